This design comes from an exercise in tuning for small area on the open sky130 flow, not from production work.
Only simulation tests tie the RTL to the original design; equivalence was not proved.
Order is by start time. A run may have started before the one above it ended, and the first run may already hold edits.
Not every run is shown, and edits may drop behaviour that the tests do not exercise.
The clock port is modelled as an ideal driver; clocking choices that lean on that would not hold on a real chip.
Power and IR drop assume default switching activity.

--- design.v ---
module ex5_start_rom
(
	input [10:0] address_a,
	input clock0,
	output [255:0] q_a
);
	assign q_a = 256'd0;
endmodule
module ex5_over_rom
(
	input [10:0] addra,
	input clka,
	output [255:0] douta
);
	assign douta = 256'd0;
endmodule
module Key_check_module 
(	
	input Clk_50mhz, 
	input Rst_n, 
	input Left, 
	input Right, 
	input Up, 
	input Down, 
	output reg Key_left, 
	output reg Key_right, 
	output reg Key_up, 
	output reg Key_down 
);
	reg [31:0] Count1; 
	reg Key_left2; 
	reg Key_right2; 
	reg Key_up2; 
	reg Key_down2; 
	always @ (posedge Clk_50mhz or negedge Rst_n)
	begin
		if(!Rst_n)
		begin
			Count1 <= 32'd0;
			Key_left <= 1'd0;
			Key_right <= 1'd0;
			Key_up <= 1'd0;
			Key_down <= 1'd0;
			Key_left2 <= 1'd0;
			Key_right2 <= 1'd0;
			Key_up2 <= 1'd0;
			Key_down2 <= 1'd0;						
		end
		else 
		begin
			if(Count1 == 32'd5)
			begin 
				Count1 <= 0; 
				Key_left2 <= Left; 
				Key_right2 <= Right;
				Key_up2 <= Up;
				Key_down2 <= Down;
				if((Key_left2 == 1'd1) && (Left == 1'd0))
					Key_left <= 1'd1;
				if((Key_right2 == 1'd1) && (Right == 1'd0))
					Key_right <= 1'd1;
				if((Key_up2 == 1'd1) && (Up == 1'd0))
					Key_up <= 1'd1;
				if((Key_down2 == 1'd1) && (Down == 1'd0))
					Key_down <= 1'd1;	
			end
			else
			begin
				Count1 <= Count1 + 32'd1;
				Key_left <= 1'd0;
				Key_right <= 1'd0;
				Key_up <= 1'd0;
				Key_down <= 1'd0;
			end
		end	
	end				
endmodule
module Game_ctrl_module 
(
	input Clk_50mhz, 
	input Rst_n, 
	input Key_left, 
	input Key_right, 
	input Key_up, 
	input Key_down, 
	output reg  [2:0] Game_status, 
	input Hit_wall_sig, 
	input Hit_body_sig, 
	output reg Flash_sig 
);
	parameter START = 3'b001;
	parameter  PLAY = 3'b010;
	parameter   END = 3'b100;
	always @ (posedge Clk_50mhz or negedge Rst_n)
	begin
		if(!Rst_n)
		begin
			Game_status <= START;; 
			Flash_sig <= 1'd1;
		end
		else
		begin
			Game_status <= START;
			case(Game_status) 
				START: 
							begin	
								if(Key_left | Key_right | Key_up | Key_down)
								begin		
									Game_status <= PLAY;
								end
								else
									Game_status <= START; 
							end
				PLAY: 
						begin
							if(Hit_wall_sig | Hit_body_sig)
							begin		
								Game_status <= END;
							end
							else
								Game_status <= PLAY;
						end
				END: 
					begin
						if(Key_left | Key_right | Key_up | Key_down)
						begin
							Game_status <= START;
							Flash_sig <= 1'd1; 
						end
						else
						begin
							Game_status <= END;
							Flash_sig <= 1'd1; 
						end		
					end
			endcase
		end
	end
	endmodule
module Apple_generate_module 
(
	input Clk_50mhz, 
	input Rst_n, 
	input [5:0] Head_x, 
	input [5:0] Head_y, 
	output reg [5:0] Apple_x, 
	output reg [4:0] Apple_y, 
	output reg Apple_type,
	output reg Body_add_sig 
);
	reg [31:0] Count1; 
	reg [10:0] Random_num; 
	always@(posedge Clk_50mhz or negedge Rst_n)
	begin
		if(!Rst_n)
			Random_num <= 11'd0;
		else
		Random_num <= Random_num + 11'd921;   
	end												  
	always@(posedge Clk_50mhz or negedge Rst_n)
	begin
		if(!Rst_n)
		begin
			Count1 <= 32'd0; 
			Apple_type<=0;
			Apple_x <= 6'd28; 
			Apple_y <= 5'd13; 
			Body_add_sig <= 1'd0; 
		end
		else	if(Count1 == 32'd25)
				begin
					Count1 <= 32'd0;
					if((Apple_x == Head_x) && (Apple_y == Head_y)) 
					begin 
						Body_add_sig <= 1'd1;
						Apple_x <= (Random_num[10:5]> 6'd38)?		(Random_num[10:5] - 6'd25)		:		((Random_num[10:5] == 6'd0)?		6'd1		:		Random_num[10:5]);
						Apple_y <= (Random_num[4:0] > 5'd28)?		(Random_num[4:0] - 5'd3)		:		((Random_num[4:0] == 5'd0)?		5'd1		:		Random_num[4:0]);
					end   
					else
						Body_add_sig <= 1'd0;
				end
		else begin
			Count1 <= Count1 + 32'd1;
		end
	end
endmodule
module Snake_ctrl_module 
(
	input Clk_50mhz, 
	input Rst_n, 
	input Key_left, 
	input Key_right, 
	input Key_up, 
	input Key_down, 
	output reg [1:0] Object, 
	input [9:0] Pixel_x, 
	input [9:0] Pixel_y, 
	output [5:0] Head_x,	 
	output [5:0] Head_y, 
	input Body_add_sig, 
	input [2:0] Game_status, 
	output reg Hit_body_sig, 
	output reg Hit_wall_sig, 
	input Flash_sig 
);
	localparam Up = 2'b00;
	localparam Down = 2'b01;
	localparam Left = 2'b10;
	localparam Right = 2'b11;
	localparam NONE = 2'b00;
	localparam HEAD = 2'b01;
	localparam BODY = 2'b10;
	localparam WALL = 2'b11;
	parameter   _END = 3'b100;
	reg [6:0] Body_num; 
	reg [31:0] Count; 
	wire [1:0] Direct;
	reg [1:0] Direct_r; 
	reg [1:0] Direct_next; 
	assign Direct = Direct_r;
	reg Direct_left; 
	reg Direct_right; 
	reg Direct_up; 
	reg Direct_down; 
	reg [5:0] Body_x [15:0]; 
	reg [5:0] Body_y [15:0]; 
	reg [15:0] Snake_light_sig; 
	reg [2:0] color; 
	assign Head_x = Body_x[0]; 
	assign Head_y = Body_y[0];
	always @ (posedge Clk_50mhz or negedge Rst_n)
	begin
		if(!Rst_n)
			Direct_r <= Right; 
		else
			Direct_r <= Direct_next;
	end
	always @ (posedge Clk_50mhz or negedge Rst_n)
	begin
		if(!Rst_n)
		begin
			Count <= 32'd0;
			Body_x[0] <= 6'd10; 
			Body_y[0] <= 6'd5; 
			Body_x[1] <= 6'd9; 
			Body_y[1] <= 6'd5; 
			Body_x[2] <= 6'd8; 
			Body_y[2] <= 6'd5; 
			Body_x[3] <= 6'd9;
			Body_y[3] <= 6'd5;
			Body_x[4] <= 6'd10;
			Body_y[4] <= 6'd5;
			Body_x[5] <= 6'd0;
			Body_y[5] <= 6'd0;
			Body_x[6] <= 6'd0;
			Body_y[6] <= 6'd0;
			Body_x[7] <= 6'd0;
			Body_y[7] <= 6'd0;
			Body_x[8] <= 6'd0;
			Body_y[8] <= 6'd0;
			Body_x[9] <= 6'd0;
			Body_y[9] <= 6'd0;
			Body_x[10] <= 6'd0;
			Body_y[10] <= 6'd0;
			Body_x[11] <= 6'd0;
			Body_y[11] <= 6'd0;
			Body_x[12] <= 6'd0;
			Body_y[12] <= 6'd0;
			Body_x[13] <= 6'd0;
			Body_y[13] <= 6'd0;
			Body_x[14] <= 6'd0;
			Body_y[14] <= 6'd0;
			Body_x[15] <= 6'd0;
			Body_y[15] <= 6'd0;
			Hit_wall_sig <= 1'd0;
			Hit_body_sig <= 1'd0;
		end
		else	if(Count == 32'd1_250)
				begin
					Count <= 32'd0;
					if(Game_status == _END)
					begin
						Body_x[0] <= 6'd10; 
						Body_y[0] <= 6'd5; 
						Body_x[1] <= 6'd9; 
						Body_y[1] <= 6'd5; 
						Body_x[2] <= 6'd8; 
						Body_y[2] <= 6'd5; 
						Body_x[3] <= 6'd0;
						Body_y[3] <= 6'd0;
						Body_x[4] <= 6'd0;
						Body_y[4] <= 6'd0;
						Body_x[5] <= 6'd0;
						Body_y[5] <= 6'd0;
						Body_x[6] <= 6'd0;
						Body_y[6] <= 6'd0;
						Body_x[7] <= 6'd0;
						Body_y[7] <= 6'd0;
						Body_x[8] <= 6'd0;
						Body_y[8] <= 6'd0;
						Body_x[9] <= 6'd0;
						Body_y[9] <= 6'd0;
						Body_x[10] <= 6'd0;
						Body_y[10] <= 6'd0;
						Body_x[11] <= 6'd0;
						Body_y[11] <= 6'd0;
						Body_x[12] <= 6'd0;
						Body_y[12] <= 6'd0;
						Body_x[13] <= 6'd0;
						Body_y[13] <= 6'd0;
						Body_x[14] <= 6'd0;
						Body_y[14] <= 6'd0;
						Body_x[15] <= 6'd0;
						Body_y[15] <= 6'd0;
						Hit_wall_sig <= 1'd0;
						Hit_body_sig <= 1'd0;
					end
					else
					begin 
						if(((Direct == Up) && (Body_y[0] == 6'd1)) | 
							((Direct == Down) && (Body_y[0] == 6'd28)) | 
							((Direct == Left) && (Body_x[0] == 6'd1)) | 
							((Direct == Right) && (Body_x[0] == 6'd38)))
							Hit_wall_sig <= 1'd1;
						else if(((Body_y[0] == Body_y[1]) && (Body_x[0] == Body_x[1]) && (Snake_light_sig[1] == 1'd1)) | 
								((Body_y[0] == Body_y[2]) && (Body_x[0] == Body_x[2]) && (Snake_light_sig[2] == 1'd1)) | 
								((Body_y[0] == Body_y[3]) && (Body_x[0] == Body_x[3]) && (Snake_light_sig[3] == 1'd1)) | 
								((Body_y[0] == Body_y[4]) && (Body_x[0] == Body_x[4]) && (Snake_light_sig[4] == 1'd1)) | 
								((Body_y[0] == Body_y[5]) && (Body_x[0] == Body_x[5]) && (Snake_light_sig[5] == 1'd1)) | 
								((Body_y[0] == Body_y[6]) && (Body_x[0] == Body_x[6]) && (Snake_light_sig[6] == 1'd1)) | 
								((Body_y[0] == Body_y[7]) && (Body_x[0] == Body_x[7]) && (Snake_light_sig[7] == 1'd1)) | 
								((Body_y[0] == Body_y[8]) && (Body_x[0] == Body_x[8]) && (Snake_light_sig[8] == 1'd1)) | 
								((Body_y[0] == Body_y[9]) && (Body_x[0] == Body_x[9]) && (Snake_light_sig[9] == 1'd1)) | 
								((Body_y[0] == Body_y[10]) && (Body_x[0] == Body_x[10]) && (Snake_light_sig[10] == 1'd1)) | 
								((Body_y[0] == Body_y[11]) && (Body_x[0] == Body_x[11]) && (Snake_light_sig[11] == 1'd1)) | 
								((Body_y[0] == Body_y[12]) && (Body_x[0] == Body_x[12]) && (Snake_light_sig[12] == 1'd1)) | 
								((Body_y[0] == Body_y[13]) && (Body_x[0] == Body_x[13]) && (Snake_light_sig[13] == 1'd1)) | 
								((Body_y[0] == Body_y[14]) && (Body_x[0] == Body_x[14]) && (Snake_light_sig[14] == 1'd1)) | 
								((Body_y[0] == Body_y[15]) && (Body_x[0] == Body_x[15]) && (Snake_light_sig[15] == 1'd1)))
								Hit_body_sig <= 1'd1; 
						else
						begin 
							Body_x[1] <= Body_x[0];
							Body_y[1] <= Body_y[0];
							Body_x[2] <= Body_x[1];
							Body_y[2] <= Body_y[1];
							Body_x[3] <= Body_x[2];
							Body_y[3] <= Body_y[2];
							Body_x[4] <= Body_x[3];
							Body_y[4] <= Body_y[3];
							Body_x[5] <= Body_x[4];
							Body_y[5] <= Body_y[4];
							Body_x[6] <= Body_x[5];
							Body_y[6] <= Body_y[5];
							Body_x[7] <= Body_x[6];
							Body_y[7] <= Body_y[6];
							Body_x[8] <= Body_x[7];
							Body_y[8] <= Body_y[7];
							Body_x[9] <= Body_x[8];
							Body_y[9] <= Body_y[8];
							Body_x[10] <= Body_x[9];
							Body_y[10] <= Body_y[9];
							Body_x[11] <= Body_x[10];
							Body_y[11] <= Body_y[10];
							Body_x[12] <= Body_x[11];
							Body_y[12] <= Body_y[11];
							Body_x[13] <= Body_x[12];
							Body_y[13] <= Body_y[12];
							Body_x[14] <= Body_x[13];
							Body_y[14] <= Body_y[13];
							Body_x[15] <= Body_x[14];
							Body_y[15] <= Body_y[14];
							case(Direct) 
								Up:
									begin
									if(Body_y[0] == 6'd1) 
											Hit_wall_sig <= 1'd1;
										else
											Body_y[0] <= Body_y[0] - 6'd1; 
									end
								Down:
									begin
										if(Body_y[0] == 6'd28)
											Hit_wall_sig <= 1'd1;
										else
											Body_y[0] <= Body_y[0] + 6'd1;
									end
								Left:
									begin
										if(Body_x[0] == 6'd1)
											Hit_wall_sig <= 1'd1;
										else
											Body_x[0] <= Body_x[0] - 6'd1; 
									end
								Right:
									begin
										if(Body_x[0] == 6'd38)
											Hit_wall_sig <= 1'd1;
										else
											Body_x[0] <= Body_x[0] + 6'd1;
									end
							endcase																	
						end					
					end
			end 
		else
			Count <= Count + 32'd1; 
	end
	always @ (posedge Clk_50mhz) 
	begin
		if(Key_left == 1'd1)
				Direct_left <= 1'd1; 
		else if(Key_right == 1'd1)
				Direct_right <= 1'd1;
		else if(Key_up == 1'd1)
				Direct_up <= 1'd1;
		else if(Key_down == 1'd1)
				Direct_down <= 1'd1;			
		else 
		begin
			Direct_left <= 1'd0;
			Direct_right <= 1'd0;
			Direct_up <= 1'd0;
			Direct_down <= 1'd0;
		end
	end
	always @ (*) 
	begin    
		Direct_next = Right; 
		case(Direct)
			Up: 
				begin
					if(Direct_left)
						Direct_next = Left;
					else if(Direct_right)
						Direct_next = Right;
					else
						Direct_next = Up;
				end
			Down:
				begin
					if(Direct_left)
						Direct_next = Left;
					else if(Direct_right)
						Direct_next = Right;
					else
						Direct_next = Down;
				end		
			Left:
				begin
					if(Direct_up)
						Direct_next = Up;
					else if(Direct_down)
						Direct_next = Down;
					else
						Direct_next = Left;
				end
			Right:
				begin
					if(Direct_up)
						Direct_next = Up;
					else if(Direct_down)
						Direct_next = Down;
					else
						Direct_next = Right;
				end		
		endcase
	end
	reg Eaten_sig; 
	always @ (posedge Clk_50mhz or negedge Rst_n) 
	begin
		if(!Rst_n)
		begin
			Snake_light_sig <= 16'd7; 
			Body_num <= 7'd3;
			Eaten_sig <= 1'd0; 
		end		
		else if(Game_status == _END)
				begin
					Body_num <= 7'd3;
					Eaten_sig <= 1'd0;
					Snake_light_sig <= 16'd7;
				end 
		else				
		begin 
			case(Eaten_sig)
				1'd0	:
					begin
						if(Body_add_sig)
						begin
							Body_num <= Body_num + 7'd1;
							Snake_light_sig[Body_num] <= 1'b1;
							Eaten_sig <= 1'd1; 
						end
						else
							Snake_light_sig[Body_num] <= Snake_light_sig[Body_num];
					end
				1'd1	:
					begin
						if(!Body_add_sig) 
							Eaten_sig <= 0;
						else
							Eaten_sig <= Eaten_sig;
					end
			endcase
		end
	end
	always @ (Pixel_x or Pixel_y or Snake_light_sig or Flash_sig) 
	begin
		if((Pixel_x >= 10'd0) && (Pixel_x < 10'd640) && (Pixel_y >= 10'd0) && (Pixel_y < 10'd480)) 
		begin
			if(Pixel_x[9:4] == 6'd0 |
				Pixel_y[9:4] == 6'd0 | 
				Pixel_x[9:4] == 6'd39 | 
				Pixel_y[9:4] == 6'd29)
				Object = WALL; 
			else if(Pixel_x[9:4] == Body_x[0] && Pixel_y[9:4] == Body_y[0] && Snake_light_sig[0] == 1'd1) 
					Object = (Flash_sig == 1'd1)?		HEAD		:		NONE; 
			else if(((Pixel_x[9:4] == Body_x[1]) && (Pixel_y[9:4] == Body_y[1]) && (Snake_light_sig[1] == 1'd1)) | 
					 ((Pixel_x[9:4] == Body_x[2]) && (Pixel_y[9:4] == Body_y[2]) && (Snake_light_sig[2] == 1'd1)) | 
					 ((Pixel_x[9:4] == Body_x[3]) && (Pixel_y[9:4] == Body_y[3]) && (Snake_light_sig[3] == 1'd1)) | 
					 ((Pixel_x[9:4] == Body_x[4]) && (Pixel_y[9:4] == Body_y[4]) && (Snake_light_sig[4] == 1'd1)) | 
					 ((Pixel_x[9:4] == Body_x[5]) && (Pixel_y[9:4] == Body_y[5]) && (Snake_light_sig[5] == 1'd1)) | 
					 ((Pixel_x[9:4] == Body_x[6]) && (Pixel_y[9:4] == Body_y[6]) && (Snake_light_sig[6] == 1'd1)) | 
					 ((Pixel_x[9:4] == Body_x[7]) && (Pixel_y[9:4] == Body_y[7]) && (Snake_light_sig[8] == 1'd1)) | 
					 ((Pixel_x[9:4] == Body_x[8]) && (Pixel_y[9:4] == Body_y[8]) && (Snake_light_sig[8] == 1'd1)) | 
					 ((Pixel_x[9:4] == Body_x[9]) && (Pixel_y[9:4] == Body_y[9]) && (Snake_light_sig[9] == 1'd1)) | 
					 ((Pixel_x[9:4] == Body_x[10]) && (Pixel_y[9:4] == Body_y[10]) && (Snake_light_sig[10] == 1'd1)) | 
					 ((Pixel_x[9:4] == Body_x[11]) && (Pixel_y[9:4] == Body_y[11]) && (Snake_light_sig[11] == 1'd1)) | 
					 ((Pixel_x[9:4] == Body_x[12]) && (Pixel_y[9:4] == Body_y[12]) && (Snake_light_sig[12] == 1'd1)) | 
					 ((Pixel_x[9:4] == Body_x[13]) && (Pixel_y[9:4] == Body_y[13]) && (Snake_light_sig[13] == 1'd1)) | 
					 ((Pixel_x[9:4] == Body_x[14]) && (Pixel_y[9:4] == Body_y[14]) && (Snake_light_sig[14] == 1'd1)) | 
					 ((Pixel_x[9:4] == Body_x[15]) && (Pixel_y[9:4] == Body_y[15]) && (Snake_light_sig[15] == 1'd1)))
					Object = (Flash_sig == 1)?		BODY		:		NONE; 
			else 
					Object = NONE;
		end
		else
			Object = NONE;
	end
endmodule
module Vga_ctrl_module 
(
	input Clk_25mhz, 
	input Rst_n, 
	input [1:0] Object, 
	input [5:0] Apple_x, 
	input [4:0] Apple_y, 
	input Apple_type,
	output reg [9:0] Pixel_x,
	output reg [9:0] Pixel_y,
	output reg Hsync_sig, 
	output reg Vsync_sig, 
	output  play_VGA_red,
	output  play_VGA_green,
	output  play_VGA_blue
);
	reg [2:0] Vga_rgb; 
	assign play_VGA_red = Vga_rgb[0];
	assign play_VGA_green = Vga_rgb[1];
	assign play_VGA_blue = Vga_rgb[2];
	reg [9:0] Column_count; 
	reg [9:0] Row_count; 
	localparam NONE = 2'b00;
	localparam HEAD = 2'b01;
	localparam BODY = 2'b10;
	localparam WALL = 2'b11;
	localparam HEAD_COLOR = 3'b011;
	localparam BODY_COLOR = 3'b010;
	reg [3:0] lox;
	reg [3:0] loy;
	always @ (posedge Clk_25mhz or negedge Rst_n)
	begin	
		if(!Rst_n)
		begin
			Row_count <= 10'd0;
			Column_count <= 10'd0;
			Hsync_sig <= 1'd1;
			Vsync_sig <= 1'd1;
			Pixel_x <= 10'd0;
			Pixel_y <= 10'd0;
			Vga_rgb = 3'b000;
		end
		else 
		begin
			Pixel_x <= Row_count - 10'd144; 
			Pixel_y <= Column_count - 10'd33; 
			if(Row_count == 10'd0) 
			begin
				Hsync_sig <= 1'd0;
				Row_count <= Row_count + 10'd1;
			end
			else if(Row_count == 10'd96) 
					begin
						Hsync_sig <= 1'd1;
						Row_count <= Row_count + 10'd1;
					end
			else if(Row_count == 10'd799) 
					begin
						Row_count <= 10'd0;
						Column_count <= Column_count + 10'd1; 
					end
			else 
					Row_count <= Row_count + 10'd1;
			if(Column_count == 10'd0) 
					Vsync_sig <= 1'd0;							
			else if(Column_count == 10'd2) 
						Vsync_sig <= 1'd1;
			else if(Column_count == 10'd521)
					begin
						Column_count <= 10'd0;
						Vsync_sig <= 1'd0;
					end
			if((Pixel_x >= 10'd0) && (Pixel_x < 10'd640) && (Pixel_y >= 10'd0) && (Pixel_y < 10'd480))
			begin
				lox = Pixel_x[3:0];
				loy = Pixel_y[3:0];
				if((Pixel_x[9:4] == Apple_x) && (Pixel_y[9:4] == Apple_y))begin
					if(Apple_type==1)begin
						Vga_rgb=3'b011;
					end else begin
						Vga_rgb=3'b001;
					end
				end 
				else if(Object == NONE)
						Vga_rgb = 3'b000;
				else if(Object == WALL)		
						Vga_rgb = 3'b100;
				else if((Object == HEAD) | (Object == BODY)) 
						begin
							case({lox,loy})
								8'b0000_0000:
													Vga_rgb = 3'b000; 
								8'b0000_1111:
													Vga_rgb = 3'b000; 
								8'b1111_1111:
													Vga_rgb = 3'b000; 
								8'b1111_0000:
													Vga_rgb = 3'b000; 
								default:
													Vga_rgb = (Object == HEAD)?	HEAD_COLOR		:		BODY_COLOR;
							endcase
						end
			end
			else
				Vga_rgb = 3'b000; 
		end
	end
endmodule
	module Smg_display_module 
(
	input Clk_50mhz, 
	input Rst_n, 
	input Body_add_sig, 
	input [2:0] Game_status, 
	input Apple_type,
	output reg [7:0] Smg_duan, 
	output reg [3:0] Smg_we 
);
	reg [15:0] Points; 
	reg [31:0] Count1; 
	reg apple_type;
	parameter   _END = 3'b100;
	always@(posedge Clk_50mhz)begin
		if(Apple_type==1)
			apple_type<=1;
		else
			apple_type<=0;
	end
	always@(posedge Clk_50mhz or negedge Rst_n)
	begin
		if(!Rst_n)
		begin
			Smg_duan <= 8'd0;
			Count1 <= 32'd0;
			Smg_we <= 4'b0000;	
		end
		else
		begin
			if(Count1 == 32'd5)
			begin
				Smg_we <= 4'b1110; 
				Count1 <= Count1 + 32'd1; 
				case(Points[3:0]) 
					4'b0000:
								Smg_duan <= 8'b1100_0000;
					4'b0001:
								Smg_duan <= 8'b1111_1001;
					4'b0010:
								Smg_duan <= 8'b1010_0100;
					4'b0011:
								Smg_duan <= 8'b1011_0000;
					4'b0100:
								Smg_duan <= 8'b1001_1001;
					4'b0101:
								Smg_duan <= 8'b1001_0010;
					4'b0110:
								Smg_duan <= 8'b1000_0010;
					4'b0111:
								Smg_duan <= 8'b1111_1000;
					4'b1000:
								Smg_duan <= 8'b1000_0000;
					4'b1001:
								Smg_duan <= 8'b1001_0000;
				endcase
			end
			else if(Count1 == 32'd10)
					begin
						Smg_we <= 4'b1101; 
						Count1 <= Count1 + 32'd1; 
						case(Points[7:4]) 
							4'b0000:
											Smg_duan <= 8'b1100_0000;
							4'b0001:
											Smg_duan <= 8'b1111_1001;
							4'b0010:
											Smg_duan <= 8'b1010_0100;
							4'b0011:
											Smg_duan <= 8'b1011_0000;
							4'b0100:
											Smg_duan <= 8'b1001_1001;
							4'b0101:
											Smg_duan <= 8'b1001_0010;
							4'b0110:
											Smg_duan <= 8'b1000_0010;
							4'b0111:
											Smg_duan <= 8'b1111_1000;
							4'b1000:
											Smg_duan <= 8'b1000_0000;
							4'b1001:
											Smg_duan <= 8'b1001_0000;							
						endcase
					end
			else if(Count1 == 32'd15)
					begin
						Smg_we <= 4'b1011;
						Count1 <= Count1 + 32'd1; 
						case(Points[11:8]) 
							4'b0000:
										Smg_duan <= 8'b1100_0000;
							4'b0001:
										Smg_duan <= 8'b1111_1001;
							4'b0010:
										Smg_duan <= 8'b1010_0100;
							4'b0011:
										Smg_duan <= 8'b1011_0000;
							4'b0100:
										Smg_duan <= 8'b1001_1001;
							4'b0101:
										Smg_duan <= 8'b1001_0010;
							4'b0110:
										Smg_duan <= 8'b1000_0010;
							4'b0111:
										Smg_duan <= 8'b1111_1000;
							4'b1000:
										Smg_duan <= 8'b1000_0000;
							4'b1001:
										Smg_duan <= 8'b1001_0000;				
						endcase
					end
			else if(Count1 == 32'd20)
					begin
						Count1 <= 32'd0; 
						Smg_we <= 4'b0111;
						case(Points[15:12]) 
							4'b0000:
										Smg_duan <= 8'b1100_0000;
							4'b0001:
										Smg_duan <= 8'b1111_1001;
							4'b0010:
										Smg_duan <= 8'b1010_0100;
							4'b0011:
										Smg_duan <= 8'b1011_0000;
							4'b0100:
										Smg_duan <= 8'b1001_1001;
							4'b0101:
										Smg_duan <= 8'b1001_0010;
							4'b0110:
										Smg_duan <= 8'b1000_0010;
							4'b0111:
										Smg_duan <= 8'b1111_1000;
							4'b1000:
										Smg_duan <= 8'b1000_0000;
							4'b1001:
										Smg_duan <= 8'b1001_0000;					
						endcase
					end				
			else
				Count1 <= Count1 + 32'd1;
		end	
	end
	reg Eaten_sig; 
	always @ (posedge Clk_50mhz or negedge Rst_n)
	begin
		if(!Rst_n)
		begin
			Points <= 16'd0;
			Eaten_sig <= 1'd0;
		end
		else if(Game_status == _END)
				Points <= 16'd0;
		else 
		begin
			case(Eaten_sig)
				1'd0		:
				begin
					if(Body_add_sig) 
					begin
						if(apple_type==0)begin
							if(Points[3:0] < 4'd9) 
								Points[3:0] <= Points[3:0] + 4'd1;
							else begin
								Points[3:0] <= 4'd0; 
								if(Points[7:4] < 4'd9)
									Points[7:4] <= Points[7:4] + 4'd1;
								else begin
									Points[7:4] <= 4'd0; 
									if(Points[11:8] < 4'd9)
										Points[11:8] <= Points[11:8] + 4'd1;
									else begin
										Points[11:8] <= 4'd0; 
										Points[15:12] <= Points[15:12] + 4'd1;
									end
								end
							end								
						end else begin
							if(Points[3:0]<4'd8)begin
								Points[3:0]<=Points[3:0]+4'd2;
							end else begin
								if(Points[3:0]==4'd8)begin
									Points[3:0]<=4'd0;
									if(Points[7:4]==4'd9)begin
										if(Points[11:8]==4'd9)begin
											Points[11:8]<=0;
											Points[7:4]<=0;
											Points[15:12]<=Points[15:12]+1;
										end else begin
											Points[11:8]<=Points[11:8]+1;
										end
									end else begin
										Points[7:4]<=Points[7:4]+1;
									end
								end else if(Points[3:0]==4'd9)begin
									Points[3:0]<=4'd1;
									if(Points[7:4]==4'd9)begin
										if(Points[11:8]==4'd9)begin
											Points[11:8]<=0;
											Points[7:4]<=0;
											Points[15:12]<=Points[15:12]+1;
										end else begin
											Points[11:8]<=Points[11:8]+1;
										end
									end else begin
										Points[7:4]<=Points[7:4]+1;
									end
								end
							end
						end
						Eaten_sig <= 1'd1;
					end
				end
				1'd1		:
					if(!Body_add_sig) 
						Eaten_sig <= 1'd0;	
			endcase
		end							
	end	
endmodule
module start_Vga_sync		 
(
	input CLK_40M,
	input RSTn,
	output start_Hsync_sig,		 
	output start_Vsync_sig,		 
	output start_Ready_sig,		 
	output [10:0] Row_add,	 
	output [10:0] Column_add	 
);
	reg [10:0] Count_hsync;		 
	always @ (posedge CLK_40M or negedge RSTn)
	begin
		if(!RSTn)
			Count_hsync <= 11'd 0;
		else 
			 if(Count_hsync == 11'd 800)
				Count_hsync <= 11'd 0;
			 else	
				Count_hsync <= Count_hsync + 1'd 1;	
	end
	reg [10:0] Count_vsync;		 
	always @ (posedge CLK_40M or negedge RSTn)
	begin
		if(!RSTn)
			Count_vsync <= 11'd 0;
		else 
			if(Count_vsync == 11'd 525)
				Count_vsync <= 11'd 0;
			else	if(Count_hsync == 11'd 800) 		 
						Count_vsync <= Count_vsync + 1'd 1;					
	end
	reg rReady_sig;		 
	always @ (posedge CLK_40M or negedge RSTn)
	begin
		if(!RSTn)
			rReady_sig <= 1'd 0;
		else	if((Count_hsync > (11'd 144 + 11'd200)) && (Count_hsync < (11'd 784 - 11'd184))		 
					 && (Count_vsync > (11'd 35 + 11'd93)) && (Count_vsync < (11'd 515 - 11'd133)))
					rReady_sig <= 1'd 1;
				else
					rReady_sig <= 1'd 0;		
	end
	assign start_Ready_sig = rReady_sig;		 
	reg [10:0] rRow_add;		 
	reg [10:0] rColumn_add;		 
	always @ (posedge CLK_40M or negedge RSTn)
	begin
		if(!RSTn)
			begin
				rRow_add <= 11'd 0;
				rColumn_add <= 11'd 0;
			end
		else	
			begin
				rColumn_add <= (rReady_sig)?		Count_hsync - 11'd 144   :	 11'd 0;		 
				rRow_add <= (rReady_sig)?	 Count_vsync - 11'd 27	 :	 11'd 0; 		 
			end
	end
	assign Row_add = rRow_add;
	assign Column_add = rColumn_add;
	reg rHsync_sig;		 
	reg rVsync_sig;		 
	always @ ( posedge CLK_40M or negedge RSTn )
	begin
		if(!RSTn)
			begin
				rHsync_sig <= 1'd 0;
				rVsync_sig <= 1'd 0;
			end
		else
			begin
				rVsync_sig <= (Count_vsync <= 11'd 2)?		1'd 0	:	1'd 1;		 
				rHsync_sig <= (Count_hsync <= 11'd 96)? 	1'd 0 	:	1'd 1; 		 
			end
	end
	assign start_Hsync_sig = rHsync_sig;
	assign start_Vsync_sig = rVsync_sig;
endmodule 
module start_Vga_control		 
(
	input CLK_40M,
	input RSTn,
	input start_Ready_sig,
	input [10:0] Row_add,
	input [10:0] Column_add,
	input [255:0] Rom_data,
	output [10:0] Rom_add,
	output start_Vga_red,
	output start_Vga_green,
	output start_Vga_blue
);
	reg [10:0] m;
	reg [10:0] n;
	always @ (posedge CLK_40M or negedge RSTn)
	begin
		if(!RSTn)
			begin
				m <= 11'd 0;
				n <= 11'd 0;
			end
		else
			begin 
				n <= (start_Ready_sig && ((11'd0 + 11'd200) < Column_add ) && (Column_add < (11'd 256 + 11'd200)))?		(Column_add [10:0] - 11'd200	)	:	11'd 0;
				m <= (start_Ready_sig && ((11'd0 + 11'd100) < Row_add ) && (Row_add < (11'd 256 + 11'd100)))?				(Row_add [10:0] - 11'd100		)	:	11'd 0;		
			end	
	end
	assign Rom_add = m;
	assign start_Vga_red = (start_Ready_sig)?			(		(Rom_data [11'd 255 - n])?		1'b0	:		1'b1		)				:	1'd 0;
	assign start_Vga_green = (start_Ready_sig)?		(		(Rom_data [11'd 255 - n])?		1'b0	:		1'b1		)				:	1'd 0;
	assign start_Vga_blue = (start_Ready_sig)?	(	(Rom_data [11'd 255 - n])?		1'b1		:		1'b1		):	1'b0;
endmodule 
module start_top		
(								
	input CLK_40M,				
	input RSTn,					
	output start_Vga_green,			
	output start_Vga_blue,			
	output start_Vga_red,
	output start_Hsync_sig,
	output start_Vsync_sig
);
	wire [10:0] Row_add;
	wire [10:0] Rom_add; 	
	wire [255:0] Rom_data;	
	wire [10:0] Column_add;
	wire start_Ready_sig;	
	start_Vga_sync	U2
	(
		.CLK_40M(CLK_40M),
		.RSTn(RSTn),
		.start_Hsync_sig(start_Hsync_sig),
		.start_Vsync_sig(start_Vsync_sig),
		.start_Ready_sig(start_Ready_sig),
		.Row_add(Row_add),
		.Column_add(Column_add)
	);
	start_Vga_control	U3
	(
		.CLK_40M(CLK_40M),
		.RSTn(RSTn),
		.start_Ready_sig(start_Ready_sig),
		.Row_add(Row_add),
		.Column_add(Column_add),
		.start_Vga_red(start_Vga_red),
		.start_Vga_green(start_Vga_green),
		.Rom_add(Rom_add),
		.Rom_data(Rom_data),
		.start_Vga_blue(start_Vga_blue)
	);
	ex5_start_rom	U4 
	(
		.address_a(Rom_add),
		.clock0(CLK_40M),
		.q_a(Rom_data)
	);
endmodule 
module end_Vga_sync		 
(
	input CLK_40M,
	input RSTn,
	output end_Hsync_sig,		 
	output end_Vsync_sig,		 
	output end_Ready_sig,		 
	output [10:0] Row_add,	 
	output [10:0] Column_add	 
);
	reg [10:0] Count_hsync;		 
	always @ (posedge CLK_40M or negedge RSTn)
	begin
		if(!RSTn)
			Count_hsync <= 11'd 0;
		else 
			 if(Count_hsync == 11'd 800)
				Count_hsync <= 11'd 0;
			 else	
				Count_hsync <= Count_hsync + 1'd 1;	
	end
	reg [10:0] Count_vsync;		 
	always @ (posedge CLK_40M or negedge RSTn)
	begin
		if(!RSTn)
			Count_vsync <= 11'd 0;
		else 
			if(Count_vsync == 11'd 525)
				Count_vsync <= 11'd 0;
			else	if(Count_hsync == 11'd 800) 		 
						Count_vsync <= Count_vsync + 1'd 1;					
	end
	reg r_Ready_sig;		 
	always @ (posedge CLK_40M or negedge RSTn)
	begin
		if(!RSTn)
			r_Ready_sig <= 1'd 0;
		else	if((Count_hsync > (11'd 144 + 11'd200)) && (Count_hsync < (11'd 784 - 11'd184))		 
					 && (Count_vsync > (11'd 35 + 11'd93)) && (Count_vsync < (11'd 515 - 11'd133)))
					r_Ready_sig <= 1'd 1;
				else
					r_Ready_sig <= 1'd 0;		
	end
	assign end_Ready_sig = r_Ready_sig;		 
	reg [10:0] rRow_add;		 
	reg [10:0] rColumn_add;		 
	always @ (posedge CLK_40M or negedge RSTn)
	begin
		if(!RSTn)
			begin
				rRow_add <= 11'd 0;
				rColumn_add <= 11'd 0;
			end
		else	
			begin
				rColumn_add <= (r_Ready_sig)?		Count_hsync - 11'd 144   :	 11'd 0;		 
				rRow_add <= (r_Ready_sig)?	 Count_vsync - 11'd 27	 :	 11'd 0; 		 
			end
	end
	assign Row_add = rRow_add;
	assign Column_add = rColumn_add;
	reg r_Hsync_sig;		 
	reg r_Vsync_sig;		 
	always @ ( posedge CLK_40M or negedge RSTn )
	begin
		if(!RSTn)
			begin
				r_Hsync_sig <= 1'd 0;
				r_Vsync_sig <= 1'd 0;
			end
		else
			begin
				r_Vsync_sig <= (Count_vsync <= 11'd 2)?		1'd 0	:	1'd 1;		 
				r_Hsync_sig <= (Count_hsync <= 11'd 96)? 	1'd 0 	:	1'd 1; 		 
			end
	end
	assign end_Hsync_sig = r_Hsync_sig;
	assign end_Vsync_sig = r_Vsync_sig;
endmodule 
module end_Vga_control		 
(
	input CLK_40M,            
	input RSTn,               
	input end_Ready_sig,      
	input [10:0] Row_add,     
	input [10:0] Column_add,  
	input [255:0] Rom_data,   
	output [10:0] Rom_add,    
	output end_Vga_red,       
	output end_Vga_green,     
	output end_Vga_blue       
);
	reg [10:0] m;   
	reg [10:0] n;   
	always @ (posedge CLK_40M or negedge RSTn)
	begin
		if (!RSTn)   
			begin
				m <= 11'd 0;   
				n <= 11'd 0;   
			end
		else
			begin
				n <= (end_Ready_sig && ((11'd0 + 11'd200) < Column_add ) && (Column_add < (11'd 256 + 11'd200)))?
				    (Column_add[10:0] - 11'd200) : 11'd 0;
				m <= (end_Ready_sig && ((11'd0 + 11'd100) < Row_add ) && (Row_add < (11'd 256 + 11'd100)))?
				    (Row_add[10:0] - 11'd100) : 11'd 0;		
			end	
	end
	assign Rom_add = m;
	assign end_Vga_red = (end_Ready_sig) ? ( (Rom_data[11'd 255 - n]) ? 1'b0 : 1'b0 ) : 1'd 0;
	assign end_Vga_green = (end_Ready_sig) ? ( (Rom_data[11'd 255 - n]) ? 1'b0 : 1'b0 ) : 1'd 0;
	assign end_Vga_blue = (end_Ready_sig) ? ( (Rom_data[11'd 255 - n]) ? 1'b1 : 1'b0 ) : 1'b0;
endmodule 
module end_top		 
(								
	input CLK_40M,					
	input RSTn,					
	output end_Vga_green,			
	output end_Vga_blue,			
	output end_Vga_red,
	output end_Hsync_sig,
	output end_Vsync_sig
);
	wire [10:0] Row_add;
	wire [255:0] Rom_data;
	wire [10:0] Rom_add; 	
	wire [10:0] Column_add;
	wire end_Ready_sig;	
	end_Vga_sync	U2
	(
		.CLK_40M(CLK_40M),
		.RSTn(RSTn),
		.end_Hsync_sig(end_Hsync_sig),
		.end_Vsync_sig(end_Vsync_sig),
		.end_Ready_sig(end_Ready_sig),
		.Row_add(Row_add),
		.Column_add(Column_add)
	);
	end_Vga_control	U3
	(
		.CLK_40M(CLK_40M),
		.RSTn(RSTn),
		.end_Ready_sig(end_Ready_sig),
		.Row_add(Row_add),
		.Column_add(Column_add),
		.end_Vga_red(end_Vga_red),
		.end_Vga_green(end_Vga_green),
		.Rom_add(Rom_add),
		.Rom_data(Rom_data),
		.end_Vga_blue(end_Vga_blue)
	);
	ex5_over_rom	U4 
	(
		.addra(Rom_add),
		.clka(CLK_40M),
		.douta(Rom_data)
	);
endmodule 
module vga_select_module 
(	
	input play_VSYNC_Sig,
	input play_HSYNC_Sig,
	input play_VGA_red,
	input play_VGA_green,
	input play_VGA_blue,
	input end_VSYNC_Sig,
	input end_HSYNC_Sig,
	input end_VGA_red,
	input end_VGA_green,
	input end_VGA_blue,
	input start_VSYNC_Sig,
	input start_HSYNC_Sig,
	input start_VGA_red,
	input start_VGA_green,
	input start_VGA_blue,
	input [2:0] Game_status, 
	input Flash_over_sig,
	output VSYNC_Sig_out,
	output HSYNC_Sig_out,
	output VGA_red_out,
	output VGA_green_out,
	output VGA_blue_out
);
	localparam START = 3'b001;
	localparam PLAY = 3'b010;
	localparam _END = 3'b100;
	reg VSYNC_Sig;
	reg HSYNC_Sig;
	reg VGA_red;
	reg VGA_green;
	reg VGA_blue;	
	always @ (*)	
		begin
			case(Game_status)			
				START:
					begin
						VSYNC_Sig = start_VSYNC_Sig; 
						HSYNC_Sig = start_HSYNC_Sig;
						VGA_red 	 = start_VGA_red;
						VGA_green = start_VGA_green;
						VGA_blue  = start_VGA_blue; 									
					end							
				PLAY:
					begin
						VSYNC_Sig = play_VSYNC_Sig; 
						HSYNC_Sig = play_HSYNC_Sig;
						VGA_red   = play_VGA_red;
						VGA_green = play_VGA_green;
						VGA_blue  = play_VGA_blue; 
					end	
				_END:
					begin
						VSYNC_Sig = end_VSYNC_Sig; 
						HSYNC_Sig = end_HSYNC_Sig;
						VGA_red   = end_VGA_red;
						VGA_green = end_VGA_green;
						VGA_blue  = end_VGA_blue; 
					end
				default:
					begin
						VSYNC_Sig = start_VSYNC_Sig; 
						HSYNC_Sig = start_HSYNC_Sig;
						VGA_red   = start_VGA_red;
						VGA_green = start_VGA_green;
						VGA_blue  = start_VGA_blue; 						
					end
			endcase
		end
	assign	VSYNC_Sig_out = VSYNC_Sig; 
	assign   HSYNC_Sig_out = HSYNC_Sig;
	assign	VGA_red_out   = VGA_red;
	assign	VGA_green_out = VGA_green;
	assign	VGA_blue_out  = VGA_blue; 		
endmodule					
module start_and_end_top
(
	input CLK_40M,
	input RSTn,
	input [2:0] Game_status, 
	input play_VGA_red,
	input play_VGA_green,
	input play_VGA_blue,
	input play_HSYNC_sig,
	input play_VSYNC_sig,
	output VSYNC_Sig_out,
	output HSYNC_Sig_out,
	output VGA_red_out,
	output VGA_green_out,
	output VGA_blue_out
);
	wire start_Vga_red;
	wire start_Hsync_sig;
	wire start_Vsync_sig;
	wire start_Vga_green;
	wire start_Vga_blue;
	wire end_Vsync_sig;
	wire end_Hsync_sig;
	wire end_Vga_red;
	wire end_Vga_blue;
	wire end_Vga_green;
	start_top	start_top		 
(								
	.CLK_40M(CLK_40M),					
	.RSTn(RSTn),				
	.start_Vga_green(start_Vga_green),			
	.start_Vga_blue(start_Vga_blue),			
	.start_Vga_red(start_Vga_red),
	.start_Hsync_sig(start_Hsync_sig),
	.start_Vsync_sig(start_Vsync_sig)
);
	end_top		end_top	 
(								
	.CLK_40M(CLK_40M),				
	.RSTn(RSTn),					
	.end_Vga_green(end_Vga_green),			
	.end_Vga_blue(end_Vga_blue),			
	.end_Vga_red(end_Vga_red),
	.end_Hsync_sig(end_Hsync_sig),
	.end_Vsync_sig(end_Vsync_sig)
);
	vga_select_module 	vga_select_module
(
	.play_VSYNC_Sig(play_VSYNC_sig),
	.play_HSYNC_Sig(play_HSYNC_sig),
	.play_VGA_red(play_VGA_red),
	.play_VGA_green(play_VGA_green),
	.play_VGA_blue(play_VGA_blue),
	.end_VSYNC_Sig(end_Vsync_sig),
	.end_HSYNC_Sig(end_Hsync_sig),
	.end_VGA_red(end_Vga_red),
	.end_VGA_green(end_Vga_green),
	.end_VGA_blue(end_Vga_blue),
	.start_VGA_green(start_Vga_green),			 
	.start_VGA_blue(start_Vga_blue),			 
	.start_VGA_red(start_Vga_red),
	.start_HSYNC_Sig(start_Hsync_sig),
	.start_VSYNC_Sig(start_Vsync_sig),
	.Game_status(Game_status),
	.VSYNC_Sig_out(VSYNC_Sig_out),
	.HSYNC_Sig_out(HSYNC_Sig_out),
	.VGA_red_out(VGA_red_out),
	.VGA_green_out(VGA_green_out),
	.VGA_blue_out(VGA_blue_out)
);
endmodule
module Greedy_snake 
(
	input Clk, 
	input Rst_n, 
	input Left, 
	input Right, 
	input Up, 
	input Down, 
	output VSYNC_Sig_out,
	output HSYNC_Sig_out,
	output [4:0] VGA_red_o,
	output [5:0] VGA_green_o,
	output [4:0] VGA_blue_o,
	output vga_blank,
	output vga_sync,
	output [7:0] Smg_duan, 
	output [3:0] Smg_we 
);
	assign VGA_red_o = {5{VGA_red_out}};
	assign VGA_green_o = {6{VGA_green_out}};
	assign VGA_blue_o = {5{VGA_blue_out}};
	wire VGA_red_out;
	wire VGA_green_out;
	wire VGA_blue_out; 
	assign vga_blank = VSYNC_Sig_out & HSYNC_Sig_out;
	assign vga_sync = 1'b0;
	wire Clk_50mhz;
	wire Clk_25mhz;	
	assign Clk_50mhz=Clk;
	assign Clk_25mhz=Clk;
	wire Key_left; 
	wire Key_right; 
	wire Key_up; 
	wire Key_down; 
	wire [2:0] Game_status; 
	wire Hit_wall_sig; 
	wire Hit_body_sig; 
	wire Flash_sig; 
	wire Restart_sig; 
	wire play_VGA_red;
	wire play_VGA_green;
	wire play_VGA_blue;
	wire play_HSYNC_sig;
	wire play_VSYNC_sig;	
	Game_ctrl_module	 U2 
	(
		.Clk_50mhz(Clk_50mhz),
		.Rst_n(Rst_n),
		.Key_left(Key_left),
		.Key_right(Key_right),
		.Key_up(Key_up),
		.Key_down(Key_down),
		.Game_status(Game_status),
		.Hit_wall_sig(Hit_wall_sig),
		.Hit_body_sig(Hit_body_sig),
		.Flash_sig(Flash_sig)
	);
	wire [5:0] Apple_x; 
	wire [4:0] Apple_y; 
	wire [5:0] Head_x; 
	wire [5:0] Head_y; 
	wire Body_add_sig; 
	wire Apple_type;
		Apple_generate_module	 U3 
	(
		.Clk_50mhz(Clk_50mhz),
		.Rst_n(Rst_n),
		.Apple_x(Apple_x),
		.Apple_y(Apple_y),
		.Head_x(Head_x),
		.Head_y(Head_y),
		.Body_add_sig(Body_add_sig),
		.Apple_type(Apple_type)
	);
	wire [1:0] Object; 
	wire [9:0] Pixel_x; 
	wire [9:0] Pixel_y; 
	wire [6:0] Body_num; 
	Snake_ctrl_module		U4 
	(
		.Clk_50mhz(Clk_50mhz),
		.Rst_n(Rst_n),
		.Key_left(Key_left),
		.Key_right(Key_right),
		.Key_up(Key_up),
		.Key_down(Key_down),
		.Object(Object),
		.Pixel_x(Pixel_x),
		.Pixel_y(Pixel_y),
		.Head_x(Head_x),
		.Head_y(Head_y),
		.Body_add_sig(Body_add_sig),
		.Game_status(Game_status),
		.Hit_body_sig(Hit_body_sig),
		.Hit_wall_sig(Hit_wall_sig),
		.Flash_sig(Flash_sig)
	);
	Vga_ctrl_module	 U5 
	(
		.Clk_25mhz(Clk_25mhz),
		.Rst_n(Rst_n),
		.Hsync_sig(play_HSYNC_sig),
		.Vsync_sig(play_VSYNC_sig),
		.Object(Object),
		.Apple_type(Apple_type),
		.play_VGA_red(play_VGA_red),
		.play_VGA_green(play_VGA_green),
		.play_VGA_blue(play_VGA_blue),
		.Pixel_x(Pixel_x),
		.Pixel_y(Pixel_y),
		.Apple_x(Apple_x),
		.Apple_y(Apple_y)
	);
	Key_check_module	 U6 
	(
		.Clk_50mhz(Clk_50mhz),
		.Rst_n(Rst_n),
		.Left(Left),
		.Right(Right),
		.Up(Up),
		.Down(Down),
		.Key_left(Key_left),
		.Key_right(Key_right),
		.Key_up(Key_up),
		.Key_down(Key_down)		
	);
	Smg_display_module	 U7 
	(
		.Clk_50mhz(Clk_50mhz),
		.Rst_n(Rst_n),	
		.Apple_type(Apple_type),
		.Body_add_sig(Body_add_sig),
		.Game_status(Game_status),
		.Smg_duan(Smg_duan),
		.Smg_we(Smg_we)
	);
	start_and_end_top		U8
(
	.CLK_40M(Clk_25mhz),
	.RSTn(Rst_n),
	.Game_status(Game_status),
	.play_VGA_red(play_VGA_red),
	.play_VGA_green(play_VGA_green),
	.play_VGA_blue(play_VGA_blue),
	.play_HSYNC_sig(play_HSYNC_sig),
	.play_VSYNC_sig(play_VSYNC_sig),
	.VSYNC_Sig_out(VSYNC_Sig_out),
	.HSYNC_Sig_out(HSYNC_Sig_out),
	.VGA_red_out(VGA_red_out),
	.VGA_green_out(VGA_green_out),
	.VGA_blue_out(VGA_blue_out)
);
endmodule
--- run.sh ---
#!/bin/bash
# synth_recipe.tcl (not shown) runs the flow's synth.tcl, then flattens the netlist and writes it again
# the make line also repeats each setting of config.mk as NAME=value (left out here)
make -C /OpenROAD-flow-scripts/flow DESIGN_CONFIG=/design/flow/config.mk WORK_HOME=/design/flow/orfs CLKGATE_MAP_FILE= SYNTH_SCRIPT=/design/flow/synth_recipe.tcl finish
--- config.mk ---
export PLATFORM = sky130hd
export DESIGN_NAME = Greedy_snake
export DESIGN_NICKNAME = Greedy_snake
export VERILOG_FILES = /design/flow/design.v
export SDC_FILE = /design/flow/constraint.sdc
export NUM_CORES = 4
export LEC_CHECK = 0
export CAP_MARGIN = 20
export CORE_MARGIN = 2
export CORE_UTILIZATION = 40
export PLACE_DENSITY = 0.6
export SLEW_MARGIN = 20
--- constraint.sdc ---
create_clock -name core_clock -period 10.0 [get_ports {Clk}]
set_input_delay 2.0000 -clock core_clock [delete_from_list [all_inputs] [get_ports {Clk}]]
set_output_delay 2.0000 -clock core_clock [all_outputs]
set_load 0.01 [all_outputs]
==> results_dict.tcl, run 1 <==
set metrics [dict create \
    routed_wirelength_microns 68700 \
    drtIter0Drc 1684 \
    end_kind "flip-flop" \
    cts_made_buffers 55 \
    yosysWarnings 13 \
    fin_tns_setup_ns 0 \
    ys.flop_type "dfrtp_1" \
    placed_cell_area_sq_um 29200 \
    crit_start "U4.Body_x[0][3]" \
    hold_depth 1 \
    finalMaxSlewViolations 0 \
    p_leak_nw 13.1 \
    fillCellCount 6517 \
    nNetsFinal 2810 \
    maxCapViolCount 0 \
    rsz0062_at_grt "no" \
    crit_fanout 102 \
    dp_hpwl_microns 44500 \
    utilization 0.447 \
    yosys.area.top_type "dfrtp_1" \
    period_minus_slack_ns 4.80 \
    cp_cell_sequence "xnor2_1 > nand4_1 > nor4_1 > nor4_2 > nand4_2 > nor2_4 > buf_4 > buf_4 > a22o_1" \
    setup_viol 0 \
    intPower_mw 3.59 \
    async_flop_share 0.992 \
    fmax_mhz 208 \
    cp-start-kind "flip-flop" \
    seqPwrFrac 0.458 \
    synth_top_area_frac 0.415 \
    drc 0 \
    max_stage_delay_ns 1.07 \
    port_buffers 36 \
    synth_area_per_cell_sq_um 10.2 \
    fp-row-count 97 \
    grt_pass1_vias 20361 \
    drive_above_1_share 0.0823 \
    path_delay_family "buffers and inverters" \
    synth-edff-count 3 \
    reg2reg_to "U4.Body_x[8][3]" \
    ys_seq_area_frac 0.452 \
    regArea_sq_um 12800 \
    clk_pin_slew_ns 0.07 \
    postSynthCellCount 2770 \
    area_delta_synth_final_pct 10.6 \
    crit_arrival_ns 5.33 \
    ys_ff_latch 509 \
    clockBufferDepth 3 \
    grt_pass1_wl_microns 111000 \
    synthTopCellsByArea "dfrtp_1, xnor2_1, a22o_1" \
    cts_sinks 509 \
    grtUsageTotal 0.186 \
    synth_nets 2844 \
    antennaDiodeCount 0 \
    finClkSkew_ns 0.0171 \
    cpMostUsedCell "buf_4" \
    path_buf_inv 2 \
    p_comb_frac 0.024 \
    status "timing/DRC/antenna clean" \
    die_h_microns 270 \
    cts_root_buffer "clkbuf_16" \
    design_area_sq_um 31300 \
    first_pass_iters 5 \
    criticalPathCategory "flip-flop to flip-flop" \
    regToRegStartpoint "U4.Body_x[0][3]" \
    gr-total-overflow 0 \
    finalHoldViolations 0 \
    r2r_slack_ns 5.20 \
    antenna_found_initial 0 \
    wire_per_inst_microns 18.5 \
    h-tree-depth 2 \
    start_util 0.404 \
    postCtsSetupRepairBufs 0 \
    p_per_area_nw_per_um2 145 \
    clock_latency_ns 0.61 \
    min_to "U4.Direct_r[0]" \
    tightest_slew_ns 1.14 \
    dieWidth_microns 270 \
    cp_slowest_cell "dfstp_2" \
    reg2reg_depth 9 \
    slew-limit-headroom 0.240 \
    synth_area_sq_um 28300 \
    ir_drop_uv 121 \
    grt_max_degree 164 \
    p_clk_frac 0.518 \
    crit_required_ns 10.53 \
    p_switching_mw 0.957 \
    period_share 0.480 \
    ant_nets 0 \
    core_sq_um 70000 \
    post_cts_resized 0 \
    boundaryPins 38 \
    viasPerCell 5.50 \
    hold_buffers 0 \
    via_count 20456 \
    worstHoldStart "U4.Direct_up" \
    cts_tree "built" \
    min_path_type "flip-flop to flip-flop" \
    multi_input_area_sq_um 14300 \
    globalplace.congestion 0.907 \
    synth_cell_types 84 \
    swShare 0.210 \
    dieArea_sq_um 72900 \
]
final cells by class:
class                      count  area share
multi-input combinational   2023       0.456
sequential                   509       0.408
clock buffer                  66      0.0485
tap                          940      0.0376
timing repair buffer          72      0.0207
clock inverter                36      0.0196
inverter                      75     0.00899
placed cells by master (no fill, tap or decap), types with 49 or more instances in the layout:
cell,n
a21oi_1,80
and3_1,49
ha_1,68
nor3_1,57
clkbuf_16,55
nand2_1,174
o21ai_0,54
nor2_1,208
nand3_1,107
a22o_1,173
nand4_1,106
xnor2_1,439
nor4_1,82
inv_1,75
dfrtp_1,470
xor2_1,160
power by group through the flow:
stage | clock, mW | sequential, mW | combinational, mW
5_1_grt | 2.50 | 2.08 | 0.124
3_3_place_gp | 0 | 2.12 | 0.106
3_5_place_dp | 0 | 2.12 | 0.109
2_1_floorplan | 0 | 2.11 | 0.0506
6_report | 2.36 | 2.08 | 0.108
4_1_cts | 2.41 | 2.08 | 0.110
worst reg2reg max path: stages, from the launching register on:
cell	delay, ns
dfstp_2	1.07
xnor2_1	0.18
nand4_1	0.13
nor4_1	0.07
nor4_2	0.52
nand4_2	0.52
nor2_4	0.26
buf_4	0.66
buf_4	0.93
a22o_1	0.39
cells in the mapped netlist (9+ instances only):
cell type and number:
dfrtp_1 470, xnor2_1 439, nor2_1 208, nand2_1 174, a22o_1 173, xor2_1 160
nand3_1 107, nand4_1 106, nor4_1 82, a21oi_1 80, inv_1 75, ha_1 68
nor3_1 57, o21ai_0 54, buf_2 50, and3_1 49, clkbuf_1 48, buf_4 37
dfstp_2 35, nand2b_1 21, or3_1 21, buf_6 20, nor2b_1 18, mux2_2 14
mux2i_1 12, and2_1 10, and4_1 10, a22oi_1 9, nor4b_1 9, o22ai_1 9
cell families after synthesis:
logic type | after synthesis | share of synthesized area
AO/OA/AOI/OAI | 394 | 0.103
buffers and inverters | 238 | 0.0440
multiplexers | 36 | 0.0158
adder cells (fa/ha/maj) | 68 | 0.0301
XOR/XNOR | 599 | 0.185
other | 1 | 0.000132
flip-flops | 509 | 0.452
AND/OR/NAND/NOR | 925 | 0.170
state kept, by name, indices dropped and copies added, names as in the netlist, 5 cells and up:
signal,flops
U7.Smg_duan,8
U3.Apple_x,6
U7.Points,16
U5.Pixel_x,10
U4.Snake_light_sig,16
U8.end_top.U2.Count_vsync,11
U8.end_top.U2.Count_hsync,11
U5.Pixel_y,10
U4.Body_y,96
U5.Column_count,10
U3.Apple_y,5
U6.Count1,32
U3.Count1,32
U8.start_top.U2.Count_hsync,11
U4.Body_x,96
U5.Row_count,10
U8.start_top.U2.Count_vsync,11
U4.Count,32
U7.Count1,32
U4.Body_num,7
U3.Random_num,11
metal layers:
metal | up-vias | GRT usage | wire, microns
li1 | 9604 | - | -
met1 | 10093 | 0.255 | 30900
met2 | 596 | 0.296 | 31500
met3 | 163 | 0.0277 | 3910
met4 | 0 | 0.0718 | 2470
met5 | - | 0 | 0
worst max path at each step:
stage / end / slack [ns] / cells after the start
4_1_cts: VGA_green_o[1] / 5.24 / 4
3_3_place_gp: U4.Body_x[15][5] / 5.47 / 9
2_1_floorplan: VGA_green_o[0] / 6.56 / 5
3_5_place_dp: U4.Body_x[11][3] / 5.32 / 9
5_1_grt: U4.Body_x[10][5] / 4.95 / 9
6_report: U4.Body_x[8][3] / 5.20 / 9
through the flow:
stage          hold slack, ns  instances  setup WS [ns]  total power [mW]
6_report                0.423       3721           5.20              4.55
3_3_place_gp            0.404       3619           5.47              2.23
5_1_grt                 0.441       3721           4.95              4.70
4_1_cts                 0.433       3721           5.24              4.60
2_1_floorplan           0.393       2770           6.56              2.16
3_5_place_dp            0.422       3619           5.32              2.23
==> run 2: changes to the inputs <==
==> design.v (replaced) <==
module Greedy_snake
(
	input Clk,
	input Rst_n,
	input Left,
	input Right,
	input Up,
	input Down,
	output VSYNC_Sig_out,
	output HSYNC_Sig_out,
	output [4:0] VGA_red_o,
	output [5:0] VGA_green_o,
	output [4:0] VGA_blue_o,
	output vga_blank,
	output vga_sync,
	output [7:0] Smg_duan,
	output [3:0] Smg_we
);
	reg [2:0] kc;
	reg [3:0] k2;
	reg       kany;
	reg [1:0] kidx;
	wire kc_s5 = kc[2] & ~kc[1];
	wire kc_s0 = ~kc[2] & ~kc[0];
	wire kc_s1 = ~kc[1] & kc[0];
	wire [3:0] kin = {Down, Up, Right, Left};
	wire [3:0] kfall = k2 & ~kin;
	always @(posedge Clk or negedge Rst_n)
		if (!Rst_n) begin
			kc <= 3'b000;
			k2 <= 4'd0;
			kany <= 1'b0;
			kidx <= 2'd0;
		end else begin
			kc <= {kc[1:0], ~kc[2]};
			if (kc_s5) begin
				k2 <= kin;
				kany <= |kfall;
				kidx <= kfall[0] ? 2'd0 : kfall[1] ? 2'd1 : kfall[2] ? 2'd2 : 2'd3;
			end
		end
	wire key_any = kany & kc_s0;
	reg [1:0] gs;
	wire st_play = gs[0];
	wire st_end = gs[1];
	reg hitw, hitb;
	always @(posedge Clk or negedge Rst_n)
		if (!Rst_n)
			gs <= 2'b00;
		else if (st_end) begin
			if (key_any) gs <= 2'b00;
		end else if (st_play) begin
			if (hitw | hitb) gs <= 2'b10;
		end else begin
			if (key_any) gs <= 2'b01;
		end
	reg [10:0] rnd;
	reg [4:0] ac;
	reg [5:0] ax;
	reg [4:0] ay;
	reg add;
	wire [5:0] hx;
	wire [4:0] hy;
	wire ac_end = ac[4] & ac[3] & ac[0];
	wire [5:0] rx = rnd[10:5];
	wire [4:0] ry = rnd[4:0];
	always @(posedge Clk or negedge Rst_n)
		if (!Rst_n)
			rnd <= 11'd0;
		else
			rnd <= rnd + 11'd921;
	always @(posedge Clk or negedge Rst_n)
		if (!Rst_n) begin
			ac <= 5'd0;
			ax <= 6'd28;
			ay <= 5'd13;
			add <= 1'b0;
		end else if (ac_end) begin
			ac <= 5'd0;
			if (ax == hx && ay == hy) begin
				add <= 1'b1;
				ax <= (rx > 6'd38) ? (rx - 6'd25) : ((rx == 6'd0) ? 6'd1 : rx);
				ay <= (ry > 5'd28) ? (ry - 5'd3) : ((ry == 5'd0) ? 5'd1 : ry);
			end else
				add <= 1'b0;
		end else
			ac <= ac + 5'd1;
	reg [10:0] sc;
	wire step = sc[10] & sc[7] & sc[6] & sc[5] & sc[1];    
	reg [1:0] dr;    
	reg [5:0] bx [0:15];
	reg [4:0] by [0:15];
	reg [3:0] lc;    
	reg eat_s;
	assign hx = bx[0];
	assign hy = by[0];
	wire [15:0] light;
	genvar gi;
	assign light[2:0] = 3'b111;
	generate
		for (gi = 3; gi < 16; gi = gi + 1) begin : g_light
			assign light[gi] = (lc >= gi - 2);
		end
	endgenerate
	always @(posedge Clk or negedge Rst_n)
		if (!Rst_n)
			sc <= 11'd0;
		else if (step)
			sc <= 11'd0;
		else
			sc <= sc + 11'd1;
	always @(posedge Clk or negedge Rst_n)
		if (!Rst_n)
			dr <= 2'b11;
		else if (kc_s1 & kany & (kidx[1] == dr[1]))
			dr <= {~kidx[1], kidx[0]};
	wire wallc = ((dr == 2'b00) && (hy == 5'd1)) |
	             ((dr == 2'b01) && (hy == 5'd28)) |
	             ((dr == 2'b10) && (hx == 6'd1)) |
	             ((dr == 2'b11) && (hx == 6'd38));
	reg bodyc;
	integer i;
	always @(*) begin
		bodyc = 1'b0;
		for (i = 1; i < 16; i = i + 1)
			if (bx[i] == hx && by[i] == hy && light[i]) bodyc = 1'b1;
	end
	always @(posedge Clk or negedge Rst_n)
		if (!Rst_n) begin
			bx[0] <= 6'd10; by[0] <= 5'd5;
			bx[1] <= 6'd9;  by[1] <= 5'd5;
			bx[2] <= 6'd8;  by[2] <= 5'd5;
			bx[3] <= 6'd9;  by[3] <= 5'd5;
			bx[4] <= 6'd10; by[4] <= 5'd5;
			for (i = 5; i < 16; i = i + 1) begin
				bx[i] <= 6'd0; by[i] <= 5'd0;
			end
			hitw <= 1'b0;
			hitb <= 1'b0;
		end else if (step) begin
			if (st_end) begin
				bx[0] <= 6'd10; by[0] <= 5'd5;
				bx[1] <= 6'd9;  by[1] <= 5'd5;
				bx[2] <= 6'd8;  by[2] <= 5'd5;
				for (i = 3; i < 16; i = i + 1) begin
					bx[i] <= 6'd0; by[i] <= 5'd0;
				end
				hitw <= 1'b0;
				hitb <= 1'b0;
			end else if (wallc)
				hitw <= 1'b1;
			else if (bodyc)
				hitb <= 1'b1;
			else begin
				for (i = 1; i < 16; i = i + 1) begin
					bx[i] <= bx[i-1]; by[i] <= by[i-1];
				end
				case (dr)
					2'b00: by[0] <= hy - 5'd1;
					2'b01: by[0] <= hy + 5'd1;
					2'b10: bx[0] <= hx - 6'd1;
					2'b11: bx[0] <= hx + 6'd1;
				endcase
			end
		end
	always @(posedge Clk or negedge Rst_n)
		if (!Rst_n) begin
			lc <= 4'd0;
			eat_s <= 1'b0;
		end else if (st_end) begin
			lc <= 4'd0;
			eat_s <= 1'b0;
		end else begin
			eat_s <= add;
			if (~eat_s & add & (lc != 4'd13))
				lc <= lc + 4'd1;
		end
	reg [9:0] px;
	reg [9:0] py;
	reg [2:0] rgb;
	wire px_end = (px == 10'd655);
	always @(posedge Clk or negedge Rst_n)
		if (!Rst_n) begin
			px <= 10'd655;
			py <= 10'd990;
		end else begin
			px <= px_end ? 10'd880 : px + 10'd1;
			if (py == 10'd488)
				py <= 10'd991;
			else if (px_end)
				py <= py + 10'd1;
		end
	wire p_hs = ~(px[9] & px[8] & ~(px[7] & px[6] & (px[5] | px[4])));
	wire p_vs = ~((py == 10'd991) | (py == 10'd992) | (py == 10'd488));
	wire inx = ~px[9] | (~px[8] & ~px[7]);
	wire iny = ~py[9] & ~(py[8] & py[7] & py[6] & py[5]);
	wire inr = inx & iny;
	wire [5:0] cx = px[9:4];
	wire [4:0] cy = py[8:4];
	wire [3:0] lox = px[3:0];
	wire [3:0] loy = py[3:0];
	wire wallp = (cx == 6'd0) | (cy == 5'd0) | (cx == 6'd39) | (cy == 5'd29);
	wire headp = (cx == hx) & (cy == hy);
	reg bodyp;
	always @(*) begin
		bodyp = 1'b0;
		for (i = 1; i < 16; i = i + 1)
			if (bx[i] == cx && by[i] == cy && light[(i == 7) ? 8 : i]) bodyp = 1'b1;
	end
	wire applep = (cx == ax) & (cy == ay);
	wire corner = ((lox == 4'd0) | (lox == 4'd15)) & ((loy == 4'd0) | (loy == 4'd15));
	reg [9:0] sh;
	reg [9:0] sv;
	wire first = sv[9] & sv[5];    
	wire sh_end = (sh == 10'd800);
	always @(posedge Clk or negedge Rst_n)
		if (!Rst_n) begin
			sh <= 10'd800;
			sv <= 10'd1023;
		end else begin
			sh <= sh_end ? 10'd0 : sh + 10'd1;
			if (sv == 10'd525)
				sv <= 10'd0;
			else if (sh_end)
				sv <= sv + 10'd1;
		end
	always @(posedge Clk or negedge Rst_n)
		if (!Rst_n)
			rgb <= 3'b000;
		else if (first)
			rgb <= 3'b100;
		else if (!inr)
			rgb <= 3'b000;
		else if (applep)
			rgb <= 3'b001;
		else if (wallp)
			rgb <= 3'b100;
		else if ((headp | bodyp) & ~corner)
			rgb <= headp ? 3'b011 : 3'b010;
		else
			rgb <= 3'b000;
	wire s_hs = ~first & (sh > 10'd96);
	wire s_vs = ~first & (sv > 10'd2);
	wire s_rdy = (sh > 10'd344) & (sh < 10'd600) & (sv > 10'd128) & (sv < 10'd382);
	assign HSYNC_Sig_out = st_play ? p_hs : s_hs;
	assign VSYNC_Sig_out = st_play ? p_vs : s_vs;
	wire r_o = st_play ? rgb[0] : (~st_end & s_rdy);
	wire g_o = st_play ? rgb[1] : (~st_end & s_rdy);
	wire b_o = st_play ? rgb[2] : (~st_end & s_rdy);
	assign VGA_red_o = {5{r_o}};
	assign VGA_green_o = {6{g_o}};
	assign VGA_blue_o = {5{b_o}};
	assign vga_blank = VSYNC_Sig_out & HSYNC_Sig_out;
	assign vga_sync = 1'b0;
	reg [4:0] sm;
	reg [15:0] pts;
	reg eat_m;
	reg [3:0] dig;
	wire started = ~(sm[4] & sm[3]);
	wire u0 = (sm == 5'd5) | (sm == 5'd31);
	wire u1 = (sm == 5'd10);
	wire u2 = (sm == 5'd15);
	wire u3 = (sm == 5'd20);
	always @(posedge Clk or negedge Rst_n)
		if (!Rst_n)
			sm <= 5'd26;
		else if (u3)
			sm <= 5'd0;
		else if (sm == 5'd31)
			sm <= 5'd6;
		else
			sm <= sm + 5'd1;
	always @(posedge Clk or negedge Rst_n)
		if (!Rst_n)
			dig <= 4'd0;
		else if (u0)
			dig <= pts[3:0];
		else if (u1)
			dig <= pts[7:4];
		else if (u2)
			dig <= pts[11:8];
		else if (u3 & (pts[15:12] <= 4'd9))
			dig <= pts[15:12];
	reg [7:0] seg;
	always @(*)
		case (dig)
			4'd0: seg = 8'b1100_0000;
			4'd1: seg = 8'b1111_1001;
			4'd2: seg = 8'b1010_0100;
			4'd3: seg = 8'b1011_0000;
			4'd4: seg = 8'b1001_1001;
			4'd5: seg = 8'b1001_0010;
			4'd6: seg = 8'b1000_0010;
			4'd7: seg = 8'b1111_1000;
			4'd8: seg = 8'b1000_0000;
			default: seg = 8'b1001_0000;
		endcase
	assign Smg_duan = started ? seg : 8'd0;
	reg [3:0] we;
	always @(*)
		if (!started) we = 4'b0000;
		else if (sm <= 5'd5) we = 4'b0111;
		else if (sm <= 5'd10) we = 4'b1110;
		else if (sm <= 5'd15) we = 4'b1101;
		else we = 4'b1011;
	assign Smg_we = we;
	always @(posedge Clk or negedge Rst_n)
		if (!Rst_n)
			eat_m <= 1'b0;
		else if (!st_end)
			eat_m <= add;
	always @(posedge Clk or negedge Rst_n)
		if (!Rst_n)
			pts <= 16'd0;
		else if (st_end)
			pts <= 16'd0;
		else if (~eat_m & add) begin
			if (pts[3:0] != 4'd9)
				pts[3:0] <= pts[3:0] + 4'd1;
			else begin
				pts[3:0] <= 4'd0;
				if (pts[7:4] != 4'd9)
					pts[7:4] <= pts[7:4] + 4'd1;
				else begin
					pts[7:4] <= 4'd0;
					if (pts[11:8] != 4'd9)
						pts[11:8] <= pts[11:8] + 4'd1;
					else begin
						pts[11:8] <= 4'd0;
						pts[15:12] <= pts[15:12] + 4'd1;
					end
				end
			end
		end
endmodule
==> run 2 against run 1 <==
Non-clock buffer count decreased by 10. Critical path depth decreased by 2. Synthesized area decreased by 36%. Count of clock-buffer cells in the layout decreased by 19. Largest cell class unchanged. Clock power decreased by about 40%. Register-to-register slack improved by 0.21 ns. Largest power group unchanged. Sequential cell count decreased by 204. Clock skew about the same. Die area decreased by 36%.
==> results_dict.tcl, run 2 <==
set metrics [dict create \
    status "timing/DRC/antenna clean" \
    synth_nets 1839 \
    grt_max_degree 103 \
    core_sq_um 44400 \
    finClkSkew_ns 0.0170 \
    layout_commonest_cell "dfrtp_1" \
    ys_seq_area_frac 0.426 \
    clk_pin_slew_ns 0.06 \
    regMostFlops "bx" \
    start_util 0.407 \
    grtUsageTotal 0.203 \
    ant_nets 0 \
    maxCapViolCount 0 \
    cts_root_buffer "clkbuf_16" \
    h-tree-depth 2 \
    cp_slowest_cell "or3b_2" \
    viasPerCell 5.63 \
    finalHoldViolations 0 \
    drtIter0Drc 1152 \
    yosysWarnings 3 \
    gr-total-overflow 0 \
    fmax_mhz 200 \
    postSynthCellCount 1784 \
    worst_slack_ns 5.00 \
    path_delay_family "simple AND/OR/NAND/NOR gates" \
    antenna_found_initial 0 \
    swShare 0.210 \
    netlist_top_cells_count "dfrtp_1, xnor2_1, xor2_1" \
    p_clk_frac 0.523 \
    wire_per_inst_microns 19.8 \
    crit_fanout 25 \
    dieArea_sq_um 46900 \
    synth_area_per_cell_sq_um 10.1 \
    p_leak_nw 8.92 \
    ys.flop_type "dfrtp_1" \
    setup_viol 0 \
    area_delta_synth_final_pct 10.2 \
    crit_required_ns 8.00 \
    p_switching_mw 0.572 \
    slew-limit-headroom 0.281 \
    postCtsSetupRepairBufs 0 \
    criticalPathCategory "flip-flop to primary output" \
    first_pass_iters 5 \
    p_per_area_nw_per_um2 136 \
    synth-edff-count 0 \
    globalplace.congestion 0.844 \
    ir_drop_uv 117 \
    max_stage_delay_ns 0.51 \
    synthTopCellsByArea "dfrtp_1, xnor2_1, xor2_1" \
    finalMaxSlewViolations 0 \
    fin_tns_setup_ns 0 \
    yosys.area.top_type "dfrtp_1" \
    p_comb_frac 0.018 \
    period_share 0.500 \
    synth_top_area_frac 0.343 \
    hold_buffers 0 \
    antennaDiodeCount 0 \
    final_cell_mix "dfrtp_1, xnor2_1, xor2_1" \
    drc 0 \
    fillCellCount 4041 \
    grt_pass1_vias 13224 \
    via_count 13331 \
    cts_made_buffers 36 \
    preCtsSetupSlack_ns 5.38 \
    tightest_slew_ns 1.08 \
    port_buffers 36 \
    drive_above_1_share 0.0878 \
    largest_reg_flops 96 \
    intPower_mw 2.15 \
    clock_latency_ns 0.53 \
    synth_cell_types 64 \
    synth_area_sq_um 18100 \
    dieWidth_microns 217 \
    routed_wirelength_microns 47000 \
    nNetsFinal 1805 \
    post_cts_resized 0 \
    cp_cell_sequence "buf_4 > or3b_2 > nor3b_1 > a21o_1 > a31oi_1 > and2_1 > clkdlybuf4s50_1" \
    min_path_type "flip-flop to flip-flop" \
    cts_tree "built" \
    synth_most_common_cell "dfrtp_1" \
    cts_sinks 305 \
    largest_registers "bx x96, by x80, pts x16" \
    ys_ff_latch 305 \
    clockBufferDepth 3 \
    rsz0062_at_grt "no" \
    boundaryPins 38 \
    dp_hpwl_microns 29500 \
    cp-start-kind "flip-flop" \
    async_flop_share 1.00 \
    seqPwrFrac 0.459 \
    fp-row-count 77 \
    period_minus_slack_ns 5.00 \
    grt_pass1_wl_microns 76300 \
    crit_arrival_ns 3.00 \
    path_buf_inv 2 \
    die_h_microns 217 \
    end_kind "primary output" \
]
[run 2: cell types whose count changed in the layout (fill, tap and decap cells not counted), sizes merged, moves of 19 or more]
cell	previous run	this run
nand3	107	46
nand4	108	63
nor3	64	43
nand2	174	84
nor2	209	85
xnor2	439	242
clkbuf	66	47
dfstp	35	57
a21oi	82	46
xor2	160	181
ha	68	49
and3	49	16
nor4	85	58
dfrtp	470	248
[run 2: kinds of logic (layout without fill, tap and decap cells)]
logic type / count (synthesis) / after routing / share of synthesized area
buf+inv: 192 / 184 / 0.0528
flops: 305 / 305 / 0.426
fa+ha+maj: 49 / 49 / 0.0339
mux: 28 / 28 / 0.0161
compound gates: 329 / 329 / 0.134
other cells: 1 / 1 / 0.000207
xor+xnor: 423 / 423 / 0.205
simple gates: 457 / 457 / 0.132
[run 2: power by group through the flow]
stage                     registers, mW  logic, mW  clock network [mW]
after floorplan                    1.26     0.0238                   0
after global placement             1.27     0.0502                   0
after detailed placement           1.27     0.0510                   0
after CTS                          1.25     0.0514                1.46
after global routing               1.25     0.0589                1.51
final                              1.25     0.0494                1.42
[run 2: area by class of cell]
class	instances	area, sq um	area share
timing repair buffer	62	573	0.0287
clock inverter	17	290	0.0146
inverter	58	218	0.0109
clock buffer	47	973	0.0488
sequential	305	7700	0.386
multi-input combinational	1287	9440	0.473
tap	592	741	0.0372
[run 2: worst register-to-register path: stages, from the launching register on]
cell       delay, ns
dfstp_2         1.08
inv_1           0.26
ha_1            0.25
or4b_4          0.21
a2111oi_4       0.07
nor3b_1         0.38
nor2b_1         0.23
nand4_1         0.61
nor3_4          0.36
buf_4           0.59
buf_12          0.34
a22o_1          0.18
[run 2: stage by stage]
step	total power, mW	instances	instance area (sq um)	hold slack [ns]	utilization
2_1_floorplan	1.29	1784	18100	0.358	-
3_3_place_gp	1.32	2303	18700	0.366	0.420
3_5_place_dp	1.32	2303	18700	0.370	0.420
4_1_cts	2.75	2367	19900	0.389	0.448
5_1_grt	2.81	2368	19900	0.415	0.449
6_report	2.72	2368	19900	0.392	0.449
[run 2: worst paths after layout]
path / startpoint / end / slack [ns] / cells after the start
min in group asynchronous: Rst_n / rnd[10] / 1.49 / 1
setup / recovery: py[5] / vga_blank / 5.00 / 7
setup reg to reg: bx[0][1] / by[12][1] / 5.41 / 11
max in group asynchronous: Rst_n / sh[0] / 7.01 / 2
hold / removal: kc[1] / kc[2] / 0.39 / 0
hold reg to reg: kc[1] / kc[2] / 0.39 / 0
[run 2: layer usage]
layer | vias up | track usage | wire [microns]
met1 | 6685 | 0.287 | 21900
met3 | 109 | 0.0345 | 2410
met2 | 355 | 0.312 | 21000
met5 | - | 0 | 0
li1 | 6182 | - | -
met4 | 0 | 0.0763 | 1610
==> run 3: changes to the inputs <==
--- a/design.v
+++ b/design.v
@@ -59,8 +59,8 @@
 	reg [5:0] ax;
 	reg [4:0] ay;
 	reg add;
-	wire [5:0] hx;
-	wire [4:0] hy;
+	reg [5:0] hx;    
+	reg [4:0] hy;
 	wire ac_end = ac[4] & ac[3] & ac[0];
 	wire [5:0] rx = rnd[10:5];
 	wire [4:0] ry = rnd[4:0];
@@ -88,20 +88,12 @@
 	reg [10:0] sc;
 	wire step = sc[10] & sc[7] & sc[6] & sc[5] & sc[1];    
 	reg [1:0] dr;    
-	reg [5:0] bx [0:15];
-	reg [4:0] by [0:15];
+	reg [1:0] mv [0:14];
+	reg [3:0] vc;    
 	reg [3:0] lc;    
 	reg eat_s;
-	assign hx = bx[0];
-	assign hy = by[0];
-	wire [15:0] light;
-	genvar gi;
-	assign light[2:0] = 3'b111;
-	generate
-		for (gi = 3; gi < 16; gi = gi + 1) begin : g_light
-			assign light[gi] = (lc >= gi - 2);
-		end
-	endgenerate
+	reg [3:0] hidx;  
+	integer i;
 	always @(posedge Clk or negedge Rst_n)
 		if (!Rst_n)
 			sc <= 11'd0;
@@ -118,50 +110,65 @@
 	             ((dr == 2'b01) && (hy == 5'd28)) |
 	             ((dr == 2'b10) && (hx == 6'd1)) |
 	             ((dr == 2'b11) && (hx == 6'd38));
-	reg bodyc;
-	integer i;
+	wire [4:0] lit_max = {1'b0, lc} + 5'd2;         
+	wire bodyc = (hidx != 4'd0) & ({1'b0, hidx} <= lit_max);
+	wire rstep = step & st_end;                       
+	wire mstep = step & ~st_end & ~wallc & ~bodyc;    
+	reg [5:0] hx_n;
+	reg [4:0] hy_n;
 	always @(*) begin
-		bodyc = 1'b0;
-		for (i = 1; i < 16; i = i + 1)
-			if (bx[i] == hx && by[i] == hy && light[i]) bodyc = 1'b1;
+		hx_n = hx;
+		hy_n = hy;
+		if (rstep) begin
+			hx_n = 6'd10;
+			hy_n = 5'd5;
+		end else if (mstep)
+			case (dr)
+				2'b00: hy_n = hy - 5'd1;
+				2'b01: hy_n = hy + 5'd1;
+				2'b10: hx_n = hx - 6'd1;
+				2'b11: hx_n = hx + 6'd1;
+			endcase
 	end
 	always @(posedge Clk or negedge Rst_n)
 		if (!Rst_n) begin
-			bx[0] <= 6'd10; by[0] <= 5'd5;
-			bx[1] <= 6'd9;  by[1] <= 5'd5;
-			bx[2] <= 6'd8;  by[2] <= 5'd5;
-			bx[3] <= 6'd9;  by[3] <= 5'd5;
-			bx[4] <= 6'd10; by[4] <= 5'd5;
-			for (i = 5; i < 16; i = i + 1) begin
-				bx[i] <= 6'd0; by[i] <= 5'd0;
-			end
+			hx <= 6'd10;
+			hy <= 5'd5;
+		end else begin
+			hx <= hx_n;
+			hy <= hy_n;
+		end
+	always @(posedge Clk or negedge Rst_n)
+		if (!Rst_n) begin
+			for (i = 0; i < 15; i = i + 1)
+				mv[i] <= 2'b11;
+		end else if (rstep) begin
+			mv[0] <= 2'b11;
+			mv[1] <= 2'b11;
+		end else if (mstep) begin
+			for (i = 1; i < 15; i = i + 1)
+				mv[i] <= mv[i-1];
+			mv[0] <= dr;
+		end
+	always @(posedge Clk or negedge Rst_n)
+		if (!Rst_n)
+			vc <= 4'd0;
+		else if (rstep)
+			vc <= 4'd0;
+		else if (mstep && vc != 4'd13)
+			vc <= vc + 4'd1;
+	always @(posedge Clk or negedge Rst_n)
+		if (!Rst_n) begin
 			hitw <= 1'b0;
 			hitb <= 1'b0;
 		end else if (step) begin
 			if (st_end) begin
-				bx[0] <= 6'd10; by[0] <= 5'd5;
-				bx[1] <= 6'd9;  by[1] <= 5'd5;
-				bx[2] <= 6'd8;  by[2] <= 5'd5;
-				for (i = 3; i < 16; i = i + 1) begin
-					bx[i] <= 6'd0; by[i] <= 5'd0;
-				end
 				hitw <= 1'b0;
 				hitb <= 1'b0;
 			end else if (wallc)
 				hitw <= 1'b1;
 			else if (bodyc)
 				hitb <= 1'b1;
-			else begin
-				for (i = 1; i < 16; i = i + 1) begin
-					bx[i] <= bx[i-1]; by[i] <= by[i-1];
-				end
-				case (dr)
-					2'b00: by[0] <= hy - 5'd1;
-					2'b01: by[0] <= hy + 5'd1;
-					2'b10: bx[0] <= hx - 6'd1;
-					2'b11: bx[0] <= hx + 6'd1;
-				endcase
-			end
 		end
 	always @(posedge Clk or negedge Rst_n)
 		if (!Rst_n) begin
@@ -201,12 +208,79 @@
 	wire [3:0] loy = py[3:0];
 	wire wallp = (cx == 6'd0) | (cy == 5'd0) | (cx == 6'd39) | (cy == 5'd29);
 	wire headp = (cx == hx) & (cy == hy);
-	reg bodyp;
-	always @(*) begin
-		bodyp = 1'b0;
-		for (i = 1; i < 16; i = i + 1)
-			if (bx[i] == cx && by[i] == cy && light[(i == 7) ? 8 : i]) bodyp = 1'b1;
-	end
+	wire [3:0] j = px[3:0];
+	wire j15 = &j;
+	wire dmode = (cx <= 6'd37);
+	wire [5:0] tx = dmode ? cx + 6'd1 : hx;
+	wire [4:0] ty = dmode ? cy : hy;
+	reg [5:0] wx;
+	reg [4:0] wy;
+	wire [1:0] mvj = mv[j];
+	wire cmpv = (wx == tx) & (wy == ty) & ({1'b0, j} <= {1'b0, vc} + 5'd2);
+	reg [3:0] nidx;    
+	reg n0;            
+	reg [3:0] midx;    
+	reg wclean;        
+	reg rb;            
+	wire [3:0] nshift = n0 ? 4'd1 : ((nidx != 4'd0) ? nidx + 4'd1 : 4'd0);
+	wire [3:0] nfin = (nidx != 4'd0) ? nidx : (cmpv ? 4'd15 : 4'd0);
+	always @(posedge Clk or negedge Rst_n)
+		if (!Rst_n) begin
+			wx <= 6'd0;
+			wy <= 5'd0;
+		end else if (j15) begin
+			wx <= hx_n;
+			wy <= hy_n;
+		end else if (!mstep)
+			case (mvj)
+				2'b00: wy <= wy + 5'd1;
+				2'b01: wy <= wy - 5'd1;
+				2'b10: wx <= wx + 6'd1;
+				2'b11: wx <= wx - 6'd1;
+			endcase
+	always @(posedge Clk or negedge Rst_n)
+		if (!Rst_n) begin
+			nidx <= 4'd0;
+			n0 <= 1'b0;
+		end else if (j15) begin
+			nidx <= 4'd0;
+			n0 <= 1'b0;
+		end else if (mstep) begin
+			nidx <= nshift;
+			n0 <= 1'b0;
+		end else if (j == 4'd0)
+			n0 <= cmpv;
+		else if (cmpv && nidx == 4'd0)
+			nidx <= j;
+	always @(posedge Clk or negedge Rst_n)
+		if (!Rst_n)
+			midx <= 4'd0;
+		else if (j15)
+			midx <= mstep ? nshift : nfin;
+		else if (mstep)
+			midx <= headp ? 4'd1 : ((midx != 4'd0 && midx != 4'd15) ? midx + 4'd1 : 4'd0);
+	always @(posedge Clk or negedge Rst_n)
+		if (!Rst_n)
+			hidx <= 4'd0;
+		else if (j15 & ~dmode & wclean & ~mstep & ~rstep)
+			hidx <= nfin;
+	always @(posedge Clk or negedge Rst_n)
+		if (!Rst_n) begin
+			wclean <= 1'b0;
+			rb <= 1'b1;
+		end else begin
+			if (j15)
+				wclean <= 1'b1;
+			else if (mstep | rstep)
+				wclean <= 1'b0;
+			if (rstep)
+				rb <= 1'b1;
+			else if (j15 & wclean & ~mstep)
+				rb <= 1'b0;
+		end
+	wire [4:0] lq = (midx == 4'd7) ? 5'd8 : {1'b0, midx};
+	wire bodyp = rb ? ((cy == 5'd5) & ((cx == 6'd8) | (cx == 6'd9)))
+	                : ((midx != 4'd0) & (lq <= lit_max));
 	wire applep = (cx == ax) & (cy == ay);
 	wire corner = ((lox == 4'd0) | (lox == 4'd15)) & ((loy == 4'd0) | (loy == 4'd15));
 	reg [9:0] sh;
==> run 3 against run 2 <==
Critical path depth did not move. Critical path type unchanged. Largest cell class unchanged. Still clean. First-iteration DRC count down 48%. Global-route usage down 3.4 points. Synthesized cell count decreased by 23%. Final cell count is 26% lower. Non-clock buffer count is 20 lower. Power fell by 41%. Worst hold slack barely moved. Setup slack lost 0.042 ns.
==> results_dict.tcl, run 3 <==
set metrics [dict create \
    fmax_mhz 198 \
    slew-limit-headroom 0.342 \
    clock_latency_ns 0.44 \
    crit_fanout 6 \
    dp.cells 1713 \
    final_cell_mix "nand2_1, dfrtp_1, nor2_1" \
    fillCellCount 2909 \
    end_kind "primary output" \
    maxCapViolCount 0 \
    path_buf_inv 1 \
    reg2reg_depth 17 \
    netlist_top_cells_count "nand2_1, dfrtp_1, nor2_1" \
    drive_above_1_share 0.106 \
    drc 0 \
    hold_buffers 0 \
    start_util 0.404 \
    tightest_slew_ns 0.987 \
    fin_tns_setup_ns 0 \
    synth_area_per_cell_sq_um 9.02 \
    cp_slowest_cell "or4_1" \
    cts_made_buffers 17 \
    ys_ff_latch 200 \
    crit_arrival_ns 3.04 \
    antennaDiodeCount 0 \
    cp-start-kind "flip-flop" \
    rsz0062_at_grt "no" \
    placed_cell_area_sq_um 12800 \
    port_buffers 36 \
    die_h_microns 179 \
    min_path_type "flip-flop to flip-flop" \
    post_cts_resized 0 \
    worstHoldStart "kc[1]" \
    cpMostUsedCell "or4_1" \
    synthTopCellsByArea "dfrtp_1, dfstp_2, ha_1" \
    core_sq_um 30400 \
    p_total_mw 1.60 \
    synth_nets 1450 \
    ys_seq_area_frac 0.414 \
    clockBufferDepth 2 \
    grt_pass1_wl_microns 44400 \
    dieWidth_microns 179 \
    period_minus_slack_ns 5.04 \
    ys.flop_type "dfrtp_1" \
    critical_path_depth 7 \
    synth_cell_types 79 \
    cts_sinks 200 \
    routed_wirelength_microns 26400 \
    synth-edff-count 0 \
    path_delay_family "simple AND/OR/NAND/NOR gates" \
    finalMaxSlewViolations 0 \
    preCtsSetupSlack_ns 5.42 \
    first_pass_iters 5 \
    grt_max_degree 78 \
    reg2reg_to "wx[5]" \
    p_leak_nw 5.97 \
    crit_required_ns 8.00 \
    largest_reg_flops 30 \
    synth_area_sq_um 12300 \
    setup_viol 0 \
    layout_commonest_cell "nand2_1" \
    postCtsSetupRepairBufs 0 \
    utilization 0.441 \
    grtUsageTotal 0.170 \
    boundaryPins 38 \
    crit_end "VGA_green_o[4]" \
    clk_pin_slew_ns 0.08 \
    viasPerCell 5.29 \
    r2r_slack_ns 5.91 \
    crit_start "sv[4]" \
    ant_nets 0 \
    area_delta_synth_final_pct 9.10 \
    whs_ns 0.392 \
    synth_top_area_frac 0.258 \
    nNetsFinal 1421 \
    drtIter0Drc 603 \
    postSynthCellCount 1365 \
    dp_hpwl_microns 18400 \
    yosysWarnings 2 \
    ir_drop_uv 119 \
    period_share 0.504 \
    synth_most_common_cell "nand2_1" \
    async_flop_share 1.00 \
    design_area_sq_um 13400 \
    largest_registers "mv x30, pts x16" \
    p_per_area_nw_per_um2 120 \
    h-tree-depth 4 \
    final_cells 1745 \
    finalHoldViolations 0 \
    finClkSkew_ns 0.0166 \
    regToRegStartpoint "px[0]" \
    wire_per_inst_microns 15.1 \
    worst_slack_ns 4.96 \
    max_stage_delay_ns 0.52 \
    cp_cell_sequence "or4_1 > or4_1 > or3_1 > a21oi_1 > a211oi_1 > a21o_1 > clkdlybuf4s50_1" \
    cts_root_buffer "clkbuf_16" \
    criticalPathCategory "flip-flop to primary output" \
    regMostFlops "mv" \
    gr-total-overflow 0 \
    yosys.area.top_type "dfrtp_1" \
    antenna_found_initial 0 \
    fp-row-count 64 \
    grt_pass1_vias 8730 \
    cts_tree "built" \
    via_count 9224 \
    status "timing/DRC/antenna clean" \
    dieArea_sq_um 32200 \
    globalplace.congestion 0.850 \
]
==> run 3: where the power goes <==
| part | switching, mW | internal (mW) |
|---|---|---|
| Clock | 0.354 | 0.385 |
| Sequential | 0.0117 | 0.815 |
| Combinational | 0.0256 | 0.0134 |
==> run 3: area by class of cell <==
cell class / instances / area (sq um) / share of cell area
Timing Repair Buffer: 42 / 409 / 0.0305
Multi-Input combinational cell: 1005 / 6530 / 0.487
Clock inverter: 15 / 204 / 0.0152
Sequential cell: 200 / 5100 / 0.380
Tap cell: 396 / 495 / 0.0369
Inverter: 70 / 263 / 0.0196
Clock buffer: 17 / 425 / 0.0317
==> run 3: layer usage <==
metal / global-route usage / wire [microns] / vias to the layer above
met1: 0.237 / 13100 / 4483
met3: 0.0257 / 800 / 20
met2: 0.274 / 12200 / 144
met4: 0.0467 / 331 / 0
li1: - / - / 4577
met5: 0 / 0 / -
==> run 3: worst min-delay path by stage <==
stage / cells after the start / endpoint / slack [ns]
final: 0 / kc[2] / 0.39
after global routing: 0 / kc[2] / 0.41
after floorplan: 0 / kc[2] / 0.36
after CTS: 0 / kc[2] / 0.39
after global placement: 0 / kc[2] / 0.37
after detailed placement: 0 / kc[2] / 0.37
==> run 3: cell families (layout without fill, tap and decap cells) <==
group                    Yosys count  count (layout)  synth area share
flip-flops                       200             200             0.414
buffers and inverters            160             144            0.0555
AO/OA/AOI/OAI                    237             237             0.120
AND/OR/NAND/NOR                  519             519             0.203
multiplexers                      34              34            0.0294
adder cells (fa/ha/maj)           79              79            0.0815
XOR/XNOR                         135             135            0.0961
other                              1               1          0.000305
==> run 4: changes to the inputs <==
--- a/config.mk
+++ b/config.mk
@@ -5,6 +5,7 @@
 export SDC_FILE = /design/flow/constraint.sdc
 export NUM_CORES = 4
 export LEC_CHECK = 0
+export ABC_AREA = 1
 export CAP_MARGIN = 20
 export CORE_MARGIN = 2
 export CORE_UTILIZATION = 40
==> run 4 against run 3 <==
Still clean. Utilization rose by 0.13 points. Sequential share of layout area decreased by 1.3 points. Global-route usage increased by 1.3 points. Synthesized cell count is 21% higher. Sequential cell count unchanged. Final cell count increased by 18%. Die area grew 3.0%. Final area rose by 3.5%. Sequential power fell by 1%. Critical path depth up 1. Via count is 14% higher. Critical path type unchanged. Largest cell class unchanged. Highest routed layer unchanged.
==> results_dict.tcl, run 4 <==
set metrics [dict create \
    synth-edff-count 0 \
    synth_fa_ha_area_frac 0.0791 \
    dieWidth_microns 182 \
    tightest_slew_ns 0.940 \
    multi_input_area_sq_um 6330 \
    netlist_top_cells_count "nand2_1, inv_1, nor2_1" \
    cts_sinks 200 \
    clock_latency_ns 0.44 \
    area_delta_synth_final_pct 9.49 \
    dieArea_sq_um 33200 \
    synth_area_sq_um 12700 \
    fillCellCount 3085 \
    die_h_microns 182 \
    dp_hpwl_microns 21500 \
    fp-row-count 65 \
    finClkSkew_ns 0.0159 \
    clk_pin_slew_ns 0.08 \
    wire_per_inst_microns 14.3 \
    hold_buffers 0 \
    synth_cell_types 60 \
    muxShareOfSynthArea 0 \
    end_kind "primary output" \
    ys.flop_type "dfrtp_1" \
    first_pass_iters 7 \
    crit_required_ns 8.00 \
    drive_above_1_share 0.0836 \
    period_share 0.456 \
    layout_commonest_cell "nand2_1" \
    crit_start "py[7]" \
    drtIter0Drc 750 \
    viasPerCell 5.11 \
    grt_pass1_vias 10011 \
    routed_wirelength_microns 29500 \
    maxCapViolCount 0 \
    fin_tns_setup_ns 0 \
    synth_top_family_by_area "simple AND/OR/NAND/NOR gates" \
    cts_root_buffer "clkbuf_16" \
    regMostFlops "mv" \
    p_per_area_nw_per_um2 112 \
    gr-total-overflow 0 \
    grt_max_degree 129 \
    boundaryPins 38 \
    h-tree-depth 4 \
    ant_nets 0 \
    start_util 0.404 \
    period_minus_slack_ns 4.56 \
    ys_ff_latch 200 \
    finalMaxSlewViolations 0 \
    synth_nets 1730 \
    reg2reg_to "wx[5]" \
    final_cells 2064 \
    placed_cell_area_sq_um 13300 \
    largest_reg_flops 30 \
    via_count 10545 \
    criticalPathCategory "flip-flop to primary output" \
    reg2reg_depth 19 \
    async_flop_share 1.00 \
    setup_viol 0 \
    r2r_slack_ns 6.21 \
    post_cts_resized 0 \
    slew-limit-headroom 0.369 \
    crit_end "vga_blank" \
    fmax_mhz 219 \
    yosysWarnings 2 \
    p_total_mw 1.56 \
    finalHoldViolations 0 \
    cts_tree "built" \
    globalplace.congestion 0.910 \
    synthTopCellsByArea "dfrtp_1, dfstp_2, nand2_1" \
    drc 0 \
    core_sq_um 31400 \
    cp-start-kind "flip-flop" \
    regArea_sq_um 5100 \
    ir_drop_uv 114 \
    clockBufferDepth 2 \
    dp.cells 2031 \
    status "timing/DRC/antenna clean" \
    postSynthCellCount 1645 \
    cts_made_buffers 17 \
    synth_area_per_cell_sq_um 7.71 \
    final_cell_mix "nand2_1, inv_1, nor2_1" \
    crit_fanout 7 \
    ys_seq_area_frac 0.402 \
    synth_compound_area_frac 0.123 \
    yosys.area.top_type "dfrtp_1" \
    p_leak_nw 6.56 \
    grtUsageTotal 0.182 \
    nNetsFinal 1734 \
    hold_depth 0 \
    min_path_type "flip-flop to flip-flop" \
    design_area_sq_um 13900 \
    antennaDiodeCount 0 \
    rsz0062_at_grt "no" \
    antenna_found_initial 0 \
    grt_pass1_wl_microns 49100 \
    synth_top_area_frac 0.250 \
    synth-simple-area-share 0.245 \
    synth_most_common_cell "nand2_1" \
    port_buffers 36 \
    synthXorXnorAreaFrac 0.0511 \
    postCtsSetupRepairBufs 0 \
    crit_arrival_ns 2.56 \
    largest_registers "mv x30, pts x16" \
    regToRegStartpoint "px[0]" \
]
run 4: cell types whose count changed after synthesis, sizes merged, moves of 16 or more:
| cell | delta |
|---|---|
| o22ai | +16 |
| mux2 | -17 |
| nand3 | +87 |
| nor2 | +34 |
| clkbuf | -39 |
| o21ai | +68 |
| nand2 | +138 |
| mux2i | -17 |
| xnor2 | -58 |
| inv | +182 |
run 4: area by class of cell:
class                           count  area share
Multi-Input combinational cell   1136       0.456
Tap cell                          402      0.0362
Clock inverter                     14      0.0116
Timing Repair Buffer               41      0.0304
Inverter                          253      0.0684
Sequential cell                   200       0.367
Clock buffer                       18      0.0309
run 4: critical path, cell delays in order (launching register included):
cell	delay [ns]
dfstp_2	0.61
nand2_1	0.12
nor2_1	0.16
nand2_1	0.11
nor4_1	0.19
inv_1	0.19
nand3_1	0.16
a21oi_1	0.08
clkdlybuf4s50_1	0.49
run 4: layer usage:
| metal | track usage | wire length (microns) |
|---|---|---|
| met1 | 0.235 | 13800 |
| met2 | 0.316 | 14100 |
| met3 | 0.0257 | 975 |
| met4 | 0.0594 | 594 |
| met5 | 0 | 0 |
run 4: how the worst min path moves through the flow:
stage | start | endpoint | slack [ns]
2_1_floorplan | kc[0] | kc[1] | 0.38
3_3_place_gp | kc[0] | kc[1] | 0.38
3_5_place_dp | kc[0] | kc[1] | 0.39
4_1_cts | kc[0] | kc[1] | 0.41
5_1_grt | kc[0] | kc[1] | 0.42
6_report | kc[0] | kc[1] | 0.41
run 4: power by group:
part	leakage, nW	switching [mW]	internal (mW)
combinational	3.90	0.0313	0.0103
sequential	2.37	0.00264	0.814
clock	0.287	0.347	0.357
total	6.56	0.380	1.18
run 4: stage by stage:
step	utilization	hold slack [ns]	setup slack (ns)
2_1_floorplan	-	0.375	6.46
5_1_grt	0.442	0.415	5.26
6_report	0.442	0.408	5.44
4_1_cts	0.442	0.406	5.45
3_3_place_gp	0.423	0.380	6.00
3_5_place_dp	0.423	0.388	5.94
run 4: kinds of logic (layout without fill, tap and decap cells):
family          after synthesis  count (layout)
other cells                   1               1
buf+inv                     309             326
flops                       200             200
compound gates              277             277
fa+ha+maj                    79              79
xor+xnor                     74              74
simple gates                705             705
==> run 5: changes to the inputs <==
--- a/design.v
+++ b/design.v
@@ -30,15 +30,16 @@
 			kc <= 3'b000;
 			k2 <= 4'd0;
 			kany <= 1'b0;
-			kidx <= 2'd0;
 		end else begin
 			kc <= {kc[1:0], ~kc[2]};
 			if (kc_s5) begin
 				k2 <= kin;
 				kany <= |kfall;
-				kidx <= kfall[0] ? 2'd0 : kfall[1] ? 2'd1 : kfall[2] ? 2'd2 : 2'd3;
 			end
 		end
+	always @(posedge Clk)
+		if (kc_s5)
+			kidx <= kfall[0] ? 2'd0 : kfall[1] ? 2'd1 : kfall[2] ? 2'd2 : 2'd3;
 	wire key_any = kany & kc_s0;
 	reg [1:0] gs;
 	wire st_play = gs[0];
@@ -140,16 +141,19 @@
 		end
 	always @(posedge Clk or negedge Rst_n)
 		if (!Rst_n) begin
-			for (i = 0; i < 15; i = i + 1)
-				mv[i] <= 2'b11;
+			mv[0] <= 2'b11;
+			mv[1] <= 2'b11;
 		end else if (rstep) begin
 			mv[0] <= 2'b11;
 			mv[1] <= 2'b11;
 		end else if (mstep) begin
-			for (i = 1; i < 15; i = i + 1)
-				mv[i] <= mv[i-1];
+			mv[1] <= mv[0];
 			mv[0] <= dr;
 		end
+	always @(posedge Clk)
+		if (mstep)
+			for (i = 2; i < 15; i = i + 1)
+				mv[i] <= mv[i-1];
 	always @(posedge Clk or negedge Rst_n)
 		if (!Rst_n)
 			vc <= 4'd0;
@@ -224,11 +228,8 @@
 	reg rb;            
 	wire [3:0] nshift = n0 ? 4'd1 : ((nidx != 4'd0) ? nidx + 4'd1 : 4'd0);
 	wire [3:0] nfin = (nidx != 4'd0) ? nidx : (cmpv ? 4'd15 : 4'd0);
-	always @(posedge Clk or negedge Rst_n)
-		if (!Rst_n) begin
-			wx <= 6'd0;
-			wy <= 5'd0;
-		end else if (j15) begin
+	always @(posedge Clk)
+		if (j15) begin
 			wx <= hx_n;
 			wy <= hy_n;
 		end else if (!mstep)
@@ -238,11 +239,8 @@
 				2'b10: wx <= wx + 6'd1;
 				2'b11: wx <= wx - 6'd1;
 			endcase
-	always @(posedge Clk or negedge Rst_n)
-		if (!Rst_n) begin
-			nidx <= 4'd0;
-			n0 <= 1'b0;
-		end else if (j15) begin
+	always @(posedge Clk)
+		if (j15) begin
 			nidx <= 4'd0;
 			n0 <= 1'b0;
 		end else if (mstep) begin
@@ -252,17 +250,13 @@
 			n0 <= cmpv;
 		else if (cmpv && nidx == 4'd0)
 			nidx <= j;
-	always @(posedge Clk or negedge Rst_n)
-		if (!Rst_n)
-			midx <= 4'd0;
-		else if (j15)
+	always @(posedge Clk)
+		if (j15)
 			midx <= mstep ? nshift : nfin;
 		else if (mstep)
 			midx <= headp ? 4'd1 : ((midx != 4'd0 && midx != 4'd15) ? midx + 4'd1 : 4'd0);
-	always @(posedge Clk or negedge Rst_n)
-		if (!Rst_n)
-			hidx <= 4'd0;
-		else if (j15 & ~dmode & wclean & ~mstep & ~rstep)
+	always @(posedge Clk)
+		if (j15 & ~dmode & wclean & ~mstep & ~rstep)
 			hidx <= nfin;
 	always @(posedge Clk or negedge Rst_n)
 		if (!Rst_n) begin
@@ -298,12 +292,8 @@
 			else if (sh_end)
 				sv <= sv + 10'd1;
 		end
-	always @(posedge Clk or negedge Rst_n)
-		if (!Rst_n)
-			rgb <= 3'b000;
-		else if (first)
-			rgb <= 3'b100;
-		else if (!inr)
+	always @(posedge Clk)
+		if (!inr)
 			rgb <= 3'b000;
 		else if (applep)
 			rgb <= 3'b001;
@@ -344,10 +334,8 @@
 			sm <= 5'd6;
 		else
 			sm <= sm + 5'd1;
-	always @(posedge Clk or negedge Rst_n)
-		if (!Rst_n)
-			dig <= 4'd0;
-		else if (u0)
+	always @(posedge Clk)
+		if (u0)
 			dig <= pts[3:0];
 		else if (u1)
 			dig <= pts[7:4];
==> flow/run.sh (new file) <==
#!/bin/bash
# Layout flow: the standard ORFS flow (standard.sh), with a clock tree
# built from small clock buffers and no dummy clock loads, and minimum-size
# port buffers.  The make output goes to flow_make.log; each ORFS step keeps
# its own log under orfs/logs/.
set -euo pipefail
bash standard.sh \
  "CTS_ARGS=-sink_clustering_enable -repair_clock_nets -dont_use_dummy_load -buf_list {sky130_fd_sc_hd__clkbuf_2 sky130_fd_sc_hd__clkbuf_4 sky130_fd_sc_hd__clkbuf_8}" \
  "BUFFER_PORTS_ARGS=-buffer_cell sky130_fd_sc_hd__buf_1" \
  finish > flow_make.log 2>&1
==> standard.sh (new file) <==
#!/bin/bash
# synth_recipe.tcl (not shown) runs the flow's synth.tcl, then flattens the netlist and writes it again
# the make line also repeats each setting of config.mk as NAME=value (left out here)
make -C /OpenROAD-flow-scripts/flow DESIGN_CONFIG=/design/flow/config.mk WORK_HOME=/design/flow/orfs CLKGATE_MAP_FILE= SYNTH_SCRIPT=/design/flow/synth_recipe.tcl "${@:-finish}"
removed: run.sh
==> run 5 against run 4 <==
Critical endpoint unchanged. Largest cell class unchanged. Largest power group unchanged. Global-route usage shrank 0.11 points. Count of clock-buffer cells in the layout grew 22. Power grew 0.98%. Highest routed layer unchanged. Clock skew grew 0.019 ns.
==> results_dict.tcl, run 5 <==
set metrics [dict create \
    status "timing/DRC/antenna clean" \
    globalplace.congestion 0.875 \
    synthTopCellsByArea "dfrtp_1, edfxtp_1, dfstp_2" \
    hold_buffers 0 \
    largest_reg_flops 30 \
    fp-row-count 65 \
    dieWidth_microns 184 \
    drive_above_1_share 0.0954 \
    drc 0 \
    cp_slowest_cell "dfrtp_1" \
    via_count 10361 \
    tightest_slew_ns 0.975 \
    nNetsFinal 1723 \
    grt_max_degree 61 \
    drtIter0Drc 641 \
    cts_made_buffers 40 \
    antenna_found_initial 0 \
    path_delay_family "compound AO/OA/AOI/OAI gates" \
    regToRegStartpoint "px[0]" \
    criticalPathCategory "flip-flop to primary output" \
    p_total_mw 1.58 \
    dieArea_sq_um 33800 \
    regMostFlops "mv" \
    crit_arrival_ns 2.41 \
    use_met2 0.297 \
    boundaryPins 38 \
    synth_compound_area_frac 0.108 \
    synth_area_sq_um 13000 \
    cts_tree "built" \
    min_path_type "flip-flop to flip-flop" \
    netlist_top_cells_count "nand2_1, inv_1, nor2_1" \
    postCtsSetupRepairBufs 0 \
    synth_area_per_cell_sq_um 8.06 \
    ant_nets 0 \
    ys_ff_latch 207 \
    end_kind "primary output" \
    synth_fa_ha_area_frac 0.0775 \
    yosysWarnings 2 \
    busiest_layer "met2" \
    ir_drop_uv 71.9 \
    cts_root_buffer "clkbuf_8" \
    p_leak_nw 6.30 \
    wire_per_inst_microns 14.6 \
    start_util 0.408 \
    synth_nets 1693 \
    area_delta_synth_final_pct 6.80 \
    async_flop_share 0.681 \
    core_sq_um 31700 \
    cpMostUsedCell "inv_1" \
    fmax_mhz 227 \
    antennaDiodeCount 0 \
    finalHoldViolations 0 \
    whs_ns 0.395 \
    finalMaxSlewViolations 0 \
    port_buffers 36 \
    dp_hpwl_microns 21400 \
    h-tree-depth 2 \
    cp-start-kind "flip-flop" \
    period_minus_slack_ns 4.41 \
    cts_sinks 207 \
    synth-simple-area-share 0.253 \
    synth_cell_types 65 \
    synth-edff-count 51 \
    rsz0062_at_grt "no" \
    met1_usage 0.242 \
    layout_commonest_cell "nand2_1" \
    worstHoldStart "kc[0]" \
    routed_wirelength_microns 29700 \
    fin_tns_setup_ns 0 \
    max_stage_delay_ns 0.47 \
    period_share 0.441 \
    yosys.area.top_type "dfrtp_1" \
    largest_registers "mv x30, pts x16" \
    ys_seq_area_frac 0.418 \
    crit_fanout 9 \
    grt_pass1_vias 10083 \
    viasPerCell 5.08 \
    ys.flop_type "dfrtp_1" \
    maxCapViolCount 0 \
    synth_most_common_cell "nand2_1" \
    p_per_area_nw_per_um2 114 \
    synth_top_area_frac 0.182 \
    muxShareOfSynthArea 0.00155 \
    clockBufferDepth 3 \
    finClkSkew_ns 0.0352 \
    synthXorXnorAreaFrac 0.0412 \
    cp_cell_sequence "inv_1 > ha_1 > inv_1 > a211oi_1 > o21a_1 > a21oi_1 > buf_1" \
    path_buf_inv 3 \
    crit_required_ns 8.00 \
    crit_start "px[4]" \
    die_h_microns 184 \
    grt_pass1_wl_microns 49800 \
    gr-total-overflow 0 \
    grtUsageTotal 0.181 \
    clock_latency_ns 0.54 \
    postSynthCellCount 1608 \
    clk_pin_slew_ns 0.06 \
    setup_viol 0 \
    final_cell_mix "nand2_1, inv_1, nor2_1" \
    first_pass_iters 5 \
    slew-limit-headroom 0.344 \
    met3_usage 0.0295 \
    synth_top_family_by_area "simple AND/OR/NAND/NOR gates" \
    post_cts_resized 0 \
]
-- run 5: final timing paths --
path | slack, ns | cells past startpoint | to
worst max-delay path | 5.59 | 7 | vga_blank
worst min-delay path | 0.39 | 0 | kc[1]
worst max register to register | 6.23 | 22 | wx[5]
worst min register to register | 0.39 | 0 | kc[1]
max in group asynchronous | 7.37 | 2 | px[5]
min in group asynchronous | 1.44 | 1 | pts[7]
-- run 5: power by group --
part           internal, mW  leakage (nW)  switching, mW
registers             0.867          2.13        0.00277
logic               0.00459          3.88         0.0206
clock network         0.351         0.288          0.331
total                  1.22          6.30          0.354
-- run 5: layer usage --
metal	routed length [microns]	vias up	share of wire
met5	0	-	0
met4	878	0	0.030
met3	1480	66	0.050
met2	13500	232	0.45
met1	13900	4782	0.47
li1	-	5281	-
-- run 5: cell families (layout without fill, tap and decap cells) --
logic type / count (synthesis) / count (layout)
AO/OA/AOI/OAI: 240 / 240
XOR/XNOR: 61 / 61
adder cells (fa/ha/maj): 79 / 79
buffers and inverters: 304 / 332
flip-flops: 207 / 207
multiplexers: 2 / 2
other: 1 / 1
AND/OR/NAND/NOR: 714 / 714
-- run 5: final cells by class --
cell class              instances  area [sq um]
multi-input cells            1097          6240
repair buffers                 41           176
clock buffers                  40           551
inverters                     251           942
fillers                      3157         17900
flip-flops and latches        207          5420
well taps                     402           503
-- run 5: per-stage QoR --
step / util / worst slack [ns] / std cells / area [sq um]
6_report: 0.436 / 5.59 / 2038 / 13800
5_1_grt: 0.436 / 5.41 / 2038 / 13800
4_1_cts: 0.436 / 5.59 / 2038 / 13800
3_5_place_dp: 0.419 / 6.15 / 1998 / 13300
3_3_place_gp: 0.419 / 6.20 / 1998 / 13300
2_1_floorplan: - / 6.44 / 1608 / 13000
==> run 6: changes to the inputs <==
==> design.v: back to that of run 3 <==
==> flow/run.sh (replaced) <==
#!/bin/bash
# Layout flow: the standard ORFS flow (standard.sh), with a clock tree
# of fewer, larger sink clusters and no dummy clock loads, and minimum-size
# port buffers.  The make output goes to flow_make.log; each ORFS step keeps
# its own log under orfs/logs/.
set -euo pipefail
bash standard.sh \
  "CTS_ARGS=-sink_clustering_enable -repair_clock_nets -dont_use_dummy_load -sink_clustering_size 30 -sink_clustering_max_diameter 150 -buf_list {sky130_fd_sc_hd__clkbuf_8}" \
  "BUFFER_PORTS_ARGS=-buffer_cell sky130_fd_sc_hd__buf_1" \
  finish > flow_make.log 2>&1
--- a/config.mk
+++ b/config.mk
@@ -5,7 +5,6 @@
 export SDC_FILE = /design/flow/constraint.sdc
 export NUM_CORES = 4
 export LEC_CHECK = 0
-export ABC_AREA = 1
 export CAP_MARGIN = 20
 export CORE_MARGIN = 2
 export CORE_UTILIZATION = 40
==> run 6 against run 5 <==
Utilization down 1.5 points. Die area is 4.9% lower. Count of clock-buffer cells in the layout shrank 23. Setup slack worse by 0.31 ns. Global-route usage fell by 1.3 points. Combinational power grew 46%. Sequential share of layout area is 0.59 points higher. Largest power group unchanged.
==> results_dict.tcl, run 6 <==
set metrics [dict create \
    first_pass_iters 4 \
    synth-edff-count 0 \
    grt_max_degree 158 \
    setup_viol 0 \
    dp_hpwl_microns 18200 \
    finClkSkew_ns 0.0512 \
    cts_root_buffer "clkbuf_8" \
    wire_per_inst_microns 14.8 \
    grt_pass1_vias 8892 \
    regMostFlops "mv" \
    fmax_mhz 212 \
    via_count 9120 \
    ant_nets 0 \
    maxCapViolCount 0 \
    fp-row-count 64 \
    clk_pin_slew_ns 0.08 \
    post_cts_resized 0 \
    crit_arrival_ns 2.72 \
    ys_ff_latch 200 \
    drc 0 \
    synth_most_common_cell "nand2_1" \
    preCtsSetupSlack_ns 5.76 \
    r2r_slack_ns 5.98 \
    dieArea_sq_um 32200 \
    crit_required_ns 8.00 \
    regToRegStartpoint "px[0]" \
    cts_made_buffers 17 \
    grtUsageTotal 0.168 \
    largest_reg_flops 30 \
    async_flop_share 1.00 \
    antennaDiodeCount 0 \
    ir_drop_uv 85.9 \
    synth_top_area_frac 0.258 \
    finalHoldViolations 0 \
    criticalPathCategory "flip-flop to primary output" \
    largest_registers "mv x30, pts x16" \
    p_leak_nw 5.69 \
    postSynthCellCount 1365 \
    synth_nets 1450 \
    cp-start-kind "flip-flop" \
    multi_input_area_sq_um 6530 \
    drive_above_1_share 0.0967 \
    reg2reg_depth 17 \
    dieWidth_microns 179 \
    cp_cell_sequence "or4_1 > or4_1 > or3_1 > a21oi_1 > a211oi_1 > a21o_1 > buf_1" \
    slew-limit-headroom 0.407 \
    min_path_type "flip-flop to flip-flop" \
    synth_area_sq_um 12300 \
    fillCellCount 3057 \
    h-tree-depth 4 \
    clock_latency_ns 0.50 \
    gr-total-overflow 0 \
    port_buffers 36 \
    postCtsSetupRepairBufs 0 \
    hold_buffers 0 \
    yosys.area.top_type "dfrtp_1" \
    fin_tns_setup_ns 0 \
    antenna_found_initial 0 \
    ys.flop_type "dfrtp_1" \
    worst_slack_ns 5.28 \
    rsz0062_at_grt "no" \
    cts_tree "built" \
    regArea_sq_um 5100 \
    nNetsFinal 1421 \
    ys_seq_area_frac 0.414 \
    finalMaxSlewViolations 0 \
    period_share 0.472 \
    end_kind "primary output" \
    critical_path_depth 7 \
    start_util 0.404 \
    yosysWarnings 2 \
    synthTopCellsByArea "dfrtp_1, dfstp_2, ha_1" \
    area_delta_synth_final_pct 4.16 \
    final_cell_mix "nand2_1, dfrtp_1, nor2_1" \
    viasPerCell 5.27 \
    grt_pass1_wl_microns 43800 \
    netlist_top_cells_count "nand2_1, dfrtp_1, nor2_1" \
    cpMostUsedCell "or4_1" \
    reg2reg_to "wx[5]" \
    cts_sinks 200 \
    path_buf_inv 1 \
    crit_start "sv[6]" \
    status "timing/DRC/antenna clean" \
    crit_end "VGA_green_o[3]" \
    boundaryPins 38 \
    cp_slowest_cell "or4_1" \
    clockBufferDepth 2 \
    routed_wirelength_microns 25700 \
    max_stage_delay_ns 0.54 \
    path_delay_family "simple AND/OR/NAND/NOR gates" \
    crit_fanout 6 \
    period_minus_slack_ns 4.72 \
    drtIter0Drc 506 \
    core_sq_um 30400 \
    p_per_area_nw_per_um2 98.7 \
    synth_cell_types 79 \
    globalplace.congestion 0.814 \
    die_h_microns 179 \
    tightest_slew_ns 0.889 \
    layout_commonest_cell "nand2_1" \
    synth_area_per_cell_sq_um 9.02 \
]
-- run 6: kinds of logic after synthesis --
logic type	count (synthesis)	share of synthesized area
other	1	0.000305
AND/OR/NAND/NOR	519	0.203
adder cells (fa/ha/maj)	79	0.0815
flip-flops	200	0.414
AO/OA/AOI/OAI	237	0.120
XOR/XNOR	135	0.0961
multiplexers	34	0.0294
buffers and inverters	160	0.0555
-- run 6: how the worst min path moves through the flow --
stage	cells past startpoint	endpoint	start
after floorplan	0	kc[2]	kc[1]
after global placement	0	kc[2]	kc[1]
after detailed placement	0	kc[2]	kc[1]
after CTS	0	kc[2]	kc[1]
after global routing	0	kc[1]	kc[0]
final	0	kc[2]	kc[1]
-- run 6: final cells by class --
class	count	share of cell area
timing repair buffer	42	0.0153
tap	396	0.0387
inverter	70	0.0205
clock buffer	17	0.0183
sequential	200	0.398
multi-input combinational	1005	0.510
-- run 6: stage by stage --
step           cell area (sq um)  hold WS, ns  std cells   util  total power, mW
2_1_floorplan              12300        0.358       1365      -            0.857
3_3_place_gp               12600        0.368       1713  0.413            0.880
3_5_place_dp               12600        0.375       1713  0.413            0.880
4_1_cts                    12800        0.397       1730  0.421             1.28
5_1_grt                    12800        0.409       1730  0.421             1.32
6_report                   12800        0.393       1730  0.421             1.27
-- run 6: report_power, final --
group / leakage, nW / internal [mW] / switching, mW / total (mW)
Clock: 0.122 / 0.151 / 0.250 / 0.401
Sequential: 2.37 / 0.815 / 0.0119 / 0.827
Combinational: 3.21 / 0.0125 / 0.0244 / 0.0369
Total: 5.69 / 0.979 / 0.287 / 1.27
-- run 6: routing by layer --
metal / part of all wire / vias to the layer above / routed length, microns / global-route usage
li1: - / 4569 / - / -
met1: 0.50 / 4399 / 12800 / 0.233
met2: 0.46 / 136 / 11800 / 0.277
met4: 0.010 / 0 / 259 / 0.0360
met3: 0.030 / 16 / 759 / 0.0259
met5: 0 / - / 0 / 0
==> run 7: changes to the inputs <==
==> design.v: back to that of run 5 <==
==> flow/run.sh (replaced) <==
#!/bin/bash
# Layout flow: the standard ORFS flow (standard.sh) with three changes:
#  - synthesis: the standard synthesis script, but the combinational logic
#    is mapped with an area-oriented ABC script (abc_mine.script, no delay
#    target) and without the full-adder extraction; the registers are the
#    standard synthesis's (same passes up to flip-flop mapping);
#  - clock tree: fewer, larger sink clusters of clkbuf_8 and no dummy loads;
#  - port buffers: minimum-size buffers.
# The make output goes to flow_make.log; each ORFS step keeps its own log
# under orfs/logs/.
set -euo pipefail
W=$PWD
export MY_ABC_SCRIPT=$W/flow/abc_mine.script
bash standard.sh \
  "SYNTH_SCRIPT=$W/flow/synth_recipe_area.tcl" \
  "ADDER_MAP_FILE=" \
  "CTS_ARGS=-sink_clustering_enable -repair_clock_nets -dont_use_dummy_load -sink_clustering_size 24 -sink_clustering_max_diameter 100 -buf_list {sky130_fd_sc_hd__clkbuf_16}" \
  "BUFFER_PORTS_ARGS=-buffer_cell sky130_fd_sc_hd__buf_1" \
  finish > flow_make.log 2>&1
==> flow/abc_mine.script (new file) <==
strash
&get -n
&fraig -x
&put
scorr
dc2
dretime
strash
&get -n
&dch -f
&nf
&put
==> flow/synth_recipe_area.tcl (new file) <==
proc synth {args} { yosys synth -nofsm -noshare {*}$args }
# Map the combinational logic with an area-oriented ABC script (no delay
# target); the registers are the standard synthesis's.
proc abc {args} {
  set i [lsearch -exact $args -script]
  if {$i >= 0} { set args [lreplace $args $i [expr {$i + 1}] -script $::env(MY_ABC_SCRIPT)] }
  set i [lsearch -exact $args -D]
  if {$i >= 0} { set args [lreplace $args $i [expr {$i + 1}]] }
  yosys abc {*}$args
}
source $::env(SCRIPTS_DIR)/synth.tcl
# left out here: clear keep_hierarchy, flatten, clean up, hide names made inside functions, write 1_2_yosys.v
==> run 7 against run 6 <==
Non-clock buffer count is 3 higher. Register-to-register slack better by 0.22 ns. Clock skew fell by 0.017 ns. Routed wire length down 11%. Count of clock-buffer cells in the layout is 5 lower. Sequential share of layout area grew 7.8 points. Die area is 14% lower. Synthesized area fell by 14%. Critical endpoint is now vga_blank.
==> results_dict.tcl, run 7 <==
set metrics [dict create \
    status "timing/DRC/antenna clean" \
    gr-total-overflow 0 \
    tightest_slew_ns 0.984 \
    largest_reg_flops 30 \
    drive_above_1_share 0.0627 \
    ir_drop_uv 76.1 \
    postSynthCellCount 1076 \
    final_cells 1451 \
    slew-limit-headroom 0.338 \
    dieArea_sq_um 27800 \
    final_cell_mix "nor2_1, dfrtp_1, a21oi_1" \
    swShare 0.208 \
    grtUsageTotal 0.163 \
    ys_ff_latch 207 \
    maxCapViolCount 0 \
    nNetsFinal 1124 \
    synth_cell_types 61 \
    cts_made_buffers 12 \
    fmax_mhz 222 \
    cts_sinks 207 \
    start_util 0.407 \
    design_area_sq_um 11400 \
    clock_latency_ns 0.48 \
    routed_wirelength_microns 22800 \
    finClkSkew_ns 0.0346 \
    finalHoldViolations 0 \
    port_buffers 36 \
    p_total_mw 1.37 \
    crit_fanout 7 \
    whs_ns 0.410 \
    p_switching_mw 0.286 \
    cp-start-kind "flip-flop" \
    synthTopCellsByArea "dfrtp_1, edfxtp_1, dfstp_2" \
    h-tree-depth 1 \
    regMostFlops "mv" \
    placed_cell_area_sq_um 11100 \
    dp_hpwl_microns 16000 \
    p_per_area_nw_per_um2 120 \
    fillCellCount 2486 \
    dp.cells 1439 \
    globalplace.congestion 0.849 \
    p_leak_nw 4.22 \
    yosys.area.top_type "dfrtp_1" \
    grt_pass1_vias 7407 \
    largest_registers "mv x30, pts x16" \
    area_delta_synth_final_pct 7.58 \
    antennaDiodeCount 0 \
    layout_commonest_cell "nor2_1" \
    drtIter0Drc 614 \
    synth_most_common_cell "nor2_1" \
    ys.flop_type "dfrtp_1" \
    antenna_found_initial 0 \
    preCtsSetupSlack_ns 6.01 \
    postCtsSetupRepairBufs 0 \
    cts_root_buffer "clkbuf_16" \
    synth_area_per_cell_sq_um 9.85 \
    synth_top_area_frac 0.222 \
    core_sq_um 26100 \
    drc 0 \
    rsz0062_at_grt "no" \
    end_kind "primary output" \
    die_h_microns 167 \
    worst_slack_ns 5.50 \
    async_flop_share 0.681 \
    finalMaxSlewViolations 0 \
    utilization 0.438 \
    yosysWarnings 2 \
    period_share 0.450 \
    via_count 8084 \
    p_clk_frac 0.351 \
    wire_per_inst_microns 15.7 \
    post_cts_resized 0 \
    viasPerCell 5.57 \
    hold_buffers 0 \
    crit_required_ns 8.00 \
    grt_pass1_wl_microns 38100 \
    grt_max_degree 74 \
    clockBufferDepth 3 \
    criticalPathCategory "flip-flop to primary output" \
    seqPwrFrac 0.632 \
    netlist_top_cells_count "nor2_1, dfrtp_1, a21oi_1" \
    synth_nets 1082 \
    dieWidth_microns 167 \
    first_pass_iters 5 \
    crit_arrival_ns 2.50 \
    ys_seq_area_frac 0.511 \
    boundaryPins 38 \
    period_minus_slack_ns 4.50 \
    fp-row-count 59 \
    p_comb_frac 0.017 \
    cts_tree "built" \
    fin_tns_setup_ns 0 \
    clk_pin_slew_ns 0.09 \
    synth-edff-count 51 \
    synth_area_sq_um 10600 \
    intPower_mw 1.09 \
    ant_nets 0 \
    min_path_type "flip-flop to flip-flop" \
    setup_viol 0 \
]
-- run 7: cell types whose count changed in the layout (fill, tap and decap cells not counted), moves of 21 or more --
cell and delta:
xor2_1 -28, inv_1 -70, clkinv_1 +21, and2_0 +23, ha_1 -77, a21oi_1 +22
edfxtp_1 +51, dfrtp_1 -33, dfstp_2 -26, nand2_1 -94
-- run 7: metal layers --
metal  routed length, microns  global-route usage  up-vias  share of wire
met5                        0                   0        -              0
met4                      463              0.0409        0          0.020
met3                      857              0.0185       30          0.038
met2                    10300               0.264      169           0.45
met1                    11200               0.233     3883           0.49
li1                         -                   -     4002              -
-- run 7: path summary, 6_finish.rpt --
check                      start  slack, ns        end  depth (start not counted)
setup / recovery           py[6]       5.50  vga_blank                          6
hold / removal             kc[1]       0.41      kc[2]                          0
setup reg to reg           px[1]       6.20      wy[4]                         12
hold reg to reg            kc[1]       0.41      kc[2]                          0
max in group asynchronous  Rst_n       6.80     rnd[8]                          3
min in group asynchronous  Rst_n       1.39      sm[2]                          1
-- run 7: kinds of logic after synthesis --
group / count (synthesis) / synth area share
fa+ha+maj: 4 / 0.00378
compound gates: 243 / 0.140
flops: 207 / 0.511
buf+inv: 38 / 0.0195
mux: 22 / 0.0220
other cells: 1 / 0.000354
xor+xnor: 100 / 0.0826
simple gates: 461 / 0.220
-- run 7: worst max-delay path, stage by stage (launching register included) --
cell,delay (ns)
dfstp_2,0.62
and2_0,0.27
nand3b_1,0.15
or3_1,0.45
a32o_1,0.29
and2_0,0.13
buf_1,0.12
-- run 7: final cells by class --
cell class,instances,area [sq um],share of cell area
multi-input combinational,831,4980,0.437
timing repair buffer,45,206,0.0181
clock buffer,12,300,0.0263
sequential,207,5420,0.475
tap,335,419,0.0368
inverter,21,78.8,0.00691
-- run 7: power by group through the flow --
stage	Clock, mW	Sequential (mW)	Combinational (mW)
after global routing	0.535	0.868	0.0271
final	0.482	0.868	0.0227
after CTS	0.506	0.868	0.0238
after global placement	0	0.884	0.0236
after detailed placement	0	0.884	0.0237
after floorplan	0	0.883	0.00899
==> run 8: changes to the inputs <==
--- a/flow/run.sh
+++ b/flow/run.sh
@@ -14,6 +14,6 @@
 bash standard.sh \
   "SYNTH_SCRIPT=$W/flow/synth_recipe_area.tcl" \
   "ADDER_MAP_FILE=" \
-  "CTS_ARGS=-sink_clustering_enable -repair_clock_nets -dont_use_dummy_load -sink_clustering_size 24 -sink_clustering_max_diameter 100 -buf_list {sky130_fd_sc_hd__clkbuf_16}" \
+  "CTS_ARGS=-sink_clustering_enable -repair_clock_nets -dont_use_dummy_load -sink_clustering_size 14 -sink_clustering_max_diameter 70 -buf_list {sky130_fd_sc_hd__clkbuf_8}" \
   "BUFFER_PORTS_ARGS=-buffer_cell sky130_fd_sc_hd__buf_1" \
   finish > flow_make.log 2>&1
==> run 8 against run 7 <==
Via count grew 0.74%. Non-clock buffer count is the same. Critical path type unchanged. Combinational power is essentially flat. Critical endpoint unchanged. Final cell count grew 0.41%.
==> results_dict.tcl, run 8 <==
set metrics [dict create \
    status "timing/DRC/antenna clean" \
    drtIter0Drc 635 \
    crit_fanout 7 \
    netlist_top_cells_count "nor2_1, dfrtp_1, a21oi_1" \
    largest_registers "mv x30, pts x16" \
    cp_slowest_cell "dfstp_2" \
    cts_made_buffers 18 \
    fillCellCount 2500 \
    first_pass_iters 5 \
    utilization 0.435 \
    reg2reg_depth 12 \
    grtUsageTotal 0.163 \
    dp_hpwl_microns 16000 \
    crit_required_ns 8.00 \
    gr-total-overflow 0 \
    dieArea_sq_um 27800 \
    largest_reg_flops 30 \
    finClkSkew_ns 0.0237 \
    path_delay_family "simple AND/OR/NAND/NOR gates" \
    async_flop_share 0.681 \
    rsz0062_at_grt "no" \
    drive_above_1_share 0.0677 \
    placed_cell_area_sq_um 11100 \
    max_stage_delay_ns 0.62 \
    h-tree-depth 1 \
    area_delta_synth_final_pct 7.08 \
    cp_cell_sequence "and2_0 > nand3b_1 > or3_1 > a32o_1 > and2_0 > buf_1" \
    seqPwrFrac 0.657 \
    antenna_found_initial 0 \
    min_path_type "flip-flop to flip-flop" \
    cts_root_buffer "clkbuf_8" \
    start_util 0.407 \
    ant_nets 0 \
    setup_viol 0 \
    cts_tree "built" \
    regMostFlops "mv" \
    intPower_mw 1.03 \
    r2r_slack_ns 6.17 \
    clockBufferDepth 3 \
    worstHoldStart "kc[1]" \
    hold_buffers 0 \
    cpMostUsedCell "and2_0" \
    synth_most_common_cell "nor2_1" \
    postCtsSetupRepairBufs 0 \
    synth_cell_types 61 \
    criticalPathCategory "flip-flop to primary output" \
    via_count 8144 \
    port_buffers 36 \
    grt_pass1_vias 7416 \
    clk_pin_slew_ns 0.09 \
    reg2reg_to "wy[4]" \
    cp-start-kind "flip-flop" \
    slew-limit-headroom 0.322 \
    drc 0 \
    min_to "kc[2]" \
    regToRegStartpoint "px[0]" \
    dieWidth_microns 167 \
    path_buf_inv 1 \
    antennaDiodeCount 0 \
    viasPerCell 5.59 \
    fp-row-count 59 \
    ys_ff_latch 207 \
    synth_area_per_cell_sq_um 9.85 \
    swShare 0.219 \
    crit_arrival_ns 2.54 \
    hold_depth 0 \
    cts_sinks 207 \
    layout_commonest_cell "nor2_1" \
    finalHoldViolations 0 \
    ys_seq_area_frac 0.511 \
    globalplace.congestion 0.849 \
    postSynthCellCount 1076 \
    p_switching_mw 0.289 \
    core_sq_um 26100 \
    design_area_sq_um 11300 \
    fmax_mhz 220 \
    p_clk_frac 0.326 \
    nNetsFinal 1130 \
    grt_max_degree 74 \
    fin_tns_setup_ns 0 \
    whs_ns 0.406 \
    p_comb_frac 0.017 \
    yosysWarnings 2 \
    maxCapViolCount 0 \
    synth_top_area_frac 0.222 \
    p_per_area_nw_per_um2 116 \
    synthTopCellsByArea "dfrtp_1, edfxtp_1, dfstp_2" \
    post_cts_resized 0 \
    synth_nets 1082 \
    wire_per_inst_microns 15.8 \
    p_leak_nw 4.21 \
    final_cell_mix "nor2_1, dfrtp_1, a21oi_1" \
    p_total_mw 1.32 \
    grt_pass1_wl_microns 38200 \
    synth-edff-count 51 \
    boundaryPins 38 \
    period_share 0.454 \
    period_minus_slack_ns 4.54 \
    ir_drop_uv 78.5 \
    end_kind "primary output" \
    die_h_microns 167 \
    finalMaxSlewViolations 0 \
    synth_area_sq_um 10600 \
    tightest_slew_ns 1.01 \
    yosys.area.top_type "dfrtp_1" \
    routed_wirelength_microns 23000 \
    clock_latency_ns 0.52 \
    ys.flop_type "dfrtp_1" \
]
run 8: cell families (layout without fill, tap and decap cells):
family                     Yosys count  after routing  share of synthesized area
DFF                                207            207                      0.511
AOI/OAI and AO/OA                  243            243                      0.140
buffers and inverters               38             84                     0.0195
and+or+nand+nor                    461            461                      0.220
adders and majority gates            4              4                    0.00378
other                                1              1                   0.000354
xor gates and xnor gates           100            100                     0.0826
muxes                               22             22                     0.0220
run 8: worst register-to-register path, cell delays in order (launching register included):
cell      delay (ns)
dfstp_2         0.43
and4_1          0.46
a311oi_1        0.31
nand4_1         0.13
o32ai_1         0.61
nor4_1          0.10
buf_4           0.20
maj3_1          0.40
maj3_1          0.41
mux2i_1         0.14
a21oi_1         0.15
xnor2_1         0.13
a21oi_1         0.08
run 8: worst max path at each step:
stage                      from   endpoint  slack (ns)  depth (start not counted)
after floorplan           dr[1]    hidx[0]        5.93                         10
after global placement    py[6]  vga_blank        6.05                          6
after detailed placement  py[6]  vga_blank        6.01                          6
after CTS                 py[6]  vga_blank        5.44                          6
after global routing      py[6]  vga_blank        5.29                          6
final                     py[6]  vga_blank        5.46                          6
run 8: area by class of cell:
type	count	area, sq um	area share
clock buffer	18	248	0.0218
tap	335	419	0.0369
timing repair buffer	45	206	0.0182
inverter	21	78.8	0.00695
multi-input combinational	831	4980	0.439
sequential	207	5420	0.478
run 8: per-layer routing:
metal	track usage	up-vias	routed length (microns)	part of all wire
met5	0	-	0	0
met4	0.0450	0	584	0.025
met3	0.0190	35	897	0.039
met2	0.263	161	10400	0.45
met1	0.234	3936	11100	0.48
li1	-	4012	-	-
run 8: stage by stage:
step / worst slack, ns / std cells
floorplan: 5.93 / 1076
global placement: 6.05 / 1439
detailed placement: 6.01 / 1439
CTS: 5.44 / 1457
global route: 5.29 / 1457
finish: 5.46 / 1457
run 8: power groups by stage:
| stage | Clock (mW) | Sequential, mW | Combinational (mW) |
|---|---|---|---|
| floorplan | 0 | 0.883 | 0.00899 |
| detailed placement | 0 | 0.884 | 0.0237 |
| global placement | 0 | 0.884 | 0.0236 |
| global route | 0.481 | 0.868 | 0.0271 |
| CTS | 0.455 | 0.868 | 0.0238 |
| finish | 0.431 | 0.868 | 0.0227 |
==> run 9: changes to the inputs <==
--- a/design.v
+++ b/design.v
@@ -44,14 +44,14 @@
 	reg [1:0] gs;
 	wire st_play = gs[0];
 	wire st_end = gs[1];
-	reg hitw, hitb;
+	reg hit;    
 	always @(posedge Clk or negedge Rst_n)
 		if (!Rst_n)
 			gs <= 2'b00;
 		else if (st_end) begin
 			if (key_any) gs <= 2'b00;
 		end else if (st_play) begin
-			if (hitw | hitb) gs <= 2'b10;
+			if (hit) gs <= 2'b10;
 		end else begin
 			if (key_any) gs <= 2'b01;
 		end
@@ -62,7 +62,7 @@
 	reg add;
 	reg [5:0] hx;    
 	reg [4:0] hy;
-	wire ac_end = ac[4] & ac[3] & ac[0];
+	wire ac_end = ~ac[0] & ~ac[2] & ~ac[4];
 	wire [5:0] rx = rnd[10:5];
 	wire [4:0] ry = rnd[4:0];
 	always @(posedge Clk or negedge Rst_n)
@@ -72,12 +72,12 @@
 			rnd <= rnd + 11'd921;
 	always @(posedge Clk or negedge Rst_n)
 		if (!Rst_n) begin
-			ac <= 5'd0;
+			ac <= 5'd4;
 			ax <= 6'd28;
 			ay <= 5'd13;
 			add <= 1'b0;
 		end else if (ac_end) begin
-			ac <= 5'd0;
+			ac <= 5'd4;
 			if (ax == hx && ay == hy) begin
 				add <= 1'b1;
 				ax <= (rx > 6'd38) ? (rx - 6'd25) : ((rx == 6'd0) ? 6'd1 : rx);
@@ -85,23 +85,23 @@
 			end else
 				add <= 1'b0;
 		end else
-			ac <= ac + 5'd1;
+			ac <= {ac[3:0], ac[4] ^ ac[2]};
 	reg [10:0] sc;
-	wire step = sc[10] & sc[7] & sc[6] & sc[5] & sc[1];    
+	wire step = sc[2] & ~sc[3] & ~sc[4] & sc[5] & ~sc[6] & ~sc[7] & sc[8] & ~sc[10];
 	reg [1:0] dr;    
 	reg [1:0] mv [0:14];
-	reg [3:0] vc;    
-	reg [3:0] lc;    
+	reg [3:0] vcp;   
+	reg [3:0] lcp;   
 	reg eat_s;
 	reg [3:0] hidx;  
 	integer i;
 	always @(posedge Clk or negedge Rst_n)
 		if (!Rst_n)
-			sc <= 11'd0;
+			sc <= 11'd13;
 		else if (step)
-			sc <= 11'd0;
+			sc <= 11'd13;
 		else
-			sc <= sc + 11'd1;
+			sc <= {sc[9:0], sc[10] ^ sc[8]};
 	always @(posedge Clk or negedge Rst_n)
 		if (!Rst_n)
 			dr <= 2'b11;
@@ -111,8 +111,7 @@
 	             ((dr == 2'b01) && (hy == 5'd28)) |
 	             ((dr == 2'b10) && (hx == 6'd1)) |
 	             ((dr == 2'b11) && (hx == 6'd38));
-	wire [4:0] lit_max = {1'b0, lc} + 5'd2;         
-	wire bodyc = (hidx != 4'd0) & ({1'b0, hidx} <= lit_max);
+		wire bodyc = (hidx != 4'd0) & (hidx <= lcp);
 	wire rstep = step & st_end;                       
 	wire mstep = step & ~st_end & ~wallc & ~bodyc;    
 	reg [5:0] hx_n;
@@ -156,46 +155,46 @@
 				mv[i] <= mv[i-1];
 	always @(posedge Clk or negedge Rst_n)
 		if (!Rst_n)
-			vc <= 4'd0;
+			vcp <= 4'd2;
 		else if (rstep)
-			vc <= 4'd0;
-		else if (mstep && vc != 4'd13)
-			vc <= vc + 4'd1;
+			vcp <= 4'd2;
+		else if (mstep && vcp != 4'd15)
+			vcp <= vcp + 4'd1;
 	always @(posedge Clk or negedge Rst_n)
-		if (!Rst_n) begin
-			hitw <= 1'b0;
-			hitb <= 1'b0;
-		end else if (step) begin
-			if (st_end) begin
-				hitw <= 1'b0;
-				hitb <= 1'b0;
-			end else if (wallc)
-				hitw <= 1'b1;
-			else if (bodyc)
-				hitb <= 1'b1;
+		if (!Rst_n)
+			hit <= 1'b0;
+		else if (step) begin
+			if (st_end)
+				hit <= 1'b0;
+			else if (wallc | bodyc)
+				hit <= 1'b1;
 		end
 	always @(posedge Clk or negedge Rst_n)
 		if (!Rst_n) begin
-			lc <= 4'd0;
+			lcp <= 4'd2;
 			eat_s <= 1'b0;
 		end else if (st_end) begin
-			lc <= 4'd0;
+			lcp <= 4'd2;
 			eat_s <= 1'b0;
 		end else begin
 			eat_s <= add;
-			if (~eat_s & add & (lc != 4'd13))
-				lc <= lc + 4'd1;
+			if (~eat_s & add & (lcp != 4'd15))
+				lcp <= lcp + 4'd1;
 		end
-	reg [9:0] px;
+	wire [3:0] t16 = {rnd[3] ^ rnd[0], rnd[2:0]};
+	wire [3:0] pxl = t16 - 4'd1;
+	reg [5:0] pxh;
+	wire [9:0] px = {pxh, pxl};
 	reg [9:0] py;
 	reg [2:0] rgb;
-	wire px_end = (px == 10'd655);
+	wire px_end = (pxh == 6'd40) & (t16 == 4'd0);
 	always @(posedge Clk or negedge Rst_n)
 		if (!Rst_n) begin
-			px <= 10'd655;
+			pxh <= 6'd40;
 			py <= 10'd990;
 		end else begin
-			px <= px_end ? 10'd880 : px + 10'd1;
+			if (t16 == 4'd0)
+				pxh <= (pxh == 6'd40) ? 6'd55 : pxh + 6'd1;
 			if (py == 10'd488)
 				py <= 10'd991;
 			else if (px_end)
@@ -220,7 +219,7 @@
 	reg [5:0] wx;
 	reg [4:0] wy;
 	wire [1:0] mvj = mv[j];
-	wire cmpv = (wx == tx) & (wy == ty) & ({1'b0, j} <= {1'b0, vc} + 5'd2);
+	wire cmpv = (wx == tx) & (wy == ty) & (j <= vcp);
 	reg [3:0] nidx;    
 	reg n0;            
 	reg [3:0] midx;    
@@ -272,9 +271,9 @@
 			else if (j15 & wclean & ~mstep)
 				rb <= 1'b0;
 		end
-	wire [4:0] lq = (midx == 4'd7) ? 5'd8 : {1'b0, midx};
+	wire [3:0] lq = (midx == 4'd7) ? 4'd8 : midx;
 	wire bodyp = rb ? ((cy == 5'd5) & ((cx == 6'd8) | (cx == 6'd9)))
-	                : ((midx != 4'd0) & (lq <= lit_max));
+	                : ((midx != 4'd0) & (lq <= lcp));
 	wire applep = (cx == ax) & (cy == ay);
 	wire corner = ((lox == 4'd0) | (lox == 4'd15)) & ((loy == 4'd0) | (loy == 4'd15));
 	reg [9:0] sh;
--- a/config.mk
+++ b/config.mk
@@ -7,6 +7,6 @@
 export LEC_CHECK = 0
 export CAP_MARGIN = 20
 export CORE_MARGIN = 2
-export CORE_UTILIZATION = 40
-export PLACE_DENSITY = 0.6
+export CORE_UTILIZATION = 65
+export PLACE_DENSITY = 0.8
 export SLEW_MARGIN = 20
==> run 9 against run 8 <==
Still clean. Die area decreased by 39%. Synthesized area fell by 2.6%. Clock power shrank 4.9%. Sequential cell count is 5 lower. Count of clock-buffer cells in the layout stayed put. Clock skew increased by 0.015 ns. Critical path type unchanged. Critical endpoint unchanged.
==> results_dict.tcl, run 9 <==
set metrics [dict create \
    synthTopCellsByArea "dfrtp_1, edfxtp_1, dfstp_2" \
    start_util 0.657 \
    layout_commonest_cell "nand2_1" \
    h-tree-depth 1 \
    rsz0062_at_grt "no" \
    largest_registers "mv x30, pts x16" \
    fillCellCount 1217 \
    regMostFlops "mv" \
    synthXorXnorAreaFrac 0.0840 \
    p_per_area_nw_per_um2 118 \
    die_h_microns 130 \
    min_to "sc[3]" \
    boundaryPins 38 \
    maxCapViolCount 0 \
    grt_pass1_vias 7206 \
    grt_max_degree 71 \
    slew-limit-headroom 0.293 \
    synth_area_per_cell_sq_um 9.81 \
    clock_latency_ns 0.51 \
    netlist_top_cells_count "nand2_1, nor2_1, dfrtp_1" \
    synth_most_common_cell "nand2_1" \
    criticalPathCategory "flip-flop to primary output" \
    placed_cell_area_sq_um 10600 \
    largest_reg_flops 30 \
    design_area_sq_um 10900 \
    ant_nets 0 \
    grt_pass1_wl_microns 35700 \
    synth_compound_area_frac 0.138 \
    setup_viol 0 \
    ys_ff_latch 202 \
    dp_hpwl_microns 15200 \
    final_cell_mix "nand2_1, nor2_1, dfrtp_1" \
    area_delta_synth_final_pct 5.22 \
    viasPerCell 6.07 \
    crit_fanout 11 \
    fmax_mhz 220 \
    via_count 7903 \
    min_path_type "flip-flop to flip-flop" \
    dieArea_sq_um 16900 \
    regToRegStartpoint "dr[0]" \
    cts_tree "built" \
    finalHoldViolations 0 \
    nNetsFinal 1094 \
    crit_required_ns 8.00 \
    hold_depth 0 \
    fp-row-count 46 \
    routed_wirelength_microns 21500 \
    cts_sinks 202 \
    whs_ns 0.371 \
    synth_area_sq_um 10300 \
    drc 0 \
    ys_seq_area_frac 0.513 \
    clockBufferDepth 3 \
    postSynthCellCount 1052 \
    grtUsageTotal 0.261 \
    ir_drop_uv 111 \
    tightest_slew_ns 1.06 \
    drive_above_1_share 0.0672 \
    reg2reg_to "wx[3]" \
    crit_arrival_ns 2.55 \
    antennaDiodeCount 0 \
    synth_cell_types 67 \
    yosysWarnings 2 \
    muxShareOfSynthArea 0.0265 \
    gr-total-overflow 0 \
    synth_top_area_frac 0.211 \
    core_sq_um 15700 \
    r2r_slack_ns 5.63 \
    end_kind "primary output" \
    cp-start-kind "flip-flop" \
    dieWidth_microns 130 \
    drtIter0Drc 568 \
    post_cts_resized 0 \
    cts_root_buffer "clkbuf_8" \
    clk_pin_slew_ns 0.09 \
    worstHoldStart "sc[2]" \
    period_minus_slack_ns 4.55 \
    reg2reg_depth 11 \
    synth_top_family_by_area "simple AND/OR/NAND/NOR gates" \
    hold_buffers 0 \
    yosys.area.top_type "dfrtp_1" \
    status "timing/DRC/antenna clean" \
    port_buffers 36 \
    finClkSkew_ns 0.0386 \
    cts_made_buffers 18 \
    synth-edff-count 51 \
    first_pass_iters 5 \
    async_flop_share 0.673 \
    postCtsSetupRepairBufs 0 \
    synth_fa_ha_area_frac 0.00679 \
    globalplace.congestion 0.891 \
    synth-simple-area-share 0.202 \
    p_leak_nw 4.29 \
    period_share 0.455 \
    fin_tns_setup_ns 0 \
    utilization 0.691 \
    ys.flop_type "dfrtp_1" \
    finalMaxSlewViolations 0 \
    wire_per_inst_microns 16.5 \
    antenna_found_initial 0 \
    synth_nets 1058 \
]
## run 9: final cells by class
| class | count | area (sq um) | share of cell area |
|---|---|---|---|
| Sequential cell | 202 | 5300 | 0.488 |
| Tap cell | 216 | 270 | 0.0249 |
| Inverter | 38 | 143 | 0.0131 |
| Multi-Input combinational cell | 788 | 4730 | 0.436 |
| Timing Repair Buffer | 40 | 169 | 0.0156 |
| Clock buffer | 18 | 248 | 0.0228 |
## run 9: kinds of logic after synthesis
family                   count (synthesis)
AND/OR/NAND/NOR                        423
buffers and inverters                   62
other                                    1
flip-flops                             202
AO/OA/AOI/OAI                          232
XOR/XNOR                                99
multiplexers                            26
adder cells (fa/ha/maj)                  7
## run 9: per-layer routing
metal,vias up,GRT usage,routed length [microns]
li1,3837,-,-
met1,3763,0.380,9690
met2,266,0.413,9910
met3,37,0.0365,1410
met4,0,0.0759,508
met5,-,0,0
## run 9: power by group
| part | leakage [nW] | switching [mW] | internal, mW |
|---|---|---|---|
| Sequential | 2.16 | 0.00369 | 0.844 |
| Clock | 0.129 | 0.249 | 0.162 |
| Combinational | 2.00 | 0.0174 | 0.00582 |
## run 9: critical path, stage by stage, from the launching register on
cell     delay, ns
dfstp_2       0.68
nand3_1       0.13
or4_1         0.64
a32o_1        0.33
and2_0        0.14
buf_1         0.12
## run 9: how the worst max path moves through the flow
stage | start | endpoint | slack [ns]
6_report | py[7] | vga_blank | 5.45
5_1_grt | py[0] | vga_blank | 5.32
4_1_cts | py[7] | vga_blank | 5.42
3_5_place_dp | dr[0] | wx[3] | 5.74
3_3_place_gp | dr[0] | wx[3] | 5.74
2_1_floorplan | py[0] | vga_blank | 6.12
## run 9: per-stage QoR
stage          std cells  power, mW  worst slack (ns)
4_1_cts             1302       1.30              5.42
5_1_grt             1302       1.33              5.32
3_3_place_gp        1284      0.888              5.74
3_5_place_dp        1284      0.888              5.74
2_1_floorplan       1052      0.873              6.12
6_report            1302       1.28              5.45
==> run 10: changes to the inputs <==
--- a/flow/run.sh
+++ b/flow/run.sh
@@ -14,6 +14,6 @@
 bash standard.sh \
   "SYNTH_SCRIPT=$W/flow/synth_recipe_area.tcl" \
   "ADDER_MAP_FILE=" \
-  "CTS_ARGS=-sink_clustering_enable -repair_clock_nets -dont_use_dummy_load -sink_clustering_size 14 -sink_clustering_max_diameter 70 -buf_list {sky130_fd_sc_hd__clkbuf_8}" \
+  "CTS_ARGS=-sink_clustering_enable -repair_clock_nets -dont_use_dummy_load -sink_clustering_size 10 -sink_clustering_max_diameter 50 -buf_list {sky130_fd_sc_hd__clkbuf_4}" \
   "BUFFER_PORTS_ARGS=-buffer_cell sky130_fd_sc_hd__buf_1" \
   finish > flow_make.log 2>&1
==> run 10 against run 9 <==
Count of clock-buffer cells in the layout grew 9. Clock skew grew 0.042 ns. Highest routed layer unchanged. Still clean on timing, DRC and antenna. Die area is the same. Final cell count is 0.69% higher. Setup slack got worse by 0.11 ns. Clock power shrank 9.0%.
==> results_dict.tcl, run 10 <==
set metrics [dict create \
    ir_drop_uv 110 \
    clk_pin_slew_ns 0.10 \
    criticalPathCategory "flip-flop to primary output" \
    cts_tree "built" \
    synth_top_area_frac 0.211 \
    yosysWarnings 2 \
    period_share 0.466 \
    grt_pass1_wl_microns 35700 \
    start_util 0.657 \
    largest_reg_flops 30 \
    routed_wirelength_microns 21500 \
    via_count 8006 \
    rsz0062_at_grt "no" \
    netlist_top_cells_count "nand2_1, nor2_1, dfrtp_1" \
    synth_most_common_cell "nand2_1" \
    synth_nets 1058 \
    finClkSkew_ns 0.0804 \
    antennaDiodeCount 0 \
    fmax_mhz 215 \
    clock_latency_ns 0.68 \
    postCtsSetupRepairBufs 0 \
    gr-total-overflow 0 \
    min_path_type "flip-flop to flip-flop" \
    p_leak_nw 4.29 \
    slew-limit-headroom 0.286 \
    ys.flop_type "dfrtp_1" \
    grt_max_degree 71 \
    finalMaxSlewViolations 0 \
    finalHoldViolations 0 \
    cp_cell_sequence "nand3_1 > or4_1 > a32o_1 > and2_0 > buf_1" \
    post_cts_resized 0 \
    dieArea_sq_um 16900 \
    grtUsageTotal 0.262 \
    h-tree-depth 1 \
    final_cell_mix "nand2_1, nor2_1, dfrtp_1" \
    dieWidth_microns 130 \
    core_sq_um 15700 \
    max_stage_delay_ns 0.68 \
    yosys.area.top_type "dfrtp_1" \
    drtIter0Drc 580 \
    p_per_area_nw_per_um2 115 \
    antenna_found_initial 0 \
    clockBufferDepth 3 \
    synth_area_per_cell_sq_um 9.81 \
    preCtsSetupSlack_ns 5.74 \
    synth_cell_types 67 \
    layout_commonest_cell "nand2_1" \
    cts_root_buffer "clkbuf_4" \
    regMostFlops "mv" \
    globalplace.congestion 0.891 \
    crit_arrival_ns 2.66 \
    nNetsFinal 1103 \
    worst_slack_ns 5.34 \
    wire_per_inst_microns 16.4 \
    port_buffers 36 \
    synth_area_sq_um 10300 \
    fp-row-count 46 \
    crit_fanout 12 \
    synth-edff-count 51 \
    ys_ff_latch 202 \
    first_pass_iters 5 \
    fin_tns_setup_ns 0 \
    tightest_slew_ns 1.07 \
    ys_seq_area_frac 0.513 \
    end_kind "primary output" \
    drc 0 \
    ant_nets 0 \
    viasPerCell 6.11 \
    cp_slowest_cell "dfstp_2" \
    largest_registers "mv x30, pts x16" \
    status "timing/DRC/antenna clean" \
    cts_made_buffers 27 \
    area_delta_synth_final_pct 4.79 \
    postSynthCellCount 1052 \
    period_minus_slack_ns 4.66 \
    hold_depth 0 \
    setup_viol 0 \
    drive_above_1_share 0.0749 \
    synthTopCellsByArea "dfrtp_1, edfxtp_1, dfstp_2" \
    hold_buffers 0 \
    maxCapViolCount 0 \
    crit_required_ns 8.00 \
    fillCellCount 1240 \
    cp-start-kind "flip-flop" \
    cts_sinks 202 \
    reg2reg_depth 11 \
    dp_hpwl_microns 15200 \
    async_flop_share 0.673 \
    grt_pass1_vias 7285 \
    boundaryPins 38 \
    die_h_microns 130 \
]
[run 10: changes by cell type in the layout (fill, tap and decap cells not counted), sizes merged]
cell	previous run	this run
clkbuf	19	28
[run 10: cells by family after synthesis]
group | Yosys count | share of synthesized area
AOI/OAI and AO/OA | 232 | 0.138
other | 1 | 0.000363
adders and majority gates | 7 | 0.00679
xor gates and xnor gates | 99 | 0.0840
muxes | 26 | 0.0265
DFF | 202 | 0.513
buffers and inverters | 62 | 0.0287
and+or+nand+nor | 423 | 0.202
[run 10: per-layer routing]
layer / part of all wire / wire length (microns) / up-vias / track usage
li1: - / - / 3867 / -
met1: 0.44 / 9510 / 3794 / 0.374
met2: 0.46 / 9880 / 290 / 0.416
met3: 0.067 / 1440 / 55 / 0.0422
met4: 0.029 / 632 / 0 / 0.0810
met5: 0 / 0 / - / 0
[run 10: report_power, final]
group | internal (mW) | switching, mW | leakage [nW]
registers | 0.845 | 0.00365 | 2.16
logic | 0.00582 | 0.0171 | 2.00
clock network | 0.123 | 0.250 | 0.124
total | 0.974 | 0.270 | 4.29
[run 10: final cells by class]
cell class	count	area, sq um	area share
flip-flops and latches	202	5300	0.490
well taps	216	270	0.0250
clock buffers	27	203	0.0187
inverters	38	143	0.0132
repair buffers	40	169	0.0156
multi-input cells	788	4730	0.438
[run 10: worst paths after layout]
| kind | from | end | slack, ns |
|---|---|---|---|
| setup / recovery | py[6] | vga_blank | 5.34 |
| hold / removal | sc[2] | sc[3] | 0.37 |
| setup reg to reg | dr[0] | wx[3] | 5.67 |
| hold reg to reg | sc[2] | sc[3] | 0.37 |
| max in group asynchronous | Rst_n | pts[6] | 7.12 |
| min in group asynchronous | Rst_n | ax[1] | 1.49 |
[run 10: per-stage QoR]
stage               instances  utilization  hold WS [ns]  total power, mW  instance area, sq um
global route             1311        0.688         0.367             1.30                 10800
floorplan                1052            -         0.367            0.873                 10300
finish                   1311        0.688         0.373             1.24                 10800
detailed placement       1284        0.675         0.360            0.888                 10600
CTS                      1311        0.688         0.356             1.26                 10800
global placement         1284        0.675         0.354            0.888                 10600
[run 10: worst max-delay path: cells and delay by family, from the launching register on]
family	cells	cell delay, ns
simple gates	3	0.91
flops	1	0.68
compound gates	1	0.32
buf+inv	1	0.13
==> run 11: changes to the inputs <==
--- a/flow/run.sh
+++ b/flow/run.sh
@@ -14,6 +14,6 @@
 bash standard.sh \
   "SYNTH_SCRIPT=$W/flow/synth_recipe_area.tcl" \
   "ADDER_MAP_FILE=" \
-  "CTS_ARGS=-sink_clustering_enable -repair_clock_nets -dont_use_dummy_load -sink_clustering_size 10 -sink_clustering_max_diameter 50 -buf_list {sky130_fd_sc_hd__clkbuf_4}" \
+  "CTS_ARGS=-sink_clustering_enable -repair_clock_nets -dont_use_dummy_load -buf_list {sky130_fd_sc_hd__clkbuf_4 sky130_fd_sc_hd__clkbuf_8}" \
   "BUFFER_PORTS_ARGS=-buffer_cell sky130_fd_sc_hd__buf_1" \
   finish > flow_make.log 2>&1
==> run 11 against run 10 <==
Power is 18% higher. First-iteration DRC count increased by 19%. Clock power is about 60% higher. Die area stayed put. Critical path depth did not move. Sequential power about the same. Routed wire length up 2.8%. Final cell count increased by 0.61%. Via count grew 0.87%. Count of clock-buffer cells in the layout up 8. Synthesized cell count stayed put.
==> results_dict.tcl, run 11 <==
set metrics [dict create \
    status "timing/DRC/antenna clean" \
    h-tree-depth 2 \
    crit_arrival_ns 2.56 \
    grtUsageTotal 0.270 \
    final_cell_mix "nand2_1, nor2_1, dfrtp_1" \
    largest_reg_flops 30 \
    cts_root_buffer "clkbuf_8" \
    synth_top_area_frac 0.211 \
    area_delta_synth_final_pct 7.49 \
    met1_usage 0.375 \
    grt_pass1_vias 7458 \
    die_h_microns 130 \
    fp-row-count 46 \
    fin_tns_setup_ns 0 \
    synth_area_per_cell_sq_um 9.81 \
    tightest_slew_ns 1.11 \
    synthTopCellsByArea "dfrtp_1, edfxtp_1, dfstp_2" \
    criticalPathCategory "flip-flop to primary output" \
    regMostFlops "mv" \
    use_met2 0.426 \
    p_leak_nw 4.41 \
    drtIter0Drc 693 \
    dieArea_sq_um 16900 \
    rsz0062_at_grt "no" \
    finClkSkew_ns 0.0308 \
    crit_fanout 7 \
    grt_pass1_wl_microns 36400 \
    ir_drop_uv 140 \
    utilization 0.706 \
    finalMaxSlewViolations 0 \
    finalHoldViolations 0 \
    cp_slowest_cell "or4_1" \
    antennaDiodeCount 0 \
    fmax_mhz 219 \
    via_count 8076 \
    fillCellCount 1195 \
    nNetsFinal 1111 \
    largest_registers "mv x30, pts x16" \
    period_minus_slack_ns 4.56 \
    met3_usage 0.0508 \
    grt_max_degree 71 \
    ys_seq_area_frac 0.513 \
    slew-limit-headroom 0.263 \
    dieWidth_microns 130 \
    busiest_layer "met2" \
    yosys.area.top_type "dfrtp_1" \
    ant_nets 0 \
    routed_wirelength_microns 22100 \
    cts_sinks 202 \
    ys.flop_type "dfrtp_1" \
    antenna_found_initial 0 \
    clk_pin_slew_ns 0.06 \
    cts_tree "built" \
    post_cts_resized 0 \
    synth_most_common_cell "nand2_1" \
    dp_hpwl_microns 15200 \
    netlist_top_cells_count "nand2_1, nor2_1, dfrtp_1" \
    max_stage_delay_ns 0.60 \
    synth_cell_types 67 \
    viasPerCell 6.12 \
    crit_required_ns 8.00 \
    cp_cell_sequence "or3_1 > or4_1 > a32o_1 > and2_0 > buf_1" \
    port_buffers 36 \
    postSynthCellCount 1052 \
    maxCapViolCount 0 \
    drc 0 \
    drive_above_1_share 0.0816 \
    async_flop_share 0.673 \
    cts_made_buffers 35 \
    core_sq_um 15700 \
    clock_latency_ns 0.51 \
    gr-total-overflow 0 \
    clockBufferDepth 3 \
    synth_nets 1058 \
    postCtsSetupRepairBufs 0 \
    hold_buffers 0 \
    globalplace.congestion 0.891 \
    synth-edff-count 51 \
    end_kind "primary output" \
    period_share 0.456 \
    cp-start-kind "flip-flop" \
    layout_commonest_cell "nand2_1" \
    yosysWarnings 2 \
    start_util 0.657 \
    synth_area_sq_um 10300 \
    min_path_type "flip-flop to flip-flop" \
    first_pass_iters 6 \
    ys_ff_latch 202 \
    p_per_area_nw_per_um2 132 \
    setup_viol 0 \
    boundaryPins 38 \
    wire_per_inst_microns 16.7 \
]
-- run 11: cell count changes in the layout (fill, tap and decap cells not counted), sizes merged --
cell	previous run	this run
clkbuf	28	36
-- run 11: layer usage --
metal / up-vias / routed length [microns] / part of all wire
li1: 3873 / - / -
met1: 3867 / 9740 / 0.44
met2: 276 / 10300 / 0.47
met3: 60 / 1380 / 0.063
met4: 0 / 647 / 0.029
met5: - / 0 / 0
-- run 11: through the flow --
stage | hold slack (ns) | setup WS (ns) | std cells | instance area, sq um | power, mW
2_1_floorplan | 0.367 | 6.12 | 1052 | 10300 | 0.873
3_3_place_gp | 0.354 | 5.74 | 1284 | 10600 | 0.888
3_5_place_dp | 0.360 | 5.74 | 1284 | 10600 | 0.888
4_1_cts | 0.375 | 5.42 | 1319 | 11100 | 1.49
5_1_grt | 0.380 | 5.32 | 1319 | 11100 | 1.53
6_report | 0.376 | 5.44 | 1319 | 11100 | 1.47
-- run 11: area by class of cell --
type	instances	area [sq um]	share of cell area
flip-flops and latches	202	5300	0.477
inverters	38	143	0.0129
well taps	216	270	0.0244
repair buffers	40	169	0.0152
clock buffers	35	482	0.0434
multi-input cells	788	4730	0.427
-- run 11: cell families after synthesis --
| kind of cell | synth area share |
|---|---|
| and+or+nand+nor | 0.202 |
| xor gates and xnor gates | 0.0840 |
| muxes | 0.0265 |
| adders and majority gates | 0.00679 |
| other | 0.000363 |
| AOI/OAI and AO/OA | 0.138 |
| buffers and inverters | 0.0287 |
| DFF | 0.513 |
-- run 11: power by group --
part | internal (mW) | total (mW) | switching, mW
registers | 0.847 | 0.850 | 0.00360
logic | 0.00582 | 0.0232 | 0.0174
clock network | 0.309 | 0.596 | 0.288
total | 1.16 | 1.47 | 0.308
-- run 11: worst paths after layout --
kind | startpoint | end | slack [ns] | depth (start not counted)
max reg2reg | dr[0] | wx[3] | 5.70 | 11
min in group asynchronous | Rst_n | sh[3] | 1.68 | 1
max in group asynchronous | Rst_n | sc[10] | 6.94 | 2
min reg2reg | sc[2] | sc[3] | 0.38 | 0
max | py[0] | vga_blank | 5.44 | 5
min | sc[2] | sc[3] | 0.38 | 0
-- run 11: worst max-delay path: cells and delay by family (launching register included) --
family	cells	cell delay [ns]
buf+inv	1	0.12
flops	1	0.43
simple gates	3	1.18
compound gates	1	0.33
==> run 12: changes to the inputs <==
--- a/flow/run.sh
+++ b/flow/run.sh
@@ -14,6 +14,6 @@
 bash standard.sh \
   "SYNTH_SCRIPT=$W/flow/synth_recipe_area.tcl" \
   "ADDER_MAP_FILE=" \
-  "CTS_ARGS=-sink_clustering_enable -repair_clock_nets -dont_use_dummy_load -buf_list {sky130_fd_sc_hd__clkbuf_4 sky130_fd_sc_hd__clkbuf_8}" \
+  "CTS_ARGS=-sink_clustering_enable -repair_clock_nets -dont_use_dummy_load -sink_clustering_size 8 -sink_clustering_max_diameter 40 -buf_list {sky130_fd_sc_hd__clkbuf_4}" \
   "BUFFER_PORTS_ARGS=-buffer_cell sky130_fd_sc_hd__buf_1" \
   finish > flow_make.log 2>&1
==> flow/abc_mine.script (replaced) <==
strash
&get -n
&fraig -x
&put
scorr
dc2
dretime
strash
&get -n
&dch -f
&nf -R 100
&put
--- a/config.mk
+++ b/config.mk
@@ -7,6 +7,6 @@
 export LEC_CHECK = 0
 export CAP_MARGIN = 20
 export CORE_MARGIN = 2
-export CORE_UTILIZATION = 65
-export PLACE_DENSITY = 0.8
+export CORE_UTILIZATION = 80
+export PLACE_DENSITY = 0.9
 export SLEW_MARGIN = 20
==> run 12 against run 11 <==
Still clean on timing, DRC and antenna. Count of clock-buffer cells in the layout decreased by 5. Combinational power decreased by 3%. Sequential share of layout area is 1.8 points higher. Sequential power hardly changed. Clock skew increased by 0.071 ns. Final area fell by 3.6%. Utilization up 14 points. Die area shrank 19%. Worst hold slack worse by 0.0072 ns. Critical endpoint is now VGA_green_o[0]. Largest power group unchanged.
==> results_dict.tcl, run 12 <==
set metrics [dict create \
    die_h_microns 117 \
    via_count 8196 \
    clk_pin_slew_ns 0.09 \
    worst_slack_ns 5.22 \
    regMostFlops "mv" \
    dr_wl_met3_microns 1460 \
    end_kind "primary output" \
    grtUsageTotal 0.339 \
    postCtsSetupRepairBufs 0 \
    crit_arrival_ns 2.78 \
    cp-start-kind "flip-flop" \
    p_per_area_nw_per_um2 118 \
    ys.flop_type "dfrtp_1" \
    synth_area_per_cell_sq_um 9.83 \
    top_layer "met4" \
    yosys.area.top_type "dfrtp_1" \
    gr-total-overflow 0 \
    layout_commonest_cell "nand2_1" \
    finalMaxSlewViolations 0 \
    post_cts_resized 0 \
    cts_made_buffers 30 \
    dieWidth_microns 117 \
    drtIter0Drc 703 \
    drt-met1-wl_microns 9510 \
    viasPerCell 6.51 \
    period_minus_slack_ns 4.78 \
    core_sq_um 12600 \
    globalplace.congestion 0.913 \
    hold_buffers 0 \
    yosysWarnings 2 \
    synth_most_common_cell "nand2_1" \
    final_cell_mix "nand2_1, nor2_1, dfrtp_1" \
    grt_pass1_vias 7560 \
    synth_top_area_frac 0.213 \
    synth_cell_types 66 \
    maxCapViolCount 0 \
    h-tree-depth 1 \
    routed_wirelength_microns 22600 \
    cts_tree "built" \
    fin_tns_setup_ns 0 \
    synthTopCellsByArea "dfrtp_1, edfxtp_1, dfstp_2" \
    p_clk_frac 0.311 \
    ys_ff_latch 202 \
    antennaDiodeCount 0 \
    async_flop_share 0.673 \
    synth_nets 1046 \
    netlist_top_cells_count "nand2_1, nor2_1, dfrtp_1" \
    p_comb_frac 0.018 \
    preCtsSetupSlack_ns 5.43 \
    min_path_type "flip-flop to flip-flop" \
    swShare 0.218 \
    dieArea_sq_um 13700 \
    port_buffers 36 \
    fp-row-count 41 \
    synth_area_sq_um 10200 \
    grt_max_degree 52 \
    largest_reg_flops 30 \
    start_util 0.814 \
    setup_viol 0 \
    slew-limit-headroom 0.384 \
    rsz0062_at_grt "no" \
    drc 0 \
    synth-edff-count 51 \
    fmax_mhz 209 \
    clockBufferDepth 3 \
    postSynthCellCount 1040 \
    status "timing/DRC/antenna clean" \
    finClkSkew_ns 0.102 \
    p_switching_mw 0.276 \
    first_pass_iters 6 \
    wl_met2_microns 10900 \
    clock_latency_ns 0.70 \
    period_share 0.478 \
    finalHoldViolations 0 \
    wire_per_inst_microns 17.9 \
    seqPwrFrac 0.671 \
    ir_drop_uv 115 \
    criticalPathCategory "flip-flop to primary output" \
    drive_above_1_share 0.0791 \
    antenna_found_initial 0 \
    largest_registers "mv x30, pts x16" \
    cts_sinks 202 \
    nNetsFinal 1095 \
    crit_fanout 15 \
    ant_nets 0 \
    p_leak_nw 4.26 \
    cts_root_buffer "clkbuf_4" \
    intPower_mw 0.987 \
    dp_hpwl_microns 16000 \
    grt_pass1_wl_microns 36500 \
    boundaryPins 38 \
    crit_required_ns 8.00 \
    tightest_slew_ns 0.923 \
    area_delta_synth_final_pct 4.59 \
    ys_seq_area_frac 0.518 \
]
-- run 12: changes by cell type after synthesis, sizes merged, moves of 3 or more --
cell,before,now
a32oi,2,5
clkinv,38,35
a21oi,78,86
nand3,37,34
mux2i,15,12
and3,15,18
nor2,98,93
nand4,19,15
nand2b,21,18
mux2,11,6
-- run 12: area by class of cell --
class / count / area [sq um]
sequential: 202 / 5300
timing repair buffer: 41 / 176
inverter: 35 / 131
clock buffer: 30 / 225
tap: 172 / 215
multi-input combinational: 779 / 4650
fill: 713 / 1870
-- run 12: layer usage --
metal  global-route usage  vias up
li1                     -     3861
met1                0.459     3893
met2                0.568      379
met3               0.0505       63
met4                0.115        0
met5                    0        -
-- run 12: per-stage QoR --
step	util	area, sq um	power [mW]	hold slack, ns	instances
after floorplan	-	10200	0.872	0.367	1040
after global placement	0.833	10500	0.886	0.357	1229
after detailed placement	0.833	10500	0.887	0.357	1229
after CTS	0.851	10700	1.27	0.369	1259
after global routing	0.851	10700	1.31	0.374	1259
final	0.851	10700	1.26	0.369	1259
-- run 12: critical path, stage by stage, from the launching register on --
cell and delay (ns):
dfrtp_1 0.63, nor3_1 0.26, o21ai_0 0.12, nor4_1 0.65, a21o_1 0.26, buf_1 0.18
-- run 12: power groups by stage --
stage / registers (mW) / clock network [mW] / logic, mW
after floorplan: 0.862 / 0 / 0.00920
after global placement: 0.863 / 0 / 0.0225
after detailed placement: 0.864 / 0 / 0.0232
after CTS: 0.847 / 0.398 / 0.0232
after global routing: 0.848 / 0.435 / 0.0265
final: 0.847 / 0.392 / 0.0226
-- run 12: logic make-up after synthesis --
family	Yosys count	share of synthesized area
flops	202	0.518
other cells	1	0.000367
buf+inv	59	0.0279
mux	18	0.0184
fa+ha+maj	8	0.00783
xor+xnor	103	0.0882
compound gates	240	0.145
simple gates	409	0.195
-- run 12: final timing paths --
path	startpoint	end	slack, ns	depth (start not counted)
max in group asynchronous	Rst_n	pts[6]	7.56	2
worst min register to register	sc[2]	sc[3]	0.37	0
worst min-delay path	sc[2]	sc[3]	0.37	0
worst max-delay path	gs[1]	VGA_green_o[0]	5.22	5
min in group asynchronous	Rst_n	hy[1]	1.32	1
worst max register to register	rnd[3]	wx[5]	5.29	18
==> run 13: changes to the inputs <==
--- a/flow/run.sh
+++ b/flow/run.sh
@@ -14,6 +14,6 @@
 bash standard.sh \
   "SYNTH_SCRIPT=$W/flow/synth_recipe_area.tcl" \
   "ADDER_MAP_FILE=" \
-  "CTS_ARGS=-sink_clustering_enable -repair_clock_nets -dont_use_dummy_load -sink_clustering_size 8 -sink_clustering_max_diameter 40 -buf_list {sky130_fd_sc_hd__clkbuf_4}" \
+  "CTS_ARGS=-sink_clustering_enable -repair_clock_nets -dont_use_dummy_load -sink_clustering_size 10 -sink_clustering_max_diameter 50 -buf_list {sky130_fd_sc_hd__clkbuf_4}" \
   "BUFFER_PORTS_ARGS=-buffer_cell sky130_fd_sc_hd__buf_1" \
   finish > flow_make.log 2>&1
==> run 13 against run 12 <==
Clock skew decreased by 0.049 ns. Largest cell class unchanged. Largest power group unchanged. Sequential share of layout area increased by 0.21 points. Synthesized cell count unchanged. Critical path type unchanged.
==> results_dict.tcl, run 13 <==
set metrics [dict create \
    largest_reg_flops 30 \
    routed_wirelength_microns 22600 \
    largest_registers "mv x30, pts x16" \
    fillCellCount 718 \
    antennaDiodeCount 0 \
    final_cell_mix "nand2_1, nor2_1, dfrtp_1" \
    max_stage_delay_ns 0.69 \
    die_h_microns 117 \
    antenna_found_initial 0 \
    regToRegStartpoint "rnd[3]" \
    whs_ns 0.372 \
    fmax_mhz 211 \
    grtUsageTotal 0.341 \
    path_buf_inv 1 \
    maxCapViolCount 0 \
    rsz0062_at_grt "no" \
    use_met2 0.575 \
    clk_pin_slew_ns 0.10 \
    grt_max_degree 52 \
    final_cells 1253 \
    post_cts_resized 0 \
    netlist_top_cells_count "nand2_1, nor2_1, dfrtp_1" \
    clock_latency_ns 0.65 \
    ir_drop_uv 122 \
    dp.cells 1229 \
    worst_slack_ns 5.27 \
    gr-total-overflow 0 \
    criticalPathCategory "flip-flop to primary output" \
    regMostFlops "mv" \
    busiest_layer "met2" \
    placed_cell_area_sq_um 10500 \
    cts_made_buffers 24 \
    p_clk_frac 0.291 \
    clockBufferDepth 3 \
    cts_root_buffer "clkbuf_4" \
    cts_sinks 202 \
    finalMaxSlewViolations 0 \
    met1_usage 0.461 \
    synth_area_per_cell_sq_um 9.83 \
    synth_top_area_frac 0.213 \
    finClkSkew_ns 0.0527 \
    ys.flop_type "dfrtp_1" \
    yosys.area.top_type "dfrtp_1" \
    preCtsSetupSlack_ns 5.43 \
    layout_commonest_cell "nand2_1" \
    grt_pass1_wl_microns 36600 \
    ant_nets 0 \
    path_delay_family "simple AND/OR/NAND/NOR gates" \
    nNetsFinal 1089 \
    end_kind "primary output" \
    crit_required_ns 8.00 \
    fin_tns_setup_ns 0 \
    wire_per_inst_microns 18.1 \
    status "timing/DRC/antenna clean" \
    yosysWarnings 2 \
    synth_cell_types 66 \
    cp-start-kind "flip-flop" \
    drc 0 \
    cp_cell_sequence "nand3_1 > or4_1 > a32o_1 > and2_0 > buf_1" \
    area_delta_synth_final_pct 4.15 \
    dieWidth_microns 117 \
    postSynthCellCount 1040 \
    boundaryPins 38 \
    reg2reg_to "wy[4]" \
    cts_tree "built" \
    swShare 0.218 \
    start_util 0.814 \
    cp_slowest_cell "dfstp_2" \
    first_pass_iters 5 \
    tightest_slew_ns 0.911 \
    fp-row-count 41 \
    synth_area_sq_um 10200 \
    globalplace.congestion 0.913 \
    min_path_type "flip-flop to flip-flop" \
    viasPerCell 6.54 \
    p_leak_nw 4.23 \
    hold_buffers 0 \
    synth-edff-count 51 \
    h-tree-depth 1 \
    intPower_mw 0.960 \
    setup_viol 0 \
    synthTopCellsByArea "dfrtp_1, edfxtp_1, dfstp_2" \
    synth_most_common_cell "nand2_1" \
    ys_seq_area_frac 0.518 \
    grt_pass1_vias 7478 \
    dieArea_sq_um 13700 \
    design_area_sq_um 10700 \
    crit_fanout 12 \
    p_switching_mw 0.268 \
    finalHoldViolations 0 \
    postCtsSetupRepairBufs 0 \
    crit_arrival_ns 2.73 \
    p_comb_frac 0.019 \
    seqPwrFrac 0.690 \
    async_flop_share 0.673 \
    met3_usage 0.0484 \
    r2r_slack_ns 5.35 \
    slew-limit-headroom 0.393 \
    crit_end "vga_blank" \
    drive_above_1_share 0.0740 \
    ys_ff_latch 202 \
    drtIter0Drc 741 \
    crit_start "py[6]" \
    p_per_area_nw_per_um2 115 \
    reg2reg_depth 14 \
    period_minus_slack_ns 4.73 \
    dp_hpwl_microns 16000 \
    period_share 0.473 \
    port_buffers 36 \
    critical_path_depth 5 \
    core_sq_um 12600 \
    synth_nets 1046 \
    via_count 8195 \
]
run 13: cell families after synthesis:
family	Yosys count	synth area share
other cells	1	0.000367
buf+inv	59	0.0279
xor+xnor	103	0.0882
fa+ha+maj	8	0.00783
simple gates	409	0.195
compound gates	240	0.145
mux	18	0.0184
flops	202	0.518
run 13: worst min path at each step:
stage	from	end	cells after the start	slack, ns
floorplan	kc[1]	kc[2]	0	0.37
global placement	sc[2]	sc[3]	0	0.36
detailed placement	sc[2]	sc[3]	0	0.36
CTS	sc[2]	sc[3]	0	0.37
global route	sc[2]	sc[3]	0	0.38
finish	sc[2]	sc[3]	0	0.37
run 13: layout make-up:
type	count	area, sq um	area share
clock buffer	24	180	0.0169
inverter	35	131	0.0123
multi-input combinational	779	4650	0.437
sequential	202	5300	0.497
tap	172	215	0.0202
timing repair buffer	41	176	0.0166
run 13: per-layer routing:
layer	routed length (microns)	part of all wire	vias to the layer above
li1	-	-	3834
met2	10900	0.48	383
met1	9530	0.42	3898
met3	1470	0.065	80
met4	777	0.034	0
met5	0	0	-
run 13: per-stage QoR:
step	utilization	power [mW]
2_1_floorplan	-	0.872
3_3_place_gp	0.833	0.886
3_5_place_dp	0.833	0.887
4_1_cts	0.847	1.24
5_1_grt	0.847	1.27
6_report	0.847	1.23
run 13: power by group through the flow:
stage | sequential (mW) | combinational [mW] | clock, mW
2_1_floorplan | 0.862 | 0.00920 | 0
5_1_grt | 0.848 | 0.0266 | 0.398
4_1_cts | 0.848 | 0.0233 | 0.365
3_5_place_dp | 0.864 | 0.0232 | 0
6_report | 0.848 | 0.0228 | 0.358
3_3_place_gp | 0.863 | 0.0225 | 0
==> run 14: changes to the inputs <==
--- a/design.v
+++ b/design.v
@@ -93,7 +93,8 @@
 	reg [3:0] vcp;   
 	reg [3:0] lcp;   
 	reg eat_s;
-	reg [3:0] hidx;  
+	reg [3:1] hidx_r;
+	wire [3:0] hidx = {hidx_r, 1'b0};
 	integer i;
 	always @(posedge Clk or negedge Rst_n)
 		if (!Rst_n)
@@ -111,7 +112,7 @@
 	             ((dr == 2'b01) && (hy == 5'd28)) |
 	             ((dr == 2'b10) && (hx == 6'd1)) |
 	             ((dr == 2'b11) && (hx == 6'd38));
-		wire bodyc = (hidx != 4'd0) & (hidx <= lcp);
+	wire bodyc = (hidx != 4'd0) & (hidx <= lcp);
 	wire rstep = step & st_end;                       
 	wire mstep = step & ~st_end & ~wallc & ~bodyc;    
 	reg [5:0] hx_n;
@@ -220,13 +221,13 @@
 	reg [4:0] wy;
 	wire [1:0] mvj = mv[j];
 	wire cmpv = (wx == tx) & (wy == ty) & (j <= vcp);
-	reg [3:0] nidx;    
-	reg n0;            
+	reg [3:0] nidx;
 	reg [3:0] midx;    
 	reg wclean;        
 	reg rb;            
-	wire [3:0] nshift = n0 ? 4'd1 : ((nidx != 4'd0) ? nidx + 4'd1 : 4'd0);
-	wire [3:0] nfin = (nidx != 4'd0) ? nidx : (cmpv ? 4'd15 : 4'd0);
+	wire nnone = (nidx == 4'd15);
+	wire [3:0] ninc = nidx + 4'd1;    
+	wire [3:0] nfin = nnone ? (cmpv ? 4'd15 : 4'd0) : nidx;
 	always @(posedge Clk)
 		if (j15) begin
 			wx <= hx_n;
@@ -239,24 +240,20 @@
 				2'b11: wx <= wx - 6'd1;
 			endcase
 	always @(posedge Clk)
-		if (j15) begin
-			nidx <= 4'd0;
-			n0 <= 1'b0;
-		end else if (mstep) begin
-			nidx <= nshift;
-			n0 <= 1'b0;
-		end else if (j == 4'd0)
-			n0 <= cmpv;
-		else if (cmpv && nidx == 4'd0)
+		if (j15)
+			nidx <= 4'd15;
+		else if (mstep)
+			nidx <= nnone ? 4'd15 : ninc;
+		else if (cmpv && nnone && (dmode || j != 4'd0))
 			nidx <= j;
 	always @(posedge Clk)
 		if (j15)
-			midx <= mstep ? nshift : nfin;
+			midx <= mstep ? ninc : nfin;
 		else if (mstep)
 			midx <= headp ? 4'd1 : ((midx != 4'd0 && midx != 4'd15) ? midx + 4'd1 : 4'd0);
 	always @(posedge Clk)
 		if (j15 & ~dmode & wclean & ~mstep & ~rstep)
-			hidx <= nfin;
+			hidx_r <= nfin[3:1];
 	always @(posedge Clk or negedge Rst_n)
 		if (!Rst_n) begin
 			wclean <= 1'b0;
==> flow/run.sh (replaced) <==
#!/bin/bash
# Layout flow: the standard ORFS flow (standard.sh) with three changes:
#  - synthesis: the standard synthesis script, but the combinational logic
#    is mapped with an area-oriented ABC script (abc_mine.script, no delay
#    target) and without the full-adder extraction; the registers are the
#    standard synthesis's (same passes up to flip-flop mapping);
#  - clock tree: small sink clusters of clkbuf_4 and no dummy loads; if the
#    clock tree tool finds no clustering solution with those limits, the
#    clock tree is built again with clusters of clkbuf_8 (which keep the
#    flip-flop clock slew low without clustering too);
#  - port buffers: minimum-size buffers.
# The make output goes to flow_make.log; each ORFS step keeps its own log
# under orfs/logs/.
set -euo pipefail
W=$PWD
export MY_ABC_SCRIPT=$W/flow/abc_mine.script
COMMON=(
  "SYNTH_SCRIPT=$W/flow/synth_recipe_area.tcl"
  "ADDER_MAP_FILE="
  "BUFFER_PORTS_ARGS=-buffer_cell sky130_fd_sc_hd__buf_1"
)
CTS="CTS_ARGS=-sink_clustering_enable -repair_clock_nets -dont_use_dummy_load -sink_clustering_size 10 -sink_clustering_max_diameter 50 -buf_list {sky130_fd_sc_hd__clkbuf_4}"
CTS_BIG="CTS_ARGS=-sink_clustering_enable -repair_clock_nets -dont_use_dummy_load -sink_clustering_size 14 -sink_clustering_max_diameter 70 -buf_list {sky130_fd_sc_hd__clkbuf_8}"
bash standard.sh "${COMMON[@]}" "$CTS" cts > flow_make.log 2>&1
CTS_LOG=$(ls "$W"/orfs/logs/*/Greedy_snake/base/4_1_cts.log)
if ! grep -q "A clustering solution was found" "$CTS_LOG"; then
  echo "no clustering solution with clkbuf_4; building the clock tree with clkbuf_8" >> flow_make.log
  cp "$CTS_LOG" "$W/cts_clkbuf4_attempt.log"
  bash standard.sh "${COMMON[@]}" "$CTS" clean_cts >> flow_make.log 2>&1
  CTS="$CTS_BIG"
  bash standard.sh "${COMMON[@]}" "$CTS" cts >> flow_make.log 2>&1
fi
bash standard.sh "${COMMON[@]}" "$CTS" finish >> flow_make.log 2>&1
==> run 14 against run 13 <==
Synthesized area fell by 0.91%. Fmax fell by 2.6%. Routed wire length rose by 0.59%. Still clean. Count of clock-buffer cells in the layout fell by 7. Critical path depth rose by 12. Sequential share of layout area fell by 0.48 points.
==> results_dict.tcl, run 14 <==
set metrics [dict create \
    wire_per_inst_microns 18.5 \
    hold_buffers 0 \
    cts_root_buffer "clkbuf_8" \
    h-tree-depth 4 \
    fillCellCount 732 \
    crit_fanout 20 \
    async_flop_share 0.680 \
    grt_pass1_wl_microns 36600 \
    synth_most_common_cell "nor2_1" \
    dp_hpwl_microns 16000 \
    criticalPathCategory "flip-flop to flip-flop" \
    fin_tns_setup_ns 0 \
    boundaryPins 38 \
    setup_viol 0 \
    yosysWarnings 2 \
    antenna_found_initial 0 \
    yosys.area.top_type "dfrtp_1" \
    slew-limit-headroom 0.339 \
    antennaDiodeCount 0 \
    ant_nets 0 \
    utilization 0.851 \
    dieWidth_microns 117 \
    clockBufferDepth 2 \
    regToRegStartpoint "rnd[1]" \
    drive_above_1_share 0.0720 \
    rsz0062_at_grt "no" \
    fp-row-count 41 \
    viasPerCell 6.65 \
    p_leak_nw 4.17 \
    finalMaxSlewViolations 0 \
    largest_registers "mv x30, pts x16" \
    cp-start-kind "flip-flop" \
    worst_slack_ns 5.14 \
    netlist_top_cells_count "nor2_1, nand2_1, dfrtp_1" \
    die_h_microns 117 \
    start_util 0.810 \
    final_cell_mix "nor2_1, nand2_1, dfrtp_1" \
    gr-total-overflow 0 \
    fmax_mhz 206 \
    synth_area_per_cell_sq_um 9.95 \
    cp_cell_sequence "or3_1 > nor2_1 > buf_4 > a21oi_1 > nand2_1 > nor3_1 > a22oi_1 > nand2_1 > nor3_1 > nor2b_1 > maj3_1 > maj3_1 > maj3_1 > mux2i_1 > a21oi_1 > xnor2_1 > a21oi_1" \
    max_stage_delay_ns 0.56 \
    synthTopCellsByArea "dfrtp_1, edfxtp_1, dfstp_2" \
    preCtsSetupSlack_ns 5.25 \
    via_count 8172 \
    cts_sinks 200 \
    nNetsFinal 1064 \
    first_pass_iters 9 \
    drc 0 \
    maxCapViolCount 0 \
    cts_tree "built" \
    postCtsSetupRepairBufs 0 \
    status "timing/DRC/antenna clean" \
    placed_cell_area_sq_um 10400 \
    period_minus_slack_ns 4.86 \
    finClkSkew_ns 0.0301 \
    synth_area_sq_um 10100 \
    layout_commonest_cell "nor2_1" \
    p_per_area_nw_per_um2 117 \
    min_path_type "flip-flop to flip-flop" \
    post_cts_resized 0 \
    synth_nets 1025 \
    crit_arrival_ns 5.06 \
    ir_drop_uv 192 \
    crit_start "rnd[1]" \
    reg2reg_to "wx[5]" \
    routed_wirelength_microns 22800 \
    end_kind "flip-flop" \
    reg2reg_depth 17 \
    grt_max_degree 82 \
    drtIter0Drc 1060 \
    clk_pin_slew_ns 0.09 \
    regMostFlops "mv" \
    crit_required_ns 10.20 \
    ys_seq_area_frac 0.518 \
    synth_cell_types 59 \
    finalHoldViolations 0 \
    design_area_sq_um 10700 \
    clock_latency_ns 0.48 \
    postSynthCellCount 1019 \
    grt_pass1_vias 7506 \
    cts_made_buffers 17 \
    ys.flop_type "dfrtp_1" \
    port_buffers 36 \
    synth-edff-count 50 \
    r2r_slack_ns 5.14 \
    ys_ff_latch 200 \
    core_sq_um 12500 \
    largest_reg_flops 30 \
    grtUsageTotal 0.350 \
    tightest_slew_ns 0.978 \
    area_delta_synth_final_pct 5.12 \
    globalplace.congestion 0.946 \
    crit_end "wx[5]" \
    synth_top_area_frac 0.215 \
    period_share 0.486 \
    cp_slowest_cell "dfrtp_1" \
    p_total_mw 1.25 \
    dieArea_sq_um 13600 \
]
==> run 14: final cells by class <==
cell class              count  area, sq um  area share
flip-flops and latches    200         5250       0.492
clock buffers              17          234      0.0220
well taps                 172          215      0.0202
inverters                  25         93.8     0.00881
multi-input cells         770         4650       0.436
repair buffers             44          219      0.0206
==> run 14: per-stage QoR <==
step | hold slack (ns) | cells
floorplan | 0.367 | 1019
global placement | 0.353 | 1210
detailed placement | 0.357 | 1210
CTS | 0.370 | 1227
global route | 0.375 | 1228
finish | 0.370 | 1228
==> run 14: where the power goes <==
part	total (mW)	switching, mW	internal, mW
Clock	0.387	0.237	0.151
Combinational	0.0245	0.0176	0.00688
Sequential	0.839	0.00343	0.836
Total	1.25	0.258	0.993
==> run 14: worst min-delay path by stage <==
| stage | from | end | slack, ns | cells past startpoint |
|---|---|---|---|---|
| finish | sc[2] | sc[3] | 0.37 | 0 |
| global route | sc[2] | sc[3] | 0.38 | 0 |
| CTS | sc[2] | sc[3] | 0.37 | 0 |
| detailed placement | sc[2] | sc[3] | 0.36 | 0 |
| global placement | sc[2] | sc[3] | 0.35 | 0 |
| floorplan | kc[1] | kc[2] | 0.37 | 0 |
==> run 14: kinds of logic after synthesis <==
| kind of cell | share of synthesized area |
|---|---|
| xor+xnor | 0.0959 |
| simple gates | 0.200 |
| compound gates | 0.138 |
| fa+ha+maj | 0.00790 |
| buf+inv | 0.0244 |
| mux | 0.0156 |
| flops | 0.518 |
| other cells | 0.000370 |
==> run 14: routing by layer <==
| layer | vias to the layer above | GRT usage | wire [microns] |
|---|---|---|---|
| met2 | 467 | 0.561 | 10900 |
| met1 | 3891 | 0.479 | 9280 |
| met3 | 70 | 0.0794 | 1940 |
| met5 | - | 0 | 0 |
| li1 | 3744 | - | - |
| met4 | 0 | 0.123 | 631 |
==> run 14: critical path: cells and delay by family (launching register included) <==
kind | cells | cell delay, ns
AND/OR/NAND/NOR | 7 | 1.60
adder cells (fa/ha/maj) | 3 | 1.28
AO/OA/AOI/OAI | 4 | 0.61
flip-flops | 1 | 0.56
buffers and inverters | 1 | 0.27
multiplexers | 1 | 0.14
XOR/XNOR | 1 | 0.14
==> run 15: changes to the inputs <==
--- a/config.mk
+++ b/config.mk
@@ -5,8 +5,9 @@
 export SDC_FILE = /design/flow/constraint.sdc
 export NUM_CORES = 4
 export LEC_CHECK = 0
-export CAP_MARGIN = 20
+export CAP_MARGIN = 0
 export CORE_MARGIN = 2
 export CORE_UTILIZATION = 80
+export GPL_TIMING_DRIVEN = 0
 export PLACE_DENSITY = 0.9
-export SLEW_MARGIN = 20
+export SLEW_MARGIN = 0
==> run 15 against run 14 <==
Via count decreased by 1.3%. Still clean on timing, DRC and antenna. Clock power increased by 2%. Register-to-register slack worse by 0.90 ns. Combinational power increased by 7%. Critical endpoint unchanged. Fmax down 16%.
==> results_dict.tcl, run 15 <==
set metrics [dict create \
    reg2reg_to "wx[5]" \
    regToRegStartpoint "rnd[0]" \
    dieArea_sq_um 13600 \
    via_count 8067 \
    nNetsFinal 1085 \
    clk_pin_slew_ns 0.09 \
    clock_latency_ns 0.49 \
    synth_most_common_cell "nor2_1" \
    crit_start "rnd[0]" \
    antenna_found_initial 0 \
    p_total_mw 1.26 \
    layout_commonest_cell "nor2_1" \
    dp.cells 1231 \
    p_per_area_nw_per_um2 116 \
    ant_nets 0 \
    antennaDiodeCount 0 \
    yosys.area.top_type "dfrtp_1" \
    dp_hpwl_microns 15500 \
    clockBufferDepth 2 \
    end_kind "flip-flop" \
    fin_tns_setup_ns 0 \
    grtUsageTotal 0.343 \
    core_sq_um 12500 \
    intPower_mw 0.995 \
    finalHoldViolations 0 \
    wire_per_inst_microns 17.6 \
    grt_pass1_wl_microns 36000 \
    crit_arrival_ns 5.93 \
    cp-start-kind "flip-flop" \
    utilization 0.866 \
    async_flop_share 0.680 \
    synthTopCellsByArea "dfrtp_1, edfxtp_1, dfstp_2" \
    globalplace.congestion 0.904 \
    h-tree-depth 4 \
    largest_registers "mv x30, pts x16" \
    final_cells 1249 \
    reg2reg_depth 16 \
    ys_seq_area_frac 0.518 \
    first_pass_iters 7 \
    period_minus_slack_ns 5.76 \
    cts_sinks 200 \
    synth_cell_types 59 \
    cts_made_buffers 17 \
    p_switching_mw 0.265 \
    grt_pass1_vias 7426 \
    final_cell_mix "nor2_1, nand2_1, dfrtp_1" \
    hold_depth 0 \
    swShare 0.210 \
    worstHoldStart "kc[1]" \
    cts_root_buffer "clkbuf_8" \
    postCtsSetupRepairBufs 0 \
    p_clk_frac 0.312 \
    finalMaxSlewViolations 0 \
    die_h_microns 117 \
    p_comb_frac 0.021 \
    r2r_slack_ns 4.24 \
    area_delta_synth_final_pct 6.94 \
    synth_area_sq_um 10100 \
    design_area_sq_um 10800 \
    cp_slowest_cell "nor2_1" \
    path_delay_family "simple AND/OR/NAND/NOR gates" \
    fmax_mhz 174 \
    maxCapViolCount 0 \
    routed_wirelength_microns 22000 \
    max_stage_delay_ns 1.03 \
    synth_nets 1025 \
    p_leak_nw 4.27 \
    netlist_top_cells_count "nor2_1, nand2_1, dfrtp_1" \
    slew-limit-headroom 0.0892 \
    boundaryPins 38 \
    grt_max_degree 40 \
    finClkSkew_ns 0.0313 \
    regMostFlops "mv" \
    synth_top_area_frac 0.215 \
    hold_buffers 0 \
    criticalPathCategory "flip-flop to flip-flop" \
    rsz0062_at_grt "no" \
    drc 0 \
    path_buf_inv 0 \
    crit_fanout 20 \
    placed_cell_area_sq_um 10600 \
    synth_area_per_cell_sq_um 9.95 \
    gr-total-overflow 0 \
    status "timing/DRC/antenna clean" \
    crit_required_ns 10.18 \
    postSynthCellCount 1019 \
    min_path_type "flip-flop to flip-flop" \
    ir_drop_uv 118 \
    cp_cell_sequence "or3_1 > nor2_1 > a21oi_1 > nand2_1 > nor3_1 > a22oi_1 > nand2_1 > nor3_1 > nor2b_1 > maj3_1 > maj3_1 > maj3_1 > mux2i_1 > a21oi_1 > xnor2_1 > a21oi_1" \
    setup_viol 0 \
    viasPerCell 6.46 \
    start_util 0.810 \
    seqPwrFrac 0.667 \
    yosysWarnings 2 \
    cts_tree "built" \
    fp-row-count 41 \
    post_cts_resized 0 \
    tightest_slew_ns 1.36 \
    port_buffers 36 \
    period_share 0.576 \
    ys_ff_latch 200 \
    min_to "kc[2]" \
    drive_above_1_share 0.0845 \
    drtIter0Drc 960 \
    fillCellCount 682 \
    dieWidth_microns 117 \
    synth-edff-count 50 \
    largest_reg_flops 30 \
    ys.flop_type "dfrtp_1" \
]
==> run 15: cell counts after synthesis <==
No cell type changed its count.
==> run 15: worst max path at each step <==
stage / slack, ns / cells past startpoint / end
4_1_cts: 4.23 / 16 / wx[5]
2_1_floorplan: 5.42 / 16 / wx[5]
6_report: 4.24 / 16 / wx[5]
3_5_place_dp: 4.27 / 16 / wx[5]
3_3_place_gp: 1.02 / 1 / k2[3]
5_1_grt: 3.79 / 16 / wx[5]
==> run 15: logic make-up (layout without fill, tap and decap cells) <==
logic type / count (synthesis) / after routing / share of synthesized area
multiplexers: 15 / 15 / 0.0156
AND/OR/NAND/NOR: 410 / 410 / 0.200
flip-flops: 200 / 200 / 0.518
adder cells (fa/ha/maj): 8 / 8 / 0.00790
XOR/XNOR: 111 / 111 / 0.0959
other: 1 / 1 / 0.000370
buffers and inverters: 49 / 107 / 0.0244
AO/OA/AOI/OAI: 225 / 225 / 0.138
==> run 15: layout make-up <==
class	instances	area [sq um]	share of cell area
timing repair buffer	41	243	0.0224
buffer	24	154	0.0142
clock buffer	17	234	0.0216
inverter	25	93.8	0.00866
sequential	200	5250	0.484
tap	172	215	0.0199
multi-input combinational	770	4650	0.429
==> run 15: power groups by stage <==
stage | Clock, mW | Combinational, mW | Sequential (mW)
final | 0.393 | 0.0262 | 0.840
after global routing | 0.424 | 0.0300 | 0.841
after CTS | 0.394 | 0.0265 | 0.840
after detailed placement | 0 | 0.0264 | 0.856
after global placement | 0 | 0.0221 | 0.856
after floorplan | 0 | 0.00958 | 0.854
==> run 15: metal layers <==
layer | global-route usage | up-vias | routed length (microns)
li1 | - | 3798 | -
met1 | 0.471 | 3810 | 9350
met2 | 0.562 | 398 | 10700
met3 | 0.0690 | 61 | 1570
met4 | 0.106 | 0 | 445
met5 | 0 | - | 0
==> run 15: metrics by stage <==
stage                     setup slack [ns]  hold slack [ns]
after CTS                             4.23            0.430
after global placement                1.02            0.381
final                                 4.24            0.429
after global routing                  3.79            0.444
after detailed placement              4.27            0.394
after floorplan                       5.42            0.367
==> run 16: changes to the inputs <==
--- a/config.mk
+++ b/config.mk
@@ -8,6 +8,5 @@
 export CAP_MARGIN = 0
 export CORE_MARGIN = 2
 export CORE_UTILIZATION = 80
-export GPL_TIMING_DRIVEN = 0
 export PLACE_DENSITY = 0.9
 export SLEW_MARGIN = 0
==> run 16 against run 15 <==
Still clean on timing, DRC and antenna. Largest power group unchanged. Largest cell class unchanged. Combinational power fell by 13%. Sequential power is essentially flat. Clock skew about the same. Sequential share of layout area rose by 0.96 points.
==> results_dict.tcl, run 16 <==
set metrics [dict create \
    ys.flop_type "dfrtp_1" \
    async_flop_share 0.680 \
    p_switching_mw 0.260 \
    synth_most_common_cell "nor2_1" \
    crit_arrival_ns 5.05 \
    finalHoldViolations 0 \
    grt_pass1_wl_microns 36600 \
    post_cts_resized 0 \
    largest_reg_flops 30 \
    status "timing/DRC/antenna clean" \
    cts_made_buffers 17 \
    cp-start-kind "flip-flop" \
    start_util 0.810 \
    ys_ff_latch 200 \
    max_stage_delay_ns 0.56 \
    grt_pass1_vias 7506 \
    port_buffers 36 \
    antennaDiodeCount 0 \
    min_path_type "flip-flop to flip-flop" \
    nNetsFinal 1063 \
    h-tree-depth 4 \
    viasPerCell 6.60 \
    synthXorXnorAreaFrac 0.0959 \
    end_kind "flip-flop" \
    worst_slack_ns 5.16 \
    finClkSkew_ns 0.0314 \
    netlist_top_cells_count "nor2_1, nand2_1, dfrtp_1" \
    wire_per_inst_microns 18.3 \
    p_total_mw 1.25 \
    p_per_area_nw_per_um2 118 \
    synth_compound_area_frac 0.138 \
    ant_nets 0 \
    criticalPathCategory "flip-flop to flip-flop" \
    tightest_slew_ns 0.972 \
    clockBufferDepth 2 \
    postSynthCellCount 1019 \
    die_h_microns 117 \
    seqPwrFrac 0.671 \
    synth_area_per_cell_sq_um 9.95 \
    fmax_mhz 207 \
    core_sq_um 12500 \
    drive_above_1_share 0.0711 \
    synth_cell_types 59 \
    use_met2 0.561 \
    first_pass_iters 5 \
    setup_viol 0 \
    swShare 0.207 \
    synth-edff-count 50 \
    synth_area_sq_um 10100 \
    area_delta_synth_final_pct 4.85 \
    clk_pin_slew_ns 0.09 \
    ys_seq_area_frac 0.518 \
    intPower_mw 0.992 \
    routed_wirelength_microns 22400 \
    maxCapViolCount 0 \
    busiest_layer "met2" \
    synth-simple-area-share 0.200 \
    dieArea_sq_um 13600 \
    drtIter0Drc 973 \
    synth_nets 1025 \
    slew-limit-headroom 0.343 \
    p_comb_frac 0.018 \
    fp-row-count 41 \
    gr-total-overflow 0 \
    yosysWarnings 2 \
    synth_fa_ha_area_frac 0.00790 \
    finalMaxSlewViolations 0 \
    synth_top_family_by_area "simple AND/OR/NAND/NOR gates" \
    final_cell_mix "nor2_1, nand2_1, dfrtp_1" \
    fin_tns_setup_ns 0 \
    cts_tree "built" \
    period_minus_slack_ns 4.84 \
    largest_registers "mv x30, pts x16" \
    hold_buffers 0 \
    rsz0062_at_grt "no" \
    dieWidth_microns 117 \
    regMostFlops "mv" \
    cp_slowest_cell "dfrtp_1" \
    clock_latency_ns 0.48 \
    globalplace.congestion 0.946 \
    preCtsSetupSlack_ns 5.25 \
    grtUsageTotal 0.350 \
    fillCellCount 742 \
    yosys.area.top_type "dfrtp_1" \
    met1_usage 0.479 \
    met3_usage 0.0794 \
    boundaryPins 38 \
    dp_hpwl_microns 16000 \
    ir_drop_uv 195 \
    drc 0 \
    cts_root_buffer "clkbuf_8" \
    period_share 0.484 \
    crit_required_ns 10.21 \
    crit_fanout 20 \
    cts_sinks 200 \
    p_leak_nw 4.16 \
    grt_max_degree 82 \
    muxShareOfSynthArea 0.0156 \
    whs_ns 0.370 \
    via_count 8094 \
    postCtsSetupRepairBufs 0 \
    antenna_found_initial 0 \
    synth_top_area_frac 0.215 \
    p_clk_frac 0.311 \
    cp_cell_sequence "or3_1 > nor2_1 > buf_4 > a21oi_1 > nand2_1 > nor3_1 > a22oi_1 > nand2_1 > nor3_1 > nor2b_1 > maj3_1 > maj3_1 > maj3_1 > mux2i_1 > a21oi_1 > xnor2_1 > a21oi_1" \
    synthTopCellsByArea "dfrtp_1, edfxtp_1, dfstp_2" \
    layout_commonest_cell "nor2_1" \
]
[run 16: cell counts after synthesis]
No cell type changed its count.
[run 16: cell type report]
cell class                      count  area [sq um]  area share
Sequential cell                   200          5250       0.494
Tap cell                          172           215      0.0203
Multi-Input combinational cell    770          4650       0.437
Inverter                           25          93.8     0.00883
Timing Repair Buffer               43           191      0.0180
Clock buffer                       17           234      0.0220
[run 16: stage by stage]
| stage | area, sq um | utilization | std cells |
|---|---|---|---|
| detailed placement | 10400 | 0.830 | 1210 |
| global route | 10600 | 0.849 | 1227 |
| CTS | 10600 | 0.849 | 1227 |
| finish | 10600 | 0.849 | 1227 |
| global placement | 10400 | 0.830 | 1210 |
| floorplan | 10100 | - | 1019 |
[run 16: worst paths after layout]
kind	start	end	slack, ns	depth (start not counted)
setup / recovery	rnd[1]	wx[5]	5.16	17
min in group asynchronous	Rst_n	ay[4]	1.61	1
hold reg to reg	sc[2]	sc[3]	0.37	0
max in group asynchronous	Rst_n	eat_s	6.93	2
setup reg to reg	rnd[1]	wx[5]	5.16	17
hold / removal	sc[2]	sc[3]	0.37	0
[run 16: logic make-up after synthesis]
| group | Yosys count |
|---|---|
| other | 1 |
| flip-flops | 200 |
| XOR/XNOR | 111 |
| AND/OR/NAND/NOR | 410 |
| buffers and inverters | 49 |
| multiplexers | 15 |
| adder cells (fa/ha/maj) | 8 |
| AO/OA/AOI/OAI | 225 |
[run 16: routing by layer]
layer	wire, microns	vias to the layer above
li1	-	3749
met1	9280	3875
met2	10700	405
met3	1790	65
met4	607	0
met5	0	-
[run 16: worst max-delay path, delay by kind of cell (launching register included)]
family,cells,cell delay [ns]
muxes,1,0.14
DFF,1,0.56
adders and majority gates,3,1.27
xor gates and xnor gates,1,0.14
AOI/OAI and AO/OA,4,0.61
buffers and inverters,1,0.27
and+or+nand+nor,7,1.59
[run 16: power by group through the flow]
stage          combinational, mW  sequential [mW]  clock (mW)
3_5_place_dp              0.0233            0.855           0
6_report                  0.0229            0.839       0.390
2_1_floorplan            0.00958            0.854           0
3_3_place_gp              0.0228            0.855           0
4_1_cts                   0.0233            0.839       0.392
5_1_grt                   0.0266            0.840       0.421
==> run 17: changes to the inputs <==
--- a/design.v
+++ b/design.v
@@ -312,33 +312,32 @@
 	assign VGA_blue_o = {5{b_o}};
 	assign vga_blank = VSYNC_Sig_out & HSYNC_Sig_out;
 	assign vga_sync = 1'b0;
-	reg [4:0] sm;
+	reg [1:0] sp;
+	reg [2:0] sq;
+	reg started;
 	reg [15:0] pts;
 	reg eat_m;
 	reg [3:0] dig;
-	wire started = ~(sm[4] & sm[3]);
-	wire u0 = (sm == 5'd5) | (sm == 5'd31);
-	wire u1 = (sm == 5'd10);
-	wire u2 = (sm == 5'd15);
-	wire u3 = (sm == 5'd20);
+	wire sq_end = sq[2] & ~sq[1];
 	always @(posedge Clk or negedge Rst_n)
-		if (!Rst_n)
-			sm <= 5'd26;
-		else if (u3)
-			sm <= 5'd0;
-		else if (sm == 5'd31)
-			sm <= 5'd6;
-		else
-			sm <= sm + 5'd1;
+		if (!Rst_n) begin
+			sp <= 2'd3;
+			sq <= 3'b000;
+			started <= 1'b0;
+		end else if (sq_end) begin
+			sp <= sp + 2'd1;
+			sq <= (sp == 2'd2) ? 3'b000 : 3'b001;
+			started <= 1'b1;
+		end else
+			sq <= {sq[1:0], ~sq[2]};
 	always @(posedge Clk)
-		if (u0)
-			dig <= pts[3:0];
-		else if (u1)
-			dig <= pts[7:4];
-		else if (u2)
-			dig <= pts[11:8];
-		else if (u3 & (pts[15:12] <= 4'd9))
-			dig <= pts[15:12];
+		if (sq_end)
+			case (sp)
+				2'd3: dig <= pts[3:0];
+				2'd0: dig <= pts[7:4];
+				2'd1: dig <= pts[11:8];
+				default: if (pts[15:12] <= 4'd9) dig <= pts[15:12];
+			endcase
 	reg [7:0] seg;
 	always @(*)
 		case (dig)
@@ -357,10 +356,12 @@
 	reg [3:0] we;
 	always @(*)
 		if (!started) we = 4'b0000;
-		else if (sm <= 5'd5) we = 4'b0111;
-		else if (sm <= 5'd10) we = 4'b1110;
-		else if (sm <= 5'd15) we = 4'b1101;
-		else we = 4'b1011;
+		else case (sp)
+			2'd3: we = 4'b0111;
+			2'd0: we = 4'b1110;
+			2'd1: we = 4'b1101;
+			default: we = 4'b1011;
+		endcase
 	assign Smg_we = we;
 	always @(posedge Clk or negedge Rst_n)
 		if (!Rst_n)
==> run 17 against run 16 <==
First-iteration DRC count down 6.3%. Critical path depth shrank 10. Final area fell by 1.3%. Sequential power rose by 0.5%. Final cell count rose by 0.24%. Clock skew up 0.019 ns.
==> results_dict.tcl, run 17 <==
set metrics [dict create \
    status "timing/DRC/antenna clean" \
    ys_seq_area_frac 0.524 \
    gr-total-overflow 0 \
    slew-limit-headroom 0.328 \
    post_cts_resized 0 \
    synthTopCellsByArea "dfrtp_1, edfxtp_1, dfstp_2" \
    start_util 0.828 \
    reg2reg_to "wx[5]" \
    finClkSkew_ns 0.0499 \
    dieArea_sq_um 13500 \
    min_to "sc[3]" \
    cp-start-kind "flip-flop" \
    crit_required_ns 8.00 \
    core_sq_um 12200 \
    postSynthCellCount 1022 \
    boundaryPins 38 \
    ant_nets 0 \
    layout_commonest_cell "nor2_1" \
    synth-edff-count 50 \
    ir_drop_uv 125 \
    final_cell_mix "nor2_1, a21oi_1, nand2_1, dfrtp_1, nand3_1" \
    largest_registers "mv x30, pts x16" \
    maxCapViolCount 0 \
    clk_pin_slew_ns 0.11 \
    antenna_found_initial 0 \
    busiest_layer "met2" \
    hold_depth 0 \
    ys_ff_latch 201 \
    r2r_slack_ns 5.64 \
    grt_max_degree 81 \
    met3_usage 0.0550 \
    cts_sinks 201 \
    postCtsSetupRepairBufs 0 \
    largest_reg_flops 30 \
    crit_fanout 6 \
    async_flop_share 0.682 \
    dp_hpwl_microns 16000 \
    final_cells 1230 \
    drc 0 \
    setup_viol 0 \
    nNetsFinal 1070 \
    globalplace.congestion 0.951 \
    crit_arrival_ns 2.65 \
    viasPerCell 6.63 \
    regMostFlops "mv" \
    via_count 8155 \
    dp.cells 1206 \
    worstHoldStart "sc[2]" \
    cp_slowest_cell "dfstp_2" \
    finalHoldViolations 0 \
    placed_cell_area_sq_um 10300 \
    grtUsageTotal 0.353 \
    period_share 0.465 \
    period_minus_slack_ns 4.65 \
    cts_root_buffer "clkbuf_4" \
    p_leak_nw 4.18 \
    first_pass_iters 8 \
    hold_buffers 0 \
    synth_most_common_cell "nor2_1" \
    antennaDiodeCount 0 \
    synth_area_sq_um 10100 \
    design_area_sq_um 10500 \
    utilization 0.862 \
    h-tree-depth 1 \
    ys.flop_type "dfrtp_1" \
    synth_nets 1028 \
    area_delta_synth_final_pct 4.18 \
    finalMaxSlewViolations 0 \
    multi_input_area_sq_um 4540 \
    synth_top_area_frac 0.221 \
    dieWidth_microns 116 \
    grt_pass1_vias 7546 \
    tightest_slew_ns 1.01 \
    fin_tns_setup_ns 0 \
    netlist_top_cells_count "nor2_1, a21oi_1, dfrtp_1, nand2_1, nand3_1" \
    fillCellCount 713 \
    regToRegStartpoint "rnd[3]" \
    rsz0062_at_grt "no" \
    max_stage_delay_ns 0.62 \
    clock_latency_ns 0.65 \
    met1_usage 0.490 \
    use_met2 0.586 \
    port_buffers 36 \
    clockBufferDepth 3 \
    cts_tree "built" \
    drive_above_1_share 0.0772 \
    cts_made_buffers 24 \
    grt_pass1_wl_microns 37200 \
    fmax_mhz 215 \
    yosys.area.top_type "dfrtp_1" \
    criticalPathCategory "flip-flop to primary output" \
    synth_area_per_cell_sq_um 9.85 \
    cp_cell_sequence "xnor2_1 > nor4_1 > o21ai_0 > a31o_1 > a211oi_1 > a21o_1 > buf_1" \
    min_path_type "flip-flop to flip-flop" \
    wire_per_inst_microns 18.6 \
    routed_wirelength_microns 22800 \
    end_kind "primary output" \
    synth_cell_types 63 \
    fp-row-count 40 \
    p_per_area_nw_per_um2 117 \
    die_h_microns 116 \
    yosysWarnings 2 \
    drtIter0Drc 912 \
    reg2reg_depth 15 \
    regArea_sq_um 5270 \
]
-- run 17: metrics by stage --
| stage | setup WS [ns] | hold slack, ns | power [mW] |
|---|---|---|---|
| 3_5_place_dp | 5.79 | 0.360 | 0.882 |
| 2_1_floorplan | 5.95 | 0.367 | 0.867 |
| 6_report | 5.35 | 0.375 | 1.23 |
| 4_1_cts | 5.37 | 0.376 | 1.23 |
| 5_1_grt | 5.14 | 0.379 | 1.27 |
| 3_3_place_gp | 6.04 | 0.354 | 0.881 |
-- run 17: final cells by class --
class | instances | area share
Clock buffer | 24 | 0.0172
Inverter | 26 | 0.00931
Multi-Input combinational cell | 769 | 0.433
Sequential cell | 201 | 0.503
Tap cell | 168 | 0.0200
Timing Repair Buffer | 42 | 0.0175
-- run 17: logic make-up after synthesis --
logic type,share of synthesized area
DFF,0.524
muxes,0.0183
buffers and inverters,0.0261
adders and majority gates,0.00696
xor gates and xnor gates,0.0809
and+or+nand+nor,0.209
other,0.000373
AOI/OAI and AO/OA,0.135
-- run 17: report_power, final --
group	internal (mW)	switching [mW]	leakage, nW
sequential	0.840	0.00323	2.15
clock	0.110	0.250	0.110
combinational	0.00564	0.0173	1.92
total	0.956	0.270	4.18
-- run 17: worst max-delay path by stage --
stage                start  cells past startpoint  slack, ns        endpoint
finish               sv[7]                      7       5.35  VGA_green_o[2]
global route         gs[1]                      6       5.14  VGA_green_o[2]
CTS                  gs[1]                      6       5.37  VGA_green_o[2]
detailed placement  rnd[3]                     15       5.79           wx[5]
global placement    rnd[3]                     15       6.04           wx[5]
floorplan           lcp[1]                      9       5.95           wx[0]
-- run 17: routing by layer --
layer | up-vias | share of wire
met5 | - | 0
met4 | 0 | 0.028
met3 | 79 | 0.088
met2 | 445 | 0.49
met1 | 3872 | 0.40
li1 | 3759 | -
-- run 17: critical path: cells and delay by family (launching register included) --
kind                      cells  cell delay, ns
buffers and inverters         1            0.17
and+or+nand+nor               1            0.19
xor gates and xnor gates      1            0.11
DFF                           1            0.62
AOI/OAI and AO/OA             4            0.93
==> run 18: changes to the inputs <==
--- a/design.v
+++ b/design.v
@@ -188,21 +188,23 @@
 	wire [9:0] px = {pxh, pxl};
 	reg [9:0] py;
 	reg [2:0] rgb;
-	wire px_end = (pxh == 6'd40) & (t16 == 4'd0);
+	wire pxh40 = pxh[5] & ~pxh[4] & pxh[3];                  
+	wire py488 = ~py[9] & (py[8:3] == 6'b111101);            
+	wire px_end = pxh40 & (t16 == 4'd0);
 	always @(posedge Clk or negedge Rst_n)
 		if (!Rst_n) begin
 			pxh <= 6'd40;
 			py <= 10'd990;
 		end else begin
 			if (t16 == 4'd0)
-				pxh <= (pxh == 6'd40) ? 6'd55 : pxh + 6'd1;
-			if (py == 10'd488)
+				pxh <= pxh40 ? 6'd55 : pxh + 6'd1;
+			if (py488)
 				py <= 10'd991;
 			else if (px_end)
 				py <= py + 10'd1;
 		end
 	wire p_hs = ~(px[9] & px[8] & ~(px[7] & px[6] & (px[5] | px[4])));
-	wire p_vs = ~((py == 10'd991) | (py == 10'd992) | (py == 10'd488));
+	wire p_vs = ~((py[9] & ((py[5:0] == 6'd31) | (py[5:0] == 6'd32))) | py488);    
 	wire inx = ~px[9] | (~px[8] & ~px[7]);
 	wire iny = ~py[9] & ~(py[8] & py[7] & py[6] & py[5]);
 	wire inr = inx & iny;
@@ -210,7 +212,7 @@
 	wire [4:0] cy = py[8:4];
 	wire [3:0] lox = px[3:0];
 	wire [3:0] loy = py[3:0];
-	wire wallp = (cx == 6'd0) | (cy == 5'd0) | (cx == 6'd39) | (cy == 5'd29);
+	wire wallp = (cx == 6'd0) | (cy == 5'd0) | (cx[5] & cx[2] & cx[1] & cx[0]) | (cy[4] & cy[3] & cy[2] & cy[0]);
 	wire headp = (cx == hx) & (cy == hy);
 	wire [3:0] j = px[3:0];
 	wire j15 = &j;
@@ -276,14 +278,14 @@
 	reg [9:0] sh;
 	reg [9:0] sv;
 	wire first = sv[9] & sv[5];    
-	wire sh_end = (sh == 10'd800);
+	wire sh_end = sh[9] & sh[8] & sh[5];    
 	always @(posedge Clk or negedge Rst_n)
 		if (!Rst_n) begin
 			sh <= 10'd800;
 			sv <= 10'd1023;
 		end else begin
 			sh <= sh_end ? 10'd0 : sh + 10'd1;
-			if (sv == 10'd525)
+			if (sv[9] & ~sv[4] & sv[3] & sv[2] & sv[0])    
 				sv <= 10'd0;
 			else if (sh_end)
 				sv <= sv + 10'd1;
@@ -338,20 +340,16 @@
 				2'd1: dig <= pts[11:8];
 				default: if (pts[15:12] <= 4'd9) dig <= pts[15:12];
 			endcase
-	reg [7:0] seg;
-	always @(*)
-		case (dig)
-			4'd0: seg = 8'b1100_0000;
-			4'd1: seg = 8'b1111_1001;
-			4'd2: seg = 8'b1010_0100;
-			4'd3: seg = 8'b1011_0000;
-			4'd4: seg = 8'b1001_1001;
-			4'd5: seg = 8'b1001_0010;
-			4'd6: seg = 8'b1000_0010;
-			4'd7: seg = 8'b1111_1000;
-			4'd8: seg = 8'b1000_0000;
-			default: seg = 8'b1001_0000;
-		endcase
+	wire [3:0] d = dig;
+	wire [7:0] seg;
+	assign seg[7] = 1'b1;
+	assign seg[6] = (d[0] & d[1] & d[2]) | (~d[1] & ~d[2] & ~d[3]);
+	assign seg[5] = (d[0] & d[1]) | (d[1] & ~d[2]) | (d[0] & ~d[2] & ~d[3]);
+	assign seg[4] = d[0] | (~d[1] & d[2]);
+	assign seg[3] = (~d[0] & ~d[1] & d[2]) | (d[0] & d[1] & d[2]) | (d[0] & ~d[1] & ~d[2] & ~d[3]);
+	assign seg[2] = ~d[0] & d[1] & ~d[2];
+	assign seg[1] = (d[0] & ~d[1] & d[2]) | (~d[0] & d[1] & d[2]);
+	assign seg[0] = (~d[0] & ~d[1] & d[2]) | (d[0] & ~d[1] & ~d[2] & ~d[3]);
 	assign Smg_duan = started ? seg : 8'd0;
 	reg [3:0] we;
 	always @(*)
==> run 18 against run 17 <==
Sequential cell count fell by 7. Register-to-register slack got worse by 0.08 ns. Final cell count fell by 5.4%. Via count fell by 1.5%. Utilization fell by 0.70 points. Setup slack improved by 0.21 ns. Synthesized cell count fell by 3.8%. Clock skew fell by 0.024 ns. Still clean on timing, DRC and antenna. Die area fell by 2.8%. Clock power rose by 5.6%. Global-route usage rose by 2.0 points.
==> results_dict.tcl, run 18 <==
set metrics [dict create \
    worstHoldStart "sc[2]" \
    hold_depth 0 \
    regToRegStartpoint "rnd[2]" \
    boundaryPins 38 \
    reg2reg_depth 13 \
    regMostFlops "mv" \
    worst_slack_ns 5.56 \
    h-tree-depth 4 \
    finalMaxSlewViolations 0 \
    clk_pin_slew_ns 0.09 \
    crit_fanout 16 \
    drc 0 \
    globalplace.congestion 0.997 \
    layout_commonest_cell "nand2_1" \
    setup_viol 0 \
    synth_area_sq_um 9770 \
    viasPerCell 6.90 \
    cts_made_buffers 17 \
    postCtsSetupRepairBufs 0 \
    clockBufferDepth 2 \
    reg2reg_to "wy[4]" \
    maxCapViolCount 0 \
    ys_seq_area_frac 0.525 \
    crit_arrival_ns 4.65 \
    routed_wirelength_microns 23000 \
    r2r_slack_ns 5.56 \
    nNetsFinal 1025 \
    grt_max_degree 71 \
    core_sq_um 12000 \
    period_minus_slack_ns 4.44 \
    tightest_slew_ns 1.20 \
    yosysWarnings 2 \
    area_delta_synth_final_pct 4.66 \
    dieArea_sq_um 13100 \
    fmax_mhz 225 \
    postSynthCellCount 983 \
    ys.flop_type "dfrtp_1" \
    utilization 0.855 \
    drive_above_1_share 0.0737 \
    clock_latency_ns 0.48 \
    p_leak_nw 4.23 \
    via_count 8035 \
    drtIter0Drc 1143 \
    start_util 0.817 \
    port_buffers 36 \
    synth_top_area_frac 0.228 \
    grtUsageTotal 0.373 \
    yosys.area.top_type "dfrtp_1" \
    cts_sinks 194 \
    die_h_microns 115 \
    synth_cell_types 61 \
    finalHoldViolations 0 \
    criticalPathCategory "flip-flop to flip-flop" \
    whs_ns 0.376 \
    largest_reg_flops 30 \
    final_cell_mix "nand2_1, nor2_1, dfrtp_1" \
    grt_pass1_wl_microns 38000 \
    async_flop_share 0.706 \
    p_per_area_nw_per_um2 119 \
    dp_hpwl_microns 16000 \
    dieWidth_microns 115 \
    synth_nets 989 \
    hold_buffers 0 \
    crit_required_ns 10.20 \
    antenna_found_initial 0 \
    cp-start-kind "flip-flop" \
    synth_area_per_cell_sq_um 9.94 \
    slew-limit-headroom 0.197 \
    netlist_top_cells_count "nand2_1, nor2_1, dfrtp_1" \
    finClkSkew_ns 0.0263 \
    cts_root_buffer "clkbuf_8" \
    end_kind "flip-flop" \
    post_cts_resized 0 \
    synthTopCellsByArea "dfrtp_1, edfxtp_1, dfstp_2" \
    ir_drop_uv 144 \
    largest_registers "mv x30, pts x16" \
    synth-edff-count 50 \
    period_share 0.444 \
    fp-row-count 40 \
    ys_ff_latch 194 \
    min_path_type "flip-flop to flip-flop" \
    min_to "sc[3]" \
    gr-total-overflow 0 \
    cts_tree "built" \
    antennaDiodeCount 0 \
    ant_nets 0 \
    rsz0062_at_grt "no" \
    preCtsSetupSlack_ns 5.83 \
    first_pass_iters 8 \
    fin_tns_setup_ns 0 \
    status "timing/DRC/antenna clean" \
    wire_per_inst_microns 19.8 \
    synth_most_common_cell "nand2_1" \
    grt_pass1_vias 7718 \
]
run 18: changes by cell type in the layout (fill, tap and decap cells not counted), sizes merged, moves of 7 or more:
cell / change
xnor2: +7
and2: -7
xor2: -8
nand2: +12
clkbuf: -7
a21oi: -11
nor2: -22
nor3: +11
and3: +7
nand3: -23
o21ai: +9
dfxtp: -7
run 18: routing by layer:
layer  GRT usage  part of all wire
met1       0.476              0.39
met4       0.175             0.041
met5           0                 0
met3      0.0783             0.076
met2       0.615              0.50
run 18: how the worst max path moves through the flow:
stage,startpoint,to,slack (ns),depth (start not counted)
3_5_place_dp,rnd[2],wy[4],5.83,13
5_1_grt,py[5],vga_blank,5.39,6
2_1_floorplan,pxh[4],nidx[3],6.25,13
4_1_cts,py[5],vga_blank,5.62,6
6_report,rnd[2],wy[4],5.56,13
3_3_place_gp,rnd[0],wx[5],6.09,15
run 18: report_power, final:
| part | total [mW] | internal [mW] | switching (mW) |
|---|---|---|---|
| Sequential | 0.816 | 0.812 | 0.00346 |
| Combinational | 0.0221 | 0.00547 | 0.0166 |
| Clock | 0.380 | 0.150 | 0.229 |
run 18: cell families after synthesis:
kind of cell	share of synthesized area
fa+ha+maj	0.00717
xor+xnor	0.0824
simple gates	0.194
compound gates	0.144
other cells	0.000384
buf+inv	0.0265
mux	0.0205
flops	0.525
run 18: metrics by stage:
| stage | power (mW) | area (sq um) | instances |
|---|---|---|---|
| after floorplan | 0.839 | 9770 | 983 |
| final | 1.22 | 10200 | 1164 |
| after detailed placement | 0.853 | 9990 | 1147 |
| after global placement | 0.852 | 9990 | 1147 |
| after global routing | 1.25 | 10200 | 1164 |
| after CTS | 1.22 | 10200 | 1164 |
run 18: layout make-up:
class / count / area (sq um)
well taps: 147 / 184
flip-flops and latches: 194 / 5130
inverters: 25 / 93.8
repair buffers: 43 / 191
clock buffers: 17 / 234
multi-input cells: 738 / 4400
fillers: 656 / 1730
run 18: worst max-delay path, stage by stage, from the launching register on:
cell	delay, ns
dfrtp_1	0.69
nor3_1	0.18
a32o_1	0.29
a2111oi_0	0.53
nand3_1	0.15
a21oi_1	0.18
a31oi_1	0.16
and2_0	0.35
maj3_1	0.46
maj3_1	0.41
mux2i_1	0.21
a21oi_1	0.09
xor2_1	0.16
mux2_1	0.30
==> run 19: changes to the inputs <==
--- a/flow/run.sh
+++ b/flow/run.sh
@@ -19,7 +19,7 @@
   "ADDER_MAP_FILE="
   "BUFFER_PORTS_ARGS=-buffer_cell sky130_fd_sc_hd__buf_1"
 )
-CTS="CTS_ARGS=-sink_clustering_enable -repair_clock_nets -dont_use_dummy_load -sink_clustering_size 10 -sink_clustering_max_diameter 50 -buf_list {sky130_fd_sc_hd__clkbuf_4}"
+CTS="CTS_ARGS=-sink_clustering_enable -repair_clock_nets -dont_use_dummy_load -sink_clustering_size 8 -sink_clustering_max_diameter 40 -buf_list {sky130_fd_sc_hd__clkbuf_4}"
 CTS_BIG="CTS_ARGS=-sink_clustering_enable -repair_clock_nets -dont_use_dummy_load -sink_clustering_size 14 -sink_clustering_max_diameter 70 -buf_list {sky130_fd_sc_hd__clkbuf_8}"
 bash standard.sh "${COMMON[@]}" "$CTS" cts > flow_make.log 2>&1
 CTS_LOG=$(ls "$W"/orfs/logs/*/Greedy_snake/base/4_1_cts.log)
==> run 19 against run 18 <==
Combinational power hardly changed. Still clean on timing, DRC and antenna. Sequential share of layout area unchanged. Power is the same. Utilization stayed put. Sequential cell count unchanged. Critical endpoint unchanged. Critical path type unchanged. Die area unchanged. Non-clock buffer count did not move. Worst hold slack stayed put. Fmax did not move. Critical path depth unchanged. Clock skew did not move.
==> results_dict.tcl, run 19 <==
set metrics [dict create \
    period_share 0.444 \
    slew-limit-headroom 0.197 \
    globalplace.congestion 0.997 \
    crit_arrival_ns 4.65 \
    ys_seq_area_frac 0.525 \
    yosys.area.top_type "dfrtp_1" \
    drive_above_1_share 0.0737 \
    min_path_type "flip-flop to flip-flop" \
    grtUsageTotal 0.373 \
    p_per_area_nw_per_um2 119 \
    clock_latency_ns 0.48 \
    wire_per_inst_microns 19.8 \
    final_cell_mix "nand2_1, nor2_1, dfrtp_1" \
    setup_viol 0 \
    worst_slack_ns 5.56 \
    grt_pass1_wl_microns 38000 \
    fp-row-count 40 \
    die_h_microns 115 \
    fmax_mhz 225 \
    rsz0062_at_grt "no" \
    ir_drop_uv 144 \
    drc 0 \
    cts_root_buffer "clkbuf_8" \
    finClkSkew_ns 0.0263 \
    fillCellCount 656 \
    period_minus_slack_ns 4.44 \
    area_delta_synth_final_pct 4.66 \
    path_delay_family "compound AO/OA/AOI/OAI gates" \
    via_count 8035 \
    ant_nets 0 \
    cp_slowest_cell "dfrtp_1" \
    placed_cell_area_sq_um 9990 \
    synth_cell_types 61 \
    finalHoldViolations 0 \
    grt_max_degree 71 \
    postSynthCellCount 983 \
    crit_required_ns 10.20 \
    port_buffers 36 \
    synth_nets 989 \
    p_total_mw 1.22 \
    p_leak_nw 4.23 \
    regMostFlops "mv" \
    dp_hpwl_microns 16000 \
    tightest_slew_ns 1.20 \
    clockBufferDepth 2 \
    postCtsSetupRepairBufs 0 \
    yosysWarnings 2 \
    dieArea_sq_um 13100 \
    synth_most_common_cell "nand2_1" \
    ys.flop_type "dfrtp_1" \
    core_sq_um 12000 \
    first_pass_iters 8 \
    gr-total-overflow 0 \
    cts_tree "built" \
    synth-edff-count 50 \
    largest_registers "mv x30, pts x16" \
    criticalPathCategory "flip-flop to flip-flop" \
    design_area_sq_um 10200 \
    maxCapViolCount 0 \
    netlist_top_cells_count "nand2_1, nor2_1, dfrtp_1" \
    max_stage_delay_ns 0.69 \
    antenna_found_initial 0 \
    grt_pass1_vias 7718 \
    antennaDiodeCount 0 \
    post_cts_resized 0 \
    fin_tns_setup_ns 0 \
    boundaryPins 38 \
    preCtsSetupSlack_ns 5.83 \
    h-tree-depth 4 \
    start_util 0.817 \
    finalMaxSlewViolations 0 \
    viasPerCell 6.90 \
    synthTopCellsByArea "dfrtp_1, edfxtp_1, dfstp_2" \
    whs_ns 0.376 \
    crit_fanout 16 \
    async_flop_share 0.706 \
    dieWidth_microns 115 \
    synth_area_sq_um 9770 \
    synth_area_per_cell_sq_um 9.94 \
    cp_cell_sequence "nor3_1 > a32o_1 > a2111oi_0 > nand3_1 > a21oi_1 > a31oi_1 > and2_0 > maj3_1 > maj3_1 > mux2i_1 > a21oi_1 > xor2_1 > mux2_1" \
    status "timing/DRC/antenna clean" \
    drtIter0Drc 1143 \
    synth_top_area_frac 0.228 \
    hold_buffers 0 \
    path_buf_inv 0 \
    end_kind "flip-flop" \
    cts_sinks 194 \
    clk_pin_slew_ns 0.09 \
    cp-start-kind "flip-flop" \
    ys_ff_latch 194 \
    cts_made_buffers 17 \
    layout_commonest_cell "nand2_1" \
    nNetsFinal 1025 \
    routed_wirelength_microns 23000 \
    largest_reg_flops 30 \
]
[run 19: through the flow]
stage | cells | util
after global routing | 1164 | 0.855
after global placement | 1147 | 0.836
after floorplan | 983 | -
after detailed placement | 1147 | 0.836
final | 1164 | 0.855
after CTS | 1164 | 0.855
[run 19: path summary, 6_finish.rpt]
| check | slack, ns | cells past startpoint | start | to |
|---|---|---|---|---|
| min | 0.38 | 0 | sc[2] | sc[3] |
| max in group asynchronous | 6.92 | 2 | Rst_n | hy[1] |
| min reg2reg | 0.38 | 0 | sc[2] | sc[3] |
| max | 5.56 | 13 | rnd[2] | wy[4] |
| max reg2reg | 5.56 | 13 | rnd[2] | wy[4] |
| min in group asynchronous | 1.69 | 1 | Rst_n | gs[0] |
[run 19: kinds of logic after synthesis]
logic type | count (synthesis) | share of synthesized area
muxes | 19 | 0.0205
DFF | 194 | 0.525
AOI/OAI and AO/OA | 230 | 0.144
other | 1 | 0.000384
and+or+nand+nor | 389 | 0.194
adders and majority gates | 7 | 0.00717
buffers and inverters | 51 | 0.0265
xor gates and xnor gates | 92 | 0.0824
[run 19: layout make-up]
type	count	area [sq um]	share of cell area
flip-flops and latches	194	5130	0.502
multi-input cells	738	4400	0.430
clock buffers	17	234	0.0229
repair buffers	43	191	0.0187
well taps	147	184	0.0180
inverters	25	93.8	0.00917
[run 19: power breakdown]
part,switching (mW),internal (mW)
Combinational,0.0166,0.00547
Clock,0.229,0.150
Sequential,0.00346,0.812
Total,0.249,0.968
[run 19: routing by layer]
layer,part of all wire,vias up,track usage
met4,0.041,0,0.175
li1,-,3613,-
met5,0,-,0
met1,0.39,3836,0.476
met2,0.50,494,0.615
met3,0.076,92,0.0783
==> run 20: changes to the inputs <==
--- a/design.v
+++ b/design.v
@@ -115,22 +115,10 @@
 	wire bodyc = (hidx != 4'd0) & (hidx <= lcp);
 	wire rstep = step & st_end;                       
 	wire mstep = step & ~st_end & ~wallc & ~bodyc;    
-	reg [5:0] hx_n;
-	reg [4:0] hy_n;
-	always @(*) begin
-		hx_n = hx;
-		hy_n = hy;
-		if (rstep) begin
-			hx_n = 6'd10;
-			hy_n = 5'd5;
-		end else if (mstep)
-			case (dr)
-				2'b00: hy_n = hy - 5'd1;
-				2'b01: hy_n = hy + 5'd1;
-				2'b10: hx_n = hx - 6'd1;
-				2'b11: hx_n = hx + 6'd1;
-			endcase
-	end
+	wire [5:0] hdx = (mstep & dr[1]) ? (dr[0] ? 6'h01 : 6'h3f) : 6'h00;
+	wire [4:0] hdy = (mstep & ~dr[1]) ? (dr[0] ? 5'h01 : 5'h1f) : 5'h00;
+	wire [5:0] hx_n = rstep ? 6'd10 : hx + hdx;
+	wire [4:0] hy_n = rstep ? 5'd5 : hy + hdy;
 	always @(posedge Clk or negedge Rst_n)
 		if (!Rst_n) begin
 			hx <= 6'd10;
@@ -159,8 +147,8 @@
 			vcp <= 4'd2;
 		else if (rstep)
 			vcp <= 4'd2;
-		else if (mstep && vcp != 4'd15)
-			vcp <= vcp + 4'd1;
+		else
+			vcp <= vcp + {3'd0, mstep & (vcp != 4'd15)};
 	always @(posedge Clk or negedge Rst_n)
 		if (!Rst_n)
 			hit <= 1'b0;
@@ -179,8 +167,7 @@
 			eat_s <= 1'b0;
 		end else begin
 			eat_s <= add;
-			if (~eat_s & add & (lcp != 4'd15))
-				lcp <= lcp + 4'd1;
+			lcp <= lcp + {3'd0, ~eat_s & add & (lcp != 4'd15)};
 		end
 	wire [3:0] t16 = {rnd[3] ^ rnd[0], rnd[2:0]};
 	wire [3:0] pxl = t16 - 4'd1;
@@ -196,12 +183,8 @@
 			pxh <= 6'd40;
 			py <= 10'd990;
 		end else begin
-			if (t16 == 4'd0)
-				pxh <= pxh40 ? 6'd55 : pxh + 6'd1;
-			if (py488)
-				py <= 10'd991;
-			else if (px_end)
-				py <= py + 10'd1;
+			pxh <= (pxh40 & (t16 == 4'd0)) ? 6'd55 : pxh + {5'd0, t16 == 4'd0};
+			py <= py488 ? 10'd991 : py + {9'd0, px_end};
 		end
 	wire p_hs = ~(px[9] & px[8] & ~(px[7] & px[6] & (px[5] | px[4])));
 	wire p_vs = ~((py[9] & ((py[5:0] == 6'd31) | (py[5:0] == 6'd32))) | py488);    
@@ -230,17 +213,13 @@
 	wire nnone = (nidx == 4'd15);
 	wire [3:0] ninc = nidx + 4'd1;    
 	wire [3:0] nfin = nnone ? (cmpv ? 4'd15 : 4'd0) : nidx;
-	always @(posedge Clk)
-		if (j15) begin
-			wx <= hx_n;
-			wy <= hy_n;
-		end else if (!mstep)
-			case (mvj)
-				2'b00: wy <= wy + 5'd1;
-				2'b01: wy <= wy - 5'd1;
-				2'b10: wx <= wx + 6'd1;
-				2'b11: wx <= wx - 6'd1;
-			endcase
+	wire wgo = ~mstep;
+	wire [5:0] wdx = (wgo & mvj[1]) ? (mvj[0] ? 6'h3f : 6'h01) : 6'h00;
+	wire [4:0] wdy = (wgo & ~mvj[1]) ? (mvj[0] ? 5'h1f : 5'h01) : 5'h00;
+	always @(posedge Clk) begin
+		wx <= j15 ? hx_n : wx + wdx;
+		wy <= j15 ? hy_n : wy + wdy;
+	end
 	always @(posedge Clk)
 		if (j15)
 			nidx <= 4'd15;
@@ -287,8 +266,8 @@
 			sh <= sh_end ? 10'd0 : sh + 10'd1;
 			if (sv[9] & ~sv[4] & sv[3] & sv[2] & sv[0])    
 				sv <= 10'd0;
-			else if (sh_end)
-				sv <= sv + 10'd1;
+			else
+				sv <= sv + {9'd0, sh_end};
 		end
 	always @(posedge Clk)
 		if (!inr)
--- a/flow/run.sh
+++ b/flow/run.sh
@@ -19,7 +19,7 @@
   "ADDER_MAP_FILE="
   "BUFFER_PORTS_ARGS=-buffer_cell sky130_fd_sc_hd__buf_1"
 )
-CTS="CTS_ARGS=-sink_clustering_enable -repair_clock_nets -dont_use_dummy_load -sink_clustering_size 8 -sink_clustering_max_diameter 40 -buf_list {sky130_fd_sc_hd__clkbuf_4}"
+CTS="CTS_ARGS=-sink_clustering_enable -repair_clock_nets -dont_use_dummy_load -sink_clustering_size 10 -sink_clustering_max_diameter 50 -buf_list {sky130_fd_sc_hd__clkbuf_4}"
 CTS_BIG="CTS_ARGS=-sink_clustering_enable -repair_clock_nets -dont_use_dummy_load -sink_clustering_size 14 -sink_clustering_max_diameter 70 -buf_list {sky130_fd_sc_hd__clkbuf_8}"
 bash standard.sh "${COMMON[@]}" "$CTS" cts > flow_make.log 2>&1
 CTS_LOG=$(ls "$W"/orfs/logs/*/Greedy_snake/base/4_1_cts.log)
==> run 20 against run 19 <==
First-iteration DRC count shrank 7.0%. Register-to-register slack lost 0.62 ns. Still clean. Fmax shrank 12%. Via count shrank 3.0%. Routed wire length shrank 3.3%. Final cell count shrank 1.1%. Sequential power shrank 0.9%. Critical path depth grew 4. Power shrank 0.55%. Count of clock-buffer cells in the layout is the same. Worst hold slack lost 0.0041 ns.
==> results_dict.tcl, run 20 <==
set metrics [dict create \
    async_flop_share 0.706 \
    path_delay_family "simple AND/OR/NAND/NOR gates" \
    cts_made_buffers 17 \
    cp_slowest_cell "nor4_1" \
    finClkSkew_ns 0.0217 \
    whs_ns 0.372 \
    rsz0062_at_grt "no" \
    synth_cell_types 61 \
    dieArea_sq_um 12900 \
    globalplace.congestion 0.938 \
    area_delta_synth_final_pct 4.42 \
    ir_drop_uv 130 \
    p_leak_nw 4.01 \
    largest_reg_flops 30 \
    gr-total-overflow 0 \
    path_buf_inv 2 \
    cts_root_buffer "clkbuf_8" \
    boundaryPins 38 \
    end_kind "flip-flop" \
    cp-start-kind "flip-flop" \
    fin_tns_setup_ns 0 \
    clockBufferDepth 2 \
    synthTopCellsByArea "dfrtp_1, dfstp_2, edfxtp_1" \
    postCtsSetupRepairBufs 0 \
    period_minus_slack_ns 5.07 \
    ys_ff_latch 194 \
    synth-edff-count 39 \
    cp_cell_sequence "nor4bb_1 > nand2_1 > nor4_1 > nand2_1 > clkinv_1 > buf_4 > nor3_1 > xnor2_1 > nor2_1 > a21oi_1 > nand2_1 > nand2_1 > nor2_1 > nor2_1 > o21ai_0 > xnor2_1 > a21oi_1" \
    max_stage_delay_ns 1.01 \
    fp-row-count 39 \
    finalHoldViolations 0 \
    synth_nets 982 \
    postSynthCellCount 976 \
    grt_max_degree 71 \
    regArea_sq_um 5020 \
    core_sq_um 11600 \
    nNetsFinal 1016 \
    die_h_microns 113 \
    viasPerCell 6.77 \
    maxCapViolCount 0 \
    grtUsageTotal 0.362 \
    synth_area_sq_um 9590 \
    clock_latency_ns 0.47 \
    setup_viol 0 \
    worst_slack_ns 4.93 \
    cpMostUsedCell "nand2_1" \
    synth_most_common_cell "nand2_1" \
    largest_registers "mv x30, pts x16" \
    antennaDiodeCount 0 \
    clk_pin_slew_ns 0.09 \
    hold_buffers 0 \
    period_share 0.507 \
    cts_tree "built" \
    multi_input_area_sq_um 4320 \
    wire_per_inst_microns 19.3 \
    min_path_type "flip-flop to flip-flop" \
    crit_fanout 43 \
    netlist_top_cells_count "nand2_1, dfrtp_1, nor2_1" \
    yosys.area.top_type "dfrtp_1" \
    p_total_mw 1.21 \
    drive_above_1_share 0.0704 \
    preCtsSetupSlack_ns 5.04 \
    synth_area_per_cell_sq_um 9.83 \
    dp_hpwl_microns 15500 \
    routed_wirelength_microns 22200 \
    grt_pass1_vias 7608 \
    via_count 7797 \
    grt_pass1_wl_microns 36800 \
    drc 0 \
    first_pass_iters 6 \
    final_cell_mix "nand2_1, nor2_1, dfrtp_1" \
    tightest_slew_ns 1.14 \
    crit_required_ns 10.34 \
    fillCellCount 622 \
    status "timing/DRC/antenna clean" \
    regMostFlops "mv" \
    layout_commonest_cell "nand2_1" \
    start_util 0.829 \
    drtIter0Drc 1063 \
    port_buffers 36 \
    yosysWarnings 2 \
    cts_sinks 194 \
    h-tree-depth 4 \
    dieWidth_microns 113 \
    fmax_mhz 197 \
    criticalPathCategory "flip-flop to flip-flop" \
    ant_nets 0 \
    p_per_area_nw_per_um2 121 \
    finalMaxSlewViolations 0 \
    slew-limit-headroom 0.234 \
    antenna_found_initial 0 \
    synth_top_area_frac 0.232 \
    post_cts_resized 0 \
    ys.flop_type "dfrtp_1" \
    ys_seq_area_frac 0.523 \
    crit_arrival_ns 5.41 \
]
run 20: stage by stage:
| stage | cell area [sq um] | util | std cells |
|---|---|---|---|
| 4_1_cts | 10000 | 0.866 | 1151 |
| 6_report | 10000 | 0.866 | 1151 |
| 3_5_place_dp | 9780 | 0.846 | 1134 |
| 5_1_grt | 10000 | 0.866 | 1151 |
| 2_1_floorplan | 9590 | - | 976 |
| 3_3_place_gp | 9780 | 0.846 | 1134 |
run 20: routing by layer:
| metal | share of wire | vias to the layer above | track usage |
|---|---|---|---|
| li1 | - | 3571 | - |
| met1 | 0.39 | 3686 | 0.460 |
| met2 | 0.50 | 437 | 0.614 |
| met3 | 0.073 | 103 | 0.0723 |
| met4 | 0.039 | 0 | 0.151 |
| met5 | 0 | - | 0 |
run 20: cell families (layout without fill, tap and decap cells):
family          after synthesis  count (layout)  synth area share
xor+xnor                     98              98            0.0895
compound gates              221             221             0.140
buf+inv                      50              82            0.0266
mux                          15              15            0.0164
fa+ha+maj                     5               5           0.00522
other cells                   1               1          0.000391
flops                       194             194             0.523
simple gates                392             392             0.199
run 20: path summary, 6_finish.rpt:
kind	slack [ns]	depth (start not counted)	end	startpoint
setup reg to reg	4.93	17	wx[5]	sc[2]
min in group asynchronous	1.70	1	sh[0]	Rst_n
hold reg to reg	0.37	0	sc[3]	sc[2]
hold / removal	0.37	0	sc[3]	sc[2]
max in group asynchronous	6.89	2	pts[2]	Rst_n
setup / recovery	4.93	17	wx[5]	sc[2]
run 20: area by class of cell:
| type | instances | share of cell area |
|---|---|---|
| multi-input combinational | 732 | 0.431 |
| clock buffer | 17 | 0.0234 |
| timing repair buffer | 41 | 0.0176 |
| inverter | 24 | 0.00900 |
| tap | 143 | 0.0179 |
| sequential | 194 | 0.501 |
run 20: where the power goes:
group          internal (mW)  switching [mW]  total, mW  leakage (nW)
combinational        0.00318          0.0140     0.0171          1.84
clock                  0.151           0.234      0.384         0.122
sequential             0.806         0.00309      0.809          2.05
==> run 21: changes to the inputs <==
--- a/design.v
+++ b/design.v
@@ -345,27 +345,19 @@
 			eat_m <= 1'b0;
 		else if (!st_end)
 			eat_m <= add;
+	wire pc0 = ~eat_m & add;                       
+	wire pc1 = pc0 & pts[3] & pts[0];              
+	wire pc2 = pc1 & pts[7] & pts[4];
+	wire pc3 = pc2 & pts[11] & pts[8];
 	always @(posedge Clk or negedge Rst_n)
 		if (!Rst_n)
 			pts <= 16'd0;
 		else if (st_end)
 			pts <= 16'd0;
-		else if (~eat_m & add) begin
-			if (pts[3:0] != 4'd9)
-				pts[3:0] <= pts[3:0] + 4'd1;
-			else begin
-				pts[3:0] <= 4'd0;
-				if (pts[7:4] != 4'd9)
-					pts[7:4] <= pts[7:4] + 4'd1;
-				else begin
-					pts[7:4] <= 4'd0;
-					if (pts[11:8] != 4'd9)
-						pts[11:8] <= pts[11:8] + 4'd1;
-					else begin
-						pts[11:8] <= 4'd0;
-						pts[15:12] <= pts[15:12] + 4'd1;
-					end
-				end
-			end
+		else begin
+			pts[3:0] <= (pc0 & pts[3] & pts[0]) ? 4'd0 : pts[3:0] + {3'd0, pc0};
+			pts[7:4] <= (pc1 & pts[7] & pts[4]) ? 4'd0 : pts[7:4] + {3'd0, pc1};
+			pts[11:8] <= (pc2 & pts[11] & pts[8]) ? 4'd0 : pts[11:8] + {3'd0, pc2};
+			pts[15:12] <= pts[15:12] + {3'd0, pc3};
 		end
 endmodule
==> run 21 against run 20 <==
Still clean. Global-route usage grew 0.85 points. Clock skew rose by 0.0040 ns. Routed wire length grew 1.5%. Sequential power is essentially flat. Die area shrank 0.37%. Final area decreased by 0.30%.
==> results_dict.tcl, run 21 <==
set metrics [dict create \
    area_delta_synth_final_pct 4.51 \
    multi_input_area_sq_um 4280 \
    synth_nets 970 \
    core_sq_um 11500 \
    netlist_top_cells_count "nand2_1, dfrtp_1, nor2_1" \
    layout_commonest_cell "nand2_1" \
    synth_top_family_by_area "simple AND/OR/NAND/NOR gates" \
    dr_wl_met3_microns 1660 \
    criticalPathCategory "flip-flop to flip-flop" \
    first_pass_iters 7 \
    ys_ff_latch 194 \
    crit_arrival_ns 5.85 \
    whs_ns 0.372 \
    finalMaxSlewViolations 0 \
    slew-limit-headroom 0.230 \
    globalplace.congestion 0.948 \
    regArea_sq_um 5020 \
    clk_pin_slew_ns 0.10 \
    finalHoldViolations 0 \
    antenna_found_initial 0 \
    fillCellCount 612 \
    maxCapViolCount 0 \
    synth_top_area_frac 0.233 \
    dieWidth_microns 113 \
    finClkSkew_ns 0.0256 \
    port_buffers 36 \
    grtUsageTotal 0.371 \
    synth_compound_area_frac 0.125 \
    postCtsSetupRepairBufs 0 \
    dieArea_sq_um 12800 \
    cp-start-kind "flip-flop" \
    reg2reg_to "wy[4]" \
    cts_tree "built" \
    r2r_slack_ns 4.49 \
    cts_root_buffer "clkbuf_8" \
    ys_seq_area_frac 0.525 \
    yosys.area.top_type "dfrtp_1" \
    dp.cells 1122 \
    nNetsFinal 1004 \
    fmax_mhz 181 \
    grt_pass1_vias 7576 \
    regToRegStartpoint "lcp[1]" \
    wire_per_inst_microns 19.8 \
    synth_most_common_cell "nand2_1" \
    final_cells 1139 \
    synth_area_per_cell_sq_um 9.91 \
    p_leak_nw 4.08 \
    drc 0 \
    gr-total-overflow 0 \
    h-tree-depth 4 \
    synthXorXnorAreaFrac 0.0898 \
    worstHoldStart "sc[2]" \
    crit_fanout 34 \
    period_minus_slack_ns 5.51 \
    end_kind "flip-flop" \
    post_cts_resized 0 \
    final_cell_mix "nand2_1, dfrtp_1, nor2_1" \
    clockBufferDepth 2 \
    die_h_microns 113 \
    drive_above_1_share 0.0723 \
    async_flop_share 0.706 \
    top_layer "met4" \
    cts_made_buffers 17 \
    ys.flop_type "dfrtp_1" \
    synth_fa_ha_area_frac 0.0168 \
    cts_sinks 194 \
    grt_max_degree 88 \
    status "timing/DRC/antenna clean" \
    viasPerCell 6.80 \
    tightest_slew_ns 1.14 \
    synth-simple-area-share 0.196 \
    largest_registers "mv x30, pts x16" \
    boundaryPins 38 \
    antennaDiodeCount 0 \
    start_util 0.830 \
    hold_depth 0 \
    muxShareOfSynthArea 0.0198 \
    dp_hpwl_microns 15700 \
    clock_latency_ns 0.47 \
    synth-edff-count 39 \
    drtIter0Drc 747 \
    synth_cell_types 55 \
    synthTopCellsByArea "dfrtp_1, dfstp_2, edfxtp_1" \
    min_path_type "flip-flop to flip-flop" \
    min_to "sc[3]" \
    largest_reg_flops 30 \
    p_per_area_nw_per_um2 121 \
    wl_met2_microns 11300 \
    synth_area_sq_um 9550 \
    setup_viol 0 \
    period_share 0.551 \
    drt-met1-wl_microns 8920 \
    routed_wirelength_microns 22600 \
    grt_pass1_wl_microns 37100 \
    hold_buffers 0 \
    regMostFlops "mv" \
    yosysWarnings 2 \
    utilization 0.867 \
    reg2reg_depth 17 \
    ant_nets 0 \
    postSynthCellCount 964 \
    crit_required_ns 10.34 \
    fp-row-count 39 \
    ir_drop_uv 216 \
    rsz0062_at_grt "no" \
    via_count 7747 \
    fin_tns_setup_ns 0 \
]
run 21: cell count changes in the layout (fill, tap and decap cells not counted), moves of 4 or more:
cell	delta
maj3_1	+11
nand3_1	+24
xnor2_1	-14
nor3_1	+6
a22oi_1	-4
nor2_1	-17
nand3b_1	-4
a21oi_1	-21
nand4_1	-8
o21ai_0	+5
xor2_1	+14
nor2b_1	+4
o22a_1	+5
run 21: cell families after synthesis:
group / after synthesis
xor+xnor: 98
fa+ha+maj: 16
simple gates: 388
compound gates: 198
buf+inv: 51
mux: 18
flops: 194
other cells: 1
run 21: per-layer routing:
metal | vias up | global-route usage
met1 | 3731 | 0.475
met4 | 0 | 0.159
met2 | 442 | 0.628
li1 | 3501 | -
met5 | - | 0
met3 | 73 | 0.0664
run 21: worst max-delay path by stage:
stage,start,to,cells past startpoint,slack [ns]
global placement,lcp[1],wy[4],17,5.06
CTS,lcp[1],wy[4],17,4.55
finish,lcp[1],wy[4],17,4.49
floorplan,lcp[1],wx[5],17,4.66
detailed placement,lcp[1],wy[4],17,4.63
global route,lcp[1],wy[4],17,4.19
run 21: per-stage QoR:
stage          power (mW)  setup slack, ns  instance area [sq um]
2_1_floorplan       0.828             4.66                   9550
3_3_place_gp        0.841             5.06                   9750
3_5_place_dp        0.842             4.63                   9750
4_1_cts              1.21             4.55                   9980
5_1_grt              1.24             4.19                   9980
6_report             1.21             4.49                   9980
run 21: layout make-up:
class                      count  share of cell area
timing repair buffer          41              0.0177
inverter                      25             0.00940
sequential                   194               0.503
tap                          143              0.0179
clock buffer                  17              0.0234
multi-input combinational    719               0.429
run 21: where the power goes:
part	internal [mW]	total [mW]	switching, mW	leakage (nW)
Clock	0.150	0.381	0.231	0.122
Combinational	0.00365	0.0180	0.0143	1.91
Sequential	0.806	0.809	0.00317	2.05
Total	0.960	1.21	0.248	4.08
run 21: critical path, stage by stage (launching register included):
cell	delay (ns)
dfstp_2	0.61
nor2b_1	0.08
maj3_1	0.38
maj3_1	0.37
o21ai_0	0.15
a21oi_1	0.09
nor2b_1	0.24
nand2_1	0.48
clkinv_1	0.27
buf_4	0.33
nor3_1	0.73
xnor2_1	0.22
o21ai_0	0.36
maj3_1	0.31
mux2i_1	0.20
a21oi_1	0.07
xor2_1	0.18
mux2_1	0.31
==> run 22: changes to the inputs <==
--- a/flow/run.sh
+++ b/flow/run.sh
@@ -19,7 +19,7 @@
   "ADDER_MAP_FILE="
   "BUFFER_PORTS_ARGS=-buffer_cell sky130_fd_sc_hd__buf_1"
 )
-CTS="CTS_ARGS=-sink_clustering_enable -repair_clock_nets -dont_use_dummy_load -sink_clustering_size 10 -sink_clustering_max_diameter 50 -buf_list {sky130_fd_sc_hd__clkbuf_4}"
+CTS="CTS_ARGS=-sink_clustering_enable -repair_clock_nets -dont_use_dummy_load -sink_clustering_size 8 -sink_clustering_max_diameter 60 -buf_list {sky130_fd_sc_hd__clkbuf_4}"
 CTS_BIG="CTS_ARGS=-sink_clustering_enable -repair_clock_nets -dont_use_dummy_load -sink_clustering_size 14 -sink_clustering_max_diameter 70 -buf_list {sky130_fd_sc_hd__clkbuf_8}"
 bash standard.sh "${COMMON[@]}" "$CTS" cts > flow_make.log 2>&1
 CTS_LOG=$(ls "$W"/orfs/logs/*/Greedy_snake/base/4_1_cts.log)
==> run 22 against run 21 <==
Still clean on timing, DRC and antenna. Synthesized cell count did not move. Sequential cell count did not move. Setup slack did not move. Clock skew did not move. Fmax did not move. Critical path depth did not move. Global-route usage did not move. Largest power group unchanged.
==> results_dict.tcl, run 22 <==
set metrics [dict create \
    synth_most_common_cell "nand2_1" \
    first_pass_iters 7 \
    crit_fanout 34 \
    regArea_sq_um 5020 \
    boundaryPins 38 \
    final_cells 1139 \
    grt_pass1_vias 7576 \
    slew-limit-headroom 0.230 \
    preCtsSetupSlack_ns 4.63 \
    cp_cell_sequence "nor2b_1 > maj3_1 > maj3_1 > o21ai_0 > a21oi_1 > nor2b_1 > nand2_1 > clkinv_1 > buf_4 > nor3_1 > xnor2_1 > o21ai_0 > maj3_1 > mux2i_1 > a21oi_1 > xor2_1 > mux2_1" \
    drive_above_1_share 0.0723 \
    crit_arrival_ns 5.85 \
    worst_slack_ns 4.49 \
    drtIter0Drc 747 \
    wire_per_inst_microns 19.8 \
    period_share 0.551 \
    dieArea_sq_um 12800 \
    drc 0 \
    fillCellCount 612 \
    cts_root_buffer "clkbuf_8" \
    yosysWarnings 2 \
    ir_drop_uv 216 \
    viasPerCell 6.80 \
    min_path_type "flip-flop to flip-flop" \
    ys.flop_type "dfrtp_1" \
    largest_reg_flops 30 \
    p_leak_nw 4.08 \
    h-tree-depth 4 \
    cp-start-kind "flip-flop" \
    yosys.area.top_type "dfrtp_1" \
    design_area_sq_um 9980 \
    rsz0062_at_grt "no" \
    grt_max_degree 88 \
    hold_buffers 0 \
    nNetsFinal 1004 \
    largest_registers "mv x30, pts x16" \
    cpMostUsedCell "maj3_1" \
    routed_wirelength_microns 22600 \
    ys_ff_latch 194 \
    period_minus_slack_ns 5.51 \
    ant_nets 0 \
    synthTopCellsByArea "dfrtp_1, dfstp_2, edfxtp_1" \
    antennaDiodeCount 0 \
    fin_tns_setup_ns 0 \
    maxCapViolCount 0 \
    path_buf_inv 2 \
    post_cts_resized 0 \
    status "timing/DRC/antenna clean" \
    synth_cell_types 55 \
    die_h_microns 113 \
    clock_latency_ns 0.47 \
    grt_pass1_wl_microns 37100 \
    path_delay_family "simple AND/OR/NAND/NOR gates" \
    synth_top_area_frac 0.233 \
    port_buffers 36 \
    via_count 7747 \
    async_flop_share 0.706 \
    globalplace.congestion 0.948 \
    clk_pin_slew_ns 0.10 \
    dp_hpwl_microns 15700 \
    end_kind "flip-flop" \
    p_per_area_nw_per_um2 121 \
    core_sq_um 11500 \
    postCtsSetupRepairBufs 0 \
    gr-total-overflow 0 \
    dieWidth_microns 113 \
    criticalPathCategory "flip-flop to flip-flop" \
    regMostFlops "mv" \
    grtUsageTotal 0.371 \
    synth_nets 970 \
    ys_seq_area_frac 0.525 \
    cts_made_buffers 17 \
    start_util 0.830 \
    synth_area_sq_um 9550 \
    multi_input_area_sq_um 4280 \
    final_cell_mix "nand2_1, dfrtp_1, nor2_1" \
    synth_area_per_cell_sq_um 9.91 \
    crit_required_ns 10.34 \
    finalMaxSlewViolations 0 \
    fmax_mhz 181 \
    netlist_top_cells_count "nand2_1, dfrtp_1, nor2_1" \
    finalHoldViolations 0 \
    layout_commonest_cell "nand2_1" \
    cp_slowest_cell "nor3_1" \
    max_stage_delay_ns 0.73 \
    synth-edff-count 39 \
    area_delta_synth_final_pct 4.51 \
    cts_tree "built" \
    placed_cell_area_sq_um 9750 \
    cts_sinks 194 \
    dp.cells 1122 \
    finClkSkew_ns 0.0256 \
    clockBufferDepth 2 \
    postSynthCellCount 964 \
    tightest_slew_ns 1.14 \
    setup_viol 0 \
    fp-row-count 39 \
    utilization 0.867 \
    antenna_found_initial 0 \
]
## run 22: cell counts after synthesis
No cell type changed its count.
## run 22: report_power, final
part	total, mW	leakage, nW	internal [mW]	switching (mW)
Combinational	0.0180	1.91	0.00365	0.0143
Clock	0.381	0.122	0.150	0.231
Sequential	0.809	2.05	0.806	0.00317
Total	1.21	4.08	0.960	0.248
## run 22: path summary, 6_finish.rpt
path,from,end,slack [ns],cells after the start
max,lcp[1],wy[4],4.49,17
min,sc[2],sc[3],0.37,0
max reg2reg,lcp[1],wy[4],4.49,17
min reg2reg,sc[2],sc[3],0.37,0
max in group asynchronous,Rst_n,pxh[1],6.88,2
min in group asynchronous,Rst_n,sh[0],1.60,1
## run 22: routing by layer
metal  GRT usage  vias up  wire length (microns)
met4       0.159        0                    683
met1       0.475     3731                   8920
met2       0.628      442                  11300
met5           0        -                      0
li1            -     3501                      -
met3      0.0664       73                   1660
## run 22: worst reg2reg max path, cell delays in order, from the launching register on
cell      delay (ns)
dfstp_2         0.61
nor2b_1         0.08
maj3_1          0.38
maj3_1          0.37
o21ai_0         0.15
a21oi_1         0.09
nor2b_1         0.24
nand2_1         0.48
clkinv_1        0.27
buf_4           0.33
nor3_1          0.74
xnor2_1         0.22
o21ai_0         0.36
maj3_1          0.31
mux2i_1         0.20
a21oi_1         0.07
xor2_1          0.18
mux2_1          0.31
## run 22: metrics by stage
stage	hold WS [ns]	power, mW
2_1_floorplan	0.367	0.828
3_3_place_gp	0.353	0.841
3_5_place_dp	0.359	0.842
4_1_cts	0.373	1.21
5_1_grt	0.376	1.24
6_report	0.372	1.21
## run 22: cell families (layout without fill, tap and decap cells)
group	count (synthesis)	count (layout)	synth area share
other cells	1	1	0.000392
fa+ha+maj	16	16	0.0168
compound gates	198	198	0.125
flops	194	194	0.525
mux	18	18	0.0198
simple gates	388	388	0.196
buf+inv	51	83	0.0271
xor+xnor	98	98	0.0898
## run 22: final cells by class
| type | instances | area share |
|---|---|---|
| clock buffers | 17 | 0.0234 |
| repair buffers | 41 | 0.0177 |
| well taps | 143 | 0.0179 |
| inverters | 25 | 0.00940 |
| flip-flops and latches | 194 | 0.503 |
| multi-input cells | 719 | 0.429 |
==> run 23: changes to the inputs <==
--- a/flow/run.sh
+++ b/flow/run.sh
@@ -19,7 +19,7 @@
   "ADDER_MAP_FILE="
   "BUFFER_PORTS_ARGS=-buffer_cell sky130_fd_sc_hd__buf_1"
 )
-CTS="CTS_ARGS=-sink_clustering_enable -repair_clock_nets -dont_use_dummy_load -sink_clustering_size 8 -sink_clustering_max_diameter 60 -buf_list {sky130_fd_sc_hd__clkbuf_4}"
+CTS="CTS_ARGS=-sink_clustering_enable -repair_clock_nets -dont_use_dummy_load -sink_clustering_size 6 -sink_clustering_max_diameter 50 -buf_list {sky130_fd_sc_hd__clkbuf_4}"
 CTS_BIG="CTS_ARGS=-sink_clustering_enable -repair_clock_nets -dont_use_dummy_load -sink_clustering_size 14 -sink_clustering_max_diameter 70 -buf_list {sky130_fd_sc_hd__clkbuf_8}"
 bash standard.sh "${COMMON[@]}" "$CTS" cts > flow_make.log 2>&1
 CTS_LOG=$(ls "$W"/orfs/logs/*/Greedy_snake/base/4_1_cts.log)
==> run 23 against run 22 <==
Sequential cell count unchanged. Die area unchanged. Largest cell class unchanged. Clock power about the same. Still clean.
==> results_dict.tcl, run 23 <==
set metrics [dict create \
    ys_ff_latch 194 \
    fillCellCount 612 \
    cts_tree "built" \
    criticalPathCategory "flip-flop to flip-flop" \
    reg2reg_to "wy[4]" \
    ant_nets 0 \
    drive_above_1_share 0.0723 \
    largest_reg_flops 30 \
    synth_top_area_frac 0.233 \
    period_minus_slack_ns 5.51 \
    yosys.area.top_type "dfrtp_1" \
    first_pass_iters 7 \
    wire_per_inst_microns 19.8 \
    async_flop_share 0.706 \
    antenna_found_initial 0 \
    clk_pin_slew_ns 0.10 \
    yosysWarnings 2 \
    cts_made_buffers 17 \
    min_path_type "flip-flop to flip-flop" \
    dieArea_sq_um 12800 \
    r2r_slack_ns 4.49 \
    grt_pass1_vias 7576 \
    area_delta_synth_final_pct 4.51 \
    synth_area_per_cell_sq_um 9.91 \
    boundaryPins 38 \
    cts_sinks 194 \
    p_total_mw 1.21 \
    finClkSkew_ns 0.0256 \
    final_cell_mix "nand2_1, dfrtp_1, nor2_1" \
    drtIter0Drc 747 \
    nNetsFinal 1004 \
    preCtsSetupSlack_ns 4.63 \
    fp-row-count 39 \
    rsz0062_at_grt "no" \
    viasPerCell 6.80 \
    crit_fanout 34 \
    globalplace.congestion 0.948 \
    antennaDiodeCount 0 \
    layout_commonest_cell "nand2_1" \
    grt_max_degree 88 \
    fin_tns_setup_ns 0 \
    clock_latency_ns 0.47 \
    worstHoldStart "sc[2]" \
    finalMaxSlewViolations 0 \
    synth_area_sq_um 9550 \
    period_share 0.551 \
    start_util 0.830 \
    die_h_microns 113 \
    worst_slack_ns 4.49 \
    regMostFlops "mv" \
    synth_cell_types 55 \
    ir_drop_uv 216 \
    postSynthCellCount 964 \
    via_count 7747 \
    ys.flop_type "dfrtp_1" \
    intPower_mw 0.960 \
    final_cells 1139 \
    reg2reg_depth 17 \
    grtUsageTotal 0.371 \
    cts_root_buffer "clkbuf_8" \
    status "timing/DRC/antenna clean" \
    dieWidth_microns 113 \
    synthTopCellsByArea "dfrtp_1, dfstp_2, edfxtp_1" \
    clockBufferDepth 2 \
    synth_most_common_cell "nand2_1" \
    swShare 0.205 \
    drc 0 \
    p_comb_frac 0.015 \
    fmax_mhz 181 \
    slew-limit-headroom 0.230 \
    port_buffers 36 \
    min_to "sc[3]" \
    post_cts_resized 0 \
    core_sq_um 11500 \
    regArea_sq_um 5020 \
    postCtsSetupRepairBufs 0 \
    crit_required_ns 10.34 \
    h-tree-depth 4 \
    largest_registers "mv x30, pts x16" \
    utilization 0.867 \
    synth-edff-count 39 \
    multi_input_area_sq_um 4280 \
    gr-total-overflow 0 \
    cp-start-kind "flip-flop" \
    netlist_top_cells_count "nand2_1, dfrtp_1, nor2_1" \
    p_leak_nw 4.08 \
    finalHoldViolations 0 \
    tightest_slew_ns 1.14 \
    seqPwrFrac 0.670 \
    p_switching_mw 0.248 \
    maxCapViolCount 0 \
    hold_buffers 0 \
    setup_viol 0 \
    p_per_area_nw_per_um2 121 \
    dp_hpwl_microns 15700 \
    synth_nets 970 \
    regToRegStartpoint "lcp[1]" \
    routed_wirelength_microns 22600 \
    end_kind "flip-flop" \
    ys_seq_area_frac 0.525 \
    grt_pass1_wl_microns 37100 \
    dp.cells 1122 \
    hold_depth 0 \
    crit_arrival_ns 5.85 \
    p_clk_frac 0.315 \
]
==> run 23: cell counts in the layout (fill, tap and decap cells not counted) <==
Identical to the previous run, type by type.
==> run 23: per-layer routing <==
| layer | GRT usage | up-vias | share of wire |
|---|---|---|---|
| met1 | 0.475 | 3731 | 0.40 |
| met2 | 0.628 | 442 | 0.50 |
| met4 | 0.159 | 0 | 0.030 |
| met5 | 0 | - | 0 |
| met3 | 0.0664 | 73 | 0.073 |
| li1 | - | 3501 | - |
==> run 23: cell families after synthesis <==
family | share of synthesized area
flip-flops | 0.525
AND/OR/NAND/NOR | 0.196
AO/OA/AOI/OAI | 0.125
XOR/XNOR | 0.0898
multiplexers | 0.0198
buffers and inverters | 0.0271
other | 0.000392
adder cells (fa/ha/maj) | 0.0168
==> run 23: power by group through the flow <==
stage | sequential [mW] | combinational, mW | clock [mW]
final | 0.809 | 0.0180 | 0.381
after global routing | 0.809 | 0.0208 | 0.408
after CTS | 0.809 | 0.0184 | 0.381
after detailed placement | 0.824 | 0.0180 | 0
after global placement | 0.824 | 0.0168 | 0
after floorplan | 0.823 | 0.00520 | 0
==> run 23: worst max path at each step <==
stage | start | to | slack (ns) | cells past startpoint
finish | lcp[1] | wy[4] | 4.49 | 17
CTS | lcp[1] | wy[4] | 4.55 | 17
floorplan | lcp[1] | wx[5] | 4.66 | 17
global placement | lcp[1] | wy[4] | 5.06 | 17
global route | lcp[1] | wy[4] | 4.19 | 17
detailed placement | lcp[1] | wy[4] | 4.63 | 17
==> run 23: cell type report <==
type	instances	area share
repair buffers	41	0.0177
flip-flops and latches	194	0.503
multi-input cells	719	0.429
inverters	25	0.00940
well taps	143	0.0179
clock buffers	17	0.0234
==> run 23: critical path, cell delays in order (launching register included) <==
cell and delay, ns:
dfstp_2 0.61, nor2b_1 0.08, maj3_1 0.38, maj3_1 0.37, o21ai_0 0.15, a21oi_1 0.09
nor2b_1 0.24, nand2_1 0.48, clkinv_1 0.27, buf_4 0.33, nor3_1 0.73, xnor2_1 0.22
o21ai_0 0.36, maj3_1 0.31, mux2i_1 0.20, a21oi_1 0.07, xor2_1 0.18, mux2_1 0.31
==> run 23: per-stage QoR <==
stage	hold WS [ns]	area, sq um
final	0.372	9980
after global routing	0.376	9980
after CTS	0.373	9980
after detailed placement	0.359	9750
after global placement	0.353	9750
after floorplan	0.367	9550

-- static timing again, ports no longer ideal --
The flow's constraints put no driver on any port. The routed layouts listed below were extracted and timed again, unchanged, in two steps. Step 1, drivers: a clkbuf_16 drives Clk and a buf_2 each remaining input, both assumed. Step 2 adds t to the input delays and takes it off the output delays; t is the mean of the earliest and latest rising clock arrival at the registers after step 1. Input paths then give back, and output paths get back, about the clock's delay inside the block. a / b / c = ideal ports / drivers / drivers and shift; a / b = the first two.
run	shift t [ns]	setup slack, ns	worst register clock-pin slew, ns
run 1	0.665	5.203 / 5.203 / 5.203	0.07 / 0.07
run 2	0.573	5.001 / 4.947 / 5.410	0.06 / 0.06
run 3	0.483	4.958 / 4.910 / 5.394	0.09 / 0.09
run 4	0.488	5.442 / 5.391 / 5.879	0.09 / 0.09
run 5	0.567	5.585 / 5.539 / 6.105	0.06 / 0.06
run 6	0.514	5.278 / 5.233 / 5.748	0.12 / 0.12
run 7	0.506	5.501 / 5.456 / 5.961	0.10 / 0.10
run 8	0.555	5.465 / 5.420 / 5.975	0.10 / 0.10
run 9	0.533	5.447 / 5.405 / 5.634	0.10 / 0.10
run 10	0.674	5.340 / 5.302 / 5.671	0.11 / 0.11
run 11	0.536	5.444 / 5.406 / 5.699	0.06 / 0.06
run 12	0.684	5.221 / 5.183 / 5.286	0.11 / 0.11
run 13	0.661	5.267 / 5.229 / 5.345	0.12 / 0.12
run 14	0.499	5.140 / 5.140 / 5.140	0.10 / 0.10
run 15	0.509	4.243 / 4.243 / 4.243	0.10 / 0.10
run 16	0.504	5.158 / 5.158 / 5.158	0.10 / 0.10
run 17	0.662	5.346 / 5.312 / 5.641	0.12 / 0.12
run 18	0.506	5.556 / 5.556 / 5.556	0.10 / 0.10
run 19	0.506	5.556 / 5.556 / 5.556	0.10 / 0.10
run 20	0.496	4.932 / 4.932 / 4.932	0.10 / 0.10
run 21	0.500	4.490 / 4.490 / 4.490	0.10 / 0.10
run 22	0.500	4.490 / 4.490 / 4.490	0.10 / 0.10
run 23	0.500	4.490 / 4.490 / 4.490	0.10 / 0.10
After both steps every run listed still meets setup and hold.
